Background: an optimization exercise with open tools, aiming at small area, a short achievable clock period and few clock cycles. Do not read the settings as production practice. Where RTL was checked, it was by simulation tests only, not by an equivalence proof against the original. Order is by start time. A run may have started before the one above it ended, and the first run may already hold edits. Some runs may be left out. An edit can pass the tests and still lose a function that they never use. The RTL of runs 2, 3, 6 and 9 was laid out without a check of its function. Power figures rest on the tool's default switching activity, not on a simulated workload.

### design/flow/run.sh
#!/bin/bash
# synth_recipe.tcl (not shown) runs the flow's synth.tcl, then flattens the netlist and writes it again
# the make line also repeats each setting of config.mk as NAME=value (left out here)
make -C /OpenROAD-flow-scripts/flow DESIGN_CONFIG=/design/flow/config.mk WORK_HOME=/design/flow/orfs CLKGATE_MAP_FILE= SYNTH_SCRIPT=/design/flow/synth_recipe.tcl finish
### design/flow/config.mk
export PLATFORM = sky130hd
export DESIGN_NAME = psudolegal_board
export DESIGN_NICKNAME = psudolegal_board
export VERILOG_FILES = /design/flow/design.v
export SDC_FILE = /design/flow/constraint.sdc
export NUM_CORES = 4
export LEC_CHECK = 0
export CAP_MARGIN = 40
export CORE_MARGIN = 2
export CORE_UTILIZATION = 40
export PLACE_DENSITY = 0.6
export SETUP_SLACK_MARGIN = 1.0
export SLEW_MARGIN = 40
### design/flow/constraint.sdc
create_clock -name core_clock -period 13.0 [get_ports {clk}]
set_input_delay 2.6000 -clock core_clock [delete_from_list [all_inputs] [get_ports {clk}]]
set_output_delay 2.6000 -clock core_clock [all_outputs]
set_load 0.01 [all_outputs]
### design/flow/design.v
module onehot_from_bin (in,out);
function integer log2;
  input integer val;
  begin
	 log2 = 0;
	 while (val > 0) begin
	    val = val >> 1;
		log2 = log2 + 1;
	 end
  end
endfunction
parameter WIDTH = 64;
parameter LOG_WIDTH = log2(WIDTH-1);
input [LOG_WIDTH-1:0] in;
output [WIDTH-1:0] out;
reg [WIDTH-1:0] out;
always @(in) begin
	out = 0;
	out[in] = 1'b1;
end
endmodule
module onehot_to_bin #(
        parameter ONEHOT_WIDTH = 16
    ) (
    input  [ONEHOT_WIDTH-1:0]  onehot,
    output [BIN_WIDTH-1:0]     bin);
localparam BIN_WIDTH = $clog2(ONEHOT_WIDTH-1);
genvar i,j;
generate
    for (j=0; j<BIN_WIDTH; j=j+1)
    begin : jl
        wire [ONEHOT_WIDTH-1:0] tmp_mask;
        for (i=0; i<ONEHOT_WIDTH; i=i+1)
        begin : il
            assign tmp_mask[i] = i[j];
        end
        assign bin[j] = |(tmp_mask & onehot);
    end
endgenerate
endmodule
module arbiter (
	req, grant, base
);
parameter WIDTH = 16;
input [WIDTH-1:0] req;
output [WIDTH-1:0] grant;
input [WIDTH-1:0] base;
wire [2*WIDTH-1:0] double_req = {req,req};
wire [2*WIDTH-1:0] double_grant = double_req & ~(double_req-base);
assign grant = double_grant[WIDTH-1:0] | double_grant[2*WIDTH-1:WIDTH];
endmodule
module movegen_piece_stack #(
        parameter POSITION = 1,
        parameter WIDTH = 10
  ) (
    input logic              clk,
    input logic              clear,
    input logic [WIDTH-1:0]  in_data,
    input logic              load,
    output reg  [WIDTH-1:0]  out_data
  );
  always @(posedge clk) begin
    if (clear) begin
      out_data <= 0;
    end else if (load) begin
      out_data <= in_data;
    end
  end
endmodule
module movegen_rankfile (
  input logic        clk,
  input logic        in_pos_valid,
  input logic        in_pos_sop,
  output wire [5:0]  out_rankfile
  );
  reg [5:0] r_rankfile_bin;
  always @(posedge clk) begin
    if (in_pos_valid && in_pos_sop) begin
      r_rankfile_bin <= 0;
    end else begin
      r_rankfile_bin <= r_rankfile_bin + in_pos_valid;
    end
  end
  wire [5:0] rankfile_bin = in_pos_sop ? 6'b0 : r_rankfile_bin + in_pos_valid;
  assign out_rankfile = {{ 3'd7 - rankfile_bin[5:3], rankfile_bin[2:0] }};
endmodule
module movegen_lookup_output(
  input logic clk,
  input logic        in_pos_valid,
  input logic [3:0]  in_pos_data,
  input logic        in_pos_sop,
  input logic [5:0]  lookup_rankfile,
  output [3:0]       out_piece
  );
  reg was_in_pos_data_sop;
  always @(posedge clk) begin
    if (in_pos_valid) begin
      was_in_pos_data_sop <= in_pos_sop;
    end
  end
  assign out_piece = 4'b0;
endmodule
module movegen_square #(
        parameter RANK = 1,
        parameter FILE = 1
  ) (
  input logic clk,
  input logic        in_pos_valid,
  input logic [3:0]  in_pos_data,
  output wire  [3:0] out_pos_data,
  input logic        i_ep_file,
  input logic [3:0]  i_castle_rights,
  output        o_pn,
  output        o_ps,
  output        o_pne_nw,
  output        o_pse_sw,
  input logic   i_pn,
  input logic   i_pne,
  input logic   i_pse,
  input logic   i_ps,
  input logic   i_psw,
  input logic   i_pnw,
  output        o_kn,
  output        o_kne,
  output        o_ke,
  output        o_kse,
  output        o_ks,
  output        o_ksw,
  output        o_kw,
  output        o_knw,
  input logic   i_ks,
  input logic   i_ksw,
  input logic   i_kw,
  input logic   i_knw,
  input logic   i_kn,
  input logic   i_kne,
  input logic   i_ke,
  input logic   i_kse,
  output        o_sn,
  output        o_sne,
  output        o_se,
  output        o_sse,
  output        o_ss,
  output        o_ssw,
  output        o_sw,
  output        o_snw,
  input logic   i_ss,
  input logic   i_ssw,
  input logic   i_sw,
  input logic   i_snw,
  input logic   i_sn,
  input logic   i_sne,
  input logic   i_se,
  input logic   i_sse,
  output        o_nnne,
  output        o_nnnw,
  output        o_nsse,
  output        o_nssw,
  output        o_neen,
  output        o_nees,
  output        o_nwwn,
  output        o_nwws,
  input logic   i_nsse,
  input logic   i_nssw,
  input logic   i_nnne,
  input logic   i_nnnw,
  input logic   i_nwwn,
  input logic   i_nwws,
  input logic   i_neen,
  input logic   i_nees,
  output        o_castle_e,
  output        o_castle_w,
  input logic   i_castle_e,
  input logic   i_castle_w,
  input logic   emit_move,
  output        target_square,
  input logic   load_attackers,
  input logic   wtp
  );
  reg [3:0] pos;
  reg       is_attacked;
  always @(posedge clk) begin
    if (in_pos_valid) begin
      pos <= in_pos_data;
    end
    if (load_attackers) begin
      is_attacked <=  i_pne | i_pse | i_psw | i_pnw |
                      i_kn | i_kne | i_ke | i_kse | i_ks | i_ksw | i_kw | i_knw |
                      i_ss | i_sn | i_sw | i_se | i_ssw | i_snw | i_sne | i_sse |
                      i_nsse | i_nssw | i_nnne | i_nnnw | i_neen | i_nees | i_nwwn | i_nwws;
    end
  end
  assign out_pos_data = pos;
  wire [2:0] piece = pos[2:0];
  wire sq_occup = |piece;
  wire sq_empty = pos == 4'h0;
  wire sq_play  = sq_occup && pos[3] == wtp;
  wire sq_oppos = sq_occup && pos[3] != wtp;
  wire p_king, p_queen, p_rook, p_bishop, p_knight;
  assign p_king   = piece == 3'h1;
  assign p_queen  = piece == 3'h2;
  assign p_rook   = piece == 3'h3;
  assign p_bishop = piece == 3'h4;
  assign p_knight = piece == 3'h5;
  wire p_white_pawn = pos == 4'hE;
  wire p_black_pawn = pos == 4'h6;
  wire emit_attack = sq_oppos & load_attackers;
  wire pn = (emit_move & p_white_pawn);
  assign o_pn  = pn || (RANK == 3 & i_ps & sq_empty);    
  assign o_pne_nw = pn || (emit_attack & p_white_pawn);  
  wire ps = (emit_move & p_black_pawn);
  assign o_ps  = ps || (RANK == 6 & i_pn & sq_empty);    
  assign o_pse_sw = ps || (emit_attack & p_black_pawn);  
  wire k = (emit_move || emit_attack) & p_king;
  assign o_kn  = k;
  assign o_kne = k;
  assign o_ke  = k;
  assign o_kse = k;
  assign o_ks  = k;
  assign o_ksw = k;
  assign o_kw  = k;
  assign o_knw = k;
  wire slide_hver = (emit_move || emit_attack) & (p_queen | p_rook);
  wire slide_diag = (emit_move || emit_attack) & (p_queen | p_bishop);
  assign o_sn  = slide_hver | (sq_empty & i_ss);
  assign o_ss  = slide_hver | (sq_empty & i_sn);
  assign o_se  = slide_hver | (sq_empty & i_sw);
  assign o_sw  = slide_hver | (sq_empty & i_se);
  assign o_sne = slide_diag | (sq_empty & i_ssw);
  assign o_sse = slide_diag | (sq_empty & i_snw);
  assign o_ssw = slide_diag | (sq_empty & i_sne);
  assign o_snw = slide_diag | (sq_empty & i_sse);
  wire n = (emit_move || emit_attack) & p_knight;
  assign o_nnne = n;
  assign o_nnnw = n;
  assign o_nssw = n;
  assign o_nsse = n;
  assign o_nwwn = n;
  assign o_nwws = n;
  assign o_neen = n;
  assign o_nees = n;
  wire castle_move;
  generate
    if (RANK == 1 && FILE == 5) begin  
      assign o_castle_w = i_castle_rights[2] & emit_move & !is_attacked;  
      assign o_castle_e = i_castle_rights[3] & emit_move & !is_attacked;  
      assign castle_move = 0;
    end
    else if (RANK == 8 && FILE == 5) begin  
      assign o_castle_w = i_castle_rights[0] & emit_move & !is_attacked;  
      assign o_castle_e = i_castle_rights[1] & emit_move & !is_attacked;  
      assign castle_move = 0;
    end
    else if (RANK == 1) begin  
      assign o_castle_w = sq_empty && i_castle_e & !is_attacked;
      assign o_castle_e = sq_empty && i_castle_w & !is_attacked;
      assign castle_move = (FILE == 7 && o_castle_e) | (FILE == 3 && o_castle_w);
    end
    else if (RANK == 8) begin  
      assign o_castle_w = sq_empty && i_castle_e & !is_attacked;
      assign o_castle_e = sq_empty && i_castle_w & !is_attacked;
      assign castle_move = (FILE == 7 && o_castle_e) | (FILE == 3 && o_castle_w);
    end
    else begin : not_king_row
      assign o_castle_e = 0;
      assign o_castle_w = 0;
      assign castle_move = 0;
    end
  endgenerate
  wire pawn_move, pawn_take, pawn_ep, king_move, slide_move, knight_move;
  assign pawn_move = (i_pn | i_ps) & sq_empty;
  assign pawn_take = (i_pne | i_pse | i_psw | i_pnw) & sq_oppos;
  assign pawn_ep   = (((i_pne | i_pnw) && sq_empty && RANK == 3) |
                      ((i_pse | i_psw) && sq_empty && RANK == 6))
                    && i_ep_file;
  assign king_move = (i_kn | i_kne | i_ke | i_kse | i_ks | i_ksw | i_kw | i_knw) & (sq_empty | sq_oppos);
  assign slide_move = (i_ss | i_sn | i_sw | i_se | i_ssw | i_snw | i_sne | i_sse) & (sq_empty | sq_oppos);
  assign knight_move = (i_nsse | i_nssw | i_nnne | i_nnnw | i_neen | i_nees | i_nwwn | i_nwws) & (sq_empty | sq_oppos);
  assign target_square = pawn_move || pawn_take || pawn_ep || knight_move || slide_move || king_move || castle_move;
endmodule
module psudolegal_board(
  input logic clk,
  input logic rst,
  input logic        in_pos_valid,
  input logic [3:0]  in_pos_data,
  input logic        in_pos_sop,
  input logic        in_pos_eop,
  input logic        in_wtp,
  input logic [3:0]  in_castle,
  input logic [3:0]  in_ep,
  input logic       start,
  output reg        o_uci_valid,
  output reg [20:0] o_uci_data,
  output reg        o_uci_sop,
  output reg        o_uci_eop
  );
  wire [2:0] uci_move_promote;
  wire [2:0] uci_move_piece;
  wire [2:0] uci_move_from_r;
  wire [2:0] uci_move_from_f;
  wire [2:0] uci_move_takes;
  wire [2:0] uci_move_to_r;
  wire [2:0] uci_move_to_f;
  wire [5:0] in_pos_rf;
  movegen_rankfile movegen_rankfile (
    .clk(clk),
    .in_pos_valid( in_pos_valid ),
    .in_pos_sop(in_pos_sop),
    .out_rankfile(in_pos_rf)
  );
  wire [8:0] in_ep_onehot_z0;
  onehot_from_bin #(.WIDTH(9)) onehot_from_bin_ep(
    .in(in_ep),
    .out(in_ep_onehot_z0)
  );
  wire [7:0] ep_file = in_ep_onehot_z0[8:1];
  wire load_pieces;
  wire next_piece;
  wire in_pos_black = in_pos_valid && in_pos_data[3] == 1'b0 && |in_pos_data[2:0];
  wire in_pos_white = in_pos_valid && in_pos_data[3] == 1'b1 && |in_pos_data[2:0];
  wire [17*10-1:0] stack_interconnect_white;
  wire [17*10-1:0] stack_interconnect_black;  
  wire [16*10-1:0] stack_interconnect_to_play;
  wire [16*10-1:0] stack_interconnect_to_play_o;
  assign stack_interconnect_black[9:0] = { 1'b1, in_pos_data[2:0], in_pos_rf};
  assign stack_interconnect_white[9:0] = { 1'b1, in_pos_data[2:0], in_pos_rf};
  assign stack_interconnect_to_play = load_pieces ? (in_wtp ? stack_interconnect_white[10 +: 16*10] : stack_interconnect_black[10 +: 16*10]) : {10'b0, stack_interconnect_to_play_o[10 +: 15*10]};
  reg load_attackers;
  reg load_checkers;
  reg start_moves;
  always @(posedge clk) begin
    if (rst) begin
      load_attackers <= 0;
      load_checkers <= 0;
      start_moves <= 0;
    end else begin
      load_attackers <= start;
      load_checkers <= load_attackers;
      start_moves <= load_checkers;
    end
  end
  assign load_pieces = start_moves;
  genvar i;
  generate
    for (i=0; i<16; i=i+1)
    begin: item
      movegen_piece_stack #(.POSITION(i)) movegen_piece_white (
        .clk(clk),
        .clear(rst | (in_pos_valid & in_pos_sop & (i > 0 || !in_pos_white))),
        .in_data(stack_interconnect_white[i*10 +: 10]),
        .out_data(stack_interconnect_white[(i+1)*10 +: 10]),
        .load(in_pos_white & stack_interconnect_white[i*10+9])
        );
      movegen_piece_stack #(.POSITION(i)) movegen_piece_black (
        .clk(clk),
        .clear(rst | (in_pos_valid & in_pos_sop && (i > 0 || !in_pos_black))),
        .in_data(stack_interconnect_black[i*10 +: 10]),
        .out_data(stack_interconnect_black[(i+1)*10 +: 10]),
        .load(in_pos_black & stack_interconnect_black[i*10+9])
        );
      movegen_piece_stack #(.POSITION(i)) movegen_move_stack (
        .clk(clk),
        .clear(rst),
        .in_data(stack_interconnect_to_play[i*10 +: 10]),
        .out_data(stack_interconnect_to_play_o[i*10 +: 10]),
        .load(load_pieces | next_piece)
      );
    end
  endgenerate
  wire [8:0] stack_piece_to_play = stack_interconnect_to_play_o[0 +: 9];
  assign uci_move_from_f = stack_piece_to_play[0 +: 3];
  assign uci_move_from_r = stack_piece_to_play[3 +: 3];
  assign uci_move_piece =  stack_piece_to_play[6 +: 3];
  assign next_piece = square_done;
  wire [63:0] square_from;    
  wire [63:0] square_to;      
  wire [63:0] square_to_arb;  
  onehot_from_bin #(.WIDTH(64)) onehot_from_bin_square_from(
    .in({uci_move_from_r, uci_move_from_f}),
    .out(square_from)
  );
  wire [(65*4)-1:0]pos_interconnect;  
  assign pos_interconnect[3:0] = in_pos_data;
  wire [10*10-1:0] w_pn, w_ps, w_pne_nw, w_pse_sw;
  wire [10*10-1:0] w_sn, w_sne, w_se, w_sse, w_ss, w_ssw, w_sw, w_snw;
  wire [10*10-1:0] w_kn, w_kne, w_ke, w_kse, w_ks, w_ksw, w_kw, w_knw;
  wire [10*10-1:0] w_castle_e, w_castle_w;
  wire [12*12-1:0] w_nnne, w_nnnw, w_nsse, w_nssw, w_neen, w_nees, w_nwwn, w_nwws;
  genvar r,f;
  generate
    for (r=0; r<8; r=r+1)
    begin: rank  
      for (f=0; f<8; f=f+1)
      begin: file  
        movegen_square #(.RANK(r+1), .FILE(f+1)) movegen_square (
          .clk(clk),
          .in_pos_valid(in_pos_valid),
          .in_pos_data( pos_interconnect[(r*8+(7-f)+0)*4 +: 4]),
          .out_pos_data(pos_interconnect[(r*8+(7-f)+1)*4 +: 4]),
          .emit_move( !load_attackers & square_from[r*8+f] ),
          .target_square( square_to[r*8+f]),
          .load_attackers( load_attackers ),
          .o_pn(     w_pn[    (r+1)*10 + f+1]),  .i_ps( w_pn[    (r+1-1)*10 + f+1+0]),
          .o_pne_nw( w_pne_nw[(r+1)*10 + f+1]),  .i_psw(w_pne_nw[(r+1-1)*10 + f+1+1]),
                                                 .i_pse(w_pne_nw[(r+1-1)*10 + f+1-1]),
          .o_ps(     w_ps[    (r+1)*10 + f+1]),  .i_pn( w_ps[    (r+1+1)*10 + f+1+0]),
          .o_pse_sw( w_pse_sw[(r+1)*10 + f+1]),  .i_pnw(w_pse_sw[(r+1+1)*10 + f+1+1]),
                                                 .i_pne(w_pse_sw[(r+1+1)*10 + f+1-1]),
          .i_ep_file(ep_file[f]),
          .o_sn(  w_sn[ (r+1)*10 + f+1]),    .i_ss(  w_sn[ (r+1-1)*10 + f+1+0]),
          .o_sne( w_sne[(r+1)*10 + f+1]),    .i_ssw( w_sne[(r+1-1)*10 + f+1-1]),
          .o_se(  w_se[ (r+1)*10 + f+1]),    .i_sw(  w_se[ (r+1-0)*10 + f+1-1]),
          .o_sse( w_sse[(r+1)*10 + f+1]),    .i_snw( w_sse[(r+1+1)*10 + f+1-1]),
          .o_ss(  w_ss[ (r+1)*10 + f+1]),    .i_sn(  w_ss[ (r+1+1)*10 + f+1+0]),
          .o_ssw( w_ssw[(r+1)*10 + f+1]),    .i_sne( w_ssw[(r+1+1)*10 + f+1+1]),
          .o_sw(  w_sw[ (r+1)*10 + f+1]),    .i_se(  w_sw[ (r+1+0)*10 + f+1+1]),
          .o_snw( w_snw[(r+1)*10 + f+1]),    .i_sse( w_snw[(r+1-1)*10 + f+1+1]),
          .o_nnne(w_nnne[(r+2+2)*12 + (f+2+1)]),  .i_nssw(w_nnne[(r+2)*12 + (f+2)]),
          .o_nnnw(w_nnnw[(r+2+2)*12 + (f+2-1)]),  .i_nsse(w_nnnw[(r+2)*12 + (f+2)]),
          .o_nsse(w_nsse[(r+2-2)*12 + (f+2+1)]),  .i_nnnw(w_nsse[(r+2)*12 + (f+2)]),
          .o_nssw(w_nssw[(r+2-2)*12 + (f+2-1)]),  .i_nnne(w_nssw[(r+2)*12 + (f+2)]),
          .o_nwwn(w_nwwn[(r+2+1)*12 + (f+2-2)]),  .i_nees(w_nwwn[(r+2)*12 + (f+2)]),
          .o_nwws(w_nwws[(r+2-1)*12 + (f+2-2)]),  .i_neen(w_nwws[(r+2)*12 + (f+2)]),
          .o_neen(w_neen[(r+2+1)*12 + (f+2+2)]),  .i_nwws(w_neen[(r+2)*12 + (f+2)]),
          .o_nees(w_nees[(r+2-1)*12 + (f+2+2)]),  .i_nwwn(w_nees[(r+2)*12 + (f+2)]),
          .o_kn(  w_kn[ (r+1)*10 + f+1]),    .i_ks(  w_kn[ (r+1-1)*10 + f+1+0]),
          .o_kne( w_kne[(r+1)*10 + f+1]),    .i_ksw( w_kne[(r+1-1)*10 + f+1-1]),
          .o_ke(  w_ke[ (r+1)*10 + f+1]),    .i_kw(  w_ke[ (r+1-0)*10 + f+1-1]),
          .o_kse( w_kse[(r+1)*10 + f+1]),    .i_knw( w_kse[(r+1+1)*10 + f+1-1]),
          .o_ks(  w_ks[ (r+1)*10 + f+1]),    .i_kn(  w_ks[ (r+1+1)*10 + f+1+0]),
          .o_ksw( w_ksw[(r+1)*10 + f+1]),    .i_kne( w_ksw[(r+1+1)*10 + f+1+1]),
          .o_kw(  w_kw[ (r+1)*10 + f+1]),    .i_ke(  w_kw[ (r+1+0)*10 + f+1+1]),
          .o_knw( w_knw[(r+1)*10 + f+1]),    .i_kse( w_knw[(r+1-1)*10 + f+1+1]),
          .i_castle_rights(in_castle),
          .o_castle_e( w_castle_e[(r+1)*10 + f+1]), .i_castle_w(w_castle_e[(r+1-0)*10 + f+1-1]),
          .o_castle_w( w_castle_w[(r+1)*10 + f+1]), .i_castle_e(w_castle_w[(r+1+0)*10 + f+1+1]),
          .wtp(in_wtp)
        );
      end
      assign w_pn[0*10 + r+1] = 0;  
      assign w_ps[9*10 + r+1] = 0;  
    end
  endgenerate
  genvar pr,pf;
  generate
    for (pr=0; pr<10; pr=pr+1)
    begin: prank  
      for (pf=0; pf<10; pf=pf+1)
      begin: pfile  
        if ((pr-1) < 0 || (pr-1) > 7 || (pf-1) < 0 || (pf-1) > 7) begin
          assign w_pne_nw[pr*10 + pf] = 0;
          assign w_pse_sw[pr*10 + pf] = 0;
        end
        if ((pr-1) > 7) begin
          assign w_ss[pr*10 + pf] = 0;
          assign w_ks[pr*10 + pf] = 0;
        end
        if ((pr-1) < 0) begin
          assign w_sn[pr*10 + pf] = 0;
          assign w_kn[pr*10 + pf] = 0;
        end
        if ((pf-1) > 7) begin
          assign w_sw[pr*10 + pf] = 0;
          assign w_kw[pr*10 + pf] = 0;
          assign w_castle_w[pr*10 + pf] = 0;
        end
        if ((pf-1) < 0) begin
          assign w_se[pr*10 + pf] = 0;
          assign w_ke[pr*10 + pf] = 0;
          assign w_castle_e[pr*10 + pf] = 0;
        end
        if ((pr-1) > 7 | (pf-1) > 7) begin
          assign w_ssw[pr*10 + pf] = 0;
          assign w_ksw[pr*10 + pf] = 0;
        end
        if ((pr-1) > 7 | (pf-1) < 0) begin
          assign w_sse[pr*10 + pf] = 0;
          assign w_kse[pr*10 + pf] = 0;
        end
        if ((pr-1) < 0 | (pf-1) < 0) begin
          assign w_sne[pr*10 + pf] = 0;
          assign w_kne[pr*10 + pf] = 0;
        end
        if ((pr-1) < 0 | (pf-1) > 7) begin
          assign w_snw[pr*10 + pf] = 0;
          assign w_knw[pr*10 + pf] = 0;
        end
      end
    end
  endgenerate
  genvar nr,nf;
  generate
    for (nr=0; nr<12; nr=nr+1)
    begin: nrank  
      for (nf=0; nf<12; nf=nf+1)
      begin: nfile  
        if ((nr-2) < 2 || (nf-2) < 1) begin
          assign w_nnne[nr*12 + nf] = 0;
        end
        if ((nr-2) < 2 || (nf-2) > 6) begin
          assign w_nnnw[nr*12 + nf] = 0;
        end
        if ((nr-2) > 5 || (nf-2) < 1) begin
          assign w_nsse[nr*12 + nf] = 0;
        end
        if ((nr-2) > 5 || (nf-2) > 6) begin
          assign w_nssw[nr*12 + nf] = 0;
        end
        if ((nr-2) < 1 || (nf-2) > 5) begin
          assign w_nwwn[nr*12 + nf] = 0;
        end
        if ((nr-2) > 6 || (nf-2) > 5) begin
          assign w_nwws[nr*12 + nf] = 0;
        end
        if ((nr-2) < 1 || (nf-2) < 2) begin
          assign w_neen[nr*12 + nf] = 0;
        end
        if ((nr-2) > 6 || (nf-2) < 2) begin
          assign w_nees[nr*12 + nf] = 0;
        end
      end
    end
  endgenerate
  reg [64:0] square_base;
  wire square_done;
  wire promotion_move;
  reg [1:0] uci_move_promote_r;
  arbiter #(.WIDTH(65)) arbiter_target (
    .base(square_base),
    .req({{1'b1, square_to}}),
    .grant({{square_done, square_to_arb}})
  );
  always @(posedge clk) begin
    if (rst || start_moves || square_done) begin
      square_base <= 1;
      uci_move_promote_r <= 0;
    end else if (!promotion_move || uci_move_promote_r == 2'd3) begin
      square_base <= square_to_arb << 1;
      uci_move_promote_r <= 0;
    end else begin
      uci_move_promote_r <= uci_move_promote_r + 1;
    end
  end
  wire promotion_move_is_pawn = uci_move_piece == 3'h6;
  wire [5:0] square_to_rf;
  onehot_to_bin #(.ONEHOT_WIDTH(64) ) oh2b_square_to (.onehot(square_to_arb), .bin(square_to_rf));
  assign uci_move_to_r = square_to_rf[3 +: 3];
  assign uci_move_to_f = square_to_rf[0 +: 3];
  assign uci_move_promote = {promotion_move, uci_move_promote_r[1:0]};
  assign uci_move_takes = 0;
  assign promotion_move = promotion_move_is_pawn && (uci_move_to_r == 3'd0 || uci_move_to_r == 3'd7);
  movegen_lookup_output movegen_lookup (
    .clk(clk),
    .in_pos_valid(in_pos_valid),
    .in_pos_data(in_pos_data),
    .in_pos_sop(in_pos_sop),
    .lookup_rankfile({uci_move_to_r, uci_move_to_f}),
    .out_piece()
  );
  wire [20:0] o_uci_data_w = {uci_move_promote, uci_move_piece, uci_move_from_f, uci_move_from_r, uci_move_takes, uci_move_to_f, uci_move_to_r};
  wire        o_uci_data_valid = stack_interconnect_to_play_o[9] & ~square_done;
  reg [20:0] o_uci_buffer_data;
  reg        o_uci_buffer_valid;
  reg        o_uci_buffer_sop;
  reg        done_sop;
  wire last_piece_is_done = !stack_interconnect_to_play_o[10+9] & square_done;
  always_ff @(posedge clk) begin
    if (o_uci_data_valid) begin
      o_uci_buffer_data  <= o_uci_data_w;
      o_uci_buffer_sop <= o_uci_data_valid & !done_sop;
    end
    if (o_uci_data_valid || last_piece_is_done) begin
      o_uci_buffer_valid <= o_uci_data_valid;
      done_sop <= (done_sop | o_uci_data_valid) & !last_piece_is_done;
    end
    o_uci_data <= o_uci_buffer_data;
    o_uci_sop <= o_uci_buffer_sop;
    o_uci_valid <= o_uci_buffer_valid && (o_uci_data_valid || last_piece_is_done);
    o_uci_eop <= last_piece_is_done;
    if (rst) begin
      o_uci_buffer_valid <= 0;
      done_sop <= 0;
      o_uci_valid <= 0;
      o_uci_sop <= 0;
      o_uci_eop <= 0;
    end
  end
endmodule
==> flow_summary.toml, run 1 <==
[placed_design]
postPlaceCellArea_um2 = 66800
io_buffers = 38
place.gp.congestion = 1.12
dp_hpwl_mm = 263

[worst_setup_path]
path_common_cell = "buf_4"
crit_arrival_ps = 12620
crit_fanout = 29
cp_top_family = "simple AND/OR/NAND/NOR gates"
crit_buf_inv = 9
critPathLaunchType = "input port"
worstPathRequired_ps = 13650
slowest_stage = "o41ai_1"
end_kind = "register"
critical_path_class = "in2reg"
startpoint = "in_wtp"
critPathMaxStageDelay_ps = 660
rr_startpoint = "item[0].movegen_move_stack.out_data[0]"

[flow_run]
max-cap-violations = 0

[finish]
finish.utilization = 0.485
design_area_um2 = 70400
drive_above_1_share = 0.162
num-nets-final = 8218
area_delta_synth_final_pct = 20.8

[power_and_ir_drop]
combPwrFrac = 0.391
p_int_w = 0.00599
power.switching_w = 0.00398
total_leakage_power_nw = 25.0
sequentialPowerShare = 0.314
power.density_nw_per_um2 = 142
vdd.ir_drop.worst_mv = 0.145
p_clk_frac = 0.296
switching_share = 0.399
p_total_w = 0.00997

[logic_synthesis]
synth.top_cell.area_share = 0.199
syn_inst = 7556
synth_cell_types = 136
async_flop_share = 0
yosys.area.top_type = "dfxtp_1"
synth_top_flop_cell = "dfxtp_1"
synth_edf_count = 285
synth-seq-cells = 864
syn_area_um2 = 58300
syn_avg_cell_area_um2 = 7.72
synth.area.top_cells = "dfxtp_1 20%, edfxtp_1 15%, nand2_1 9.4%"
ys.warnings.count = 85
synth-seq-area-share = 0.345

[sta]
tightest_slew_ps = 1020
post-route-period-util = 0.920
setup_violations = 0
whs_ps = 336
finalHoldViolCount = 0
min_period_ps = 11960
relSlewSlack = 0.317
finClkSkew_ps = 79.4
rsz0062_at_grt = "no"
fin_tns_setup_ps = 0
max_freq_mhz = 83.6
drv_slew = 0

[global_routing]
antenna_found_initial = 19
grt_busiest_layer = "met2"
grt-ovfl-total = 0
grt_use_met2 = 0.637
grt_pass1_wl_mm = 456
grt_use_met1 = 0.551
grt_pass1_vias = 60600
grt_usage = 0.428
grt_max_degree = 152
gr-usage-met3 = 0.0944

[drt]
initialDrtViolationCount = 8153
routed_wl_mm = 330
wire_per_inst_um = 32.5
drc = 0
via_per_inst = 6.46
vias = 65400
final_antenna_net_count = 0
firstDrtPassIters = 6

[die]
start_util = 0.402
core_area_um2 = 145000
dieArea_um2 = 149000
die_w_um = 386
die_y_um = 386
io_pins = 43
fp-row-count = 140

[clock_tree]
cts_root_buf = "clkbuf_16"
cts.sinks = 864
path_clk_slew_ps = 60
cts_tree = "built"
cts_max_level = 3
numCtsBuffers = 98
clockBufferDepth = 3
clock_latency_ps = 770

[worst_hold_path]
hold_start = "o_uci_buffer_data[20]"
min_path_type = "reg2reg"

[status]
status = "timing/DRC/antenna clean"
stage by stage:
stage	setup WS (ps)	instances
floorplan	2320	7558
global placement	-189	9930
detailed placement	-152	9938
CTS	1080	10100
global route	1000	10100
finish	1040	10100
cell usage in the layout, fill, tap and decap left out, types with 179 or more instances in the layout:
cell	instances
dfxtp_1	578
o21ai_0	210
nand2_1	1456
a211oi_1	257
a21oi_1	700
nor2_1	557
buf_4	888
nand3_1	219
edfxtp_1	285
inv_1	179
nor3_1	183
nor2b_1	203
power groups by stage:
stage / registers [W] / clock network, W / logic (W)
after floorplan: 0.00306 / 0 / 0.00198
after global placement: 0.00317 / 0 / 0.00371
after detailed placement: 0.00317 / 0 / 0.00373
after CTS: 0.00312 / 0.00299 / 0.00375
after global routing: 0.00314 / 0.00309 / 0.00407
final: 0.00313 / 0.00295 / 0.00390
final timing paths:
kind         slack (ps)        endpoint  cells past startpoint
max reg2reg        1340  square_base[4]                     34
min                 340  o_uci_data[20]                      0
min reg2reg         340  o_uci_data[20]                      0
max                1040  square_base[4]                     36
synth_stat cells, types with 27 or more instances:
library cell / count
xor2_1: 75
a211oi_1: 265
and3_1: 38
o2111ai_1: 30
o31ai_1: 39
a21oi_1: 703
or2_2: 27
nor4_1: 149
clkbuf_1: 410
nand3b_1: 39
xnor2_1: 126
nor3_1: 186
o21ai_0: 214
a31oi_1: 98
nand4_1: 115
nor2_1: 560
ha_1: 74
nor2b_1: 203
nand2_1: 1456
nand4b_1: 31
and2_1: 63
nand2b_1: 158
o21bai_1: 36
nand3_1: 219
edfxtp_1: 285
a311oi_1: 170
buf_2: 44
inv_1: 181
a22oi_1: 56
dfxtp_1: 579
or3_1: 40
o211ai_1: 58
nor3b_1: 39
a2111oi_0: 29
a21boi_0: 27
a21o_1: 76
mux2i_1: 74
per-layer routing:
layer / up-vias / wire length, µm / part of all wire
met2: 3748 / 139000 / 0.42
met5: - / 60 / 0.00018
met4: 8 / 27100 / 0.082
met1: 31800 / 132000 / 0.40
li1: 29000 / - / -
met3: 892 / 31400 / 0.095
flip-flops by register name (all words and copies together), names as in the netlist:
signal                                count
done_sop                                  1
item.movegen_move_stack.out_data        160
item.movegen_piece_black.out_data       160
item.movegen_piece_white.out_data       160
load_attackers                            1
load_checkers                             1
movegen_rankfile.r_rankfile_bin           6
o_uci_buffer_data                        18
o_uci_buffer_sop                          1
o_uci_buffer_valid                        1
o_uci_data                               18
o_uci_eop                                 1
o_uci_sop                                 1
o_uci_valid                               1
rank.file.movegen_square.is_attacked     10
rank.file.movegen_square.pos            256
square_base                              65
start_moves                               1
uci_move_promote_r                        2
logic make-up after synthesis:
logic type	count (synthesis)	share of synthesized area
multiplexers	75	0.0129
AO/OA/AOI/OAI	2208	0.263
flip-flops	864	0.345
XOR/XNOR	201	0.0302
AND/OR/NAND/NOR	3441	0.283
adder cells (fa/ha/maj)	75	0.0162
other	1	0.0000643
buffers and inverters	691	0.0493
repair_timing:
item,CTS,global route
setup endpoints to repair,68,68
setup buffers,0,0
resized for setup,3,13
pin swaps,0,2
hold buffers,0,0
hold endpoints to repair,0,0
final cells by class:
type                       count  area [µm²]
clock inverter                55         729
timing repair buffer         973        7890
inverter                     184         711
tap                         1917        2400
antenna                       10        25.0
clock buffer                 128        2700
fill                       14400       74800
multi-input combinational   6003       35800
sequential                   864       20200
Testbench counts, summed over its fixed seeds: cycles 121,909.
==> run 2: changes to the inputs <==
==> design/flow/design.v (replaced) <==
module onehot_from_bin (in,out);
function integer log2;
  input integer val;
  begin
	 log2 = 0;
	 while (val > 0) begin
	    val = val >> 1;
		log2 = log2 + 1;
	 end
  end
endfunction
parameter WIDTH = 64;
parameter LOG_WIDTH = log2(WIDTH-1);
input [LOG_WIDTH-1:0] in;
output [WIDTH-1:0] out;
reg [WIDTH-1:0] out;
always @(in) begin
	out = 0;
	out[in] = 1'b1;
end
endmodule
module onehot_to_bin #(
        parameter ONEHOT_WIDTH = 16
    ) (
    input  [ONEHOT_WIDTH-1:0]  onehot,
    output [BIN_WIDTH-1:0]     bin);
localparam BIN_WIDTH = $clog2(ONEHOT_WIDTH-1);
genvar i,j;
generate
    for (j=0; j<BIN_WIDTH; j=j+1)
    begin : jl
        wire [ONEHOT_WIDTH-1:0] tmp_mask;
        for (i=0; i<ONEHOT_WIDTH; i=i+1)
        begin : il
            assign tmp_mask[i] = i[j];
        end
        assign bin[j] = |(tmp_mask & onehot);
    end
endgenerate
endmodule
module arbiter (
	req, grant, base
);
parameter WIDTH = 16;
input [WIDTH-1:0] req;
output [WIDTH-1:0] grant;
input [WIDTH-1:0] base;
wire [2*WIDTH-1:0] double_req = {req,req};
wire [2*WIDTH-1:0] double_grant = double_req & ~(double_req-base);
assign grant = double_grant[WIDTH-1:0] | double_grant[2*WIDTH-1:WIDTH];
endmodule
module movegen_piece_stack #(
        parameter POSITION = 1,
        parameter WIDTH = 10
  ) (
    input logic              clk,
    input logic              clear,
    input logic [WIDTH-1:0]  in_data,
    input logic              load,
    output reg  [WIDTH-1:0]  out_data
  );
  always @(posedge clk) begin
    if (clear) begin
      out_data <= 0;
    end else if (load) begin
      out_data <= in_data;
    end
  end
endmodule
module movegen_rankfile (
  input logic        clk,
  input logic        in_pos_valid,
  input logic        in_pos_sop,
  output wire [5:0]  out_rankfile
  );
  reg [5:0] r_rankfile_bin;
  always @(posedge clk) begin
    if (in_pos_valid && in_pos_sop) begin
      r_rankfile_bin <= 0;
    end else begin
      r_rankfile_bin <= r_rankfile_bin + in_pos_valid;
    end
  end
  wire [5:0] rankfile_bin = in_pos_sop ? 6'b0 : r_rankfile_bin + in_pos_valid;
  assign out_rankfile = {{ 3'd7 - rankfile_bin[5:3], rankfile_bin[2:0] }};
endmodule
module movegen_lookup_output(
  input logic clk,
  input logic        in_pos_valid,
  input logic [3:0]  in_pos_data,
  input logic        in_pos_sop,
  input logic [5:0]  lookup_rankfile,
  output [3:0]       out_piece
  );
  reg was_in_pos_data_sop;
  always @(posedge clk) begin
    if (in_pos_valid) begin
      was_in_pos_data_sop <= in_pos_sop;
    end
  end
  assign out_piece = 4'b0;
endmodule
module movegen_square #(
        parameter RANK = 1,
        parameter FILE = 1
  ) (
  input logic clk,
  input logic        in_pos_valid,
  input logic [3:0]  in_pos_data,
  output wire  [3:0] out_pos_data,
  input logic        i_ep_file,
  input logic [3:0]  i_castle_rights,
  output        o_pn,
  output        o_ps,
  output        o_pne_nw,
  output        o_pse_sw,
  input logic   i_pn,
  input logic   i_pne,
  input logic   i_pse,
  input logic   i_ps,
  input logic   i_psw,
  input logic   i_pnw,
  output        o_kn,
  output        o_kne,
  output        o_ke,
  output        o_kse,
  output        o_ks,
  output        o_ksw,
  output        o_kw,
  output        o_knw,
  input logic   i_ks,
  input logic   i_ksw,
  input logic   i_kw,
  input logic   i_knw,
  input logic   i_kn,
  input logic   i_kne,
  input logic   i_ke,
  input logic   i_kse,
  output        o_sn,
  output        o_sne,
  output        o_se,
  output        o_sse,
  output        o_ss,
  output        o_ssw,
  output        o_sw,
  output        o_snw,
  input logic   i_ss,
  input logic   i_ssw,
  input logic   i_sw,
  input logic   i_snw,
  input logic   i_sn,
  input logic   i_sne,
  input logic   i_se,
  input logic   i_sse,
  output        o_nnne,
  output        o_nnnw,
  output        o_nsse,
  output        o_nssw,
  output        o_neen,
  output        o_nees,
  output        o_nwwn,
  output        o_nwws,
  input logic   i_nsse,
  input logic   i_nssw,
  input logic   i_nnne,
  input logic   i_nnnw,
  input logic   i_nwwn,
  input logic   i_nwws,
  input logic   i_neen,
  input logic   i_nees,
  output        o_castle_e,
  output        o_castle_w,
  input logic   i_castle_e,
  input logic   i_castle_w,
  input logic   emit_move,
  output        target_square,
  input logic   load_attackers,
  input logic   wtp
  );
  reg [3:0] pos;
  reg       is_attacked;
  always @(posedge clk) begin
    if (in_pos_valid) begin
      pos <= in_pos_data;
    end
    if (load_attackers) begin
      is_attacked <=  i_pne | i_pse | i_psw | i_pnw |
                      i_kn | i_kne | i_ke | i_kse | i_ks | i_ksw | i_kw | i_knw |
                      i_ss | i_sn | i_sw | i_se | i_ssw | i_snw | i_sne | i_sse |
                      i_nsse | i_nssw | i_nnne | i_nnnw | i_neen | i_nees | i_nwwn | i_nwws;
    end
  end
  assign out_pos_data = pos;
  wire [2:0] piece = pos[2:0];
  wire sq_occup = |piece;
  wire sq_empty = pos == 4'h0;
  wire sq_play  = sq_occup && pos[3] == wtp;
  wire sq_oppos = sq_occup && pos[3] != wtp;
  wire p_king, p_queen, p_rook, p_bishop, p_knight;
  assign p_king   = piece == 3'h1;
  assign p_queen  = piece == 3'h2;
  assign p_rook   = piece == 3'h3;
  assign p_bishop = piece == 3'h4;
  assign p_knight = piece == 3'h5;
  wire p_white_pawn = pos == 4'hE;
  wire p_black_pawn = pos == 4'h6;
  wire emit_attack = sq_oppos & load_attackers;
  wire pn = (emit_move & p_white_pawn);
  assign o_pn  = pn || (RANK == 3 & i_ps & sq_empty);    
  assign o_pne_nw = pn || (emit_attack & p_white_pawn);  
  wire ps = (emit_move & p_black_pawn);
  assign o_ps  = ps || (RANK == 6 & i_pn & sq_empty);    
  assign o_pse_sw = ps || (emit_attack & p_black_pawn);  
  wire k = (emit_move || emit_attack) & p_king;
  assign o_kn  = k;
  assign o_kne = k;
  assign o_ke  = k;
  assign o_kse = k;
  assign o_ks  = k;
  assign o_ksw = k;
  assign o_kw  = k;
  assign o_knw = k;
  wire slide_hver = (emit_move || emit_attack) & (p_queen | p_rook);
  wire slide_diag = (emit_move || emit_attack) & (p_queen | p_bishop);
  assign o_sn  = slide_hver | (sq_empty & i_ss);
  assign o_ss  = slide_hver | (sq_empty & i_sn);
  assign o_se  = slide_hver | (sq_empty & i_sw);
  assign o_sw  = slide_hver | (sq_empty & i_se);
  assign o_sne = slide_diag | (sq_empty & i_ssw);
  assign o_sse = slide_diag | (sq_empty & i_snw);
  assign o_ssw = slide_diag | (sq_empty & i_sne);
  assign o_snw = slide_diag | (sq_empty & i_sse);
  wire n = (emit_move || emit_attack) & p_knight;
  assign o_nnne = n;
  assign o_nnnw = n;
  assign o_nssw = n;
  assign o_nsse = n;
  assign o_nwwn = n;
  assign o_nwws = n;
  assign o_neen = n;
  assign o_nees = n;
  wire castle_move;
  generate
    if (RANK == 1 && FILE == 5) begin  
      assign o_castle_w = i_castle_rights[2] & emit_move & !is_attacked;  
      assign o_castle_e = i_castle_rights[3] & emit_move & !is_attacked;  
      assign castle_move = 0;
    end
    else if (RANK == 8 && FILE == 5) begin  
      assign o_castle_w = i_castle_rights[0] & emit_move & !is_attacked;  
      assign o_castle_e = i_castle_rights[1] & emit_move & !is_attacked;  
      assign castle_move = 0;
    end
    else if (RANK == 1) begin  
      assign o_castle_w = sq_empty && i_castle_e & !is_attacked;
      assign o_castle_e = sq_empty && i_castle_w & !is_attacked;
      assign castle_move = (FILE == 7 && o_castle_e) | (FILE == 3 && o_castle_w);
    end
    else if (RANK == 8) begin  
      assign o_castle_w = sq_empty && i_castle_e & !is_attacked;
      assign o_castle_e = sq_empty && i_castle_w & !is_attacked;
      assign castle_move = (FILE == 7 && o_castle_e) | (FILE == 3 && o_castle_w);
    end
    else begin : not_king_row
      assign o_castle_e = 0;
      assign o_castle_w = 0;
      assign castle_move = 0;
    end
  endgenerate
  wire pawn_move, pawn_take, pawn_ep, king_move, slide_move, knight_move;
  assign pawn_move = (i_pn | i_ps) & sq_empty;
  assign pawn_take = (i_pne | i_pse | i_psw | i_pnw) & sq_oppos;
  assign pawn_ep   = (((i_pne | i_pnw) && sq_empty && RANK == 3) |
                      ((i_pse | i_psw) && sq_empty && RANK == 6))
                    && i_ep_file;
  assign king_move = (i_kn | i_kne | i_ke | i_kse | i_ks | i_ksw | i_kw | i_knw) & (sq_empty | sq_oppos);
  assign slide_move = (i_ss | i_sn | i_sw | i_se | i_ssw | i_snw | i_sne | i_sse) & (sq_empty | sq_oppos);
  assign knight_move = (i_nsse | i_nssw | i_nnne | i_nnnw | i_neen | i_nees | i_nwwn | i_nwws) & (sq_empty | sq_oppos);
  assign target_square = pawn_move || pawn_take || pawn_ep || knight_move || slide_move || king_move || castle_move;
endmodule
module psudolegal_board(
  input logic clk,
  input logic rst,
  input logic        in_pos_valid,
  input logic [3:0]  in_pos_data,
  input logic        in_pos_sop,
  input logic        in_pos_eop,
  input logic        in_wtp,
  input logic [3:0]  in_castle,
  input logic [3:0]  in_ep,
  input logic       start,
  output reg        o_uci_valid,
  output reg [20:0] o_uci_data,
  output reg        o_uci_sop,
  output reg        o_uci_eop
  );
  reg [255:0] bdv;
  always @(posedge clk)
    if (in_pos_valid) bdv <= {bdv[251:0], in_pos_data};
  reg       wtp_r;
  reg [3:0] cas_r;
  reg [3:0] ep_r;
  always @(posedge clk) begin
    wtp_r <= in_wtp;
    cas_r <= in_castle;
    ep_r  <= in_ep;
  end
  function automatic [5:0] pidx(input [2:0] r, input [2:0] f);
    pidx = {r, ~f};
  endfunction
  wire [63:0] occ, colw, own;
  genvar gi;
  generate
    for (gi = 0; gi < 64; gi = gi + 1) begin : sq
      assign occ[gi]  = |bdv[gi*4 +: 3];
      assign colw[gi] = bdv[gi*4 + 3];
      assign own[gi]  = occ[gi] & (colw[gi] == wtp_r);
    end
  endgenerate
  function automatic [3:0] sqv(input [255:0] b, input integer p);
    sqv = b[p*4 +: 4];
  endfunction
  reg  [5:0] cnt;      
  reg        vld_d;    
  always @(posedge clk) begin
    if (in_pos_valid) cnt <= in_pos_sop ? 6'd1 : cnt + 6'd1;
    vld_d <= in_pos_valid;
  end
  wire [2:0] wj = cnt[2:0] + 3'd6;    
  function automatic ray(input [255:0] b, input integer p0, input integer st,
                         input [2:0] n, input bit by_white, input bit diag);
    integer k;
    reg a;
    reg [3:0] c;
    begin
      a = 1'b0;
      for (k = 6; k >= 0; k = k - 1) begin
        c = b[(p0 + k*st)*4 +: 4];
        if (k < n)
          a = (c == {by_white, 3'd2} || c == {by_white, diag ? 3'd4 : 3'd3}) ||
              (c[2:0] == 3'd0 && a);
      end
      ray = a;
    end
  endfunction
  function automatic is_pc(input [3:0] c, input bit w, input [2:0] t);
    is_pc = c == {w, t};
  endfunction
  wire w1 = ray(bdv, 9, 8, 3'd7, 1'b0, 1'b0) |              
            ray(bdv, 8, 7, 3'd7 - wj, 1'b0, 1'b1) |         
            ray(bdv, 10, 9, wj, 1'b0, 1'b1) |               
            ray(bdv, 2, 1, wj, 1'b0, 1'b0) |                
            (wj != 3'd7 && wj != 3'd6 && is_pc(sqv(bdv, 7), 1'b0, 3'd5)) |
            is_pc(sqv(bdv, 11), 1'b0, 3'd5) | is_pc(sqv(bdv, 16), 1'b0, 3'd5) |
            is_pc(sqv(bdv, 18), 1'b0, 3'd5) |
            is_pc(sqv(bdv, 8), 1'b0, 3'd6) | is_pc(sqv(bdv, 10), 1'b0, 3'd6) |
            is_pc(sqv(bdv, 8), 1'b0, 3'd1) | is_pc(sqv(bdv, 9), 1'b0, 3'd1) |
            is_pc(sqv(bdv, 10), 1'b0, 3'd1) | is_pc(sqv(bdv, 2), 1'b0, 3'd1) |
            is_pc(sqv(bdv, 0), 1'b0, 3'd1);
  wire w8 = ray(bdv, 49, -8, 3'd7, 1'b1, 1'b0) |            
            ray(bdv, 48, -9, 3'd7 - wj, 1'b1, 1'b1) |       
            ray(bdv, 50, -7, wj, 1'b1, 1'b1) |              
            ray(bdv, 58, 1, wj, 1'b1, 1'b0) |               
            ray(bdv, 56, -1, 3'd7 - wj, 1'b1, 1'b0) |       
            (wj != 3'd7 && wj != 3'd6 && is_pc(sqv(bdv, 47), 1'b1, 3'd5)) |
            is_pc(sqv(bdv, 51), 1'b1, 3'd5) | is_pc(sqv(bdv, 40), 1'b1, 3'd5) |
            is_pc(sqv(bdv, 42), 1'b1, 3'd5) |
            is_pc(sqv(bdv, 48), 1'b1, 3'd6) | is_pc(sqv(bdv, 50), 1'b1, 3'd6) |
            is_pc(sqv(bdv, 48), 1'b1, 3'd1) | is_pc(sqv(bdv, 49), 1'b1, 3'd1) |
            is_pc(sqv(bdv, 50), 1'b1, 3'd1) | is_pc(sqv(bdv, 58), 1'b1, 3'd1) |
            is_pc(sqv(bdv, 56), 1'b1, 3'd1);
  reg [4:0] a1, a8;
  always @(posedge clk)
    if (vld_d) begin
      a1 <= {a1[3:0], w1};
      a8 <= {a8[3:0], w8};
    end
  wire e1_east = ray(bdv, 2, -1, 3'd3, 1'b0, 1'b0);
  wire wk_ok = cas_r[3] & !occ[pidx(0,5)] & !occ[pidx(0,6)] & !a1[2] & !a1[1] & !a1[0] & !e1_east;
  wire wq_ok = cas_r[2] & !occ[pidx(0,3)] & !occ[pidx(0,2)] & !a1[2] & !a1[3] & !a1[4] & !e1_east;
  wire bk_ok = cas_r[1] & !occ[pidx(7,5)] & !occ[pidx(7,6)] & !a8[2] & !a8[1] & !a8[0];
  wire bq_ok = cas_r[0] & !occ[pidx(7,3)] & !occ[pidx(7,2)] & !a8[2] & !a8[3] & !a8[4];
  wire ck_ok = wtp_r ? wk_ok : bk_ok;
  wire cq_ok = wtp_r ? wq_ok : bq_ok;
  function automatic [10:0] nextdir(input [2:0] t, input [2:0] r, input [2:0] f,
                                    input all, input [3:0] dir, input w,
                                    input kok, input qok);
    reg rp1, rp2, rm1, rm2, fp1, fp2, fm1, fm2;
    reg [9:0] m, ab, oh;
    reg [7:0] km, nm;
    reg [2:0] rr [0:9];
    reg [2:0] ff [0:9];
    reg [2:0] otr, otf;
    reg [3:0] od;
    reg kn, seen;
    integer d;
    begin
      rp1 = r != 3'd7; rp2 = r[2:1] != 2'b11; rm1 = r != 3'd0; rm2 = r[2:1] != 2'b00;
      fp1 = f != 3'd7; fp2 = f[2:1] != 2'b11; fm1 = f != 3'd0; fm2 = f[2:1] != 2'b00;
      km = {rp1 & fm1, fm1, rm1 & fm1, rm1, rm1 & fp1, fp1, rp1 & fp1, rp1};
      nm = {rp2 & fm1, rp1 & fm2, rm1 & fm2, rm2 & fm1, rm2 & fp1, rm1 & fp2, rp1 & fp2, rp2 & fp1};
      kn = t == 3'd5;
      case (t)
        3'd1: m = {qok && f == 3'd4 && r == (w ? 3'd0 : 3'd7),
                   kok && f == 3'd4 && r == (w ? 3'd0 : 3'd7), km};
        3'd2: m = {2'b00, km};
        3'd3: m = {2'b00, km & 8'h55};
        3'd4: m = {2'b00, km & 8'hAA};
        3'd5: m = {2'b00, nm};
        3'd6: m = {2'b00, km & (w ? 8'h83 : 8'h38)};
        default: m = 10'd0;
      endcase
      for (d = 0; d < 10; d = d + 1)
        ab[d] = all || (d > dir);
      m = m & ab;
      seen = 1'b0;
      for (d = 0; d < 10; d = d + 1) begin
        oh[d] = m[d] && !seen;
        seen = seen | m[d];
      end
      if (kn) begin
        rr[0] = r + 3'd2; ff[0] = f + 3'd1;
        rr[1] = r + 3'd1; ff[1] = f + 3'd2;
        rr[2] = r - 3'd1; ff[2] = f + 3'd2;
        rr[3] = r - 3'd2; ff[3] = f + 3'd1;
        rr[4] = r - 3'd2; ff[4] = f - 3'd1;
        rr[5] = r - 3'd1; ff[5] = f - 3'd2;
        rr[6] = r + 3'd1; ff[6] = f - 3'd2;
        rr[7] = r + 3'd2; ff[7] = f - 3'd1;
      end else begin
        rr[0] = r + 3'd1; ff[0] = f;
        rr[1] = r + 3'd1; ff[1] = f + 3'd1;
        rr[2] = r;        ff[2] = f + 3'd1;
        rr[3] = r - 3'd1; ff[3] = f + 3'd1;
        rr[4] = r - 3'd1; ff[4] = f;
        rr[5] = r - 3'd1; ff[5] = f - 3'd1;
        rr[6] = r;        ff[6] = f - 3'd1;
        rr[7] = r + 3'd1; ff[7] = f - 3'd1;
      end
      rr[8] = r; ff[8] = f + 3'd2;
      rr[9] = r; ff[9] = f - 3'd2;
      otr = 3'd0; otf = 3'd0; od = 4'd0;
      for (d = 0; d < 10; d = d + 1) begin
        otr = otr | ({3{oh[d]}} & rr[d]);
        otf = otf | ({3{oh[d]}} & ff[d]);
        od  = od  | ({4{oh[d]}} & d[3:0]);
      end
      nextdir = {seen, od, otr, otf};
    end
  endfunction
  reg        seed;
  reg        f_v;
  reg  [5:0] f_sq;
  reg  [2:0] f_t;
  wire [7:0] f_gt, f_eq, i_gt;
  generate
    for (gi = 0; gi < 8; gi = gi + 1) begin : thr
      assign f_gt[gi] = gi > f_sq[5:3];
      assign f_eq[gi] = gi == f_sq[5:3];
      assign i_gt[gi] = gi > f_sq[2:0];
    end
  endgenerate
  wire [63:0] fcand;
  generate
    for (gi = 0; gi < 64; gi = gi + 1) begin : fc
      assign fcand[gi] = own[gi] & (seed | f_gt[gi/8] | (f_eq[gi/8] & i_gt[gi%8]));
    end
  endgenerate
  reg  [63:0] foh;
  reg  [7:0]  gany, gsel;
  reg  [5:0]  fn_sq;
  reg  [2:0]  fn_t;
  reg         fseen;
  integer fg, fi;
  always @(*) begin
    for (fg = 0; fg < 8; fg = fg + 1)
      gany[fg] = |fcand[fg*8 +: 8];
    fseen = 1'b0;
    for (fg = 0; fg < 8; fg = fg + 1) begin
      gsel[fg] = gany[fg] && !fseen;
      fseen = fseen | gany[fg];
    end
    for (fg = 0; fg < 8; fg = fg + 1) begin
      for (fi = 0; fi < 8; fi = fi + 1)
        foh[fg*8+fi] = gsel[fg] && fcand[fg*8+fi] && !(fi > 0 && |(fcand[fg*8 +: 8] & ((8'd1 << fi) - 8'd1)));
    end
    fn_sq = 6'd0; fn_t = 3'd0;
    for (fg = 0; fg < 64; fg = fg + 1) begin
      fn_sq = fn_sq | ({6{foh[fg]}} & fg[5:0]);
      fn_t  = fn_t  | ({3{foh[fg]}} & bdv[fg*4 +: 3]);
    end
  end
  reg        run;      
  reg        act;      
  reg  [2:0] cr, cf, ct;    
  reg  [3:0] dir;
  reg  [2:0] tr, tf;       
  reg  [1:0] pm;
  wire [5:0] tp = pidx(tr, tf);
  wire t_occ = occ[tp];
  wire t_col = colw[tp];
  wire t_own = t_occ & (t_col == wtp_r);
  wire t_opp = t_occ & (t_col != wtp_r);
  wire is_pawn = ct == 3'd6;
  wire is_sld  = ct == 3'd2 || ct == 3'd3 || ct == 3'd4;
  wire push    = dir[1:0] == 2'd0;      
  wire ep_hit  = ep_r != 4'd0 && {1'b0, tf} == ep_r - 4'd1 && tr == (wtp_r ? 3'd5 : 3'd2);
  reg  mv;
  always @(*) begin
    if (is_pawn)
      mv = push ? !t_occ : (t_opp | (!t_occ & ep_hit));
    else if (dir[3])
      mv = 1'b1;             
    else
      mv = !t_own;
  end
  wire promo = is_pawn && (tr == 3'd0 || tr == 3'd7);
  wire hold  = act && mv && promo && pm != 2'd3;
  reg [2:0] sr, sf;
  reg       son;
  always @(*) begin
    case (dir[2:0])
      3'd0: begin sr = tr + 3'd1; sf = tf;        son = tr != 3'd7; end
      3'd1: begin sr = tr + 3'd1; sf = tf + 3'd1; son = tr != 3'd7 && tf != 3'd7; end
      3'd2: begin sr = tr;        sf = tf + 3'd1; son = tf != 3'd7; end
      3'd3: begin sr = tr - 3'd1; sf = tf + 3'd1; son = tr != 3'd0 && tf != 3'd7; end
      3'd4: begin sr = tr - 3'd1; sf = tf;        son = tr != 3'd0; end
      3'd5: begin sr = tr - 3'd1; sf = tf - 3'd1; son = tr != 3'd0 && tf != 3'd0; end
      3'd6: begin sr = tr;        sf = tf - 3'd1; son = tf != 3'd0; end
      default: begin sr = tr + 3'd1; sf = tf - 3'd1; son = tr != 3'd7 && tf != 3'd0; end
    endcase
  end
  wire cont = act && !t_occ &&
              ((is_sld && son) || (is_pawn && push && tr == (wtp_r ? 3'd2 : 3'd5)));
  wire [10:0] wn = nextdir(ct, cr, cf, 1'b0, dir, wtp_r, ck_ok, cq_ok);
  wire [10:0] fnd = nextdir(f_t, f_sq[5:3], ~f_sq[2:0], 1'b1, 4'd0, wtp_r, ck_ok, cq_ok);
  wire piece_end = !act || (!hold && !cont && !wn[10]);
  wire do_switch = run && piece_end && f_v;
  wire done_now  = run && act && piece_end && !f_v;
  always @(posedge clk) begin
    if (rst) begin
      run <= 1'b0; act <= 1'b0; seed <= 1'b0; f_v <= 1'b0;
    end else begin
      seed <= start;
      if (start) begin
        run <= 1'b1; act <= 1'b0;
      end
      if (seed || do_switch) begin
        f_sq <= fn_sq;
        f_t  <= fn_t;
        f_v  <= fseen;
      end
      if (done_now) begin
        run <= 1'b0; act <= 1'b0;
      end
      if (do_switch) act <= 1'b1;
    end
    if (hold) begin
      pm <= pm + 2'd1;
    end else begin
      pm <= 2'd0;
      if (do_switch) begin
        cr <= f_sq[5:3]; cf <= ~f_sq[2:0]; ct <= f_t;
        dir <= fnd[9:6];
        tr <= fnd[5:3]; tf <= fnd[2:0];
      end else if (cont) begin
        tr <= sr; tf <= sf;
      end else if (act) begin
        dir <= wn[9:6];
        tr <= wn[5:3]; tf <= wn[2:0];
      end
    end
  end
  wire        m_v = act && mv;
  wire [20:0] m_w = {promo, pm, ct, cf, cr, 3'd0, tf, tr};
  reg [20:0] hbuf;
  reg        hv, flush, sent;
  always @(posedge clk) begin
    if (m_v) hbuf <= m_w;
    o_uci_data <= hbuf;
    o_uci_sop  <= !sent;
    if (rst) begin
      hv <= 1'b0; flush <= 1'b0; sent <= 1'b0;
      o_uci_valid <= 1'b0; o_uci_eop <= 1'b0;
    end else begin
      o_uci_valid <= hv && (m_v || done_now || flush);
      o_uci_eop   <= (done_now && !m_v) || flush;
      flush <= done_now && m_v;
      if (hv && (m_v || done_now || flush)) sent <= 1'b1;
      if (m_v) hv <= 1'b1;
      else if ((done_now || flush) && hv) hv <= 1'b0;
      if (start) sent <= 1'b0;
    end
  end
endmodule
==> run 2 against run 1 <==
  * Cell count shrank 73%
  * Largest cell class unchanged
  * Maximum frequency grew 100%
  * Flip-flop and latch count shrank 509
  * Sequential power shrank 55%
  * Synthesized cell count shrank 73%
  * Critical endpoint is now f_t[2]
  * Still clean
==> flow_summary.toml, run 2 <==
[power_and_ir_drop]
total_leakage_power_nw = 8.20
switching_share = 0.319
p_int_w = 0.00227
p_total_w = 0.00333
sequentialPowerShare = 0.428
combPwrFrac = 0.204
p_clk_frac = 0.368
power.density_nw_per_um2 = 138
vdd.ir_drop.worst_mv = 0.0911
power.switching_w = 0.00106

[worst_setup_path]
worstPathRequired_ps = 13250
critical_path_class = "reg2reg"
crit_fanout = 34
reg2reg_setup_slack_ps = 7120
critPathLaunchType = "register"
crit_arrival_ps = 6130
end_kind = "register"

[logic_synthesis]
synth_top_flop_cell = "edfxtp_1"
syn_area_um2 = 21600
synth-compound-area-share = 0.182
synth.area.top_cells = "edfxtp_1 44%, dfxtp_1 3.7%, mux4_2 2.6%"
synth.top_cell.area_share = 0.437
synth_cell_types = 120
yosysMostFrequentCell = "edfxtp_1"
synth_mux_area_frac = 0.0412
synth_top_family_by_area = "simple AND/OR/NAND/NOR gates"
yosys.area_share.simple = 0.198
syn_inst = 2009
yosys.area.top_type = "edfxtp_1"
syn_avg_cell_area_um2 = 10.8
async_flop_share = 0
synth-seq-cells = 355
ys.warnings.count = 12
synth-seq-area-share = 0.474
synth_common_cells = "315 x edfxtp_1, 140 x nor2_1, 126 x nand2_1"
synth_edf_count = 315
synth_fa_ha_area_frac = 0.0305
synth-xor-area-share = 0.0368

[drt]
via_per_inst = 6.71
wire_per_inst_um = 30.6
routed_wl_mm = 84.8
initialDrtViolationCount = 2544
vias = 18600
drc = 0
firstDrtPassIters = 6
final_antenna_net_count = 0

[finish]
drive_above_1_share = 0.0968
layout_commonest_cell = "edfxtp_1"
seq_area_um2 = 10300
regMostFlops = "bdv"
largestRegisters = "bdv (256), hbuf (18), o_uci_data (18)"
area_delta_synth_final_pct = 11.4
num-nets-final = 2108
instances_no_fill = 2774
finish.utilization = 0.449
fillers = 5015
final_cell_mix = "315 x edfxtp_1, 139 x nor2_1, 126 x nand2_1"
largest_reg_flops = 256
multi_input_area_um2 = 10600

[sta]
min_period_ps = 5880
finalHoldViolCount = 0
rsz0062_at_grt = "no"
relSlewSlack = 0.421
tightest_slew_ps = 846
finClkSkew_ps = 30.9
drv_slew = 0
setup_violations = 0
fin_tns_setup_ps = 0
fin_ws_ps = 7120
post-route-period-util = 0.452
max_freq_mhz = 170

[die]
fp-row-count = 85
core_area_um2 = 53700
io_pins = 43
start_util = 0.403
die_w_um = 237
dieArea_um2 = 56000
die_y_um = 237

[placed_design]
dp_slack_ps = 7340
place.gp.congestion = 1.03
io_buffers = 38
place_inst = 2694
dp_hpwl_mm = 63.2

[clock_tree]
clock_latency_ps = 600
numCtsBuffers = 41
cts_tree = "built"
cts_hold_repair.buffers = 0
path_clk_slew_ps = 70
cts_max_level = 2
cts_root_buf = "clkbuf_16"
clockBufferDepth = 3
ctsResizeCount = 0
cts.sinks = 355
postCtsSetupBuffers = 0

[global_routing]
grt_pass1_vias = 17700
grt_max_degree = 167
grt_usage = 0.299
antenna_found_initial = 3
grt-ovfl-total = 0
grt_pass1_wl_mm = 123

[worst_hold_path]
min_path_type = "reg2reg"

[flow_run]
max-cap-violations = 0

[status]
status = "timing/DRC/antenna clean"
run 2: layout make-up:
cell class / instances / area share
Clock buffer: 51 / 0.0472
Sequential cell: 355 / 0.426
Timing Repair Buffer: 69 / 0.0269
Inverter: 80 / 0.0125
Antenna cell: 2 / 0.000208
Multi-Input combinational cell: 1496 / 0.440
Clock inverter: 25 / 0.0116
Tap cell: 696 / 0.0361
run 2: cells by family after synthesis:
group / count (synthesis)
flip-flops: 355
AO/OA/AOI/OAI: 529
XOR/XNOR: 90
buffers and inverters: 160
AND/OR/NAND/NOR: 764
adder cells (fa/ha/maj): 53
multiplexers: 57
other: 1
run 2: final timing paths:
path             from              to  depth (start not counted)
max reg2reg   f_sq[4]          f_t[2]                         12
max           f_sq[4]          f_t[2]                         12
min reg2reg  hbuf[20]  o_uci_data[20]                          0
min          hbuf[20]  o_uci_data[20]                          0
run 2: layer usage:
layer	global-route usage	share of wire	vias up
met4	0.151	0.056	4
met1	0.409	0.41	9242
li1	-	-	8052
met3	0.0495	0.086	239
met2	0.460	0.45	1066
met5	0	0.00021	-
run 2: stage by stage:
stage	instance area, µm²	hold WS (ps)
finish	24100	340
global route	24100	345
CTS	24100	341
detailed placement	22700	327
global placement	22600	325
floorplan	21700	323
run 2: power by group through the flow:
stage | sequential, W | clock [W] | combinational (W)
6_report | 0.00142 | 0.00123 | 0.000679
5_1_grt | 0.00143 | 0.00129 | 0.000712
4_1_cts | 0.00142 | 0.00125 | 0.000657
3_5_place_dp | 0.00145 | 0 | 0.000654
3_3_place_gp | 0.00144 | 0 | 0.000649
2_1_floorplan | 0.00139 | 0 | 0.000429
run 2: worst max-delay path: stages (launching register included):
cell	delay, ps
edfxtp_1	840
inv_1	420
ha_1	430
a21boi_1	530
nor2_1	250
a311oi_2	580
or4b_1	530
nor3_4	40
buf_4	260
o211a_1	240
nor4_1	490
nor4b_1	530
nand4_1	360
==> run 3: changes to the inputs <==
--- a/design/flow/design.v
+++ b/design/flow/design.v
@@ -382,173 +382,200 @@
   wire bq_ok = cas_r[0] & !occ[pidx(7,3)] & !occ[pidx(7,2)] & !a8[2] & !a8[3] & !a8[4];
   wire ck_ok = wtp_r ? wk_ok : bk_ok;
   wire cq_ok = wtp_r ? wq_ok : bq_ok;
-  function automatic [10:0] nextdir(input [2:0] t, input [2:0] r, input [2:0] f,
-                                    input all, input [3:0] dir, input w,
-                                    input kok, input qok);
-    reg rp1, rp2, rm1, rm2, fp1, fp2, fm1, fm2;
-    reg [9:0] m, ab, oh;
-    reg [7:0] km, nm;
-    reg [2:0] rr [0:9];
-    reg [2:0] ff [0:9];
-    reg [2:0] otr, otf;
-    reg [3:0] od;
-    reg kn, seen;
-    integer d;
+  function automatic [11:0] phstart(input [2:0] t, input [2:0] r, input [2:0] f,
+                                    input w, input kok, input qok, input integer p);
+    reg [7:0] fo, f1, f2, cm;
+    reg [2:0] tr;
+    reg ok, hv, dg, home;
     begin
-      rp1 = r != 3'd7; rp2 = r[2:1] != 2'b11; rm1 = r != 3'd0; rm2 = r[2:1] != 2'b00;
-      fp1 = f != 3'd7; fp2 = f[2:1] != 2'b11; fm1 = f != 3'd0; fm2 = f[2:1] != 2'b00;
-      km = {rp1 & fm1, fm1, rm1 & fm1, rm1, rm1 & fp1, fp1, rp1 & fp1, rp1};
-      nm = {rp2 & fm1, rp1 & fm2, rm1 & fm2, rm2 & fm1, rm2 & fp1, rm1 & fp2, rp1 & fp2, rp2 & fp1};
-      kn = t == 3'd5;
+      fo = 8'd1 << f;
+      f1 = (fo << 1) | (fo >> 1);
+      f2 = (fo << 2) | (fo >> 2);
+      hv = t == 3'd2 || t == 3'd3;
+      dg = t == 3'd2 || t == 3'd4;
+      home = f == 3'd4 && r == (w ? 3'd0 : 3'd7);
+      ok = 1'b0; tr = r; cm = 8'd0;
       case (t)
-        3'd1: m = {qok && f == 3'd4 && r == (w ? 3'd0 : 3'd7),
-                   kok && f == 3'd4 && r == (w ? 3'd0 : 3'd7), km};
-        3'd2: m = {2'b00, km};
-        3'd3: m = {2'b00, km & 8'h55};
-        3'd4: m = {2'b00, km & 8'hAA};
-        3'd5: m = {2'b00, nm};
-        3'd6: m = {2'b00, km & (w ? 8'h83 : 8'h38)};
-        default: m = 10'd0;
+        3'd5: begin
+          case (p)
+            0: begin ok = r <= 3'd5; tr = r + 3'd2; cm = f1; end
+            1: begin ok = r <= 3'd6; tr = r + 3'd1; cm = f2; end
+            2: begin ok = r >= 3'd1; tr = r - 3'd1; cm = f2; end
+            default: begin ok = r >= 3'd2; tr = r - 3'd2; cm = f1; end
+          endcase
+        end
+        3'd1: begin
+          case (p)
+            0: begin ok = r <= 3'd6; tr = r + 3'd1; cm = f1 | fo; end
+            1: begin ok = 1'b1; tr = r;
+                     cm = f1 | {1'b0, home & kok, 3'b000, home & qok, 2'b00}; end
+            2: begin ok = r >= 3'd1; tr = r - 3'd1; cm = f1 | fo; end
+            default: ;
+          endcase
+        end
+        3'd6: begin
+          if (p == 0) begin ok = 1'b1; tr = w ? r + 3'd1 : r - 3'd1; cm = f1 | fo; end
+        end
+        default: begin
+          case (p)
+            0: begin ok = hv; tr = r; cm = f1; end
+            1: begin ok = r <= 3'd6; tr = r + 3'd1; cm = (dg ? f1 : 8'd0) | (hv ? fo : 8'd0); end
+            2: begin ok = r >= 3'd1; tr = r - 3'd1; cm = (dg ? f1 : 8'd0) | (hv ? fo : 8'd0); end
+            default: ;
+          endcase
+        end
       endcase
-      for (d = 0; d < 10; d = d + 1)
-        ab[d] = all || (d > dir);
-      m = m & ab;
+      phstart = {ok, tr, cm};
+    end
+  endfunction
+  function automatic [13:0] nextph(input [2:0] t, input [2:0] r, input [2:0] f,
+                                   input w, input kok, input qok, input all, input [1:0] ph);
+    reg [11:0] s [0:3];
+    reg [3:0] okv, oh;
+    reg seen;
+    reg [1:0] op;
+    reg [2:0] otr;
+    reg [7:0] ocm;
+    integer p;
+    begin
+      for (p = 0; p < 4; p = p + 1) begin
+        s[p] = phstart(t, r, f, w, kok, qok, p);
+        okv[p] = s[p][11] && (all || p > ph);
+      end
       seen = 1'b0;
-      for (d = 0; d < 10; d = d + 1) begin
-        oh[d] = m[d] && !seen;
-        seen = seen | m[d];
-      end
-      if (kn) begin
-        rr[0] = r + 3'd2; ff[0] = f + 3'd1;
-        rr[1] = r + 3'd1; ff[1] = f + 3'd2;
-        rr[2] = r - 3'd1; ff[2] = f + 3'd2;
-        rr[3] = r - 3'd2; ff[3] = f + 3'd1;
-        rr[4] = r - 3'd2; ff[4] = f - 3'd1;
-        rr[5] = r - 3'd1; ff[5] = f - 3'd2;
-        rr[6] = r + 3'd1; ff[6] = f - 3'd2;
-        rr[7] = r + 3'd2; ff[7] = f - 3'd1;
-      end else begin
-        rr[0] = r + 3'd1; ff[0] = f;
-        rr[1] = r + 3'd1; ff[1] = f + 3'd1;
-        rr[2] = r;        ff[2] = f + 3'd1;
-        rr[3] = r - 3'd1; ff[3] = f + 3'd1;
-        rr[4] = r - 3'd1; ff[4] = f;
-        rr[5] = r - 3'd1; ff[5] = f - 3'd1;
-        rr[6] = r;        ff[6] = f - 3'd1;
-        rr[7] = r + 3'd1; ff[7] = f - 3'd1;
-      end
-      rr[8] = r; ff[8] = f + 3'd2;
-      rr[9] = r; ff[9] = f - 3'd2;
-      otr = 3'd0; otf = 3'd0; od = 4'd0;
-      for (d = 0; d < 10; d = d + 1) begin
-        otr = otr | ({3{oh[d]}} & rr[d]);
-        otf = otf | ({3{oh[d]}} & ff[d]);
-        od  = od  | ({4{oh[d]}} & d[3:0]);
+      for (p = 0; p < 4; p = p + 1) begin
+        oh[p] = okv[p] && !seen;
+        seen = seen | okv[p];
+      end
+      op = 2'd0; otr = 3'd0; ocm = 8'd0;
+      for (p = 0; p < 4; p = p + 1) begin
+        op  = op  | ({2{oh[p]}} & p[1:0]);
+        otr = otr | ({3{oh[p]}} & s[p][10:8]);
+        ocm = ocm | ({8{oh[p]}} & s[p][7:0]);
       end
-      nextdir = {seen, od, otr, otf};
+      nextph = {seen, op, otr, ocm};
     end
   endfunction
   reg        seed;
+  reg        ns_v;
+  reg  [5:0] ns;
   reg        f_v;
   reg  [5:0] f_sq;
   reg  [2:0] f_t;
-  wire [7:0] f_gt, f_eq, i_gt;
+  wire [7:0] s_gt, s_eq, s_igt;
   generate
     for (gi = 0; gi < 8; gi = gi + 1) begin : thr
-      assign f_gt[gi] = gi > f_sq[5:3];
-      assign f_eq[gi] = gi == f_sq[5:3];
-      assign i_gt[gi] = gi > f_sq[2:0];
+      assign s_gt[gi]  = gi > ns[5:3];
+      assign s_eq[gi]  = gi == ns[5:3];
+      assign s_igt[gi] = gi > ns[2:0];
     end
   endgenerate
   wire [63:0] fcand;
   generate
     for (gi = 0; gi < 64; gi = gi + 1) begin : fc
-      assign fcand[gi] = own[gi] & (seed | f_gt[gi/8] | (f_eq[gi/8] & i_gt[gi%8]));
+      assign fcand[gi] = own[gi] & (seed | s_gt[gi/8] | (s_eq[gi/8] & s_igt[gi%8]));
     end
   endgenerate
-  reg  [63:0] foh;
   reg  [7:0]  gany, gsel;
-  reg  [5:0]  fn_sq;
-  reg  [2:0]  fn_t;
-  reg         fseen;
+  reg  [2:0]  glo [0:7];
+  reg  [5:0]  sn;
+  reg         sseen;
   integer fg, fi;
   always @(*) begin
-    for (fg = 0; fg < 8; fg = fg + 1)
-      gany[fg] = |fcand[fg*8 +: 8];
-    fseen = 1'b0;
     for (fg = 0; fg < 8; fg = fg + 1) begin
-      gsel[fg] = gany[fg] && !fseen;
-      fseen = fseen | gany[fg];
+      gany[fg] = |fcand[fg*8 +: 8];
+      glo[fg] = 3'd0;
+      for (fi = 7; fi >= 0; fi = fi - 1)
+        if (fcand[fg*8+fi]) glo[fg] = fi[2:0];
     end
+    sseen = 1'b0;
     for (fg = 0; fg < 8; fg = fg + 1) begin
-      for (fi = 0; fi < 8; fi = fi + 1)
-        foh[fg*8+fi] = gsel[fg] && fcand[fg*8+fi] && !(fi > 0 && |(fcand[fg*8 +: 8] & ((8'd1 << fi) - 8'd1)));
-    end
-    fn_sq = 6'd0; fn_t = 3'd0;
-    for (fg = 0; fg < 64; fg = fg + 1) begin
-      fn_sq = fn_sq | ({6{foh[fg]}} & fg[5:0]);
-      fn_t  = fn_t  | ({3{foh[fg]}} & bdv[fg*4 +: 3]);
+      gsel[fg] = gany[fg] && !sseen;
+      sseen = sseen | gany[fg];
     end
+    sn = 6'd0;
+    for (fg = 0; fg < 8; fg = fg + 1)
+      sn = sn | ({6{gsel[fg]}} & {fg[2:0], glo[fg]});
   end
+  wire [2:0] ns_t = bdv[ns*4 +: 3];
   reg        run;      
   reg        act;      
   reg  [2:0] cr, cf, ct;    
-  reg  [3:0] dir;
-  reg  [2:0] tr, tf;       
+  reg  [1:0] ph;
+  reg  [2:0] tr;           
+  reg  [7:0] cm;           
+  reg  [7:0] dn;           
   reg  [1:0] pm;
-  wire [5:0] tp = pidx(tr, tf);
-  wire t_occ = occ[tp];
-  wire t_col = colw[tp];
-  wire t_own = t_occ & (t_col == wtp_r);
-  wire t_opp = t_occ & (t_col != wtp_r);
-  wire is_pawn = ct == 3'd6;
-  wire is_sld  = ct == 3'd2 || ct == 3'd3 || ct == 3'd4;
-  wire push    = dir[1:0] == 2'd0;      
-  wire ep_hit  = ep_r != 4'd0 && {1'b0, tf} == ep_r - 4'd1 && tr == (wtp_r ? 3'd5 : 3'd2);
-  reg  mv;
+  reg [7:0] r_occ, r_col;
+  integer rf;
+  always @(*)
+    for (rf = 0; rf < 8; rf = rf + 1) begin
+      r_occ[rf] = occ[{tr, ~rf[2:0]}];
+      r_col[rf] = colw[{tr, ~rf[2:0]}];
+    end
+  wire [7:0] own8 = r_occ & ~(r_col ^ {8{wtp_r}});
+  wire [7:0] opp8 = r_occ &  (r_col ^ {8{wtp_r}});
+  wire [7:0] emp8 = ~r_occ;
+  wire       is_pawn = ct == 3'd6;
+  wire       is_sld  = ct == 3'd2 || ct == 3'd3 || ct == 3'd4;
+  wire [7:0] fo  = 8'd1 << cf;
+  wire [7:0] ep8 = (ep_r != 4'd0 && tr == (wtp_r ? 3'd5 : 3'd2)) ? (8'd1 << (ep_r[2:0] - 3'd1)) : 8'd0;
+  wire [7:0] vm = !is_pawn ? cm & ~own8 :
+                  ph[0]    ? cm & emp8 :
+                             cm & ((fo & emp8) | (~fo & (opp8 | (ep8 & emp8))));
+  wire [7:0] ev = vm & ~dn;
+  reg  [7:0] e1;
+  reg  [2:0] etf;
+  reg        eseen;
+  integer ei;
   always @(*) begin
-    if (is_pawn)
-      mv = push ? !t_occ : (t_opp | (!t_occ & ep_hit));
-    else if (dir[3])
-      mv = 1'b1;             
-    else
-      mv = !t_own;
+    eseen = 1'b0; etf = 3'd0;
+    for (ei = 0; ei < 8; ei = ei + 1) begin
+      e1[ei] = ev[ei] && !eseen;
+      if (ev[ei] && !eseen) etf = ei[2:0];
+      eseen = eseen | ev[ei];
+    end
   end
+  wire last  = (ev & ~e1) == 8'd0;
+  wire emit  = act && eseen;
   wire promo = is_pawn && (tr == 3'd0 || tr == 3'd7);
-  wire hold  = act && mv && promo && pm != 2'd3;
-  reg [2:0] sr, sf;
-  reg       son;
-  always @(*) begin
-    case (dir[2:0])
-      3'd0: begin sr = tr + 3'd1; sf = tf;        son = tr != 3'd7; end
-      3'd1: begin sr = tr + 3'd1; sf = tf + 3'd1; son = tr != 3'd7 && tf != 3'd7; end
-      3'd2: begin sr = tr;        sf = tf + 3'd1; son = tf != 3'd7; end
-      3'd3: begin sr = tr - 3'd1; sf = tf + 3'd1; son = tr != 3'd0 && tf != 3'd7; end
-      3'd4: begin sr = tr - 3'd1; sf = tf;        son = tr != 3'd0; end
-      3'd5: begin sr = tr - 3'd1; sf = tf - 3'd1; son = tr != 3'd0 && tf != 3'd0; end
-      3'd6: begin sr = tr;        sf = tf - 3'd1; son = tf != 3'd0; end
-      default: begin sr = tr + 3'd1; sf = tf - 3'd1; son = tr != 3'd7 && tf != 3'd0; end
-    endcase
-  end
-  wire cont = act && !t_occ &&
-              ((is_sld && son) || (is_pawn && push && tr == (wtp_r ? 3'd2 : 3'd5)));
-  wire [10:0] wn = nextdir(ct, cr, cf, 1'b0, dir, wtp_r, ck_ok, cq_ok);
-  wire [10:0] fnd = nextdir(f_t, f_sq[5:3], ~f_sq[2:0], 1'b1, 4'd0, wtp_r, ck_ok, cq_ok);
-  wire piece_end = !act || (!hold && !cont && !wn[10]);
+  wire hold  = emit && promo && pm != 2'd3;
+  wire [7:0] rx   = cm & emp8;
+  wire [7:0] fbel = fo - 8'd1;
+  wire [7:0] fabv = ~(fo | fbel);
+  wire [7:0] rays = ((rx & fbel) >> 1) | ((rx & fabv) << 1) | (rx & fo);
+  wire s_cont = is_sld && rays != 8'd0 &&
+                (ph == 2'd0 || (ph == 2'd1 ? tr != 3'd7 : tr != 3'd0));
+  wire p_cont = is_pawn && ph == 2'd0 && cr == (wtp_r ? 3'd1 : 3'd6) && (emp8 & fo) != 8'd0;
+  wire [2:0] tr_up = tr + 3'd1;
+  wire [2:0] tr_dn = tr - 3'd1;
+  wire [2:0] c_tr = (ph == 2'd0 && is_sld) ? tr : ((ph == 2'd1 || (is_pawn && wtp_r)) ? tr_up : tr_dn);
+  wire cont = s_cont || p_cont;
+  wire [13:0] w_np = nextph(ct, cr, cf, wtp_r, ck_ok, cq_ok, 1'b0, ph);
+  wire [2:0]  f_r = f_sq[5:3];
+  wire [2:0]  f_f = ~f_sq[2:0];
+  wire [13:0] f_np = nextph(f_t, f_r, f_f, wtp_r, ck_ok, cq_ok, 1'b1, 2'd0);
+  wire more = w_np[13] && !is_pawn;
+  wire gend      = act && !hold && last;
+  wire piece_end = !act || (gend && !cont && !more);
   wire do_switch = run && piece_end && f_v;
   wire done_now  = run && act && piece_end && !f_v;
+  wire f_take    = do_switch || !f_v;
   always @(posedge clk) begin
     if (rst) begin
-      run <= 1'b0; act <= 1'b0; seed <= 1'b0; f_v <= 1'b0;
+      run <= 1'b0; act <= 1'b0; seed <= 1'b0; ns_v <= 1'b0; f_v <= 1'b0;
     end else begin
       seed <= start;
       if (start) begin
-        run <= 1'b1; act <= 1'b0;
-      end
-      if (seed || do_switch) begin
-        f_sq <= fn_sq;
-        f_t  <= fn_t;
-        f_v  <= fseen;
+        run <= 1'b1; act <= 1'b0; f_v <= 1'b0; ns_v <= 1'b0;
+      end else begin
+        if (seed || (f_take && ns_v)) begin
+          ns <= sn;
+          ns_v <= sseen;
+        end
+        if (f_take) begin
+          f_sq <= ns; f_t <= ns_t; f_v <= ns_v && !seed;
+        end
       end
       if (done_now) begin
         run <= 1'b0; act <= 1'b0;
@@ -560,19 +587,25 @@
     end else begin
       pm <= 2'd0;
       if (do_switch) begin
-        cr <= f_sq[5:3]; cf <= ~f_sq[2:0]; ct <= f_t;
-        dir <= fnd[9:6];
-        tr <= fnd[5:3]; tf <= fnd[2:0];
-      end else if (cont) begin
-        tr <= sr; tf <= sf;
+        cr <= f_r; cf <= f_f; ct <= f_t;
+        ph <= f_np[12:11]; tr <= f_np[10:8]; cm <= f_np[7:0];
+        dn <= 8'd0;
+      end else if (act && !last) begin
+        dn <= dn | e1;
       end else if (act) begin
-        dir <= wn[9:6];
-        tr <= wn[5:3]; tf <= wn[2:0];
+        dn <= 8'd0;
+        if (cont) begin
+          tr <= c_tr;
+          if (is_pawn) begin ph <= 2'd1; cm <= fo; end
+          else cm <= rays;
+        end else begin
+          ph <= w_np[12:11]; tr <= w_np[10:8]; cm <= w_np[7:0];
+        end
       end
     end
   end
-  wire        m_v = act && mv;
-  wire [20:0] m_w = {promo, pm, ct, cf, cr, 3'd0, tf, tr};
+  wire        m_v = emit;
+  wire [20:0] m_w = {promo, pm, ct, cf, cr, 3'd0, etf, tr};
   reg [20:0] hbuf;
   reg        hv, flush, sent;
   always @(posedge clk) begin
==> run 3 against run 2 <==
  * Register-to-register slack better by 640 ps
  * Maximum frequency up 12%
  * Via count down 2.4%
  * Design area up 2.1%
  * Area after synthesis up 2.5%
  * Sequential share of layout area up 1.3 points
  * Cell count up 1.2%
  * Worst hold slack worse by 4.0 ps
  * Combinational power down 48%
  * Die area up 2.5%
  * Count of clock-buffer cells in the layout up 2
  * First-iteration DRC count down 5.0%
  * Largest power group unchanged
  * Highest routed layer is now met4
==> flow_summary.toml, run 3 <==
[clock_tree]
cts_tree = "built"
clock_latency_ps = 590
cts_hold_repair.buffers = 0
cts_max_level = 2
numCtsBuffers = 42
cts.sinks = 373
clockBufferDepth = 3
path_clk_slew_ps = 80
postCtsSetupBuffers = 0
cts_root_buf = "clkbuf_16"
ctsResizeCount = 0

[logic_synthesis]
synth-seq-area-share = 0.486
synth.area.top_cells = "edfxtp_1 45%, mux4_2 6.1%, dfxtp_1 3.7%"
yosysMostFrequentCell = "edfxtp_1"
syn_avg_cell_area_um2 = 11.0
async_flop_share = 0
synth_edf_count = 332
synth_common_cells = "332 x edfxtp_1, 154 x nor2_1, 127 x nand2_1"
synth_top_flop_cell = "edfxtp_1"
syn_area_um2 = 22200
synth.top_cell.area_share = 0.449
synth_cell_types = 106
ys.warnings.count = 11
syn_inst = 2018
synth-seq-cells = 373
yosys.area.top_type = "edfxtp_1"

[drt]
vias = 18200
final_antenna_net_count = 0
firstDrtPassIters = 6
wire_per_inst_um = 27.8
initialDrtViolationCount = 2418
routed_wl_mm = 78.0
via_per_inst = 6.47
drc = 0

[finish]
area_delta_synth_final_pct = 11.0
seq_area_um2 = 10800
num-nets-final = 2081
largestRegisters = "bdv (256), hbuf (18), o_uci_data (18)"
regMostFlops = "bdv"
final_cell_mix = "332 x edfxtp_1, 154 x nor2_1, 127 x nand2_1"
fillers = 5100
design_area_um2 = 24600
layout_commonest_cell = "edfxtp_1"
drive_above_1_share = 0.107
largest_reg_flops = 256
multi_input_area_um2 = 10700

[sta]
finClkSkew_ps = 26.6
max_freq_mhz = 191
whs_ps = 336
tightest_slew_ps = 961
fin_tns_setup_ps = 0
post-route-period-util = 0.403
finalHoldViolCount = 0
min_period_ps = 5240
relSlewSlack = 0.355
drv_slew = 0
rsz0062_at_grt = "no"
setup_violations = 0

[die]
io_pins = 43
die_y_um = 240
die_w_um = 240
core_area_um2 = 55000
start_util = 0.404
fp-row-count = 86
dieArea_um2 = 57400

[worst_setup_path]
reg2reg_setup_slack_ps = 7760
crit_arrival_ps = 5560
crit_fanout = 45
worstPathRequired_ps = 13320
end_kind = "register"
critPathLaunchType = "register"
critical_path_class = "reg2reg"

[placed_design]
dp_hpwl_mm = 57.0
io_buffers = 38
place.gp.congestion = 1.02
postPlaceCellArea_um2 = 23200

[power_and_ir_drop]
vdd.ir_drop.worst_mv = 0.101
power.density_nw_per_um2 = 123
total_leakage_power_nw = 8.30

[worst_hold_path]
min_path_type = "reg2reg"

[flow_run]
max-cap-violations = 0

[global_routing]
grt_max_degree = 117
grt_pass1_vias = 17000
grt_pass1_wl_mm = 114
grt_usage = 0.269
grt-ovfl-total = 0
antenna_found_initial = 4

[status]
status = "timing/DRC/antenna clean"
==> run 3: kinds of logic after synthesis <==
family                     synth area share
muxes                                0.0915
adders and majority gates            0.0210
and+or+nand+nor                       0.173
xor gates and xnor gates             0.0339
DFF                                   0.486
other                              0.000169
buffers and inverters                0.0359
AOI/OAI and AO/OA                     0.159
==> run 3: layout make-up <==
type	instances	share of cell area
Inverter	54	0.00843
Tap cell	748	0.0380
Antenna cell	1	0.000102
Clock inverter	22	0.00899
Sequential cell	373	0.438
Multi-Input combinational cell	1488	0.433
Timing Repair Buffer	68	0.0262
Clock buffer	53	0.0473
==> run 3: final timing paths <==
| kind | from | to | cells after the start |
|---|---|---|---|
| worst max-delay path | tr[0] | tr[1] | 12 |
| worst min-delay path | hbuf[9] | o_uci_data[9] | 0 |
| worst min register to register | hbuf[9] | o_uci_data[9] | 0 |
| worst max register to register | tr[0] | tr[1] | 12 |
==> run 3: stage by stage <==
stage	cells	setup slack (ps)	utilization	total power (W)
final	2807	7760	0.448	0.00304
after global routing	2806	7580	0.448	0.00313
after CTS	2804	7690	0.447	0.00305
after detailed placement	2729	7700	0.422	0.00182
after global placement	2729	7730	0.421	0.00181
after floorplan	2020	9020	-	0.00167
==> run 3: layer usage <==
metal / routed length [µm] / global-route usage / up-vias
li1: - / - / 7941
met4: 3810 / 0.120 / 0
met2: 35200 / 0.417 / 1022
met5: 0 / 0 / -
met3: 7130 / 0.0529 / 197
met1: 31800 / 0.365 / 8990
==> run 3: critical path, cell delays in order, from the launching register on <==
cell	delay, ps
edfxtp_1	420
buf_4	390
buf_4	610
nor4_1	200
o21ai_0	440
o2111ai_1	560
or3b_1	520
o22ai_1	380
nor2_2	170
a221oi_2	410
o21ai_2	150
nand4_4	290
mux2_2	380
==> run 3: report_power, final <==
| part | switching [W] | leakage, nW | internal (W) |
|---|---|---|---|
| clock network | 0.000515 | 0.674 | 0.000716 |
| registers | 0.0000828 | 3.55 | 0.00137 |
| logic | 0.000219 | 4.08 | 0.000135 |
| total | 0.000817 | 8.30 | 0.00222 |
==> run 4: changes to the inputs <==
--- a/design/flow/design.v
+++ b/design/flow/design.v
@@ -382,78 +382,73 @@
   wire bq_ok = cas_r[0] & !occ[pidx(7,3)] & !occ[pidx(7,2)] & !a8[2] & !a8[3] & !a8[4];
   wire ck_ok = wtp_r ? wk_ok : bk_ok;
   wire cq_ok = wtp_r ? wq_ok : bq_ok;
-  function automatic [11:0] phstart(input [2:0] t, input [2:0] r, input [2:0] f,
-                                    input w, input kok, input qok, input integer p);
-    reg [7:0] fo, f1, f2, cm;
-    reg [2:0] tr;
-    reg ok, hv, dg, home;
+  function automatic [9:0] dmask(input [2:0] t, input [2:0] r, input [2:0] f, input w,
+                                 input kok, input qok);
+    reg rp1, rp2, rm1, rm2, fp1, fp2, fm1, fm2;
+    reg [7:0] km, nm;
     begin
-      fo = 8'd1 << f;
-      f1 = (fo << 1) | (fo >> 1);
-      f2 = (fo << 2) | (fo >> 2);
-      hv = t == 3'd2 || t == 3'd3;
-      dg = t == 3'd2 || t == 3'd4;
-      home = f == 3'd4 && r == (w ? 3'd0 : 3'd7);
-      ok = 1'b0; tr = r; cm = 8'd0;
+      rp1 = r != 3'd7; rp2 = r[2:1] != 2'b11; rm1 = r != 3'd0; rm2 = r[2:1] != 2'b00;
+      fp1 = f != 3'd7; fp2 = f[2:1] != 2'b11; fm1 = f != 3'd0; fm2 = f[2:1] != 2'b00;
+      km = {rp1 & fm1, fm1, rm1 & fm1, rm1, rm1 & fp1, fp1, rp1 & fp1, rp1};
+      nm = {rp2 & fm1, rp1 & fm2, rm1 & fm2, rm2 & fm1, rm2 & fp1, rm1 & fp2, rp1 & fp2, rp2 & fp1};
       case (t)
-        3'd5: begin
-          case (p)
-            0: begin ok = r <= 3'd5; tr = r + 3'd2; cm = f1; end
-            1: begin ok = r <= 3'd6; tr = r + 3'd1; cm = f2; end
-            2: begin ok = r >= 3'd1; tr = r - 3'd1; cm = f2; end
-            default: begin ok = r >= 3'd2; tr = r - 3'd2; cm = f1; end
-          endcase
-        end
-        3'd1: begin
-          case (p)
-            0: begin ok = r <= 3'd6; tr = r + 3'd1; cm = f1 | fo; end
-            1: begin ok = 1'b1; tr = r;
-                     cm = f1 | {1'b0, home & kok, 3'b000, home & qok, 2'b00}; end
-            2: begin ok = r >= 3'd1; tr = r - 3'd1; cm = f1 | fo; end
-            default: ;
-          endcase
-        end
-        3'd6: begin
-          if (p == 0) begin ok = 1'b1; tr = w ? r + 3'd1 : r - 3'd1; cm = f1 | fo; end
-        end
-        default: begin
-          case (p)
-            0: begin ok = hv; tr = r; cm = f1; end
-            1: begin ok = r <= 3'd6; tr = r + 3'd1; cm = (dg ? f1 : 8'd0) | (hv ? fo : 8'd0); end
-            2: begin ok = r >= 3'd1; tr = r - 3'd1; cm = (dg ? f1 : 8'd0) | (hv ? fo : 8'd0); end
-            default: ;
-          endcase
-        end
+        3'd1: dmask = {qok && f == 3'd4 && r == (w ? 3'd0 : 3'd7),
+                       kok && f == 3'd4 && r == (w ? 3'd0 : 3'd7), km};
+        3'd2: dmask = {2'b00, km};
+        3'd3: dmask = {2'b00, km & 8'h55};
+        3'd4: dmask = {2'b00, km & 8'hAA};
+        3'd5: dmask = {2'b00, nm};
+        3'd6: dmask = {2'b00, km & (w ? 8'h83 : 8'h38)};
+        default: dmask = 10'd0;
       endcase
-      phstart = {ok, tr, cm};
     end
   endfunction
-  function automatic [13:0] nextph(input [2:0] t, input [2:0] r, input [2:0] f,
-                                   input w, input kok, input qok, input all, input [1:0] ph);
-    reg [11:0] s [0:3];
-    reg [3:0] okv, oh;
+  function automatic [9:0] low10(input [9:0] m);
+    integer d;
     reg seen;
-    reg [1:0] op;
-    reg [2:0] otr;
-    reg [7:0] ocm;
-    integer p;
     begin
-      for (p = 0; p < 4; p = p + 1) begin
-        s[p] = phstart(t, r, f, w, kok, qok, p);
-        okv[p] = s[p][11] && (all || p > ph);
-      end
       seen = 1'b0;
-      for (p = 0; p < 4; p = p + 1) begin
-        oh[p] = okv[p] && !seen;
-        seen = seen | okv[p];
-      end
-      op = 2'd0; otr = 3'd0; ocm = 8'd0;
-      for (p = 0; p < 4; p = p + 1) begin
-        op  = op  | ({2{oh[p]}} & p[1:0]);
-        otr = otr | ({3{oh[p]}} & s[p][10:8]);
-        ocm = ocm | ({8{oh[p]}} & s[p][7:0]);
+      for (d = 0; d < 10; d = d + 1) begin
+        low10[d] = m[d] && !seen;
+        seen = seen | m[d];
+      end
+    end
+  endfunction
+  function automatic [9:0] dtarget(input [9:0] oh, input kn, input [2:0] r, input [2:0] f);
+    reg [2:0] rr [0:9];
+    reg [2:0] ff [0:9];
+    reg [2:0] otr, otf;
+    reg [3:0] od;
+    integer d;
+    begin
+      if (kn) begin
+        rr[0] = r + 3'd2; ff[0] = f + 3'd1;
+        rr[1] = r + 3'd1; ff[1] = f + 3'd2;
+        rr[2] = r - 3'd1; ff[2] = f + 3'd2;
+        rr[3] = r - 3'd2; ff[3] = f + 3'd1;
+        rr[4] = r - 3'd2; ff[4] = f - 3'd1;
+        rr[5] = r - 3'd1; ff[5] = f - 3'd2;
+        rr[6] = r + 3'd1; ff[6] = f - 3'd2;
+        rr[7] = r + 3'd2; ff[7] = f - 3'd1;
+      end else begin
+        rr[0] = r + 3'd1; ff[0] = f;
+        rr[1] = r + 3'd1; ff[1] = f + 3'd1;
+        rr[2] = r;        ff[2] = f + 3'd1;
+        rr[3] = r - 3'd1; ff[3] = f + 3'd1;
+        rr[4] = r - 3'd1; ff[4] = f;
+        rr[5] = r - 3'd1; ff[5] = f - 3'd1;
+        rr[6] = r;        ff[6] = f - 3'd1;
+        rr[7] = r + 3'd1; ff[7] = f - 3'd1;
+      end
+      rr[8] = r; ff[8] = f + 3'd2;
+      rr[9] = r; ff[9] = f - 3'd2;
+      otr = 3'd0; otf = 3'd0; od = 4'd0;
+      for (d = 0; d < 10; d = d + 1) begin
+        otr = otr | ({3{oh[d]}} & rr[d]);
+        otf = otf | ({3{oh[d]}} & ff[d]);
+        od  = od  | ({4{oh[d]}} & d[3:0]);
       end
-      nextph = {seen, op, otr, ocm};
+      dtarget = {od, otr, otf};
     end
   endfunction
   reg        seed;
@@ -501,63 +496,55 @@
   reg        run;      
   reg        act;      
   reg  [2:0] cr, cf, ct;    
-  reg  [1:0] ph;
-  reg  [2:0] tr;           
-  reg  [7:0] cm;           
-  reg  [7:0] dn;           
+  reg  [3:0] dir;
+  reg  [9:0] rem;          
+  reg  [2:0] tr, tf;       
   reg  [1:0] pm;
-  reg [7:0] r_occ, r_col;
-  integer rf;
-  always @(*)
-    for (rf = 0; rf < 8; rf = rf + 1) begin
-      r_occ[rf] = occ[{tr, ~rf[2:0]}];
-      r_col[rf] = colw[{tr, ~rf[2:0]}];
-    end
-  wire [7:0] own8 = r_occ & ~(r_col ^ {8{wtp_r}});
-  wire [7:0] opp8 = r_occ &  (r_col ^ {8{wtp_r}});
-  wire [7:0] emp8 = ~r_occ;
-  wire       is_pawn = ct == 3'd6;
-  wire       is_sld  = ct == 3'd2 || ct == 3'd3 || ct == 3'd4;
-  wire [7:0] fo  = 8'd1 << cf;
-  wire [7:0] ep8 = (ep_r != 4'd0 && tr == (wtp_r ? 3'd5 : 3'd2)) ? (8'd1 << (ep_r[2:0] - 3'd1)) : 8'd0;
-  wire [7:0] vm = !is_pawn ? cm & ~own8 :
-                  ph[0]    ? cm & emp8 :
-                             cm & ((fo & emp8) | (~fo & (opp8 | (ep8 & emp8))));
-  wire [7:0] ev = vm & ~dn;
-  reg  [7:0] e1;
-  reg  [2:0] etf;
-  reg        eseen;
-  integer ei;
+  wire [5:0] tp = pidx(tr, tf);
+  wire t_occ = occ[tp];
+  wire t_col = colw[tp];
+  wire t_own = t_occ & (t_col == wtp_r);
+  wire t_opp = t_occ & (t_col != wtp_r);
+  wire is_pawn = ct == 3'd6;
+  wire is_sld  = ct == 3'd2 || ct == 3'd3 || ct == 3'd4;
+  wire push    = dir[1:0] == 2'd0;      
+  wire ep_hit  = ep_r != 4'd0 && {1'b0, tf} == ep_r - 4'd1 && tr == (wtp_r ? 3'd5 : 3'd2);
+  reg  mv;
   always @(*) begin
-    eseen = 1'b0; etf = 3'd0;
-    for (ei = 0; ei < 8; ei = ei + 1) begin
-      e1[ei] = ev[ei] && !eseen;
-      if (ev[ei] && !eseen) etf = ei[2:0];
-      eseen = eseen | ev[ei];
-    end
+    if (is_pawn)
+      mv = push ? !t_occ : (t_opp | (!t_occ & ep_hit));
+    else if (dir[3])
+      mv = 1'b1;             
+    else
+      mv = !t_own;
   end
-  wire last  = (ev & ~e1) == 8'd0;
-  wire emit  = act && eseen;
   wire promo = is_pawn && (tr == 3'd0 || tr == 3'd7);
-  wire hold  = emit && promo && pm != 2'd3;
-  wire [7:0] rx   = cm & emp8;
-  wire [7:0] fbel = fo - 8'd1;
-  wire [7:0] fabv = ~(fo | fbel);
-  wire [7:0] rays = ((rx & fbel) >> 1) | ((rx & fabv) << 1) | (rx & fo);
-  wire s_cont = is_sld && rays != 8'd0 &&
-                (ph == 2'd0 || (ph == 2'd1 ? tr != 3'd7 : tr != 3'd0));
-  wire p_cont = is_pawn && ph == 2'd0 && cr == (wtp_r ? 3'd1 : 3'd6) && (emp8 & fo) != 8'd0;
-  wire [2:0] tr_up = tr + 3'd1;
-  wire [2:0] tr_dn = tr - 3'd1;
-  wire [2:0] c_tr = (ph == 2'd0 && is_sld) ? tr : ((ph == 2'd1 || (is_pawn && wtp_r)) ? tr_up : tr_dn);
-  wire cont = s_cont || p_cont;
-  wire [13:0] w_np = nextph(ct, cr, cf, wtp_r, ck_ok, cq_ok, 1'b0, ph);
-  wire [2:0]  f_r = f_sq[5:3];
-  wire [2:0]  f_f = ~f_sq[2:0];
-  wire [13:0] f_np = nextph(f_t, f_r, f_f, wtp_r, ck_ok, cq_ok, 1'b1, 2'd0);
-  wire more = w_np[13] && !is_pawn;
-  wire gend      = act && !hold && last;
-  wire piece_end = !act || (gend && !cont && !more);
+  wire hold  = act && mv && promo && pm != 2'd3;
+  reg [2:0] sr, sf;
+  reg       son;
+  always @(*) begin
+    case (dir[2:0])
+      3'd0: begin sr = tr + 3'd1; sf = tf;        son = tr != 3'd7; end
+      3'd1: begin sr = tr + 3'd1; sf = tf + 3'd1; son = tr != 3'd7 && tf != 3'd7; end
+      3'd2: begin sr = tr;        sf = tf + 3'd1; son = tf != 3'd7; end
+      3'd3: begin sr = tr - 3'd1; sf = tf + 3'd1; son = tr != 3'd0 && tf != 3'd7; end
+      3'd4: begin sr = tr - 3'd1; sf = tf;        son = tr != 3'd0; end
+      3'd5: begin sr = tr - 3'd1; sf = tf - 3'd1; son = tr != 3'd0 && tf != 3'd0; end
+      3'd6: begin sr = tr;        sf = tf - 3'd1; son = tf != 3'd0; end
+      default: begin sr = tr + 3'd1; sf = tf - 3'd1; son = tr != 3'd7 && tf != 3'd0; end
+    endcase
+  end
+  wire cont = act && !t_occ &&
+              ((is_sld && son) || (is_pawn && push && tr == (wtp_r ? 3'd2 : 3'd5)));
+  wire [9:0] w_oh = low10(rem);
+  wire [9:0] w_nt = dtarget(w_oh, ct == 3'd5, cr, cf);
+  wire       more = |rem;
+  wire [2:0] f_r = f_sq[5:3];
+  wire [2:0] f_f = ~f_sq[2:0];
+  wire [9:0] f_m  = dmask(f_t, f_r, f_f, wtp_r, ck_ok, cq_ok);
+  wire [9:0] f_oh = low10(f_m);
+  wire [9:0] f_nt = dtarget(f_oh, f_t == 3'd5, f_r, f_f);
+  wire piece_end = !act || (!hold && !cont && !more);
   wire do_switch = run && piece_end && f_v;
   wire done_now  = run && act && piece_end && !f_v;
   wire f_take    = do_switch || !f_v;
@@ -588,24 +575,20 @@
       pm <= 2'd0;
       if (do_switch) begin
         cr <= f_r; cf <= f_f; ct <= f_t;
-        ph <= f_np[12:11]; tr <= f_np[10:8]; cm <= f_np[7:0];
-        dn <= 8'd0;
-      end else if (act && !last) begin
-        dn <= dn | e1;
+        dir <= f_nt[9:6];
+        rem <= f_m & ~f_oh;
+        tr <= f_nt[5:3]; tf <= f_nt[2:0];
+      end else if (cont) begin
+        tr <= sr; tf <= sf;
       end else if (act) begin
-        dn <= 8'd0;
-        if (cont) begin
-          tr <= c_tr;
-          if (is_pawn) begin ph <= 2'd1; cm <= fo; end
-          else cm <= rays;
-        end else begin
-          ph <= w_np[12:11]; tr <= w_np[10:8]; cm <= w_np[7:0];
-        end
+        dir <= w_nt[9:6];
+        rem <= rem & ~w_oh;
+        tr <= w_nt[5:3]; tf <= w_nt[2:0];
       end
     end
   end
-  wire        m_v = emit;
-  wire [20:0] m_w = {promo, pm, ct, cf, cr, 3'd0, etf, tr};
+  wire        m_v = act && mv;
+  wire [20:0] m_w = {promo, pm, ct, cf, cr, 3'd0, tf, tr};
   reg [20:0] hbuf;
   reg        hv, flush, sent;
   always @(posedge clk) begin
==> run 4 against run 3 <==
  * Register-to-register slack better by 710 ps
  * Total power is 1.2% higher
  * Sequential share of layout area is 1.3 points higher
  * Critical path depth is 2 lower
  * Worst setup slack better by 710 ps
  * Die area is 4.0% lower
  * Non-clock buffer count is 2 lower
  * Flip-flop and latch count is 2 lower
  * Critical endpoint is now rem[7]
  * Largest cell class unchanged
==> flow_summary.toml, run 4 <==
[status]
status = "timing/DRC/antenna clean"

[worst_setup_path]
r2r_cells = 10
critical_path_class = "reg2reg"
end_kind = "register"
crit_arrival_ps = 4730
crit_fanout = 39
critPathLaunchType = "register"
reg2reg_setup_slack_ps = 8470
worstPathRequired_ps = 13190

[finish]
drive_above_1_share = 0.113
largest_reg_flops = 256
fillers = 4819
area_delta_synth_final_pct = 11.9
largestRegisters = "bdv (256), hbuf (18), o_uci_data (18)"
antenna_cells = 0
regMostFlops = "bdv"
layout_commonest_cell = "edfxtp_1"
num-nets-final = 1906
final_cell_mix = "330 x edfxtp_1, 126 x nor2_1, 106 x nand2_1"

[global_routing]
grt_busiest_layer = "met2"
grt_use_met1 = 0.318
grt_pass1_vias = 15800
grt_pass1_wl_mm = 100
antenna_found_initial = 4
grt_max_degree = 79
grt_usage = 0.237
grt_use_met2 = 0.362
gr-usage-met3 = 0.0555
grt-ovfl-total = 0

[sta]
drv_slew = 0
min_period_ps = 4530
setup_violations = 0
fin_tns_setup_ps = 0
relSlewSlack = 0.371
whs_ps = 340
rsz0062_at_grt = "no"
tightest_slew_ps = 944
post-route-period-util = 0.349
max_freq_mhz = 221
finalHoldViolCount = 0
finClkSkew_ps = 17.4

[clock_tree]
postCtsSetupBuffers = 0
cts_hold_repair.buffers = 0
cts_tree = "built"
path_clk_slew_ps = 60
clock_latency_ps = 570
ctsResizeCount = 0
numCtsBuffers = 42
clockBufferDepth = 3
cts_root_buf = "clkbuf_16"
cts_max_level = 2
cts.sinks = 371

[logic_synthesis]
yosys.area.top_type = "edfxtp_1"
synth-compound-area-share = 0.154
synth_edf_count = 330
synth_mux_area_frac = 0.0911
synth_fa_ha_area_frac = 0.0209
syn_area_um2 = 21300
synth_cell_types = 101
synth_common_cells = "330 x edfxtp_1, 127 x nor2_1, 106 x nand2_1"
synth-seq-cells = 371
synth_top_family_by_area = "simple AND/OR/NAND/NOR gates"
ys.warnings.count = 13
synth.top_cell.area_share = 0.466
yosys.area_share.simple = 0.158
syn_inst = 1845
synth_top_flop_cell = "edfxtp_1"
synth.area.top_cells = "edfxtp_1 47%, mux4_2 7.6%, dfxtp_1 3.9%"
syn_avg_cell_area_um2 = 11.5
async_flop_share = 0
synth-seq-area-share = 0.504
synth-xor-area-share = 0.0383
yosysMostFrequentCell = "edfxtp_1"

[drt]
via_per_inst = 6.43
initialDrtViolationCount = 2096
vias = 16600
wire_per_inst_um = 25.9
firstDrtPassIters = 6
final_antenna_net_count = 0
drc = 0
routed_wl_mm = 66.7

[placed_design]
dp_hpwl_mm = 47.5
place.gp.congestion = 0.946
io_buffers = 38

[power_and_ir_drop]
vdd.ir_drop.worst_mv = 0.113
power.density_nw_per_um2 = 129
total_leakage_power_nw = 7.91

[worst_hold_path]
whs_path_depth = 0
min_path_type = "reg2reg"

[die]
fp-row-count = 84
die_y_um = 235
start_util = 0.405
io_pins = 43
dieArea_um2 = 55100
die_w_um = 235
core_area_um2 = 52600

[flow_run]
max-cap-violations = 0
## run 4: stage by stage
stage	std cells	setup WS [ps]	area [µm²]	utilization	power, W
after floorplan	1847	9050	21300	-	0.00166
after CTS	2577	8390	23800	0.453	0.00308
after global routing	2578	8270	23800	0.453	0.00317
final	2578	8470	23800	0.453	0.00307
after detailed placement	2502	8170	22300	0.424	0.00180
after global placement	2499	7710	22200	0.423	0.00179
## run 4: layout make-up
cell class | count | area (µm²) | area share
flip-flops and latches | 371 | 10700 | 0.451
multi-input cells | 1328 | 9870 | 0.415
clock buffers | 54 | 1220 | 0.0513
well taps | 688 | 861 | 0.0362
repair buffers | 66 | 643 | 0.0270
clock inverters | 21 | 285 | 0.0120
inverters | 50 | 190 | 0.00799
## run 4: logic make-up after synthesis
logic type / count (synthesis)
compound gates: 475
flops: 371
buf+inv: 148
xor+xnor: 93
other cells: 1
mux: 103
fa+ha+maj: 36
simple gates: 618
## run 4: worst paths after layout
check / start / end
worst min register to register: hbuf[20] / o_uci_data[20]
worst min-delay path: hbuf[20] / o_uci_data[20]
worst max-delay path: tf[0] / rem[7]
worst max register to register: tf[0] / rem[7]
## run 4: layer usage
| layer | vias to the layer above | wire, µm |
|---|---|---|
| met4 | 4 | 3250 |
| met5 | - | 30 |
| met1 | 8243 | 27500 |
| met3 | 179 | 5850 |
| met2 | 815 | 30100 |
| li1 | 7323 | - |
## run 4: worst max-delay path, cell delays in order (launching register included)
cell and delay [ps]:
edfxtp_1 340, buf_4 520, mux4_2 600, a22oi_1 210, nand4_1 190, a32oi_1 570
mux2i_1 390, o22ai_4 220, nand2_1 150, o21ai_0 230, nor2_2 680
## run 4: power breakdown
group	switching [W]	internal [W]
clock	0.000488	0.000802
combinational	0.000209	0.000136
sequential	0.0000768	0.00136
total	0.000774	0.00230
Testbench counts for the RTL of run 4, summed over its fixed seeds: cycles 128,220.
==> run 5: changes to the inputs <==
--- a/design/flow/design.v
+++ b/design/flow/design.v
@@ -299,11 +299,11 @@
     if (in_pos_valid) bdv <= {bdv[251:0], in_pos_data};
   reg       wtp_r;
   reg [3:0] cas_r;
-  reg [3:0] ep_r;
+  reg [7:0] ep1h;    
   always @(posedge clk) begin
     wtp_r <= in_wtp;
     cas_r <= in_castle;
-    ep_r  <= in_ep;
+    ep1h  <= (in_ep != 4'd0) ? 8'd1 << (in_ep[2:0] - 3'd1) : 8'd0;
   end
   function automatic [5:0] pidx(input [2:0] r, input [2:0] f);
     pidx = {r, ~f};
@@ -382,73 +382,78 @@
   wire bq_ok = cas_r[0] & !occ[pidx(7,3)] & !occ[pidx(7,2)] & !a8[2] & !a8[3] & !a8[4];
   wire ck_ok = wtp_r ? wk_ok : bk_ok;
   wire cq_ok = wtp_r ? wq_ok : bq_ok;
-  function automatic [9:0] dmask(input [2:0] t, input [2:0] r, input [2:0] f, input w,
-                                 input kok, input qok);
-    reg rp1, rp2, rm1, rm2, fp1, fp2, fm1, fm2;
-    reg [7:0] km, nm;
+  function automatic [11:0] phstart(input [2:0] t, input [2:0] r, input [2:0] f,
+                                    input w, input kok, input qok, input integer p);
+    reg [7:0] fo, f1, f2, cm;
+    reg [2:0] tr;
+    reg ok, hv, dg, home;
     begin
-      rp1 = r != 3'd7; rp2 = r[2:1] != 2'b11; rm1 = r != 3'd0; rm2 = r[2:1] != 2'b00;
-      fp1 = f != 3'd7; fp2 = f[2:1] != 2'b11; fm1 = f != 3'd0; fm2 = f[2:1] != 2'b00;
-      km = {rp1 & fm1, fm1, rm1 & fm1, rm1, rm1 & fp1, fp1, rp1 & fp1, rp1};
-      nm = {rp2 & fm1, rp1 & fm2, rm1 & fm2, rm2 & fm1, rm2 & fp1, rm1 & fp2, rp1 & fp2, rp2 & fp1};
+      fo = 8'd1 << f;
+      f1 = (fo << 1) | (fo >> 1);
+      f2 = (fo << 2) | (fo >> 2);
+      hv = t == 3'd2 || t == 3'd3;
+      dg = t == 3'd2 || t == 3'd4;
+      home = f == 3'd4 && r == (w ? 3'd0 : 3'd7);
+      ok = 1'b0; tr = r; cm = 8'd0;
       case (t)
-        3'd1: dmask = {qok && f == 3'd4 && r == (w ? 3'd0 : 3'd7),
-                       kok && f == 3'd4 && r == (w ? 3'd0 : 3'd7), km};
-        3'd2: dmask = {2'b00, km};
-        3'd3: dmask = {2'b00, km & 8'h55};
-        3'd4: dmask = {2'b00, km & 8'hAA};
-        3'd5: dmask = {2'b00, nm};
-        3'd6: dmask = {2'b00, km & (w ? 8'h83 : 8'h38)};
-        default: dmask = 10'd0;
+        3'd5: begin
+          case (p)
+            0: begin ok = r <= 3'd5; tr = r + 3'd2; cm = f1; end
+            1: begin ok = r <= 3'd6; tr = r + 3'd1; cm = f2; end
+            2: begin ok = r >= 3'd1; tr = r - 3'd1; cm = f2; end
+            default: begin ok = r >= 3'd2; tr = r - 3'd2; cm = f1; end
+          endcase
+        end
+        3'd1: begin
+          case (p)
+            0: begin ok = r <= 3'd6; tr = r + 3'd1; cm = f1 | fo; end
+            1: begin ok = 1'b1; tr = r;
+                     cm = f1 | {1'b0, home & kok, 3'b000, home & qok, 2'b00}; end
+            2: begin ok = r >= 3'd1; tr = r - 3'd1; cm = f1 | fo; end
+            default: ;
+          endcase
+        end
+        3'd6: begin
+          if (p == 0) begin ok = 1'b1; tr = w ? r + 3'd1 : r - 3'd1; cm = f1 | fo; end
+        end
+        default: begin
+          case (p)
+            0: begin ok = hv; tr = r; cm = f1; end
+            1: begin ok = r <= 3'd6; tr = r + 3'd1; cm = (dg ? f1 : 8'd0) | (hv ? fo : 8'd0); end
+            2: begin ok = r >= 3'd1; tr = r - 3'd1; cm = (dg ? f1 : 8'd0) | (hv ? fo : 8'd0); end
+            default: ;
+          endcase
+        end
       endcase
+      phstart = {ok, tr, cm};
     end
   endfunction
-  function automatic [9:0] low10(input [9:0] m);
-    integer d;
+  function automatic [13:0] nextph(input [2:0] t, input [2:0] r, input [2:0] f,
+                                   input w, input kok, input qok, input all, input [1:0] ph);
+    reg [11:0] s [0:3];
+    reg [3:0] okv, oh;
     reg seen;
+    reg [1:0] op;
+    reg [2:0] otr;
+    reg [7:0] ocm;
+    integer p;
     begin
-      seen = 1'b0;
-      for (d = 0; d < 10; d = d + 1) begin
-        low10[d] = m[d] && !seen;
-        seen = seen | m[d];
+      for (p = 0; p < 4; p = p + 1) begin
+        s[p] = phstart(t, r, f, w, kok, qok, p);
+        okv[p] = s[p][11] && (all || p > ph);
       end
-    end
-  endfunction
-  function automatic [9:0] dtarget(input [9:0] oh, input kn, input [2:0] r, input [2:0] f);
-    reg [2:0] rr [0:9];
-    reg [2:0] ff [0:9];
-    reg [2:0] otr, otf;
-    reg [3:0] od;
-    integer d;
-    begin
-      if (kn) begin
-        rr[0] = r + 3'd2; ff[0] = f + 3'd1;
-        rr[1] = r + 3'd1; ff[1] = f + 3'd2;
-        rr[2] = r - 3'd1; ff[2] = f + 3'd2;
-        rr[3] = r - 3'd2; ff[3] = f + 3'd1;
-        rr[4] = r - 3'd2; ff[4] = f - 3'd1;
-        rr[5] = r - 3'd1; ff[5] = f - 3'd2;
-        rr[6] = r + 3'd1; ff[6] = f - 3'd2;
-        rr[7] = r + 3'd2; ff[7] = f - 3'd1;
-      end else begin
-        rr[0] = r + 3'd1; ff[0] = f;
-        rr[1] = r + 3'd1; ff[1] = f + 3'd1;
-        rr[2] = r;        ff[2] = f + 3'd1;
-        rr[3] = r - 3'd1; ff[3] = f + 3'd1;
-        rr[4] = r - 3'd1; ff[4] = f;
-        rr[5] = r - 3'd1; ff[5] = f - 3'd1;
-        rr[6] = r;        ff[6] = f - 3'd1;
-        rr[7] = r + 3'd1; ff[7] = f - 3'd1;
+      seen = 1'b0;
+      for (p = 0; p < 4; p = p + 1) begin
+        oh[p] = okv[p] && !seen;
+        seen = seen | okv[p];
       end
-      rr[8] = r; ff[8] = f + 3'd2;
-      rr[9] = r; ff[9] = f - 3'd2;
-      otr = 3'd0; otf = 3'd0; od = 4'd0;
-      for (d = 0; d < 10; d = d + 1) begin
-        otr = otr | ({3{oh[d]}} & rr[d]);
-        otf = otf | ({3{oh[d]}} & ff[d]);
-        od  = od  | ({4{oh[d]}} & d[3:0]);
+      op = 2'd0; otr = 3'd0; ocm = 8'd0;
+      for (p = 0; p < 4; p = p + 1) begin
+        op  = op  | ({2{oh[p]}} & p[1:0]);
+        otr = otr | ({3{oh[p]}} & s[p][10:8]);
+        ocm = ocm | ({8{oh[p]}} & s[p][7:0]);
       end
-      dtarget = {od, otr, otf};
+      nextph = {seen, op, otr, ocm};
     end
   endfunction
   reg        seed;
@@ -496,55 +501,71 @@
   reg        run;      
   reg        act;      
   reg  [2:0] cr, cf, ct;    
-  reg  [3:0] dir;
-  reg  [9:0] rem;          
-  reg  [2:0] tr, tf;       
+  reg  [1:0] ph;
+  reg  [2:0] tr;           
+  reg  [7:0] tro;          
+  reg  [7:0] cm;           
+  reg  [7:0] dn;           
   reg  [1:0] pm;
-  wire [5:0] tp = pidx(tr, tf);
-  wire t_occ = occ[tp];
-  wire t_col = colw[tp];
-  wire t_own = t_occ & (t_col == wtp_r);
-  wire t_opp = t_occ & (t_col != wtp_r);
-  wire is_pawn = ct == 3'd6;
-  wire is_sld  = ct == 3'd2 || ct == 3'd3 || ct == 3'd4;
-  wire push    = dir[1:0] == 2'd0;      
-  wire ep_hit  = ep_r != 4'd0 && {1'b0, tf} == ep_r - 4'd1 && tr == (wtp_r ? 3'd5 : 3'd2);
-  reg  mv;
+  reg [7:0] r_occ, r_col;
+  integer rf;
+  integer rk;
+  always @(*)
+    for (rf = 0; rf < 8; rf = rf + 1) begin
+      r_occ[rf] = 1'b0; r_col[rf] = 1'b0;
+      for (rk = 0; rk < 8; rk = rk + 1) begin
+        r_occ[rf] = r_occ[rf] | (tro[rk] & occ[rk*8 + 7 - rf]);
+        r_col[rf] = r_col[rf] | (tro[rk] & colw[rk*8 + 7 - rf]);
+      end
+    end
+  wire [7:0] own8 = r_occ & ~(r_col ^ {8{wtp_r}});
+  wire [7:0] opp8 = r_occ &  (r_col ^ {8{wtp_r}});
+  wire [7:0] emp8 = ~r_occ;
+  wire       is_pawn = ct == 3'd6;
+  wire       is_sld  = ct == 3'd2 || ct == 3'd3 || ct == 3'd4;
+  reg  [7:0] fbel;         
+  wire [7:0] fo   = ~fbel & {fbel[6:0], 1'b1};
+  wire [7:0] ep8  = (wtp_r ? tro[5] : tro[2]) ? ep1h : 8'd0;
+  wire [7:0] vm = !is_pawn ? cm & ~own8 :
+                  ph[0]    ? cm & emp8 :
+                             cm & ((fo & emp8) | (~fo & (opp8 | (ep8 & emp8))));
+  wire [7:0] ev = vm & ~dn;
+  reg  [7:0] e1;
+  reg  [2:0] etf;
+  reg        eseen;
+  integer ei;
   always @(*) begin
-    if (is_pawn)
-      mv = push ? !t_occ : (t_opp | (!t_occ & ep_hit));
-    else if (dir[3])
-      mv = 1'b1;             
-    else
-      mv = !t_own;
+    eseen = 1'b0; etf = 3'd0;
+    for (ei = 0; ei < 8; ei = ei + 1) begin
+      e1[ei] = ev[ei] && !eseen;
+      if (ev[ei] && !eseen) etf = ei[2:0];
+      eseen = eseen | ev[ei];
+    end
   end
+  wire last  = (ev & ~e1) == 8'd0;
+  wire emit  = act && eseen;
   wire promo = is_pawn && (tr == 3'd0 || tr == 3'd7);
-  wire hold  = act && mv && promo && pm != 2'd3;
-  reg [2:0] sr, sf;
-  reg       son;
-  always @(*) begin
-    case (dir[2:0])
-      3'd0: begin sr = tr + 3'd1; sf = tf;        son = tr != 3'd7; end
-      3'd1: begin sr = tr + 3'd1; sf = tf + 3'd1; son = tr != 3'd7 && tf != 3'd7; end
-      3'd2: begin sr = tr;        sf = tf + 3'd1; son = tf != 3'd7; end
-      3'd3: begin sr = tr - 3'd1; sf = tf + 3'd1; son = tr != 3'd0 && tf != 3'd7; end
-      3'd4: begin sr = tr - 3'd1; sf = tf;        son = tr != 3'd0; end
-      3'd5: begin sr = tr - 3'd1; sf = tf - 3'd1; son = tr != 3'd0 && tf != 3'd0; end
-      3'd6: begin sr = tr;        sf = tf - 3'd1; son = tf != 3'd0; end
-      default: begin sr = tr + 3'd1; sf = tf - 3'd1; son = tr != 3'd7 && tf != 3'd0; end
-    endcase
-  end
-  wire cont = act && !t_occ &&
-              ((is_sld && son) || (is_pawn && push && tr == (wtp_r ? 3'd2 : 3'd5)));
-  wire [9:0] w_oh = low10(rem);
-  wire [9:0] w_nt = dtarget(w_oh, ct == 3'd5, cr, cf);
-  wire       more = |rem;
-  wire [2:0] f_r = f_sq[5:3];
-  wire [2:0] f_f = ~f_sq[2:0];
-  wire [9:0] f_m  = dmask(f_t, f_r, f_f, wtp_r, ck_ok, cq_ok);
-  wire [9:0] f_oh = low10(f_m);
-  wire [9:0] f_nt = dtarget(f_oh, f_t == 3'd5, f_r, f_f);
-  wire piece_end = !act || (!hold && !cont && !more);
+  wire hold  = emit && promo && pm != 2'd3;
+  wire [7:0] rx   = cm & emp8;
+  wire [7:0] fabv = ~(fo | fbel);
+  wire [7:0] rays = ((rx & fbel) >> 1) | ((rx & fabv) << 1) | (rx & fo);
+  wire s_cont = is_sld && rays != 8'd0 &&
+                (ph == 2'd0 || (ph == 2'd1 ? tr != 3'd7 : tr != 3'd0));
+  wire p_cont = is_pawn && ph == 2'd0 && cr == (wtp_r ? 3'd1 : 3'd6) && (emp8 & fo) != 8'd0;
+  wire [2:0] tr_up = tr + 3'd1;
+  wire [2:0] tr_dn = tr - 3'd1;
+  wire c_same = ph == 2'd0 && is_sld;
+  wire c_up   = ph == 2'd1 || (is_pawn && wtp_r);
+  wire [2:0] c_tr  = c_same ? tr : (c_up ? tr_up : tr_dn);
+  wire [7:0] c_tro = c_same ? tro : (c_up ? {tro[6:0], 1'b0} : {1'b0, tro[7:1]});
+  wire cont = s_cont || p_cont;
+  wire [13:0] w_np = nextph(ct, cr, cf, wtp_r, ck_ok, cq_ok, 1'b0, ph);
+  wire [2:0]  f_r = f_sq[5:3];
+  wire [2:0]  f_f = ~f_sq[2:0];
+  wire [13:0] f_np = nextph(f_t, f_r, f_f, wtp_r, ck_ok, cq_ok, 1'b1, 2'd0);
+  wire more = w_np[13] && !is_pawn;
+  wire gend      = act && !hold && last;
+  wire piece_end = !act || (gend && !cont && !more);
   wire do_switch = run && piece_end && f_v;
   wire done_now  = run && act && piece_end && !f_v;
   wire f_take    = do_switch || !f_v;
@@ -575,20 +596,27 @@
       pm <= 2'd0;
       if (do_switch) begin
         cr <= f_r; cf <= f_f; ct <= f_t;
-        dir <= f_nt[9:6];
-        rem <= f_m & ~f_oh;
-        tr <= f_nt[5:3]; tf <= f_nt[2:0];
-      end else if (cont) begin
-        tr <= sr; tf <= sf;
+        fbel <= (8'd1 << f_f) - 8'd1;
+        ph <= f_np[12:11]; tr <= f_np[10:8]; cm <= f_np[7:0];
+        tro <= 8'd1 << f_np[10:8];
+        dn <= 8'd0;
+      end else if (act && !last) begin
+        dn <= dn | e1;
       end else if (act) begin
-        dir <= w_nt[9:6];
-        rem <= rem & ~w_oh;
-        tr <= w_nt[5:3]; tf <= w_nt[2:0];
+        dn <= 8'd0;
+        if (cont) begin
+          tr <= c_tr; tro <= c_tro;
+          if (is_pawn) begin ph <= 2'd1; cm <= fo; end
+          else cm <= rays;
+        end else begin
+          ph <= w_np[12:11]; tr <= w_np[10:8]; cm <= w_np[7:0];
+          tro <= 8'd1 << w_np[10:8];
+        end
       end
     end
   end
-  wire        m_v = act && mv;
-  wire [20:0] m_w = {promo, pm, ct, cf, cr, 3'd0, tf, tr};
+  wire        m_v = emit;
+  wire [20:0] m_w = {promo, pm, ct, cf, cr, 3'd0, etf, tr};
   reg [20:0] hbuf;
   reg        hv, flush, sent;
   always @(posedge clk) begin
--- a/design/flow/config.mk
+++ b/design/flow/config.mk
@@ -10,4 +10,4 @@
 export CORE_UTILIZATION = 40
 export PLACE_DENSITY = 0.6
 export SETUP_SLACK_MARGIN = 1.0
-export SLEW_MARGIN = 40
+export SLEW_MARGIN = 60
==> run 5 against run 4 <==
  * Still clean on timing, DRC and antenna
  * Worst setup slack got worse by 54 ps
  * Clock power increased by 7%
  * Core utilization up 1.3 points
  * Combinational power increased by 9.6%
  * Clock skew up 7.7 ps
  * Total power grew 6.6%
  * Wire length increased by 29%
  * Count of clock-buffer cells in the layout is 3 lower
  * Worst hold slack got worse by 0.85 ps
  * Non-clock buffer count is 41 higher
  * Area after synthesis up 8.5%
  * Largest power group unchanged
==> flow_summary.toml, run 5 <==
[status]
status = "timing/DRC/antenna clean"

[finish]
final_cell_mix = "348 x edfxtp_1, 153 x nor2_1, 123 x a21oi_1"
layout_commonest_cell = "edfxtp_1"
regMostFlops = "bdv"
largest_reg_flops = 256
drive_above_1_share = 0.156
area_delta_synth_final_pct = 15.7
finish.utilization = 0.466
largestRegisters = "bdv (256), hbuf (18), o_uci_data (18)"
instances_no_fill = 2983
antenna_cells = 0
num-nets-final = 2225

[drt]
firstDrtPassIters = 6
initialDrtViolationCount = 2270
final_antenna_net_count = 0
via_per_inst = 6.48
wire_per_inst_um = 28.9
vias = 19300
drc = 0
routed_wl_mm = 86.3

[clock_tree]
cts.sinks = 393
cts_hold_repair.buffers = 0
cts_tree = "built"
postCtsSetupBuffers = 0
clockBufferDepth = 3
path_clk_slew_ps = 60
numCtsBuffers = 46
clock_latency_ps = 600
ctsResizeCount = 0
cts_max_level = 2
cts_root_buf = "clkbuf_16"

[logic_synthesis]
syn_inst = 2141
yosys.area.top_type = "edfxtp_1"
synth-seq-area-share = 0.492
synth_top_flop_cell = "edfxtp_1"
async_flop_share = 0
syn_area_um2 = 23100
synth-seq-cells = 393
synth_cell_types = 94
synth.area.top_cells = "edfxtp_1 45%, mux4_2 5.0%, dfxtp_1 3.9%"
yosysMostFrequentCell = "edfxtp_1"
ys.warnings.count = 11
synth_common_cells = "348 x edfxtp_1, 155 x nor2_1, 125 x a21oi_1"
synth_edf_count = 348
syn_avg_cell_area_um2 = 10.8
synth.top_cell.area_share = 0.453

[die]
fp-row-count = 88
start_util = 0.402
dieArea_um2 = 59700
die_y_um = 244
io_pins = 43
core_area_um2 = 57400
die_w_um = 244

[worst_setup_path]
crit_arrival_ps = 5050
crit_chain = "buf_4 > buf_6 > nand4b_1 > o2111ai_1 > o21a_1 > nand4_1 > nor4_1 > nand4_1 > or3_1 > nor3_1 > or4_1"
worstPathRequired_ps = 13460
slowest_stage = "or3_1"
r2r_cells = 11
worst-path-stages = 11
path_common_cell = "nand4_1"
critical_path_class = "reg2reg"
crit_fanout = 46
critPathMaxStageDelay_ps = 520
critPathLaunchType = "register"
crit_buf_inv = 2
cp_top_family = "simple AND/OR/NAND/NOR gates"
end_kind = "register"

[worst_hold_path]
whs_path_depth = 0
min_path_type = "reg2reg"

[placed_design]
place.gp.congestion = 1.00
io_buffers = 38
place_inst = 2894
dp_hpwl_mm = 64.3
dp_slack_ps = 8280

[global_routing]
grt_max_degree = 76
grt_pass1_wl_mm = 126
grt_usage = 0.287
grt_pass1_vias = 18200
grt-ovfl-total = 0
antenna_found_initial = 0

[sta]
setup_violations = 0
fin_tns_setup_ps = 0
finClkSkew_ps = 25.0
rsz0062_at_grt = "no"
min_period_ps = 4590
post-route-period-util = 0.353
drv_slew = 0
max_freq_mhz = 218
tightest_slew_ps = 696
fin_ws_ps = 8410
relSlewSlack = 0.532
finalHoldViolCount = 0

[flow_run]
max-cap-violations = 0

[power_and_ir_drop]
sequentialPowerShare = 0.465
power.density_nw_per_um2 = 123
total_leakage_power_nw = 9.11
p_total_w = 0.00328
p_int_w = 0.00239
p_clk_frac = 0.420
vdd.ir_drop.worst_mv = 0.0991
combPwrFrac = 0.115
switching_share = 0.270
power.switching_w = 0.000886
## run 5: changes by cell type in the layout (fill, tap and decap cells not counted), moves of 19 or more
cell | previous run | this run
a21oi_1 | 84 | 123
buf_4 | 24 | 51
a22oi_1 | 9 | 48
mux4_2 | 72 | 51
inv_1 | 47 | 78
mux2i_1 | 25 | 44
nand2b_1 | 24 | 49
nor2_1 | 126 | 153
## run 5: worst reg2reg max path: stages, from the launching register on
cell and delay, ps:
edfxtp_1 340, buf_4 390, buf_6 470, nand4b_1 460, o2111ai_1 390, o21a_1 220
nand4_1 290, nor4_1 430, nand4_1 300, or3_1 530, nor3_1 460, or4_1 190
## run 5: through the flow
stage               cell area [µm²]  hold WS (ps)
floorplan                     23100           323
global placement              24200           325
detailed placement            25000           327
CTS                           26600           339
global route                  26700           347
finish                        26700           339
## run 5: final timing paths
path | to | slack [ps] | start
hold reg to reg | o_uci_data[20] | 340 | hbuf[20]
setup / recovery | ns[1] | 8410 | ns[1]
setup reg to reg | ns[1] | 8410 | ns[1]
hold / removal | o_uci_data[20] | 340 | hbuf[20]
## run 5: routing by layer
layer  up-vias  GRT usage  part of all wire
met5         -          0                 0
met4         0      0.139             0.057
met3       194     0.0515             0.082
met2      1030      0.455              0.46
met1      9596      0.379              0.40
li1       8507          -                 -
## run 5: logic make-up (layout without fill, tap and decap cells)
family | after synthesis | count (layout) | synth area share
compound gates | 632 | 632 | 0.189
xor+xnor | 85 | 85 | 0.0322
other cells | 1 | 4 | 0.000162
fa+ha+maj | 32 | 32 | 0.0170
flops | 393 | 393 | 0.492
mux | 110 | 110 | 0.0763
buf+inv | 202 | 276 | 0.0372
simple gates | 686 | 686 | 0.157
## run 5: power by group through the flow
stage / Combinational [W] / Clock [W] / Sequential [W]
after floorplan: 0.000225 / 0 / 0.00150
after CTS: 0.000367 / 0.00140 / 0.00152
final: 0.000378 / 0.00138 / 0.00152
after detailed placement: 0.000365 / 0 / 0.00155
after global routing: 0.000399 / 0.00145 / 0.00153
after global placement: 0.000343 / 0 / 0.00155
## run 5: area by class of cell
cell class | count | area [µm²]
fill | 5236 | 30600
multi-input combinational | 1549 | 11500
clock buffer | 51 | 1230
clock inverter | 35 | 377
timing repair buffer | 107 | 1020
inverter | 83 | 312
tap | 765 | 957
sequential | 393 | 11400
Testbench counts for the RTL of run 5, summed over its fixed seeds: cycles 117,286.
==> run 6: changes to the inputs <==
--- a/design/flow/design.v
+++ b/design/flow/design.v
@@ -559,11 +559,19 @@
   wire [2:0] c_tr  = c_same ? tr : (c_up ? tr_up : tr_dn);
   wire [7:0] c_tro = c_same ? tro : (c_up ? {tro[6:0], 1'b0} : {1'b0, tro[7:1]});
   wire cont = s_cont || p_cont;
-  wire [13:0] w_np = nextph(ct, cr, cf, wtp_r, ck_ok, cq_ok, 1'b0, ph);
   wire [2:0]  f_r = f_sq[5:3];
   wire [2:0]  f_f = ~f_sq[2:0];
-  wire [13:0] f_np = nextph(f_t, f_r, f_f, wtp_r, ck_ok, cq_ok, 1'b1, 2'd0);
-  wire more = w_np[13] && !is_pawn;
+  wire [11:0] ps1 = phstart(ct, cr, cf, wtp_r, ck_ok, cq_ok, 1);
+  wire [11:0] ps2 = phstart(ct, cr, cf, wtp_r, ck_ok, cq_ok, 2);
+  wire [11:0] ps3 = phstart(ct, cr, cf, wtp_r, ck_ok, cq_ok, 3);
+  wire more = act && !is_pawn &&
+              ((ph == 2'd0 && (ps1[11] || ps2[11] || ps3[11])) ||
+               (ph == 2'd1 && (ps2[11] || ps3[11])) ||
+               (ph == 2'd2 && ps3[11]));
+  wire [13:0] x_np = nextph(more ? ct : f_t, more ? cr : f_r, more ? cf : f_f,
+                            wtp_r, ck_ok, cq_ok, !more, ph);
+  wire [13:0] w_np = x_np;
+  wire [13:0] f_np = x_np;
   wire gend      = act && !hold && last;
   wire piece_end = !act || (gend && !cont && !more);
   wire do_switch = run && piece_end && f_v;
--- a/design/flow/config.mk
+++ b/design/flow/config.mk
@@ -10,4 +10,4 @@
 export CORE_UTILIZATION = 40
 export PLACE_DENSITY = 0.6
 export SETUP_SLACK_MARGIN = 1.0
-export SLEW_MARGIN = 60
+export SLEW_MARGIN = 40
==> run 6 against run 5 <==
  * Still clean on timing, DRC and antenna
  * Largest cell class is now flip-flops and latches
  * Register-to-register slack got worse by 770 ps
  * Area after synthesis fell by 4.1%
  * Clock skew rose by 1.1 ps
  * Via count fell by 6.9%
  * Highest routed layer unchanged
  * Critical endpoint is now cm[4]
==> flow_summary.toml, run 6 <==
[logic_synthesis]
synth_cell_types = 117
syn_area_um2 = 22100
synth.top_cell.area_share = 0.472
synth_edf_count = 348
yosys.area.top_type = "edfxtp_1"
async_flop_share = 0
yosysMostFrequentCell = "edfxtp_1"
synth_mux_area_frac = 0.0706
synth_top_flop_cell = "edfxtp_1"
synth-xor-area-share = 0.0340
syn_avg_cell_area_um2 = 11.3
synth-seq-area-share = 0.513
ys.warnings.count = 10
synth-compound-area-share = 0.178
synth_top_family_by_area = "compound AO/OA/AOI/OAI gates"
synth_fa_ha_area_frac = 0.0152
synth-seq-cells = 393
synth.area.top_cells = "edfxtp_1 47%, mux4_2 5.9%, dfxtp_1 4.1%"
synth_common_cells = "348 x edfxtp_1, 138 x nor2_1, 111 x nand2_1"
yosys.area_share.simple = 0.158
syn_inst = 1955

[placed_design]
place.gp.congestion = 0.977
dp_hpwl_mm = 61.5
place_inst = 2638
io_buffers = 38

[sta]
finClkSkew_ps = 26.1
fin_tns_setup_ps = 0
setup_violations = 0
post-route-period-util = 0.412
whs_ps = 339
max_freq_mhz = 187
rsz0062_at_grt = "no"
tightest_slew_ps = 1020
drv_slew = 0
min_period_ps = 5360
relSlewSlack = 0.319
finalHoldViolCount = 0

[worst_setup_path]
crit_arrival_ps = 5650
slowest_stage = "a2111oi_0"
critical_path_class = "reg2reg"
crit_fanout = 16
end_kind = "register"
critPathMaxStageDelay_ps = 840
crit_chain = "clkinv_1 > a21oi_1 > a22oi_1 > inv_1 > ha_1 > inv_1 > o311ai_1 > a31oi_1 > o211ai_1 > o2bb2ai_1 > mux2_2 > a2111oi_0 > a21oi_1"
worstPathRequired_ps = 13290
critPathLaunchType = "register"

[clock_tree]
path_clk_slew_ps = 60
postCtsSetupBuffers = 0
ctsResizeCount = 0
clockBufferDepth = 3
cts_hold_repair.buffers = 0
cts_tree = "built"
cts.sinks = 393
numCtsBuffers = 46
cts_max_level = 2
clock_latency_ps = 590
cts_root_buf = "clkbuf_16"

[finish]
fillers = 5053
multi_input_area_um2 = 10200
area_delta_synth_final_pct = 11.9
instances_no_fill = 2725
regMostFlops = "bdv"
antenna_cells = 0
finish.utilization = 0.451
drive_above_1_share = 0.119
layout_commonest_cell = "edfxtp_1"
largestRegisters = "bdv (256), hbuf (18), o_uci_data (18)"
largest_reg_flops = 256
final_cell_mix = "348 x edfxtp_1, 138 x nor2_1, 111 x nand2_1"
seq_area_um2 = 11400
num-nets-final = 2021

[drt]
final_antenna_net_count = 0
via_per_inst = 6.60
wire_per_inst_um = 30.3
firstDrtPassIters = 6
initialDrtViolationCount = 2445
drc = 0
routed_wl_mm = 82.6
vias = 18000

[flow_run]
max-cap-violations = 0

[die]
dieArea_um2 = 57200
die_y_um = 239
fp-row-count = 86
die_w_um = 239
start_util = 0.403
io_pins = 43
core_area_um2 = 54900

[global_routing]
grt-ovfl-total = 0
grt_pass1_wl_mm = 119
grt_max_degree = 105
antenna_found_initial = 0
grt_pass1_vias = 17000
grt_usage = 0.288

[power_and_ir_drop]
power.density_nw_per_um2 = 128
total_leakage_power_nw = 8.24
vdd.ir_drop.worst_mv = 0.112

[worst_hold_path]
min_path_type = "reg2reg"

[status]
status = "timing/DRC/antenna clean"
==> run 6: cell count changes after synthesis, sizes merged, moves of 8 or more <==
cell | previous run | this run
mux2i | 47 | 17
a21oi | 125 | 98
clkbuf | 67 | 43
nand2b | 49 | 31
inv | 82 | 65
nor2 | 155 | 139
o211ai | 33 | 20
nand2 | 120 | 111
o311ai | 14 | 5
buf | 52 | 44
nor3 | 100 | 108
o21ai | 113 | 105
==> run 6: worst paths after layout <==
path / from / endpoint / slack (ps) / depth (start not counted)
max: act / cm[4] / 7640 / 13
min: hbuf[0] / o_uci_data[0] / 340 / 0
max reg2reg: act / cm[4] / 7640 / 13
min reg2reg: hbuf[0] / o_uci_data[0] / 340 / 0
==> run 6: final cells by class <==
type / instances / share of cell area
clock buffer: 63 / 0.0524
clock inverter: 23 / 0.00803
inverter: 68 / 0.0104
multi-input combinational: 1410 / 0.411
sequential: 393 / 0.459
tap: 704 / 0.0356
timing repair buffer: 64 / 0.0244
==> run 6: logic make-up (layout without fill, tap and decap cells) <==
family | after synthesis | after routing
flops | 393 | 393
xor+xnor | 86 | 86
fa+ha+maj | 28 | 28
mux | 82 | 82
other cells | 1 | 4
simple gates | 648 | 648
buf+inv | 155 | 218
compound gates | 562 | 562
==> run 6: critical path, delay by kind of cell (launching register included) <==
family | cells | cell delay, ps
compound gates | 8 | 2890
fa+ha+maj | 1 | 230
buf+inv | 3 | 890
flops | 1 | 740
mux | 1 | 310
==> run 6: stage by stage <==
| stage | power [W] | cell area, µm² | setup WS, ps |
|---|---|---|---|
| 6_report | 0.00318 | 24800 | 7640 |
| 5_1_grt | 0.00328 | 24800 | 7250 |
| 4_1_cts | 0.00319 | 24700 | 7720 |
| 3_5_place_dp | 0.00190 | 23200 | 7740 |
| 3_3_place_gp | 0.00190 | 23200 | 7760 |
| 2_1_floorplan | 0.00174 | 22100 | 9120 |
==> run 6: layer usage <==
metal / track usage / vias to the layer above / share of wire
met5: 0 / - / 0
met4: 0.162 / 0 / 0.062
met3: 0.0436 / 204 / 0.087
met2: 0.451 / 1076 / 0.45
met1: 0.383 / 8879 / 0.40
li1: - / 7830 / -
==> run 6: where the power goes <==
group | internal, W | switching, W
Combinational | 0.000136 | 0.000226
Sequential | 0.00144 | 0.0000887
Clock | 0.000745 | 0.000542
==> run 7: changes to the inputs <==
--- a/design/flow/design.v
+++ b/design/flow/design.v
@@ -299,11 +299,11 @@
     if (in_pos_valid) bdv <= {bdv[251:0], in_pos_data};
   reg       wtp_r;
   reg [3:0] cas_r;
-  reg [7:0] ep1h;    
+  reg [3:0] ep_r;
   always @(posedge clk) begin
     wtp_r <= in_wtp;
     cas_r <= in_castle;
-    ep1h  <= (in_ep != 4'd0) ? 8'd1 << (in_ep[2:0] - 3'd1) : 8'd0;
+    ep_r  <= in_ep;
   end
   function automatic [5:0] pidx(input [2:0] r, input [2:0] f);
     pidx = {r, ~f};
@@ -462,40 +462,36 @@
   reg        f_v;
   reg  [5:0] f_sq;
   reg  [2:0] f_t;
-  wire [7:0] s_gt, s_eq, s_igt;
-  generate
-    for (gi = 0; gi < 8; gi = gi + 1) begin : thr
-      assign s_gt[gi]  = gi > ns[5:3];
-      assign s_eq[gi]  = gi == ns[5:3];
-      assign s_igt[gi] = gi > ns[2:0];
-    end
-  endgenerate
-  wire [63:0] fcand;
-  generate
-    for (gi = 0; gi < 64; gi = gi + 1) begin : fc
-      assign fcand[gi] = own[gi] & (seed | s_gt[gi/8] | (s_eq[gi/8] & s_igt[gi%8]));
-    end
-  endgenerate
-  reg  [7:0]  gany, gsel;
+  reg  [7:0]  gany, gsel, grow, gin;
   reg  [2:0]  glo [0:7];
+  reg  [2:0]  ilo;
   reg  [5:0]  sn;
-  reg         sseen;
+  reg         sseen, iseen;
   integer fg, fi;
   always @(*) begin
     for (fg = 0; fg < 8; fg = fg + 1) begin
-      gany[fg] = |fcand[fg*8 +: 8];
+      gany[fg] = |own[fg*8 +: 8];
       glo[fg] = 3'd0;
       for (fi = 7; fi >= 0; fi = fi - 1)
-        if (fcand[fg*8+fi]) glo[fg] = fi[2:0];
+        if (own[fg*8+fi]) glo[fg] = fi[2:0];
     end
+    grow = own[ns[5:3]*8 +: 8];
+    for (fi = 0; fi < 8; fi = fi + 1)
+      gin[fi] = grow[fi] && fi > ns[2:0] && !seed;
+    iseen = |gin;
+    ilo = 3'd0;
+    for (fi = 7; fi >= 0; fi = fi - 1)
+      if (gin[fi]) ilo = fi[2:0];
     sseen = 1'b0;
     for (fg = 0; fg < 8; fg = fg + 1) begin
-      gsel[fg] = gany[fg] && !sseen;
-      sseen = sseen | gany[fg];
+      gsel[fg] = gany[fg] && (seed || fg > ns[5:3]) && !sseen;
+      sseen = sseen | (gany[fg] && (seed || fg > ns[5:3]));
     end
     sn = 6'd0;
     for (fg = 0; fg < 8; fg = fg + 1)
       sn = sn | ({6{gsel[fg]}} & {fg[2:0], glo[fg]});
+    if (iseen) sn = {ns[5:3], ilo};
+    sseen = sseen | iseen;
   end
   wire [2:0] ns_t = bdv[ns*4 +: 3];
   reg        run;      
@@ -523,9 +519,14 @@
   wire [7:0] emp8 = ~r_occ;
   wire       is_pawn = ct == 3'd6;
   wire       is_sld  = ct == 3'd2 || ct == 3'd3 || ct == 3'd4;
-  reg  [7:0] fbel;         
-  wire [7:0] fo   = ~fbel & {fbel[6:0], 1'b1};
-  wire [7:0] ep8  = (wtp_r ? tro[5] : tro[2]) ? ep1h : 8'd0;
+  reg  [7:0] fbel, fo, ep8;    
+  integer fx;
+  always @(*)
+    for (fx = 0; fx < 8; fx = fx + 1) begin
+      fbel[fx] = cf > fx;
+      fo[fx]   = cf == fx;
+      ep8[fx]  = ep_r == fx + 1 && (wtp_r ? tro[5] : tro[2]);
+    end
   wire [7:0] vm = !is_pawn ? cm & ~own8 :
                   ph[0]    ? cm & emp8 :
                              cm & ((fo & emp8) | (~fo & (opp8 | (ep8 & emp8))));
@@ -561,15 +562,36 @@
   wire cont = s_cont || p_cont;
   wire [2:0]  f_r = f_sq[5:3];
   wire [2:0]  f_f = ~f_sq[2:0];
-  wire [11:0] ps1 = phstart(ct, cr, cf, wtp_r, ck_ok, cq_ok, 1);
-  wire [11:0] ps2 = phstart(ct, cr, cf, wtp_r, ck_ok, cq_ok, 2);
-  wire [11:0] ps3 = phstart(ct, cr, cf, wtp_r, ck_ok, cq_ok, 3);
-  wire more = act && !is_pawn &&
-              ((ph == 2'd0 && (ps1[11] || ps2[11] || ps3[11])) ||
-               (ph == 2'd1 && (ps2[11] || ps3[11])) ||
-               (ph == 2'd2 && ps3[11]));
-  wire [13:0] x_np = nextph(more ? ct : f_t, more ? cr : f_r, more ? cf : f_f,
-                            wtp_r, ck_ok, cq_ok, !more, ph);
+  function automatic [3:0] phok(input [2:0] t, input [2:0] r, input [2:0] f,
+                                input w, input kok, input qok);
+    reg [11:0] x0, x1, x2, x3;
+    begin
+      x0 = phstart(t, r, f, w, kok, qok, 0);
+      x1 = phstart(t, r, f, w, kok, qok, 1);
+      x2 = phstart(t, r, f, w, kok, qok, 2);
+      x3 = phstart(t, r, f, w, kok, qok, 3);
+      phok = {x3[11], x2[11], x1[11], x0[11]};
+    end
+  endfunction
+  reg  [3:0] rem4;           
+  wire       more = act && !is_pawn && rem4 != 4'd0;
+  wire [3:0] f_ok = phok(f_t, f_r, f_f, wtp_r, ck_ok, cq_ok);
+  wire [2:0] x_t = more ? ct : f_t;
+  wire [2:0] x_r = more ? cr : f_r;
+  wire [2:0] x_f = more ? cf : f_f;
+  wire [3:0] x_m = more ? rem4 : f_ok;
+  wire [3:0] x_oh = x_m & ~{x_m[2:0], 1'b0} & ~{x_m[1:0], 2'b0} & ~{x_m[0], 3'b0};
+  reg  [13:0] x_np;
+  reg  [11:0] x_s;
+  integer xp;
+  always @(*) begin
+    x_np = 14'd0;
+    for (xp = 0; xp < 4; xp = xp + 1) begin
+      x_s = phstart(x_t, x_r, x_f, wtp_r, ck_ok, cq_ok, xp);
+      x_np = x_np | ({14{x_oh[xp]}} & {1'b1, xp[1:0], x_s[10:0]});
+    end
+  end
+  wire [3:0] rem4_n = x_m & ~x_oh;
   wire [13:0] w_np = x_np;
   wire [13:0] f_np = x_np;
   wire gend      = act && !hold && last;
@@ -604,8 +626,8 @@
       pm <= 2'd0;
       if (do_switch) begin
         cr <= f_r; cf <= f_f; ct <= f_t;
-        fbel <= (8'd1 << f_f) - 8'd1;
         ph <= f_np[12:11]; tr <= f_np[10:8]; cm <= f_np[7:0];
+        rem4 <= rem4_n;
         tro <= 8'd1 << f_np[10:8];
         dn <= 8'd0;
       end else if (act && !last) begin
@@ -618,6 +640,7 @@
           else cm <= rays;
         end else begin
           ph <= w_np[12:11]; tr <= w_np[10:8]; cm <= w_np[7:0];
+          rem4 <= rem4_n;
           tro <= 8'd1 << w_np[10:8];
         end
       end
==> run 7 against run 6 <==
  * Maximum frequency up 8.7%
  * Design area down 4.9%
  * Total power decreased by 5.1%
  * Worst hold slack about the same
  * Still clean
  * Largest cell class unchanged
  * Largest power group unchanged
  * Highest routed layer is now met5
  * Critical path type unchanged
==> flow_summary.toml, run 7 <==
[sta]
finalHoldViolCount = 0
drv_slew = 0
finClkSkew_ps = 30.3
fin_tns_setup_ps = 0
post-route-period-util = 0.379
max_freq_mhz = 203
setup_violations = 0
tightest_slew_ps = 937
relSlewSlack = 0.368
fin_ws_ps = 8070
min_period_ps = 4930
rsz0062_at_grt = "no"

[clock_tree]
cts_root_buf = "clkbuf_16"
cts.sinks = 384
ctsResizeCount = 0
postCtsSetupBuffers = 0
path_clk_slew_ps = 60
cts_hold_repair.buffers = 0
cts_tree = "built"
clockBufferDepth = 3
clock_latency_ps = 600
cts_max_level = 2
numCtsBuffers = 42

[global_routing]
grt_usage = 0.270
grt_pass1_wl_mm = 107
grt_max_degree = 108
antenna_found_initial = 1
grt-ovfl-total = 0
grt_pass1_vias = 15500

[drt]
wl_met1_mm = 30.2
final_antenna_net_count = 0
vias = 16600
via_per_inst = 6.43
wire_per_inst_um = 28.5
routed_wl_mm = 73.6
wl_met3_mm = 6.62
top_layer = "met5"
firstDrtPassIters = 6
wl_met2_mm = 33.1
initialDrtViolationCount = 2563
drc = 0

[status]
status = "timing/DRC/antenna clean"

[power_and_ir_drop]
p_total_w = 0.00302
combPwrFrac = 0.110
power.switching_w = 0.000811
total_leakage_power_nw = 7.87
power.density_nw_per_um2 = 128
sequentialPowerShare = 0.495
vdd.ir_drop.worst_mv = 0.122
p_clk_frac = 0.395
switching_share = 0.269
p_int_w = 0.00221

[worst_setup_path]
crit_buf_inv = 0
crit_arrival_ps = 5150
crit_chain = "o31ai_1 > o2111ai_1 > or2_2 > a31oi_1 > o22ai_1 > nor3_1 > a31oi_1 > nand3_1 > nand4bb_1 > o211a_1 > o31ai_1"
cp_top_family = "compound AO/OA/AOI/OAI gates"
crit_fanout = 7
end_kind = "register"
worstPathRequired_ps = 13220
critPathMaxStageDelay_ps = 790
slowest_stage = "o31ai_1"
critical_path_class = "reg2reg"
critPathLaunchType = "register"

[logic_synthesis]
yosysMostFrequentCell = "edfxtp_1"
yosys.area.top_type = "edfxtp_1"
syn_area_um2 = 21000
synth-seq-area-share = 0.530
syn_avg_cell_area_um2 = 11.5
ys.warnings.count = 9
synth.top_cell.area_share = 0.491
synth_top_flop_cell = "edfxtp_1"
synth_edf_count = 343
synth_common_cells = "343 x edfxtp_1, 166 x nor2_1, 130 x nand2_1"
async_flop_share = 0
synth-seq-cells = 384
syn_inst = 1832
synth.area.top_cells = "edfxtp_1 49%, mux4_2 6.8%, dfxtp_1 3.9%"
synth_cell_types = 101

[placed_design]
io_buffers = 38
place.gp.congestion = 0.994
dp_slack_ps = 8170
dp_hpwl_mm = 54.9
postPlaceCellArea_um2 = 22200

[finish]
largestRegisters = "bdv (256), hbuf (18), o_uci_data (18)"
fillers = 4714
final_cell_mix = "343 x edfxtp_1, 163 x nor2_1, 129 x nand2_1"
drive_above_1_share = 0.111
num-nets-final = 1898
regMostFlops = "bdv"
area_delta_synth_final_pct = 12.2
largest_reg_flops = 256
design_area_um2 = 23600
antenna_cells = 0
layout_commonest_cell = "edfxtp_1"

[die]
io_pins = 43
start_util = 0.407
core_area_um2 = 51600
die_y_um = 233
die_w_um = 233
dieArea_um2 = 54300
fp-row-count = 83

[flow_run]
max-cap-violations = 0

[worst_hold_path]
min_path_type = "reg2reg"
==> run 7: final cells by class <==
class	instances	area (µm²)	share of cell area
flip-flops and latches	384	11100	0.472
multi-input cells	1317	9390	0.399
repair buffers	67	642	0.0272
inverters	54	203	0.00861
clock buffers	52	1110	0.0471
clock inverters	25	233	0.00988
well taps	680	851	0.0361
==> run 7: worst reg2reg max path, cell delays in order (launching register included) <==
cell and delay, ps:
edfxtp_1 500, o31ai_1 790, o2111ai_1 510, or2_2 490
a31oi_1 480, o22ai_1 270, nor3_1 260, a31oi_1 120
nand3_1 180, nand4bb_1 200, o211a_1 270, o31ai_1 510
==> run 7: kinds of logic after synthesis <==
kind of cell,share of synthesized area
fa+ha+maj,0.0114
mux,0.0791
simple gates,0.148
compound gates,0.165
buf+inv,0.0274
flops,0.530
xor+xnor,0.0391
other cells,0.000179
==> run 7: stage by stage <==
step	utilization	instances	hold WS, ps
2_1_floorplan	-	1834	323
3_3_place_gp	0.428	2500	326
3_5_place_dp	0.429	2501	327
4_1_cts	0.455	2578	341
5_1_grt	0.456	2579	345
6_report	0.456	2579	339
==> run 7: power by group through the flow <==
| stage | sequential (W) | clock, W | combinational [W] |
|---|---|---|---|
| floorplan | 0.00148 | 0 | 0.000211 |
| global placement | 0.00151 | 0 | 0.000318 |
| detailed placement | 0.00151 | 0 | 0.000322 |
| CTS | 0.00149 | 0.00121 | 0.000323 |
| global route | 0.00150 | 0.00125 | 0.000353 |
| finish | 0.00149 | 0.00119 | 0.000333 |
==> run 7: layer usage <==
metal / track usage / up-vias
li1: - / 7295
met1: 0.371 / 8263
met2: 0.411 / 848
met3: 0.0524 / 175
met4: 0.128 / 2
met5: 0 / -
==> run 7: path summary, 6_finish.rpt <==
| kind | endpoint | depth (start not counted) | startpoint | slack [ps] |
|---|---|---|---|---|
| worst min register to register | o_uci_data[16] | 0 | hbuf[16] | 340 |
| worst max-delay path | ns[3] | 11 | bdv[9] | 8070 |
| worst min-delay path | o_uci_data[16] | 0 | hbuf[16] | 340 |
| worst max register to register | ns[3] | 11 | bdv[9] | 8070 |
Testbench counts for the RTL of run 7, summed over its fixed seeds: cycles 117,286.
==> run 8: changes to the inputs <==
==> design/flow/flow/run.sh (new file) <==
#!/bin/bash
set -euo pipefail
bash standard.sh SETUP_SLACK_MARGIN=9.5 finish > flow.log 2>&1
==> design/flow/standard.sh (new file) <==
#!/bin/bash
# synth_recipe.tcl (not shown) runs the flow's synth.tcl, then flattens the netlist and writes it again
# the make line also repeats each setting of config.mk as NAME=value (left out here)
make -C /OpenROAD-flow-scripts/flow DESIGN_CONFIG=/design/flow/config.mk WORK_HOME=/design/flow/orfs CLKGATE_MAP_FILE= SYNTH_SCRIPT=/design/flow/synth_recipe.tcl "${@:-finish}"
removed: design/flow/run.sh
==> run 8 against run 7 <==
  * Still clean
  * Via count rose by 5.5%
  * Clock power about the same
  * Die area stayed put
  * Design area is 8.6% higher
  * Clock skew is 5.6 ps lower
  * Count of clock-buffer cells in the layout is 6 higher
  * Register-to-register slack better by 1300 ps
  * Sequential share of layout area shrank 3.7 points
  * Wire length rose by 5.4%
  * Largest power group unchanged
==> flow_summary.toml, run 8 <==
[die]
fp-row-count = 83
start_util = 0.407
core_area_um2 = 51600
dieArea_um2 = 54300
die_y_um = 233
die_w_um = 233
io_pins = 43

[worst_hold_path]
min_path_type = "reg2reg"

[worst_setup_path]
end_kind = "register"
critical_path_class = "reg2reg"
crit_fanout = 8
critPathLaunchType = "register"
crit_arrival_ps = 3910
worstPathRequired_ps = 13270

[drt]
routed_wl_mm = 77.6
firstDrtPassIters = 5
vias = 17500
wire_per_inst_um = 29.0
final_antenna_net_count = 0
initialDrtViolationCount = 2474
via_per_inst = 6.54
drc = 0

[flow_run]
max-cap-violations = 0

[global_routing]
grt_pass1_wl_mm = 112
grt_usage = 0.282
grt_max_degree = 76
antenna_found_initial = 1
grt-ovfl-total = 0
grt_pass1_vias = 16300

[logic_synthesis]
syn_avg_cell_area_um2 = 11.5
synth-seq-area-share = 0.530
synth.top_cell.area_share = 0.491
syn_area_um2 = 21000
synth.area.top_cells = "edfxtp_1 49%, mux4_2 6.8%, dfxtp_1 3.9%"
synth_top_flop_cell = "edfxtp_1"
synth_cell_types = 101
syn_inst = 1832
yosysMostFrequentCell = "edfxtp_1"
async_flop_share = 0
synth-seq-cells = 384
synth_edf_count = 343
synth_common_cells = "343 x edfxtp_1, 166 x nor2_1, 130 x nand2_1"
yosys.area.top_type = "edfxtp_1"
ys.warnings.count = 9

[finish]
area_delta_synth_final_pct = 21.8
final_cell_mix = "343 x edfxtp_1, 158 x nor2_1, 122 x nand2_1"
seq_area_um2 = 11100
fillers = 4529
drive_above_1_share = 0.228
num-nets-final = 1997
multi_input_area_um2 = 10400
largest_reg_flops = 256
largestRegisters = "bdv (256), hbuf (18), o_uci_data (18)"
layout_commonest_cell = "edfxtp_1"
regMostFlops = "bdv"

[sta]
drv_slew = 0
finalHoldViolCount = 0
post-route-period-util = 0.281
whs_ps = 334
finClkSkew_ps = 24.7
fin_tns_setup_ps = 0
relSlewSlack = 0.375
setup_violations = 0
rsz0062_at_grt = "yes"
min_period_ps = 3650
fin_ws_ps = 9350
tightest_slew_ps = 930
max_freq_mhz = 274

[placed_design]
dp_slack_ps = 7760
io_buffers = 38
place.gp.congestion = 1.01
dp_hpwl_mm = 54.9

[clock_tree]
path_clk_slew_ps = 60
clock_latency_ps = 590
clockBufferDepth = 3
cts_max_level = 2
cts_root_buf = "clkbuf_16"
numCtsBuffers = 43
cts_hold_repair.buffers = 0
cts_tree = "built"
cts.sinks = 384

[power_and_ir_drop]
total_leakage_power_nw = 8.65
power.density_nw_per_um2 = 121
vdd.ir_drop.worst_mv = 0.115

[status]
status = "timing/DRC/antenna clean"
run 8: cell families after synthesis:
logic type	share of synthesized area
and+or+nand+nor	0.148
AOI/OAI and AO/OA	0.165
DFF	0.530
buffers and inverters	0.0274
xor gates and xnor gates	0.0391
muxes	0.0791
adders and majority gates	0.0114
other	0.000179
run 8: power breakdown:
part / total, W / leakage (nW) / internal (W) / switching [W]
clock network: 0.00122 / 0.680 / 0.000701 / 0.000524
registers: 0.00150 / 3.64 / 0.00141 / 0.0000876
logic: 0.000379 / 4.32 / 0.000151 / 0.000228
total: 0.00310 / 8.65 / 0.00226 / 0.000839
run 8: final timing paths:
path,from,end,slack [ps],depth (start not counted)
max reg2reg,tro[4],ns[5],9350,14
min,hbuf[12],o_uci_data[12],330,0
max,tro[4],ns[5],9350,14
min reg2reg,hbuf[12],o_uci_data[12],330,0
run 8: per-stage QoR:
step                      instance area, µm²   util  total power, W  instances
final                                  25600  0.496         0.00310       2677
after floorplan                        21100      -         0.00169       1834
after CTS                              24900  0.482         0.00309       2638
after detailed placement               22200  0.430         0.00184       2503
after global routing                   25600  0.495         0.00319       2676
after global placement                 22100  0.429         0.00183       2502
run 8: layer usage:
| layer | share of wire | up-vias | GRT usage |
|---|---|---|---|
| met5 | 0 | - | 0 |
| met4 | 0.057 | 0 | 0.137 |
| met2 | 0.45 | 1086 | 0.434 |
| met3 | 0.099 | 218 | 0.0580 |
| met1 | 0.40 | 8693 | 0.381 |
| li1 | - | 7504 | - |
run 8: area by class of cell:
type / count / share of cell area
Timing Repair Buffer: 165 / 0.0613
Inverter: 54 / 0.00871
Sequential cell: 384 / 0.435
Clock inverter: 18 / 0.00748
Tap cell: 680 / 0.0333
Multi-Input combinational cell: 1317 / 0.408
Antenna cell: 1 / 0.0000978
Clock buffer: 58 / 0.0462
run 8: worst max-delay path, cell delays in order, from the launching register on:
cell       delay (ps)
edfxtp_1          380
buf_4             200
buf_4             200
a22oi_1           340
nand4_1           340
xor2_1            240
a21oi_1           270
a2111oi_4          90
buf_4             190
a21oi_1           170
nand2_2            90
nand3_4           130
nand4bb_4         160
o211a_4           220
o31ai_4           310
run 8: timing repair:
item                       4_1_cts  5_1_grt
resized for setup              229       80
pin swaps                       19       36
setup endpoints to repair      289      199
cloned                           2        2
buffers inserted                57       35
==> run 9: changes to the inputs <==
--- a/design/flow/design.v
+++ b/design/flow/design.v
@@ -328,7 +328,8 @@
   end
   wire [2:0] wj = cnt[2:0] + 3'd6;    
   function automatic ray(input [255:0] b, input integer p0, input integer st,
-                         input [2:0] n, input bit by_white, input bit diag);
+                         input [2:0] n, input bit by_white, input bit diag,
+                         input integer kmin, input integer kmax);
     integer k;
     reg a;
     reg [3:0] c;
@@ -336,7 +337,7 @@
       a = 1'b0;
       for (k = 6; k >= 0; k = k - 1) begin
         c = b[(p0 + k*st)*4 +: 4];
-        if (k < n)
+        if (k < kmax && (k < kmin || k < n))
           a = (c == {by_white, 3'd2} || c == {by_white, diag ? 3'd4 : 3'd3}) ||
               (c[2:0] == 3'd0 && a);
       end
@@ -346,10 +347,10 @@
   function automatic is_pc(input [3:0] c, input bit w, input [2:0] t);
     is_pc = c == {w, t};
   endfunction
-  wire w1 = ray(bdv, 9, 8, 3'd7, 1'b0, 1'b0) |              
-            ray(bdv, 8, 7, 3'd7 - wj, 1'b0, 1'b1) |         
-            ray(bdv, 10, 9, wj, 1'b0, 1'b1) |               
-            ray(bdv, 2, 1, wj, 1'b0, 1'b0) |                
+  wire w1 = ray(bdv, 9, 8, 3'd7, 1'b0, 1'b0, 7, 7) |              
+            ray(bdv, 8, 7, 3'd7 - wj, 1'b0, 1'b1, 1, 5) |         
+            ray(bdv, 10, 9, wj, 1'b0, 1'b1, 2, 6) |               
+            ray(bdv, 2, 1, wj, 1'b0, 1'b0, 2, 6) |                
             (wj != 3'd7 && wj != 3'd6 && is_pc(sqv(bdv, 7), 1'b0, 3'd5)) |
             is_pc(sqv(bdv, 11), 1'b0, 3'd5) | is_pc(sqv(bdv, 16), 1'b0, 3'd5) |
             is_pc(sqv(bdv, 18), 1'b0, 3'd5) |
@@ -357,11 +358,11 @@
             is_pc(sqv(bdv, 8), 1'b0, 3'd1) | is_pc(sqv(bdv, 9), 1'b0, 3'd1) |
             is_pc(sqv(bdv, 10), 1'b0, 3'd1) | is_pc(sqv(bdv, 2), 1'b0, 3'd1) |
             is_pc(sqv(bdv, 0), 1'b0, 3'd1);
-  wire w8 = ray(bdv, 49, -8, 3'd7, 1'b1, 1'b0) |            
-            ray(bdv, 48, -9, 3'd7 - wj, 1'b1, 1'b1) |       
-            ray(bdv, 50, -7, wj, 1'b1, 1'b1) |              
-            ray(bdv, 58, 1, wj, 1'b1, 1'b0) |               
-            ray(bdv, 56, -1, 3'd7 - wj, 1'b1, 1'b0) |       
+  wire w8 = ray(bdv, 49, -8, 3'd7, 1'b1, 1'b0, 7, 7) |            
+            ray(bdv, 48, -9, 3'd7 - wj, 1'b1, 1'b1, 1, 5) |       
+            ray(bdv, 50, -7, wj, 1'b1, 1'b1, 2, 6) |              
+            ray(bdv, 58, 1, wj, 1'b1, 1'b0, 2, 6) |               
+            ray(bdv, 56, -1, 3'd7 - wj, 1'b1, 1'b0, 1, 5) |       
             (wj != 3'd7 && wj != 3'd6 && is_pc(sqv(bdv, 47), 1'b1, 3'd5)) |
             is_pc(sqv(bdv, 51), 1'b1, 3'd5) | is_pc(sqv(bdv, 40), 1'b1, 3'd5) |
             is_pc(sqv(bdv, 42), 1'b1, 3'd5) |
@@ -375,7 +376,7 @@
       a1 <= {a1[3:0], w1};
       a8 <= {a8[3:0], w8};
     end
-  wire e1_east = ray(bdv, 2, -1, 3'd3, 1'b0, 1'b0);
+  wire e1_east = ray(bdv, 2, -1, 3'd3, 1'b0, 1'b0, 3, 3);
   wire wk_ok = cas_r[3] & !occ[pidx(0,5)] & !occ[pidx(0,6)] & !a1[2] & !a1[1] & !a1[0] & !e1_east;
   wire wq_ok = cas_r[2] & !occ[pidx(0,3)] & !occ[pidx(0,2)] & !a1[2] & !a1[3] & !a1[4] & !e1_east;
   wire bk_ok = cas_r[1] & !occ[pidx(7,5)] & !occ[pidx(7,6)] & !a8[2] & !a8[1] & !a8[0];
@@ -499,7 +500,6 @@
   reg  [2:0] cr, cf, ct;    
   reg  [1:0] ph;
   reg  [2:0] tr;           
-  reg  [7:0] tro;          
   reg  [7:0] cm;           
   reg  [7:0] dn;           
   reg  [1:0] pm;
@@ -508,11 +508,8 @@
   integer rk;
   always @(*)
     for (rf = 0; rf < 8; rf = rf + 1) begin
-      r_occ[rf] = 1'b0; r_col[rf] = 1'b0;
-      for (rk = 0; rk < 8; rk = rk + 1) begin
-        r_occ[rf] = r_occ[rf] | (tro[rk] & occ[rk*8 + 7 - rf]);
-        r_col[rf] = r_col[rf] | (tro[rk] & colw[rk*8 + 7 - rf]);
-      end
+      r_occ[rf] = occ[{tr, ~rf[2:0]}];
+      r_col[rf] = colw[{tr, ~rf[2:0]}];
     end
   wire [7:0] own8 = r_occ & ~(r_col ^ {8{wtp_r}});
   wire [7:0] opp8 = r_occ &  (r_col ^ {8{wtp_r}});
@@ -525,7 +522,7 @@
     for (fx = 0; fx < 8; fx = fx + 1) begin
       fbel[fx] = cf > fx;
       fo[fx]   = cf == fx;
-      ep8[fx]  = ep_r == fx + 1 && (wtp_r ? tro[5] : tro[2]);
+      ep8[fx]  = ep_r == fx + 1 && (tr == (wtp_r ? 3'd5 : 3'd2));
     end
   wire [7:0] vm = !is_pawn ? cm & ~own8 :
                   ph[0]    ? cm & emp8 :
@@ -558,7 +555,6 @@
   wire c_same = ph == 2'd0 && is_sld;
   wire c_up   = ph == 2'd1 || (is_pawn && wtp_r);
   wire [2:0] c_tr  = c_same ? tr : (c_up ? tr_up : tr_dn);
-  wire [7:0] c_tro = c_same ? tro : (c_up ? {tro[6:0], 1'b0} : {1'b0, tro[7:1]});
   wire cont = s_cont || p_cont;
   wire [2:0]  f_r = f_sq[5:3];
   wire [2:0]  f_f = ~f_sq[2:0];
@@ -628,20 +624,18 @@
         cr <= f_r; cf <= f_f; ct <= f_t;
         ph <= f_np[12:11]; tr <= f_np[10:8]; cm <= f_np[7:0];
         rem4 <= rem4_n;
-        tro <= 8'd1 << f_np[10:8];
         dn <= 8'd0;
       end else if (act && !last) begin
         dn <= dn | e1;
       end else if (act) begin
         dn <= 8'd0;
         if (cont) begin
-          tr <= c_tr; tro <= c_tro;
+          tr <= c_tr;
           if (is_pawn) begin ph <= 2'd1; cm <= fo; end
           else cm <= rays;
         end else begin
           ph <= w_np[12:11]; tr <= w_np[10:8]; cm <= w_np[7:0];
           rem4 <= rem4_n;
-          tro <= 8'd1 << w_np[10:8];
         end
       end
     end
==> run 9 against run 8 <==
  * Still clean
  * Core utilization grew 0.83 points
  * Register-to-register slack lost 530 ps
  * Flip-flop and latch count shrank 8
  * Critical path depth shrank 3
  * Sequential power shrank 3%
  * Cell count shrank 4.1%
  * Non-clock buffer count shrank 12
  * Design area shrank 0.77%
  * Global-route usage shrank 1.1 points
  * Critical path type unchanged
==> flow_summary.toml, run 9 <==
[status]
status = "timing/DRC/antenna clean"

[global_routing]
antenna_found_initial = 1
grt_usage = 0.271
grt_pass1_vias = 15800
grt_max_degree = 98
grt-ovfl-total = 0
grt_pass1_wl_mm = 107

[worst_setup_path]
critPathMaxStageDelay_ps = 560
crit_arrival_ps = 4460
critPathLaunchType = "register"
slowest_stage = "o211ai_1"
end_kind = "register"
crit_chain = "nor3_2 > o221ai_1 > o211ai_1 > buf_4 > nor3_1 > o311a_4 > or4_4 > o21a_4 > or3_4 > o2111a_2 > and4b_2"
crit_fanout = 3
worstPathRequired_ps = 13280
critical_path_class = "reg2reg"

[finish]
largestRegisters = "bdv (256), hbuf (18), o_uci_data (18)"
final_cell_mix = "335 x edfxtp_1, 138 x nor2_1, 99 x nand2_1"
layout_commonest_cell = "edfxtp_1"
num-nets-final = 1892
finish.utilization = 0.504
area_delta_synth_final_pct = 24.0
antenna_cells = 0
regMostFlops = "bdv"
fillers = 4347
drive_above_1_share = 0.276
largest_reg_flops = 256

[clock_tree]
cts_root_buf = "clkbuf_16"
cts_hold_repair.buffers = 0
cts.sinks = 376
numCtsBuffers = 44
clockBufferDepth = 3
path_clk_slew_ps = 60
cts_max_level = 2
cts_tree = "built"
clock_latency_ps = 610

[die]
io_pins = 43
die_w_um = 230
die_y_um = 230
core_area_um2 = 50400
fp-row-count = 82
start_util = 0.406
dieArea_um2 = 53000

[logic_synthesis]
synth_cell_types = 92
synth.area.top_cells = "edfxtp_1 49%, mux4_2 9.0%, dfxtp_1 4.0%"
synth_edf_count = 335
yosysMostFrequentCell = "edfxtp_1"
synth_common_cells = "335 x edfxtp_1, 156 x nor2_1, 106 x nand2_1"
synth_top_flop_cell = "edfxtp_1"
async_flop_share = 0
ys.warnings.count = 9
syn_avg_cell_area_um2 = 11.9
synth-seq-cells = 376
syn_area_um2 = 20500
syn_inst = 1723
synth-seq-area-share = 0.532
yosys.area.top_type = "edfxtp_1"
synth.top_cell.area_share = 0.491

[drt]
final_antenna_net_count = 0
wire_per_inst_um = 28.4
top_layer = "met5"
via_per_inst = 6.41
firstDrtPassIters = 6
wl_met2_mm = 33.3
wl_met1_mm = 29.6
vias = 16400
routed_wl_mm = 72.8
drc = 0
initialDrtViolationCount = 2182
wl_met3_mm = 5.98

[sta]
rsz0062_at_grt = "yes"
finClkSkew_ps = 39.3
min_period_ps = 4180
max_freq_mhz = 239
drv_slew = 0
tightest_slew_ps = 834
fin_ws_ps = 8820
post-route-period-util = 0.322
fin_tns_setup_ps = 0
relSlewSlack = 0.439
setup_violations = 0
finalHoldViolCount = 0

[placed_design]
dp_slack_ps = 7860
io_buffers = 38
dp_hpwl_mm = 51.6
place.gp.congestion = 0.975

[power_and_ir_drop]
vdd.ir_drop.worst_mv = 0.113
power.density_nw_per_um2 = 123
total_leakage_power_nw = 8.59

[flow_run]
max-cap-violations = 0

[worst_hold_path]
min_path_type = "reg2reg"
[run 9: cell count changes in the layout (fill, tap and decap cells not counted), sizes merged, moves of 13 or more]
cell,previous run,this run
nor4,11,29
o31ai,62,17
nand2,132,107
a22oi,37,8
mux4,64,82
nand4,26,13
o21ai,108,84
[run 9: layer usage]
metal	track usage	vias up
li1	-	7077
met5	0	-
met1	0.370	8227
met2	0.424	909
met3	0.0435	221
met4	0.131	2
[run 9: area by class of cell]
type | instances | area [µm²] | share of cell area
Clock buffer | 53 | 1200 | 0.0472
Clock inverter | 28 | 320 | 0.0126
Inverter | 49 | 191 | 0.00754
Multi-Input combinational cell | 1233 | 10500 | 0.413
Sequential cell | 376 | 10900 | 0.429
Tap cell | 672 | 841 | 0.0331
Timing Repair Buffer | 153 | 1450 | 0.0570
Timing Repair inverter | 2 | 15.0 | 0.000592
[run 9: critical path: cells and delay by family, from the launching register on]
family	cells	cell delay [ps]
buf+inv	1	220
compound gates	5	1560
simple gates	5	1640
flops	1	430
[run 9: cell families (layout without fill, tap and decap cells)]
kind of cell,after synthesis,after routing,synth area share
mux,116,116,0.108
fa+ha+maj,18,18,0.0109
buf+inv,118,285,0.0261
xor+xnor,88,88,0.0377
simple gates,608,610,0.153
other cells,1,3,0.000183
compound gates,398,398,0.132
flops,376,376,0.532
[run 9: path summary, 6_finish.rpt]
| check | start | endpoint | slack, ps | cells after the start |
|---|---|---|---|---|
| min reg2reg | hbuf[20] | o_uci_data[20] | 340 | 0 |
| max reg2reg | bdv[177] | ns[3] | 8820 | 11 |
| min | hbuf[20] | o_uci_data[20] | 340 | 0 |
| max | bdv[177] | ns[3] | 8820 | 11 |
[run 9: per-stage QoR]
stage | power [W] | instances | hold WS (ps) | cell area, µm²
floorplan | 0.00164 | 1725 | 323 | 20600
global placement | 0.00178 | 2393 | 324 | 21600
detailed placement | 0.00179 | 2397 | 327 | 21700
CTS | 0.00311 | 2524 | 340 | 24500
global route | 0.00321 | 2566 | 345 | 25400
finish | 0.00312 | 2566 | 338 | 25400
[run 9: timing repair]
action	CTS	global route
gates resized for setup	283	111
gates cloned	5	2
pin swaps	34	39
setup buffers	41	40
setup endpoints to repair	291	216
[run 9: report_power, final]
| group | switching (W) | total [W] | leakage (nW) | internal (W) |
|---|---|---|---|---|
| logic | 0.000212 | 0.000358 | 4.28 | 0.000145 |
| registers | 0.0000842 | 0.00146 | 3.56 | 0.00138 |
| clock network | 0.000532 | 0.00130 | 0.738 | 0.000765 |
| total | 0.000829 | 0.00312 | 8.59 | 0.00229 |
==> run 10: changes to the inputs <==
--- a/design/flow/design.v
+++ b/design/flow/design.v
@@ -603,19 +603,18 @@
       if (start) begin
         run <= 1'b1; act <= 1'b0; f_v <= 1'b0; ns_v <= 1'b0;
       end else begin
-        if (seed || (f_take && ns_v)) begin
-          ns <= sn;
-          ns_v <= sseen;
-        end
-        if (f_take) begin
-          f_sq <= ns; f_t <= ns_t; f_v <= ns_v && !seed;
-        end
+        if (seed || (f_take && ns_v)) ns_v <= sseen;
+        if (f_take) f_v <= ns_v && !seed;
       end
       if (done_now) begin
         run <= 1'b0; act <= 1'b0;
       end
       if (do_switch) act <= 1'b1;
     end
+    if (seed || (f_take && ns_v)) ns <= sn;
+    if (f_take) begin
+      f_sq <= ns; f_t <= ns_t;
+    end
     if (hold) begin
       pm <= pm + 2'd1;
     end else begin
==> run 10 against run 9 <==
  * Count of clock-buffer cells in the layout up 5
  * Flip-flop and latch count is the same
  * Clock power down 8%
  * Core utilization shrank 1.8 points
  * Total power increased by 5.4%
  * Combinational power increased by 74%
  * Synthesized cell count up 3.4%
  * Worst setup slack better by 130 ps
  * Worst hold slack is essentially flat
  * Critical path depth increased by 2
  * Highest routed layer is now met4
  * Register-to-register slack improved by 130 ps
  * Clock skew fell by 6.3 ps
==> flow_summary.toml, run 10 <==
[finish]
regMostFlops = "bdv"
largestRegisters = "bdv (256), hbuf (18), o_uci_data (18)"
area_delta_synth_final_pct = 20.5
layout_commonest_cell = "edfxtp_1"
instances_no_fill = 2595
final_cell_mix = "335 x edfxtp_1, 131 x nor2_1, 92 x a21oi_1"
antenna_cells = 0
num-nets-final = 1913
drive_above_1_share = 0.216
largest_reg_flops = 256

[die]
fp-row-count = 83
die_y_um = 231
core_area_um2 = 51100
dieArea_um2 = 53400
io_pins = 43
die_w_um = 231
start_util = 0.403

[placed_design]
dp_slack_ps = 7520
place.gp.congestion = 0.975
io_buffers = 38
place_inst = 2455
dp_hpwl_mm = 51.3

[worst_setup_path]
end_kind = "register"
worstPathRequired_ps = 13340
critical_path_class = "reg2reg"
r2r_cells = 13
critPathLaunchType = "register"
crit_arrival_ps = 4390
crit_fanout = 7

[status]
status = "timing/DRC/antenna clean"

[sta]
whs_ps = 338
min_period_ps = 4050
fin_tns_setup_ps = 0
finClkSkew_ps = 33.0
setup_violations = 0
fin_ws_ps = 8950
post-route-period-util = 0.312
drv_slew = 0
relSlewSlack = 0.434
tightest_slew_ps = 843
rsz0062_at_grt = "yes"
finalHoldViolCount = 0
max_freq_mhz = 247

[logic_synthesis]
synth_common_cells = "335 x edfxtp_1, 144 x nor2_1, 105 x nor3_1"
synth-seq-area-share = 0.528
synth_cell_types = 98
yosys.area.top_type = "edfxtp_1"
synth_fa_ha_area_frac = 0.00862
synth.area.top_cells = "edfxtp_1 49%, mux4_2 6.7%, dfxtp_1 4.0%"
syn_inst = 1782
syn_avg_cell_area_um2 = 11.6
syn_area_um2 = 20600
synth-seq-cells = 376
synth_top_family_by_area = "compound AO/OA/AOI/OAI gates"
synth_edf_count = 335
synth_top_flop_cell = "edfxtp_1"
synth-xor-area-share = 0.0365
synth_mux_area_frac = 0.0931
async_flop_share = 0
yosys.area_share.simple = 0.152
synth-compound-area-share = 0.155
yosysMostFrequentCell = "edfxtp_1"
ys.warnings.count = 9
synth.top_cell.area_share = 0.488

[drt]
vias = 17000
drc = 0
wire_per_inst_um = 28.6
final_antenna_net_count = 0
routed_wl_mm = 74.3
initialDrtViolationCount = 2543
firstDrtPassIters = 6
via_per_inst = 6.55

[clock_tree]
cts_max_level = 2
cts_root_buf = "clkbuf_16"
cts.sinks = 376
path_clk_slew_ps = 60
clockBufferDepth = 3
cts_tree = "built"
clock_latency_ps = 610
numCtsBuffers = 43

[power_and_ir_drop]
combPwrFrac = 0.189
total_leakage_power_nw = 8.40
power.switching_w = 0.000976
switching_share = 0.297
sequentialPowerShare = 0.449
p_total_w = 0.00329
power.density_nw_per_um2 = 132
vdd.ir_drop.worst_mv = 0.0936
p_int_w = 0.00231
p_clk_frac = 0.361

[global_routing]
grt-ovfl-total = 0
grt_pass1_wl_mm = 108
grt_usage = 0.273
grt_max_degree = 77
grt_pass1_vias = 16000
antenna_found_initial = 0

[worst_hold_path]
min_path_type = "reg2reg"
whs_path_depth = 0

[flow_run]
max-cap-violations = 0
==> run 10: cell type report <==
type                            count  area [µm²]
Clock buffer                       58        1190
Clock inverter                     20         163
Fill cell                        4516       26300
Inverter                           51         211
Multi-Input combinational cell   1280       10100
Sequential cell                   376       10900
Tap cell                          680         851
Timing Repair Buffer              126        1400
Timing Repair inverter              4        56.3
==> run 10: metal layers <==
metal / share of wire / vias up / global-route usage
met5: 0 / - / 0
met4: 0.048 / 0 / 0.117
met3: 0.093 / 172 / 0.0434
met2: 0.45 / 1037 / 0.419
met1: 0.41 / 8493 / 0.382
li1: - / 7287 / -
==> run 10: through the flow <==
stage                     area (µm²)  utilization
after global placement         21800        0.426
after global routing           24800        0.486
after floorplan                20700            -
after detailed placement       21900        0.428
after CTS                      24200        0.474
final                          24800        0.486
==> run 10: worst paths after layout <==
kind	start	endpoint	slack [ps]
max	tr[0]	f_sq[1]	8950
min	hbuf[15]	o_uci_data[15]	340
max reg2reg	tr[0]	f_sq[1]	8950
min reg2reg	hbuf[15]	o_uci_data[15]	340
==> run 10: power by group through the flow <==
stage / clock network [W] / logic (W) / registers (W)
after floorplan: 0 / 0.000384 / 0.00146
final: 0.00119 / 0.000623 / 0.00148
after CTS: 0.00120 / 0.000594 / 0.00147
after global placement: 0 / 0.000554 / 0.00149
after global routing: 0.00125 / 0.000660 / 0.00148
after detailed placement: 0 / 0.000563 / 0.00149
==> run 10: what timing repair did <==
item                       CTS  global route
gates cloned                10             2
setup endpoints to repair  235           228
hold buffers                 0             0
gates resized for setup    237            77
pin swaps                   23            13
buffers inserted            26            24
==> run 10: kinds of logic after synthesis <==
family,after synthesis
flops,376
buf+inv,128
fa+ha+maj,14
other cells,1
xor+xnor,86
mux,114
simple gates,591
compound gates,472
==> run 10: critical path, stage by stage, from the launching register on <==
cell and delay [ps]:
edfxtp_1 380, buf_6 170, buf_12 140, or4b_4 490
a21bo_1 230, or4_4 420, and3_4 190, o41a_1 420
and3_1 200, o41a_1 460, a2bb2oi_4 210, a31oi_4 210
buf_12 150, clkinvlp_4 120
Testbench counts for the RTL of run 10, summed over its fixed seeds: cycles 117,286.
==> run 11: changes to the inputs <==
--- a/design/flow/config.mk
+++ b/design/flow/config.mk
@@ -5,6 +5,7 @@
 export SDC_FILE = /design/flow/constraint.sdc
 export NUM_CORES = 4
 export LEC_CHECK = 0
+export ABC_AREA = 1
 export CAP_MARGIN = 40
 export CORE_MARGIN = 2
 export CORE_UTILIZATION = 40
==> run 11 against run 10 <==
  * Non-clock buffer count up 3
  * Synthesized cell count up 36%
  * Flip-flop and latch count unchanged
  * Via count up 12%
  * Cell count up 26%
  * Clock skew up 13 ps
  * Worst setup slack better by 410 ps
  * Critical path depth up 11
  * First-iteration DRC count up 1.3%
  * Critical path type unchanged
  * Critical endpoint is now tr[1]
  * Largest power group unchanged
  * Highest routed layer unchanged
==> flow_summary.toml, run 11 <==
[placed_design]
io_buffers = 38
place.gp.congestion = 1.00
dp_hpwl_mm = 56.5
place_inst = 3097

[global_routing]
grt_use_met2 = 0.469
grt_pass1_vias = 18000
grt_max_degree = 111
antenna_found_initial = 2
gr-usage-met3 = 0.0461
grt_busiest_layer = "met2"
grt_pass1_wl_mm = 116
grt-ovfl-total = 0
grt_use_met1 = 0.389
grt_usage = 0.293

[worst_setup_path]
worstPathRequired_ps = 13310
critPathLaunchType = "register"
crit_arrival_ps = 3950
critical_path_class = "reg2reg"
crit_fanout = 13
reg2reg_setup_slack_ps = 9360
r2r_cells = 24
end_kind = "register"

[finish]
regMostFlops = "bdv"
drive_above_1_share = 0.141
layout_commonest_cell = "nand2_1"
num-nets-final = 2572
largest_reg_flops = 256
final_cell_mix = "554 x nand2_1, 335 x edfxtp_1, 315 x inv_1"
area_delta_synth_final_pct = 20.0
largestRegisters = "bdv (256), hbuf (18), o_uci_data (18)"
instances_no_fill = 3258

[logic_synthesis]
ys.warnings.count = 9
synth.top_cell.area_share = 0.485
syn_area_um2 = 20700
yosys.area.top_type = "edfxtp_1"
synth-seq-area-share = 0.525
synth-seq-cells = 376
syn_inst = 2431
synth_cell_types = 63
async_flop_share = 0
synth_edf_count = 335
yosysMostFrequentCell = "nand2_1"
synth_common_cells = "596 x nand2_1, 335 x edfxtp_1, 321 x inv_1"
synth.area.top_cells = "edfxtp_1 49%, nand2_1 11%, inv_1 5.8%"
syn_avg_cell_area_um2 = 8.52
synth_top_flop_cell = "edfxtp_1"

[clock_tree]
cts_max_level = 2
clockBufferDepth = 3
numCtsBuffers = 45
cts.sinks = 376
path_clk_slew_ps = 60
cts_root_buf = "clkbuf_16"
clock_latency_ps = 600
cts_hold_repair.buffers = 0
cts_tree = "built"

[worst_hold_path]
min_path_type = "reg2reg"
whs_path_depth = 0

[sta]
post-route-period-util = 0.280
drv_slew = 0
relSlewSlack = 0.479
rsz0062_at_grt = "yes"
finClkSkew_ps = 45.6
min_period_ps = 3640
finalHoldViolCount = 0
setup_violations = 0
tightest_slew_ps = 776
max_freq_mhz = 275
fin_tns_setup_ps = 0
whs_ps = 339

[drt]
initialDrtViolationCount = 2576
via_per_inst = 5.83
drc = 0
wire_per_inst_um = 24.3
final_antenna_net_count = 0
routed_wl_mm = 79.3
firstDrtPassIters = 6
vias = 19000

[die]
io_pins = 43
dieArea_um2 = 53600
die_w_um = 232
core_area_um2 = 51300
start_util = 0.404
die_y_um = 232
fp-row-count = 83

[flow_run]
max-cap-violations = 0

[status]
status = "timing/DRC/antenna clean"

[power_and_ir_drop]
total_leakage_power_nw = 10.1
power.density_nw_per_um2 = 132
vdd.ir_drop.worst_mv = 0.0904
run 11: per-layer routing:
layer | part of all wire | vias up | wire length [µm]
met3 | 0.087 | 182 | 6870
met5 | 0 | - | 0
met1 | 0.40 | 9160 | 32000
met2 | 0.46 | 1002 | 36600
met4 | 0.047 | 0 | 3760
li1 | - | 8637 | -
run 11: repair_timing:
item / 4_1_cts / 5_1_grt
resized for setup: 258 / 81
setup endpoints to repair: 280 / 239
cloned: 9 / 1
pin swaps: 39 / 36
buffers inserted: 52 / 15
run 11: report_power, final:
group / switching (W) / leakage [nW] / total [W] / internal (W)
Sequential: 0.0000592 / 3.59 / 0.00145 / 0.00139
Combinational: 0.000405 / 5.81 / 0.000569 / 0.000164
Clock: 0.000538 / 0.722 / 0.00127 / 0.000730
Total: 0.00100 / 10.1 / 0.00329 / 0.00228
run 11: cell families after synthesis:
group	share of synthesized area
flops	0.525
other cells	0.000181
xor+xnor	0.0161
buf+inv	0.0781
compound gates	0.149
simple gates	0.224
fa+ha+maj	0.00761
run 11: area by class of cell:
type / instances / area, µm²
diodes: 1 / 2.50
clock buffers: 60 / 1260
clock inverters: 23 / 209
fillers: 4952 / 26400
inverters: 333 / 1330
multi-input cells: 1654 / 9000
flip-flops and latches: 376 / 10900
well taps: 680 / 851
repair buffers: 129 / 1310
repair inverters: 2 / 20.0
run 11: metrics by stage:
step	setup WS [ps]	power [W]	area, µm²	utilization
floorplan	9770	0.00176	20700	-
global placement	7900	0.00198	21800	0.424
detailed placement	7850	0.00198	21800	0.425
CTS	9320	0.00327	24400	0.476
global route	9180	0.00339	24900	0.485
finish	9360	0.00329	24900	0.485
run 11: worst paths after layout:
check / start / to
max: tr[1] / tr[1]
max reg2reg: tr[1] / tr[1]
min: hbuf[15] / o_uci_data[15]
min reg2reg: hbuf[15] / o_uci_data[15]
run 11: critical path, stage by stage, from the launching register on:
cell      delay (ps)
edfxtp_1         440
buf_6            180
buf_4            150
nand2_8          150
o22ai_1          120
nor2_1           180
nand2_1          150
nand2_2          220
nand2_1          100
nand2_1           70
nand3_1          110
nand2_1          110
nor2_2            60
nor2_4           130
nand3_1           80
nand2_1           70
inv_2             30
nor2_2           110
nand3_1           90
nand2_2          110
nand3_4          200
nand2_8          210
buf_12           130
or2_1             90
o21ai_1           50
==> run 12: changes to the inputs <==
--- a/design/flow/config.mk
+++ b/design/flow/config.mk
@@ -9,6 +9,8 @@
 export CAP_MARGIN = 40
 export CORE_MARGIN = 2
 export CORE_UTILIZATION = 40
+export CTS_CLUSTER_DIAMETER = 120
+export CTS_CLUSTER_SIZE = 25
 export PLACE_DENSITY = 0.6
 export SETUP_SLACK_MARGIN = 1.0
 export SLEW_MARGIN = 40
==> run 12 against run 11 <==
  * Die area did not move
  * Count of clock-buffer cells in the layout is 37 lower
  * Critical path type unchanged
  * Sequential power hardly changed
  * Wire length is 1.6% lower
  * Clock power decreased by 47%
  * Still clean
  * Critical endpoint unchanged
  * Total power shrank 18%
  * Flip-flop and latch count stayed put
==> flow_summary.toml, run 12 <==
[status]
status = "timing/DRC/antenna clean"

[finish]
final_cell_mix = "554 x nand2_1, 335 x edfxtp_1, 314 x inv_1"
drive_above_1_share = 0.126
num-nets-final = 2542
instances_no_fill = 3199
layout_commonest_cell = "nand2_1"
finish.utilization = 0.466
largestRegisters = "bdv (256), hbuf (18), o_uci_data (18)"
area_delta_synth_final_pct = 15.4
regMostFlops = "bdv"
largest_reg_flops = 256

[logic_synthesis]
ys.warnings.count = 9
synth.area.top_cells = "edfxtp_1 49%, nand2_1 11%, inv_1 5.8%"
synth.top_cell.area_share = 0.485
syn_avg_cell_area_um2 = 8.52
syn_area_um2 = 20700
synth-seq-cells = 376
synth-seq-area-share = 0.525
synth_edf_count = 335
synth_cell_types = 63
synth_top_flop_cell = "edfxtp_1"
yosysMostFrequentCell = "nand2_1"
yosys.area.top_type = "edfxtp_1"
syn_inst = 2431
synth_common_cells = "596 x nand2_1, 335 x edfxtp_1, 321 x inv_1"
async_flop_share = 0

[worst_setup_path]
timing.rr.end = "tr[1]"
critical_path_class = "reg2reg"
reg2reg_setup_slack_ps = 9300
worstPathRequired_ps = 13310
r2r_cells = 20
critPathLaunchType = "register"
crit_arrival_ps = 4010
rr_startpoint = "bdv[233]"
end_kind = "register"
crit_fanout = 6

[power_and_ir_drop]
p_total_w = 0.00270
total_leakage_power_nw = 9.63
power.density_nw_per_um2 = 113
vdd.ir_drop.worst_mv = 0.0897

[sta]
finalHoldViolCount = 0
tightest_slew_ps = 771
relSlewSlack = 0.482
finClkSkew_ps = 51.4
setup_violations = 0
whs_ps = 343
fin_tns_setup_ps = 0
max_freq_mhz = 270
post-route-period-util = 0.285
rsz0062_at_grt = "yes"
min_period_ps = 3700
drv_slew = 0

[placed_design]
place_inst = 3097
place.gp.congestion = 1.00
io_buffers = 38
dp_hpwl_mm = 56.5

[drt]
routed_wl_mm = 78.0
via_per_inst = 5.83
wire_per_inst_um = 24.4
firstDrtPassIters = 6
final_antenna_net_count = 0
drc = 0
vias = 18700
initialDrtViolationCount = 2350

[clock_tree]
clockBufferDepth = 3
cts.sinks = 376
clock_latency_ps = 580
cts_hold_repair.buffers = 0
numCtsBuffers = 19
cts_tree = "built"
path_clk_slew_ps = 110
cts_max_level = 1
cts_root_buf = "clkbuf_16"

[die]
core_area_um2 = 51300
die_w_um = 232
dieArea_um2 = 53600
io_pins = 43
die_y_um = 232
fp-row-count = 83
start_util = 0.404

[global_routing]
grt_pass1_wl_mm = 114
grt_use_met1 = 0.388
grt_busiest_layer = "met2"
grt-ovfl-total = 0
grt_pass1_vias = 17600
grt_usage = 0.287
grt_max_degree = 111
gr-usage-met3 = 0.0406
antenna_found_initial = 0
grt_use_met2 = 0.464

[worst_hold_path]
hold_start = "hbuf[15]"
whs_path_depth = 0
min_path_type = "reg2reg"
holdPathEnd = "o_uci_data[15]"

[flow_run]
max-cap-violations = 0
==> run 12: cell counts after synthesis <==
No cell type changed its count.
==> run 12: repair_timing <==
| action | 4_1_cts | 5_1_grt |
|---|---|---|
| buffers inserted | 52 | 13 |
| setup endpoints to repair | 280 | 244 |
| resized for setup | 248 | 90 |
| pin swaps | 36 | 40 |
| hold endpoints to repair | 0 | 0 |
| cloned | 8 | 0 |
==> run 12: through the flow <==
| stage | cell area (µm²) | setup WS (ps) |
|---|---|---|
| final | 23900 | 9300 |
| after global routing | 23900 | 9130 |
| after global placement | 21800 | 7900 |
| after detailed placement | 21800 | 7850 |
| after floorplan | 20700 | 9770 |
| after CTS | 23500 | 9250 |
==> run 12: final cells by class <==
type	count	area [µm²]
clock inverter	4	36.3
antenna	2	5.00
fill	5036	27400
inverter	333	1330
tap	680	851
multi-input combinational	1652	8990
clock buffer	23	490
timing repair inverter	2	20.0
sequential	376	10900
timing repair buffer	127	1290
==> run 12: kinds of logic after synthesis <==
kind of cell / share of synthesized area
adders and majority gates: 0.00761
other: 0.000181
DFF: 0.525
buffers and inverters: 0.0781
xor gates and xnor gates: 0.0161
and+or+nand+nor: 0.224
AOI/OAI and AO/OA: 0.149
==> run 12: how the worst max path moves through the flow <==
stage | end | cells past startpoint | start | slack (ps)
4_1_cts | tr[1] | 24 | tr[1] | 9250
6_report | tr[1] | 20 | bdv[233] | 9300
5_1_grt | tr[1] | 22 | tr[1] | 9130
3_5_place_dp | rem4[2] | 19 | tr[1] | 7850
2_1_floorplan | rem4[1] | 23 | tr[1] | 9770
3_3_place_gp | rem4[3] | 19 | tr[1] | 7900
==> run 12: where the power goes <==
part,total [W],internal (W),switching (W),leakage (nW)
logic,0.000571,0.000166,0.000405,5.79
registers,0.00145,0.00139,0.0000586,3.59
clock network,0.000679,0.000275,0.000404,0.259
==> run 12: worst max-delay path: stages, from the launching register on <==
cell and delay (ps):
edfxtp_1 450, nor3_1 540, o22ai_1 170, a21oi_1 230, nand2_1 180, nand2_2 180, nand2_1 70, nand2_1 60
nand3_1 100, nand3_2 180, nand3_2 120, nand2_2 80, nand3_2 80, nor2_4 100, nand3_2 100, nand2_4 90
nand3_4 190, nand2_8 210, buf_12 130, or2_1 90, o21ai_1 60
==> run 12: per-layer routing <==
layer / routed length (µm) / up-vias
li1: - / 8528
met1: 32000 / 9007
met2: 36100 / 965
met3: 6430 / 157
met4: 3490 / 0
met5: 0 / -
==> run 13: changes to the inputs <==
--- a/design/flow/config.mk
+++ b/design/flow/config.mk
@@ -8,9 +8,9 @@
 export ABC_AREA = 1
 export CAP_MARGIN = 40
 export CORE_MARGIN = 2
-export CORE_UTILIZATION = 40
+export CORE_UTILIZATION = 60
 export CTS_CLUSTER_DIAMETER = 120
 export CTS_CLUSTER_SIZE = 25
-export PLACE_DENSITY = 0.6
+export PLACE_DENSITY = 0.7
 export SETUP_SLACK_MARGIN = 1.0
 export SLEW_MARGIN = 40
==> run 13 against run 12 <==
  * Sequential power is essentially flat
  * Worst setup slack worse by 1.6 ps
  * Design area down 1.4%
  * Worst hold slack better by 5.7 ps
  * Sequential share of layout area rose by 0.63 points
  * Total power is essentially flat
  * Synthesized cell count is the same
  * Flip-flop and latch count stayed put
  * Via count up 3.1%
  * Wire length is 4.6% lower
  * Critical path type unchanged
==> flow_summary.toml, run 13 <==
[drt]
routed_wl_mm = 74.4
via_per_inst = 6.47
initialDrtViolationCount = 3075
firstDrtPassIters = 8
wire_per_inst_um = 25.0
final_antenna_net_count = 0
drc = 0
vias = 19200

[die]
die_y_um = 190
dieArea_um2 = 36000
core_area_um2 = 34300
start_util = 0.604
io_pins = 43
die_w_um = 190
fp-row-count = 68

[placed_design]
postPlaceCellArea_um2 = 21500
place.gp.congestion = 1.06
io_buffers = 38
dp_hpwl_mm = 52.8

[logic_synthesis]
synth_mux_area_frac = 0
syn_avg_cell_area_um2 = 8.52
yosysMostFrequentCell = "nand2_1"
synth-seq-cells = 376
async_flop_share = 0
synth_fa_ha_area_frac = 0.00761
synth_top_family_by_area = "simple AND/OR/NAND/NOR gates"
yosys.area.top_type = "edfxtp_1"
synth-compound-area-share = 0.149
synth_edf_count = 335
synth_top_flop_cell = "edfxtp_1"
synth-xor-area-share = 0.0161
yosys.area_share.simple = 0.224
synth.area.top_cells = "edfxtp_1 49%, nand2_1 11%, inv_1 5.8%"
synth_cell_types = 63
ys.warnings.count = 9
synth_common_cells = "596 x nand2_1, 335 x edfxtp_1, 321 x inv_1"
synth.top_cell.area_share = 0.485
syn_area_um2 = 20700
syn_inst = 2431
synth-seq-area-share = 0.525

[worst_setup_path]
critical_path_class = "reg2reg"
crit_chain = "buf_12 > nand2_8 > inv_6 > nand2_1 > o2111ai_1 > o21ai_2 > nand2_1 > nand3_1 > nand3_1 > inv_1 > nand2_1 > inv_2 > nor2_4 > nand3_2 > nand2_4 > nand3_4 > nand2_8 > buf_4 > nor3_1 > a21oi_1"
critPathLaunchType = "register"
path_common_cell = "nand2_1"
crit_fanout = 11
slowest_stage = "edfxtp_1"
crit_arrival_ps = 4020
end_kind = "register"
worstPathRequired_ps = 13310
critPathMaxStageDelay_ps = 460

[flow_run]
max-cap-violations = 0

[power_and_ir_drop]
total_leakage_power_nw = 9.64
vdd.ir_drop.worst_mv = 0.174
power.density_nw_per_um2 = 114

[sta]
relSlewSlack = 0.512
setup_violations = 0
post-route-period-util = 0.285
finalHoldViolCount = 0
fin_tns_setup_ps = 0
max_freq_mhz = 270
rsz0062_at_grt = "yes"
drv_slew = 0
min_period_ps = 3700
finClkSkew_ps = 35.0
tightest_slew_ps = 713

[clock_tree]
cts_root_buf = "clkbuf_16"
cts.sinks = 376
clock_latency_ps = 590
numCtsBuffers = 19
cts_tree = "built"
path_clk_slew_ps = 100
clockBufferDepth = 3
cts_max_level = 1
cts_hold_repair.buffers = 0

[global_routing]
grt-ovfl-total = 0
grt_pass1_wl_mm = 108
grt_usage = 0.404
antenna_found_initial = 1
grt_pass1_vias = 17800
grt_max_degree = 106

[finish]
largestRegisters = "bdv (256), hbuf (18), o_uci_data (18)"
layout_commonest_cell = "nand2_1"
num-nets-final = 2544
final_cell_mix = "567 x nand2_1, 335 x edfxtp_1, 315 x inv_1"
design_area_um2 = 23600
largest_reg_flops = 256
area_delta_synth_final_pct = 13.7
regMostFlops = "bdv"
drive_above_1_share = 0.121
antenna_cells = 0

[status]
status = "timing/DRC/antenna clean"

[worst_hold_path]
min_path_type = "reg2reg"
## run 13: cell counts after synthesis
No cell type changed its count.
## run 13: cells by family after synthesis
family | count (synthesis)
and+or+nand+nor | 1091
AOI/OAI and AO/OA | 505
buffers and inverters | 408
DFF | 376
xor gates and xnor gates | 38
adders and majority gates | 12
other | 1
## run 13: final timing paths
path                               start        endpoint  slack (ps)  cells past startpoint
worst max-delay path               tr[0]           cm[1]        9300                     20
worst min-delay path            hbuf[17]  o_uci_data[17]         350                      0
worst max register to register     tr[0]           cm[1]        9300                     20
worst min register to register  hbuf[17]  o_uci_data[17]         350                      0
## run 13: area by class of cell
class | instances | area, µm²
Multi-Input combinational cell | 1652 | 8930
Sequential cell | 376 | 10900
Fill cell | 2684 | 10700
Clock inverter | 2 | 38.8
Inverter | 333 | 1320
Timing Repair inverter | 2 | 17.5
Clock buffer | 25 | 508
Timing Repair Buffer | 129 | 1300
Tap cell | 455 | 569
## run 13: worst max-delay path, delay by kind of cell (launching register included)
| kind | cells | cell delay (ps) |
|---|---|---|
| and+or+nand+nor | 12 | 1570 |
| DFF | 1 | 460 |
| buffers and inverters | 5 | 710 |
| AOI/OAI and AO/OA | 3 | 700 |
## run 13: routing by layer
metal	vias to the layer above	global-route usage	wire [µm]
met5	-	0	14
met4	2	0.234	5320
met3	318	0.0994	9620
met2	1451	0.627	32900
met1	8931	0.519	26500
li1	8525	-	-
## run 13: through the flow
step | total power [W] | instances | utilization | hold slack (ps) | worst slack [ps]
6_report | 0.00269 | 2974 | 0.687 | 349 | 9300
5_1_grt | 0.00276 | 2974 | 0.687 | 359 | 9220
4_1_cts | 0.00264 | 2950 | 0.671 | 349 | 9370
3_5_place_dp | 0.00197 | 2874 | 0.628 | 327 | 8040
3_3_place_gp | 0.00196 | 2874 | 0.627 | 325 | 8120
2_1_floorplan | 0.00176 | 2433 | - | 323 | 9770
## run 13: where the power goes
part | internal [W] | total (W) | switching [W]
logic | 0.000164 | 0.000563 | 0.000399
clock network | 0.000282 | 0.000684 | 0.000402
registers | 0.00139 | 0.00145 | 0.0000595
total | 0.00183 | 0.00269 | 0.000861
## run 13: timing repair
item                       4_1_cts  5_1_grt
setup endpoints to repair      285      174
buffers inserted                43       21
resized for setup              220       86
pin swaps                       32       41
gates cloned                     6        3
==> run 14: changes to the inputs <==
--- a/design/flow/config.mk
+++ b/design/flow/config.mk
@@ -9,8 +9,8 @@
 export CAP_MARGIN = 40
 export CORE_MARGIN = 2
 export CORE_UTILIZATION = 60
-export CTS_CLUSTER_DIAMETER = 120
-export CTS_CLUSTER_SIZE = 25
+export CTS_CLUSTER_DIAMETER = 100
+export CTS_CLUSTER_SIZE = 20
 export PLACE_DENSITY = 0.7
 export SETUP_SLACK_MARGIN = 1.0
 export SLEW_MARGIN = 40
==> run 14 against run 13 <==
  * Global-route usage up 0.059 points
  * Non-clock buffer count rose by 9
  * Cell count increased by 0.94%
  * Core utilization is 1.3 points higher
  * Count of clock-buffer cells in the layout is 14 higher
  * Clock skew shrank 6.1 ps
  * Total power up 2.8%
  * Die area did not move
  * Worst hold slack worse by 5.4 ps
  * Largest cell class unchanged
  * Still clean on timing, DRC and antenna
  * Critical endpoint is now o_uci_data[2]
==> flow_summary.toml, run 14 <==
[status]
status = "timing/DRC/antenna clean"

[logic_synthesis]
async_flop_share = 0
syn_area_um2 = 20700
synth-seq-cells = 376
synth_fa_ha_area_frac = 0.00761
yosys.area_share.simple = 0.224
synth-compound-area-share = 0.149
syn_avg_cell_area_um2 = 8.52
synth_edf_count = 335
synth_top_family_by_area = "simple AND/OR/NAND/NOR gates"
synth-xor-area-share = 0.0161
synth.area.top_cells = "edfxtp_1 49%, nand2_1 11%, inv_1 5.8%"
syn_inst = 2431
synth-seq-area-share = 0.525
synth_mux_area_frac = 0
yosys.area.top_type = "edfxtp_1"
synth_cell_types = 63
synth.top_cell.area_share = 0.485
yosysMostFrequentCell = "nand2_1"
synth_top_flop_cell = "edfxtp_1"
synth_common_cells = "596 x nand2_1, 335 x edfxtp_1, 321 x inv_1"
ys.warnings.count = 9

[finish]
final_cell_mix = "556 x nand2_1, 335 x edfxtp_1, 315 x inv_1"
regMostFlops = "bdv"
drive_above_1_share = 0.138
area_delta_synth_final_pct = 15.8
largestRegisters = "bdv (256), hbuf (18), o_uci_data (18)"
num-nets-final = 2559
largest_reg_flops = 256
fillers = 2633
layout_commonest_cell = "nand2_1"

[global_routing]
grt_max_degree = 106
antenna_found_initial = 2
grt_usage = 0.405
grt-ovfl-total = 0
grt_pass1_wl_mm = 108
grt_pass1_vias = 17800

[drt]
initialDrtViolationCount = 2944
via_per_inst = 6.47
firstDrtPassIters = 9
vias = 19400
wire_per_inst_um = 24.9
final_antenna_net_count = 0
routed_wl_mm = 74.8
drc = 0

[sta]
whs_ps = 343
finalHoldViolCount = 0
setup_violations = 0
finClkSkew_ps = 29.0
min_period_ps = 3620
rsz0062_at_grt = "yes"
fin_tns_setup_ps = 0
tightest_slew_ps = 855
relSlewSlack = 0.430
max_freq_mhz = 276
post-route-period-util = 0.279
drv_slew = 0

[placed_design]
io_buffers = 38
dp_hpwl_mm = 52.8
place.gp.congestion = 1.06

[clock_tree]
cts_max_level = 1
cts_tree = "built"
cts_hold_repair.buffers = 0
numCtsBuffers = 23
clock_latency_ps = 590
path_clk_slew_ps = 90
cts_root_buf = "clkbuf_16"
clockBufferDepth = 3
cts.sinks = 376

[worst_setup_path]
crit_chain = "buf_2"
critPathLaunchType = "register"
rr_startpoint = "cnt[2]"
crit_arrival_ps = 1020
slowest_stage = "dfxtp_1"
crit_buf_inv = 1
startpoint = "o_uci_data[2]"
critPathMaxStageDelay_ps = 320
crit_fanout = 1
worstPathRequired_ps = 10400
end_kind = "output port"
cp_top_family = "flip-flops"
critical_path_class = "reg2out"

[worst_hold_path]
hold_start = "hbuf[20]"
min_path_type = "reg2reg"

[die]
io_pins = 43
dieArea_um2 = 36000
start_util = 0.604
die_y_um = 190
core_area_um2 = 34300
fp-row-count = 68
die_w_um = 190

[power_and_ir_drop]
p_total_w = 0.00277
power.density_nw_per_um2 = 115
vdd.ir_drop.worst_mv = 0.134
total_leakage_power_nw = 9.77

[flow_run]
max-cap-violations = 0
==> run 14: path summary, 6_finish.rpt <==
path	slack, ps	endpoint	depth (start not counted)
hold / removal	340	o_uci_data[20]	0
hold reg to reg	340	o_uci_data[20]	0
setup reg to reg	9380	a1[0]	12
setup / recovery	9380	o_uci_data[2]	1
==> run 14: kinds of logic after synthesis <==
| logic type | count (synthesis) |
|---|---|
| and+or+nand+nor | 1091 |
| xor gates and xnor gates | 38 |
| buffers and inverters | 408 |
| other | 1 |
| DFF | 376 |
| adders and majority gates | 12 |
| AOI/OAI and AO/OA | 505 |
==> run 14: repair_timing <==
item                                    4_1_cts  5_1_grt
hold endpoints to repair                      0        0
endpoints found under the setup margin      285      195
cloned                                        7        3
buffers inserted                             42       32
resized for setup                           217      130
pin swaps                                    32       46
==> run 14: final cells by class <==
class	count	area [µm²]	area share
multi-input cells	1653	9110	0.380
repair inverters	3	25.0	0.00104
clock inverters	3	37.5	0.00156
inverters	333	1330	0.0556
flip-flops and latches	376	10900	0.454
repair buffers	138	1400	0.0582
diodes	2	5.00	0.000209
clock buffers	39	636	0.0265
well taps	455	569	0.0237
==> run 14: report_power, final <==
part	internal, W	leakage [nW]	switching (W)
sequential	0.00139	3.59	0.0000604
combinational	0.000167	5.87	0.000401
clock	0.000341	0.321	0.000414
total	0.00189	9.77	0.000875
==> run 14: layer usage <==
metal / wire length (µm) / track usage / vias up
met5: 78 / 0 / -
met2: 32800 / 0.627 / 1470
met1: 26800 / 0.525 / 9011
met3: 9390 / 0.0897 / 364
li1: - / - / 8566
met4: 5750 / 0.242 / 4
==> run 14: stage by stage <==
step	utilization	setup WS (ps)	std cells	area (µm²)
floorplan	-	9770	2433	20700
global placement	0.627	8120	2874	21500
detailed placement	0.628	8040	2874	21500
CTS	0.676	9370	2965	23200
global route	0.700	9300	3000	24000
finish	0.700	9380	3002	24000
==> run 15: changes to the inputs <==
--- a/design/flow/design.v
+++ b/design/flow/design.v
@@ -350,7 +350,6 @@
   wire w1 = ray(bdv, 9, 8, 3'd7, 1'b0, 1'b0, 7, 7) |              
             ray(bdv, 8, 7, 3'd7 - wj, 1'b0, 1'b1, 1, 5) |         
             ray(bdv, 10, 9, wj, 1'b0, 1'b1, 2, 6) |               
-            ray(bdv, 2, 1, wj, 1'b0, 1'b0, 2, 6) |                
             (wj != 3'd7 && wj != 3'd6 && is_pc(sqv(bdv, 7), 1'b0, 3'd5)) |
             is_pc(sqv(bdv, 11), 1'b0, 3'd5) | is_pc(sqv(bdv, 16), 1'b0, 3'd5) |
             is_pc(sqv(bdv, 18), 1'b0, 3'd5) |
@@ -361,8 +360,6 @@
   wire w8 = ray(bdv, 49, -8, 3'd7, 1'b1, 1'b0, 7, 7) |            
             ray(bdv, 48, -9, 3'd7 - wj, 1'b1, 1'b1, 1, 5) |       
             ray(bdv, 50, -7, wj, 1'b1, 1'b1, 2, 6) |              
-            ray(bdv, 58, 1, wj, 1'b1, 1'b0, 2, 6) |               
-            ray(bdv, 56, -1, 3'd7 - wj, 1'b1, 1'b0, 1, 5) |       
             (wj != 3'd7 && wj != 3'd6 && is_pc(sqv(bdv, 47), 1'b1, 3'd5)) |
             is_pc(sqv(bdv, 51), 1'b1, 3'd5) | is_pc(sqv(bdv, 40), 1'b1, 3'd5) |
             is_pc(sqv(bdv, 42), 1'b1, 3'd5) |
@@ -377,10 +374,13 @@
       a8 <= {a8[3:0], w8};
     end
   wire e1_east = ray(bdv, 2, -1, 3'd3, 1'b0, 1'b0, 3, 3);
-  wire wk_ok = cas_r[3] & !occ[pidx(0,5)] & !occ[pidx(0,6)] & !a1[2] & !a1[1] & !a1[0] & !e1_east;
-  wire wq_ok = cas_r[2] & !occ[pidx(0,3)] & !occ[pidx(0,2)] & !a1[2] & !a1[3] & !a1[4] & !e1_east;
-  wire bk_ok = cas_r[1] & !occ[pidx(7,5)] & !occ[pidx(7,6)] & !a8[2] & !a8[1] & !a8[0];
-  wire bq_ok = cas_r[0] & !occ[pidx(7,3)] & !occ[pidx(7,2)] & !a8[2] & !a8[3] & !a8[4];
+  wire e1_west = ray(bdv, 4, 1, 3'd4, 1'b0, 1'b0, 4, 4);
+  wire e8_east = ray(bdv, 58, -1, 3'd3, 1'b1, 1'b0, 3, 3);
+  wire e8_west = ray(bdv, 60, 1, 3'd4, 1'b1, 1'b0, 4, 4);
+  wire wk_ok = cas_r[3] & !occ[pidx(0,5)] & !occ[pidx(0,6)] & !a1[2] & !a1[1] & !a1[0] & !e1_east & !e1_west;
+  wire wq_ok = cas_r[2] & !occ[pidx(0,3)] & !occ[pidx(0,2)] & !a1[2] & !a1[3] & !a1[4] & !e1_east & !e1_west;
+  wire bk_ok = cas_r[1] & !occ[pidx(7,5)] & !occ[pidx(7,6)] & !a8[2] & !a8[1] & !a8[0] & !e8_east & !e8_west;
+  wire bq_ok = cas_r[0] & !occ[pidx(7,3)] & !occ[pidx(7,2)] & !a8[2] & !a8[3] & !a8[4] & !e8_east & !e8_west;
   wire ck_ok = wtp_r ? wk_ok : bk_ok;
   wire cq_ok = wtp_r ? wq_ok : bq_ok;
   function automatic [11:0] phstart(input [2:0] t, input [2:0] r, input [2:0] f,
==> run 15 against run 14 <==
  * Core utilization down 1.1 points
  * Worst hold slack improved by 0.57 ps
  * Wire length is 5.5% lower
  * Maximum frequency is 1.2% lower
  * Critical endpoint is now ct[0]
  * Critical path type is now reg2reg
  * First-iteration DRC count is 2.2% higher
  * Largest cell class unchanged
  * Register-to-register slack got worse by 40 ps
==> flow_summary.toml, run 15 <==
[drt]
final_antenna_net_count = 0
drc = 0
initialDrtViolationCount = 3008
wire_per_inst_um = 23.6
vias = 19300
routed_wl_mm = 70.7
firstDrtPassIters = 6
via_per_inst = 6.46

[sta]
drv_slew = 0
fin_tns_setup_ps = 0
setup_violations = 0
min_period_ps = 3670
finClkSkew_ps = 36.8
rsz0062_at_grt = "yes"
tightest_slew_ps = 988
whs_ps = 344
relSlewSlack = 0.334
post-route-period-util = 0.282
finalHoldViolCount = 0
max_freq_mhz = 273
fin_ws_ps = 9330

[worst_setup_path]
critical_path_class = "reg2reg"
end_kind = "register"
critPathLaunchType = "register"
reg2reg_setup_slack_ps = 9330
crit_fanout = 9
worstPathRequired_ps = 13270
crit_arrival_ps = 3930

[finish]
layout_commonest_cell = "nand2_1"
largest_reg_flops = 256
fillers = 2684
antenna_cells = 0
multi_input_area_um2 = 9070
seq_area_um2 = 10900
area_delta_synth_final_pct = 13.1
largestRegisters = "bdv (256), hbuf (18), o_uci_data (18)"
regMostFlops = "bdv"
drive_above_1_share = 0.119
num-nets-final = 2553
final_cell_mix = "472 x nand2_1, 335 x edfxtp_1, 280 x inv_1"

[power_and_ir_drop]
total_leakage_power_nw = 9.41
power.density_nw_per_um2 = 117
vdd.ir_drop.worst_mv = 0.110

[clock_tree]
cts_root_buf = "clkbuf_16"
cts_tree = "built"
clockBufferDepth = 3
cts_hold_repair.buffers = 0
cts.sinks = 376
cts_max_level = 1
clock_latency_ps = 570
numCtsBuffers = 22
path_clk_slew_ps = 90

[logic_synthesis]
synth_cell_types = 72
yosys.area.top_type = "edfxtp_1"
synth_edf_count = 335
synth_top_flop_cell = "edfxtp_1"
yosysMostFrequentCell = "nand2_1"
synth-seq-area-share = 0.519
synth-seq-cells = 376
ys.warnings.count = 11
synth_common_cells = "500 x nand2_1, 335 x edfxtp_1, 285 x inv_1"
async_flop_share = 0
synth.top_cell.area_share = 0.479
synth.area.top_cells = "edfxtp_1 48%, nand2_1 8.9%, inv_1 5.1%"
syn_inst = 2464
syn_area_um2 = 21000
syn_avg_cell_area_um2 = 8.52

[global_routing]
grt_busiest_layer = "met2"
grt_pass1_wl_mm = 103
grt_usage = 0.377
grt_use_met2 = 0.570
grt_pass1_vias = 17600
grt-ovfl-total = 0
grt_use_met1 = 0.520
gr-usage-met3 = 0.0661
antenna_found_initial = 2
grt_max_degree = 80

[die]
die_y_um = 191
dieArea_um2 = 36500
start_util = 0.609
core_area_um2 = 34500
die_w_um = 191
fp-row-count = 68
io_pins = 43

[flow_run]
max-cap-violations = 0

[status]
status = "timing/DRC/antenna clean"

[placed_design]
io_buffers = 38
dp_hpwl_mm = 48.4
place.gp.congestion = 0.988
dp_slack_ps = 8490

[worst_hold_path]
min_path_type = "reg2reg"
-- run 15: final cells by class --
type                       count  area share
sequential                   376       0.459
multi-input combinational   1701       0.382
timing repair buffer         121      0.0577
inverter                     295      0.0485
clock buffer                  39      0.0268
tap                          455      0.0240
clock inverter                 1     0.00127
timing repair inverter         3    0.000896
-- run 15: logic make-up (layout without fill, tap and decap cells) --
kind of cell / Yosys count / in the layout / synth area share
buffers and inverters: 389 / 459 / 0.0770
flip-flops: 376 / 376 / 0.519
other: 1 / 3 / 0.000179
XOR/XNOR: 32 / 32 / 0.0134
AND/OR/NAND/NOR: 1080 / 1080 / 0.222
AO/OA/AOI/OAI: 571 / 571 / 0.159
adder cells (fa/ha/maj): 14 / 14 / 0.00871
multiplexers: 1 / 1 / 0.000477
-- run 15: repair_timing --
action	4_1_cts	5_1_grt
endpoints found under the setup margin	257	124
pin swaps	20	31
setup buffers	33	20
gates resized for setup	206	85
gates cloned	8	7
-- run 15: worst max-delay path, cell delays in order (launching register included) --
cell and delay (ps):
edfxtp_1 470, buf_6 200, buf_12 130, buf_16 150
nand2_4 80, nand3_4 100, nand3_4 130, nand2_1 80
nand2_1 60, nand2_1 50, nor2_1 90, nor2_1 50
nand2_1 70, nand2_2 70, nand2_2 90, nand3_4 110
buf_6 130, nand2_2 40, o211ai_1 80, nor2_1 160
nand2_2 100, nor2_4 150, nand3_2 110, nand2_4 100
nand3_4 160, clkinvlp_4 190, buf_6 120, buf_6 90
-- run 15: routing by layer --
metal,share of wire,up-vias
li1,-,8668
met1,0.38,8980
met2,0.43,1389
met3,0.12,280
met4,0.066,4
met5,0.00033,-
-- run 15: through the flow --
step           cell area [µm²]   util  power, W  cells
6_report                 23700  0.689   0.00277   2991
5_1_grt                  23700  0.689   0.00286   2991
4_1_cts                  23100  0.671   0.00273   2964
3_5_place_dp             21600  0.627   0.00199   2883
3_3_place_gp             21600  0.626   0.00198   2882
2_1_floorplan            21000      -   0.00180   2466
-- run 15: path summary, 6_finish.rpt --
kind | from | to | cells after the start
hold reg to reg | hbuf[2] | o_uci_data[2] | 0
hold / removal | hbuf[2] | o_uci_data[2] | 0
setup / recovery | tr[0] | ct[0] | 27
setup reg to reg | tr[0] | ct[0] | 27
-- run 15: report_power, final --
| part | leakage (nW) | internal, W | switching (W) |
|---|---|---|---|
| Combinational | 5.51 | 0.000172 | 0.000401 |
| Clock | 0.316 | 0.000353 | 0.000395 |
| Sequential | 3.59 | 0.00139 | 0.0000626 |
Testbench counts for the RTL of run 15, summed over its fixed seeds: cycles 117,286.
==> run 16: changes to the inputs <==
--- a/design/flow/design.v
+++ b/design/flow/design.v
@@ -350,6 +350,7 @@
   wire w1 = ray(bdv, 9, 8, 3'd7, 1'b0, 1'b0, 7, 7) |              
             ray(bdv, 8, 7, 3'd7 - wj, 1'b0, 1'b1, 1, 5) |         
             ray(bdv, 10, 9, wj, 1'b0, 1'b1, 2, 6) |               
+            ray(bdv, 2, 1, wj, 1'b0, 1'b0, 2, 6) |                
             (wj != 3'd7 && wj != 3'd6 && is_pc(sqv(bdv, 7), 1'b0, 3'd5)) |
             is_pc(sqv(bdv, 11), 1'b0, 3'd5) | is_pc(sqv(bdv, 16), 1'b0, 3'd5) |
             is_pc(sqv(bdv, 18), 1'b0, 3'd5) |
@@ -360,6 +361,8 @@
   wire w8 = ray(bdv, 49, -8, 3'd7, 1'b1, 1'b0, 7, 7) |            
             ray(bdv, 48, -9, 3'd7 - wj, 1'b1, 1'b1, 1, 5) |       
             ray(bdv, 50, -7, wj, 1'b1, 1'b1, 2, 6) |              
+            ray(bdv, 58, 1, wj, 1'b1, 1'b0, 2, 6) |               
+            ray(bdv, 56, -1, 3'd7 - wj, 1'b1, 1'b0, 1, 5) |       
             (wj != 3'd7 && wj != 3'd6 && is_pc(sqv(bdv, 47), 1'b1, 3'd5)) |
             is_pc(sqv(bdv, 51), 1'b1, 3'd5) | is_pc(sqv(bdv, 40), 1'b1, 3'd5) |
             is_pc(sqv(bdv, 42), 1'b1, 3'd5) |
@@ -374,13 +377,10 @@
       a8 <= {a8[3:0], w8};
     end
   wire e1_east = ray(bdv, 2, -1, 3'd3, 1'b0, 1'b0, 3, 3);
-  wire e1_west = ray(bdv, 4, 1, 3'd4, 1'b0, 1'b0, 4, 4);
-  wire e8_east = ray(bdv, 58, -1, 3'd3, 1'b1, 1'b0, 3, 3);
-  wire e8_west = ray(bdv, 60, 1, 3'd4, 1'b1, 1'b0, 4, 4);
-  wire wk_ok = cas_r[3] & !occ[pidx(0,5)] & !occ[pidx(0,6)] & !a1[2] & !a1[1] & !a1[0] & !e1_east & !e1_west;
-  wire wq_ok = cas_r[2] & !occ[pidx(0,3)] & !occ[pidx(0,2)] & !a1[2] & !a1[3] & !a1[4] & !e1_east & !e1_west;
-  wire bk_ok = cas_r[1] & !occ[pidx(7,5)] & !occ[pidx(7,6)] & !a8[2] & !a8[1] & !a8[0] & !e8_east & !e8_west;
-  wire bq_ok = cas_r[0] & !occ[pidx(7,3)] & !occ[pidx(7,2)] & !a8[2] & !a8[3] & !a8[4] & !e8_east & !e8_west;
+  wire wk_ok = cas_r[3] & !occ[pidx(0,5)] & !occ[pidx(0,6)] & !a1[2] & !a1[1] & !a1[0] & !e1_east;
+  wire wq_ok = cas_r[2] & !occ[pidx(0,3)] & !occ[pidx(0,2)] & !a1[2] & !a1[3] & !a1[4] & !e1_east;
+  wire bk_ok = cas_r[1] & !occ[pidx(7,5)] & !occ[pidx(7,6)] & !a8[2] & !a8[1] & !a8[0];
+  wire bq_ok = cas_r[0] & !occ[pidx(7,3)] & !occ[pidx(7,2)] & !a8[2] & !a8[3] & !a8[4];
   wire ck_ok = wtp_r ? wk_ok : bk_ok;
   wire cq_ok = wtp_r ? wq_ok : bq_ok;
   function automatic [11:0] phstart(input [2:0] t, input [2:0] r, input [2:0] f,
==> design/flow/flow/run.sh (replaced) <==
#!/bin/bash
set -euo pipefail
bash standard.sh SETUP_SLACK_MARGIN=9.3 finish > flow.log 2>&1
==> run 16 against run 15 <==
  * Still clean on timing, DRC and antenna
  * Flip-flop and latch count did not move
  * Sequential share of layout area rose by 0.92 points
  * Critical endpoint is now a1[0]
  * Via count fell by 1.2%
  * Wire length rose by 4.2%
  * Clock power rose by 0.9%
  * Area after synthesis fell by 1.2%
  * Global-route usage rose by 1.9 points
  * Critical path type unchanged
  * Maximum frequency fell by 3.8%
  * Count of clock-buffer cells in the layout did not move
  * Critical path depth fell by 15
  * Worst setup slack got worse by 140 ps
  * Total power fell by 0.83%
==> flow_summary.toml, run 16 <==
[status]
status = "timing/DRC/antenna clean"

[sta]
fin_tns_setup_ps = 0
whs_ps = 345
setup_violations = 0
finClkSkew_ps = 31.0
min_period_ps = 3810
relSlewSlack = 0.436
drv_slew = 0
max_freq_mhz = 262
tightest_slew_ps = 845
rsz0062_at_grt = "yes"
post-route-period-util = 0.293
finalHoldViolCount = 0

[finish]
final_cell_mix = "572 x nand2_1, 335 x edfxtp_1, 318 x inv_1"
fillers = 2730
instances_no_fill = 2974
largestRegisters = "bdv (256), hbuf (18), o_uci_data (18)"
largest_reg_flops = 256
area_delta_synth_final_pct = 12.2
drive_above_1_share = 0.102
regMostFlops = "bdv"
num-nets-final = 2532
layout_commonest_cell = "nand2_1"
finish.utilization = 0.678

[die]
start_util = 0.604
fp-row-count = 68
core_area_um2 = 34300
dieArea_um2 = 36000
die_y_um = 190
io_pins = 43
die_w_um = 190

[worst_setup_path]
crit_arrival_ps = 4020
end_kind = "register"
crit_fanout = 13
crit_chain = "inv_1 > ha_2 > a21oi_1 > buf_4 > inv_1 > o21ai_0 > nand3_1 > a22oi_1 > o21ai_0 > a21oi_1 > nor4_1 > nand3_1"
critPathLaunchType = "register"
worstPathRequired_ps = 13210
critPathMaxStageDelay_ps = 620
critical_path_class = "reg2reg"
slowest_stage = "ha_2"

[placed_design]
dp_hpwl_mm = 52.8
place_inst = 2874
place.gp.congestion = 1.06
io_buffers = 38

[logic_synthesis]
synth_common_cells = "596 x nand2_1, 335 x edfxtp_1, 321 x inv_1"
synth-seq-area-share = 0.525
ys.warnings.count = 9
synth_top_flop_cell = "edfxtp_1"
synth-seq-cells = 376
synth_cell_types = 63
syn_area_um2 = 20700
synth.area.top_cells = "edfxtp_1 49%, nand2_1 11%, inv_1 5.8%"
yosysMostFrequentCell = "nand2_1"
yosys.area.top_type = "edfxtp_1"
async_flop_share = 0
synth_edf_count = 335
syn_inst = 2431
synth.top_cell.area_share = 0.485
syn_avg_cell_area_um2 = 8.52

[clock_tree]
clockBufferDepth = 3
numCtsBuffers = 23
path_clk_slew_ps = 80
cts_root_buf = "clkbuf_16"
clock_latency_ps = 590
cts_max_level = 1
cts.sinks = 376
cts_tree = "built"
cts_hold_repair.buffers = 0

[power_and_ir_drop]
total_leakage_power_nw = 9.54
power.density_nw_per_um2 = 118
vdd.ir_drop.worst_mv = 0.137
p_total_w = 0.00275

[drt]
drc = 0
wire_per_inst_um = 24.8
vias = 19100
firstDrtPassIters = 7
initialDrtViolationCount = 2812
final_antenna_net_count = 0
routed_wl_mm = 73.7
via_per_inst = 6.42

[global_routing]
grt_pass1_wl_mm = 106
grt-ovfl-total = 0
grt_pass1_vias = 17500
grt_max_degree = 106
antenna_found_initial = 2
grt_usage = 0.396

[worst_hold_path]
min_path_type = "reg2reg"

[flow_run]
max-cap-violations = 0
-- run 16: changes by cell type in the layout (fill, tap and decap cells not counted), sizes merged, moves of 25 or more --
cell / previous run / this run
inv: 291 / 332
nand2: 506 / 603
a21oi: 187 / 143
o21ai: 220 / 163
a22oi: 6 / 31
nand3: 177 / 127
-- run 16: worst paths after layout --
path                            cells past startpoint  slack (ps)     start              to
worst min register to register                      0         340  hbuf[20]  o_uci_data[20]
worst max-delay path                               12        9190    cnt[2]           a1[0]
worst min-delay path                                0         340  hbuf[20]  o_uci_data[20]
worst max register to register                     12        9190    cnt[2]           a1[0]
-- run 16: area by class of cell --
type / count / area [µm²] / area share
Sequential cell: 376 / 10900 / 0.468
Multi-Input combinational cell: 1651 / 8710 / 0.375
Inverter: 333 / 1320 / 0.0566
Timing Repair Buffer: 113 / 1070 / 0.0462
Clock buffer: 39 / 636 / 0.0273
Tap cell: 455 / 569 / 0.0245
Clock inverter: 3 / 37.5 / 0.00161
Timing Repair inverter: 3 / 26.3 / 0.00113
Antenna cell: 1 / 2.50 / 0.000108
-- run 16: worst max-delay path, delay by kind of cell, from the launching register on --
kind / cells / cell delay (ps)
buf+inv: 3 / 660
fa+ha+maj: 1 / 620
simple gates: 3 / 870
flops: 1 / 460
compound gates: 5 / 830
-- run 16: metrics by stage --
stage               cell area, µm²  worst slack [ps]
finish                       23300              9190
global route                 23300              9140
floorplan                    20700              9770
CTS                          22500              9300
detailed placement           21500              8040
global placement             21500              8120
-- run 16: routing by layer --
layer	global-route usage	share of wire
met1	0.516	0.36
met2	0.617	0.44
met5	0	0.00022
met4	0.223	0.071
met3	0.0869	0.13
-- run 16: repair_timing --
action | 4_1_cts | 5_1_grt
cloned | 2 | 6
endpoints found under the setup margin | 123 | 151
resized for setup | 135 | 99
setup buffers | 16 | 31
pin swaps | 3 | 19
-- run 16: cell families after synthesis --
kind of cell	Yosys count	share of synthesized area
other cells	1	0.000181
simple gates	1091	0.224
buf+inv	408	0.0781
xor+xnor	38	0.0161
compound gates	505	0.149
fa+ha+maj	12	0.00761
flops	376	0.525
-- run 16: power breakdown --
part / switching [W] / internal (W)
clock network: 0.000415 / 0.000340
registers: 0.0000602 / 0.00139
logic: 0.000390 / 0.000156
Testbench counts for the RTL of run 16, summed over its fixed seeds: cycles 117,286.

==> afterwards: timing with drivers on the ports <==
In the flow no input, the clock included, has a driving cell. The finished layouts below were timed again as built, in two steps.
Step 1 sets driving cells, clkbuf_16 on the clock port and buf_2 on the other inputs (assumed; they add their load-dependent delay and slew).
Step 2 times the ports against the registers' clock, not the clock port: input delays grow and output delays shrink by t, the midpoint of the rising clock arrivals with the driver on.
Three values: ideal, step 1, step 2; two values: the first two.
run | t, ns | slack for setup (ns) | hold slack, ns | worst setup path after step 2 | cell pins on the clock port's net
run 1 | 0.817 | 1.036 / 1.083 / 0.266 | 0.336 / 0.336 / 0.336 | input to register | 1
run 2 | 0.643 | 7.118 / 7.118 / 7.118 | 0.340 / 0.340 / 0.340 | register to register | 1
run 3 | 0.635 | 7.760 / 7.760 / 7.760 | 0.336 / 0.336 / 0.336 | register to register | 1
run 4 | 0.618 | 8.466 / 8.466 / 8.099 | 0.340 / 0.340 / 0.340 | input to register | 1
run 5 | 0.647 | 8.412 / 8.412 / 8.412 | 0.339 / 0.339 / 0.339 | register to register | 1
run 6 | 0.641 | 7.639 / 7.639 / 7.639 | 0.339 / 0.339 / 0.339 | register to register | 1
run 7 | 0.645 | 8.069 / 8.069 / 8.069 | 0.339 / 0.339 / 0.339 | register to register | 1
run 8 | 0.637 | 9.352 / 9.337 / 8.781 | 0.334 / 0.334 / 0.334 | input to register | 1
run 9 | 0.645 | 8.819 / 8.819 / 8.528 | 0.338 / 0.338 / 0.338 | input to register | 1
run 10 | 0.653 | 8.950 / 8.950 / 8.910 | 0.338 / 0.338 / 0.338 | input to register | 1
run 11 | 0.641 | 9.360 / 9.330 / 8.950 | 0.339 / 0.339 / 0.339 | input to register | 1
run 12 | 0.617 | 9.298 / 9.298 / 8.977 | 0.343 / 0.343 / 0.343 | input to register | 1
run 13 | 0.626 | 9.296 / 9.296 / 8.980 | 0.349 / 0.349 / 0.349 | input to register | 1
run 14 | 0.633 | 9.376 / 9.318 / 8.993 | 0.343 / 0.343 / 0.343 | input to register | 1
run 15 | 0.611 | 9.333 / 9.333 / 8.954 | 0.344 / 0.344 / 0.344 | input to register | 1
run 16 | 0.631 | 9.189 / 9.189 / 8.803 | 0.345 / 0.345 / 0.345 | input to register | 1
After both steps setup and hold are still met in every run listed. For run 1, which loses most, drivers alone change the setup slack by +0.047 ns; drivers and shift together by -0.770 ns.
